This is an optimization exercise on Yosys and OpenROAD, whose aim is small area, not a production implementation. RTL that was checked went through simulation tests only; none was proved equivalent to the original. Order is by start time. A run may have started before the one above it ended, and the first run may already hold edits. Not every run is shown, and edits may drop behaviour that the tests do not exercise. For runs 1, 3 to 6, 9 and 10, only the layout was checked, not whether the RTL still works.

==> config.mk <==
export PLATFORM = sky130hd
export DESIGN_NAME = test_lcd_ctrl
export DESIGN_NICKNAME = test_lcd_ctrl
export VERILOG_FILES = /design/flow/design.v
export SDC_FILE = /design/flow/constraint.sdc
export NUM_CORES = 4
export LEC_CHECK = 0
export CAP_MARGIN = 20
export CORE_MARGIN = 2
export CORE_UTILIZATION = 40
export SLEW_MARGIN = 20
==> constraint.sdc <==
create_clock -name core_clock -period 10.0 [get_ports {clk}]
set_input_delay 2.0000 -clock core_clock [delete_from_list [all_inputs] [get_ports {clk}]]
set_output_delay 2.0000 -clock core_clock [all_outputs]
set_load 0.01 [all_outputs]
==> design.v <==
module interrupt_controller #(parameter MFREQ_KHZ = 1, parameter REPEAT = 0) (input wire mclk, input wire rst, input wire raiseInterrupt, input wire[15:0] delay_ms, output reg interrupt);
    reg[63:0] clk_counter;
    reg[16:0] ms_counter;
    reg upCount;
    reg rIntLatched;
    always @ (posedge mclk) begin
        if(rst) begin
            clk_counter <= 0;
            ms_counter <= 0;
            upCount <= 0;
            interrupt <= 0;
            rIntLatched <= 0;
        end
        else if(raiseInterrupt && !rIntLatched) begin
            upCount <= 1;
            rIntLatched <= 1;
            ms_counter <= 0;
            clk_counter <= 0;
        end
        else if(clk_counter >= MFREQ_KHZ) begin
            clk_counter <= 0;
            ms_counter <= ms_counter + upCount;
            if(ms_counter >= delay_ms - 1) begin
                interrupt <= 1;
                ms_counter <= 0;
                if(REPEAT == 0) upCount <= 0;
            end
        end
        else clk_counter <= clk_counter + 1;
        if(!raiseInterrupt && rIntLatched) rIntLatched <= 0;
        if(interrupt && !rst) interrupt <= 0;
    end
endmodule
module lcd_controller #(parameter MFREQ_KHZ = 1, InsWaitTime = 16'd10, DataWaitTime = 10, RefreshTime = 320)(
    input wire mclk, input wire rst,
    input wire[127:0] LineA, input wire[127:0] LineB,
    output reg[7:0] DB, output reg RS, output reg E, output reg RW
);
    reg init_bar;
    parameter INIT_CMD_LST_SIZE = 21;
    wire[10*INIT_CMD_LST_SIZE-1: 0] init_cmd = {
        {1'b1, 1'b0, 8'b00011111},
        {1'b1, 1'b0, 8'b00011111},
        {1'b1, 1'b0, 8'b00011011},
        {1'b1, 1'b0, 8'b00011011},
        {1'b1, 1'b0, 8'b00011011},
        {1'b1, 1'b0, 8'b00010001},
        {1'b1, 1'b0, 8'b00011111},
        {1'b1, 1'b0, 8'b00011111},
        {1'b0, 1'b0, 8'b01001000},  
        {1'b1, 1'b0, 8'b00000000},
        {1'b1, 1'b0, 8'b00000100},
        {1'b1, 1'b0, 8'b00000000},
        {1'b1, 1'b0, 8'b00011111},
        {1'b1, 1'b0, 8'b00001110},
        {1'b1, 1'b0, 8'b00001110},
        {1'b1, 1'b0, 8'b00001110},
        {1'b1, 1'b0, 8'b00000100},
        {1'b0, 1'b0, 8'b01000000},  
        {1'b0, 1'b0, 8'b00000110}, 
        {1'b0, 1'b0, 8'b00001100},
        {1'b0, 1'b0, 8'b00111000}
    };
    reg[4:0] init_state;
    reg init_substate;
    parameter DATA_LST_SIZE = 34;
    wire[10*DATA_LST_SIZE-1: 0] data_lst = {
        {1'b1, 1'b0, LineB[15*8+:8]},
        {1'b1, 1'b0, LineB[14*8+:8]},
        {1'b1, 1'b0, LineB[13*8+:8]},
        {1'b1, 1'b0, LineB[12*8+:8]},
        {1'b1, 1'b0, LineB[11*8+:8]},
        {1'b1, 1'b0, LineB[10*8+:8]},
        {1'b1, 1'b0, LineB[ 9*8+:8]},
        {1'b1, 1'b0, LineB[ 8*8+:8]},
        {1'b1, 1'b0, LineB[ 7*8+:8]},
        {1'b1, 1'b0, LineB[ 6*8+:8]},
        {1'b1, 1'b0, LineB[ 5*8+:8]},
        {1'b1, 1'b0, LineB[ 4*8+:8]},
        {1'b1, 1'b0, LineB[ 3*8+:8]},
        {1'b1, 1'b0, LineB[ 2*8+:8]},
        {1'b1, 1'b0, LineB[ 1*8+:8]},
        {1'b1, 1'b0, LineB[ 0*8+:8]},
        {1'b0, 1'b0, 8'b11000000},  
        {1'b1, 1'b0, LineA[15*8+:8]},
        {1'b1, 1'b0, LineA[14*8+:8]},
        {1'b1, 1'b0, LineA[13*8+:8]},
        {1'b1, 1'b0, LineA[12*8+:8]},
        {1'b1, 1'b0, LineA[11*8+:8]},
        {1'b1, 1'b0, LineA[10*8+:8]},
        {1'b1, 1'b0, LineA[ 9*8+:8]},
        {1'b1, 1'b0, LineA[ 8*8+:8]},
        {1'b1, 1'b0, LineA[ 7*8+:8]},
        {1'b1, 1'b0, LineA[ 6*8+:8]},
        {1'b1, 1'b0, LineA[ 5*8+:8]},
        {1'b1, 1'b0, LineA[ 4*8+:8]},
        {1'b1, 1'b0, LineA[ 3*8+:8]},
        {1'b1, 1'b0, LineA[ 2*8+:8]},
        {1'b1, 1'b0, LineA[ 1*8+:8]},
        {1'b1, 1'b0, LineA[ 0*8+:8]},
        {1'b0, 1'b0, 8'b10000000}   
    };
    reg[6:0] data_state;
    reg data_substate;
    reg exec_next;
    wire init_ins_intr;
    interrupt_controller #(MFREQ_KHZ, 0) init_ctrl_ins(.mclk(mclk), .rst(rst), .raiseInterrupt(~exec_next), .delay_ms(InsWaitTime[15:0]), .interrupt(init_ins_intr));
    reg send_next;
    wire data_intr;
    interrupt_controller #(MFREQ_KHZ, 0) ctrl_data(.mclk(mclk), .rst(rst), .raiseInterrupt(send_next), .delay_ms(DataWaitTime[15:0]), .interrupt(data_intr));
    reg exec_data_next;
    wire exec_intr;
    interrupt_controller #(MFREQ_KHZ, 0) ctrl_ins(.mclk(mclk), .rst(rst), .raiseInterrupt(exec_data_next), .delay_ms(InsWaitTime[15:0]), .interrupt(exec_intr));
    reg start_refresh_intr;
    wire refresh_data_intr;
    interrupt_controller #(MFREQ_KHZ, 1) ctrl_refresh(.mclk(mclk), .rst(rst), .raiseInterrupt(start_refresh_intr), .delay_ms(RefreshTime[15:0]), .interrupt(refresh_data_intr));
    always @ (posedge mclk) begin
        if(rst) begin
            init_bar <= 0;
            init_state <= 0;
            init_substate <= 0;
            E <= 0;
            RS <= 0;
            DB <= 0;
            exec_next <= 1;
            RW <= 0;
            data_state <= 0;
            data_substate <= 0;
            send_next <= 0;
            exec_data_next <= 0;
            start_refresh_intr <= 0;
        end
        else if(~init_bar) begin
            if(init_ins_intr) begin
                if(init_substate) begin
                    if(init_state < INIT_CMD_LST_SIZE - 1) init_state <= init_state + 1;
                    else begin
                        init_bar <= 1;
                        start_refresh_intr <= 1;
                        send_next <= data_lst[9];
                        exec_data_next <= ~data_lst[9];
                    end
                    init_substate <= ~init_substate;
                end
                else begin
                    init_substate <= ~init_substate;
                end
                exec_next <= 1;
            end
            else begin
                exec_next <= 0;
            end
            if(init_substate) begin
                E <= 0;
            end
            else begin
                {RS, RW, DB} <= init_cmd[10*init_state+:10];
                E <= 1;
            end
        end
        else begin
            if(data_intr || exec_intr) begin
                if(data_substate) begin
                    if(data_state < DATA_LST_SIZE - 1) data_state <= data_state + 1;
                    else begin
                        data_state <= 0;
                    end
                    data_substate <= ~data_substate;
                end
                else begin
                    data_substate <= ~data_substate;
                end
                send_next <= data_lst[(10*data_state)+9+:1];
                exec_data_next <= ~data_lst[(10*data_state)+9+:1];
            end
            else begin
                send_next <= 0;
                exec_data_next <= 0;
            end
            if(data_substate) begin
                E <= 0;
            end
            else begin
                {RS, RW, DB} <= data_lst[10*data_state+:10];
                E <= 1;
            end
        end
    end
endmodule
module timer(input wire clk, input wire rst, input wire tick, input wire[1:0] timer_mode, input wire[23:0] time_in, output wire[23:0] time_out, output wire buzzer);
  wire [7:0] sec_in, min_in, hour_in;
  reg [7:0] sec_reg, min_reg, hour_reg;
  reg isbuzzer;
  assign {hour_in, min_in, sec_in} = time_in;
  assign time_out = {hour_reg, min_reg, sec_reg};
  assign buzzer = isbuzzer;  
    always@(posedge clk)
    if (rst)
        begin
          sec_reg <= 8'h00;
          min_reg <= 8'h00;
          hour_reg <= 8'h00;
          isbuzzer <= 0;
        end
    else if (tick)
    begin 
    if (timer_mode == 2'b01)
        begin
          sec_reg <= sec_in;
          min_reg <= min_in;
          hour_reg <= hour_in;
          isbuzzer <= 0;
        end
    else if (!isbuzzer)
        begin
          isbuzzer <= (time_out == 24'h0) ? 1 : 0;
          casex(sec_reg)
            8'h00:
              begin
                sec_reg <= 8'h59;
              end
            8'h?0:
              begin
                sec_reg <= {(sec_reg[7:4]-4'h1), 4'h9};
              end
            default:
              begin
                sec_reg <= sec_reg - 8'h01;
              end
          endcase
          if(sec_reg == 8'h00)
            begin
              casex(min_reg)
                8'h00:
                  begin
                    min_reg <= 8'h59;
                  end
                8'h?0:
                  begin
                    min_reg <= {(min_reg[7:4]-4'h1), 4'h9};
                  end
                default:
                  begin
                    min_reg <= min_reg - 8'h01;
                  end
              endcase
            end
            if((sec_reg == 8'h00) & (min_reg == 8'h00))
            begin
              casex(hour_reg)
                8'h00:
                  begin
                    hour_reg <= 8'h00;
                  end
                8'h10:
                  begin
                    hour_reg <= 8'h09;
                  end
                8'h20: 
                  begin
                    hour_reg <= 8'h19;
                  end
                default:
                  begin
                    hour_reg <= hour_reg - 8'h01;
                  end
              endcase
            end
        end
    end
endmodule
module datemodule(input clk, input rst, input [7:0] hour_in, input [23:0] date_in, input [2:0] weekday_in, input [1:0] date_mode, output [23:0] date_out, output [2:0] weekday_out);
  wire [7:0] day_in;
  wire [7:0] month_in;
  wire [7:0] year_in;
  reg [7:0] day_reg, day_reg_del;  
  reg [7:0] month_reg, month_reg_del;  
  reg [7:0] year_reg;
  reg [2:0] weekdayreg;
  reg [7:0] hour_reg;  
  reg new_day;  
  wire new_year, new_month;  
  assign {day_in, month_in, year_in} = date_in;
  assign date_out = {day_reg, month_reg, year_reg};
  assign weekday_out = weekdayreg;
  assign new_year = (month_reg == 8'h01) & (month_reg_del != 8'h01);
  assign new_month = (day_reg == 8'h01) & (day_reg_del != 8'h01);
  always@(posedge clk)  
  if (rst)
  begin
      new_day <= 0;
      hour_reg <= 8'h00;
      day_reg_del <= 8'h00;
      month_reg_del <= 8'h00;
      year_reg <= 8'h00;
      month_reg <= 8'h00;
      day_reg <= 8'h00;
      weekdayreg <= 3'b000;
  end
  else
  begin
      new_day <= (hour_in == 8'h0) & (hour_reg == 8'h23);
      hour_reg <= hour_in;
      day_reg_del <= day_reg;
      month_reg_del <= month_reg;
      if(date_mode == 2'b11)   
      begin
          year_reg <= year_in;
          month_reg <= month_in;
          day_reg <= day_in;
          weekdayreg <= weekday_in;
      end
      else begin
          if(new_year)
            begin
              casex(year_reg)
                8'h?9: year_reg <= {(year_reg[7:4]+4'h1),4'h0};  
                default: year_reg <= year_reg + 8'b01;  
              endcase 
            end
          if(new_month)
            begin
              case(month_reg)
                8'h12: month_reg <= 8'h01;  
                8'h09: month_reg <= 8'h10;  
                default: month_reg <= month_reg + 4'h1;
              endcase 
            end
          if(new_day)
            begin
              casex(month_reg)
                5'd2:  
                    casex(day_reg)
                      8'h29: day_reg <= 8'h01;  
                      8'h28: day_reg <= (year_reg[1:0] == 2'b00) ? 8'h29 : 8'h1;  
                      8'h?9: day_reg <= {(day_reg[5:4]+2'h1),4'h0};  
                      default: day_reg <= day_reg + 8'd1; 
                    endcase
                5'b00??0:  
                  casex(day_reg)
                    8'h30: day_reg <= 8'd01;
                    8'h?9: day_reg <= {(day_reg[5:4]+2'h1),4'h0};  
                    default: day_reg <= day_reg + 8'd01;
                  endcase
                5'b00??1:  
                  casex(day_reg)
                    8'h31: day_reg <= 8'd01;
                    8'h?9: day_reg <= {(day_reg[5:4]+2'h1),4'h0};  
                    default: day_reg <= day_reg + 8'd01;
                  endcase
                5'b????0:  
                  casex(day_reg)
                    8'h31: day_reg <= 8'd01;
                    8'h?9: day_reg <= {(day_reg[5:4]+2'h1),4'h0};  
                    default: day_reg <= day_reg + 8'd1;
                  endcase
                5'b????1:  
                  casex(day_reg)
                    8'h30: day_reg <= 8'd01;
                    8'h?9: day_reg <= {(day_reg[5:4]+2'h1),4'h0};  
                    default: day_reg <= day_reg + 8'd1;
                  endcase
              endcase
              weekdayreg <= (weekdayreg == 3'b110) ? 3'b000 : weekday_out + 3'b001;  
            end
        end
  end     
endmodule 
module setdate (
    input clk,
    input rst,
    input button1,
    input button2,
    input button3,
    input [1:0] set_mode,
    output reg [3:0] day1,
    output reg [3:0] day2,
    output reg [3:0] month1,
    output reg [3:0] month2,
    output reg [3:0] year1,
    output reg [3:0] year2, 
    output reg [2:0] day );
    parameter DAY = 2'b00, MONTH = 2'b01, YEAR = 2'b10, WEEKDAY = 2'b11;
    reg [1:0] state;
    reg issetpressednow;
    always @(posedge clk) begin
        if (rst) begin
            state <= DAY;
            day1 <= 0;
            day2 <= 0;
            month1 <= 0;
            month2 <= 0;
            year1 <= 0;
            year2 <= 0;
            day <= 0;
            issetpressednow <= 0;
        end
        else if (set_mode == 2'b11) begin
            if (issetpressednow) begin
                state <= 0;
                day1 <= 0;
                day2 <= 0;
                month1 <= 0;
                month2 <= 0;
                year1 <= 0;
                year2 <= 0;
                issetpressednow <= 0;
            end
            casex(state)
                DAY: begin
                    if (button1) begin
                        day1 <= (day1 == 4'h3) ? 4'b0 : day1 + 1;
                    end
                    if (button2) begin
                        day2 <= (day2 == 4'h9) ? 4'b0 : day2 + 1;
                    end
                    if (button3) begin
                        state <= MONTH;
                    end
                end
                MONTH: begin
                    if (button1) begin
                        month1 <= (month1 == 4'h3) ? 4'b0 : month1 + 1;
                    end
                    if (button2) begin
                        month2 <= (month2 == 4'h9) ? 4'b0 : month2 + 1;
                    end
                    if (button3) begin
                        state <= YEAR;
                    end
                end
                YEAR: begin
                    if (button1) begin
                        year1 <= (year1 == 4'h9) ? 4'b0 : year1 + 1;
                    end
                    if (button2) begin
                        year2 <= (year2 == 4'h9) ? 4'b0 : year2 + 1;
                    end
                    if (button3) begin
                        state <= WEEKDAY;
                    end
                end
                WEEKDAY: begin
                    if (button1) begin
                        day <= (day == 3'h6) ? 3'h0 : day + 1;
                    end
                    if (button3) begin
                        state <= DAY;
                    end
                end
                default: state <= DAY;
            endcase
        end
        else begin
           issetpressednow <= 1;
        end
    end
endmodule  
module settime (
    input wire clk,
    input wire rst,
    input wire button1,
    input wire button2,
    input wire button3,
    input wire [1:0] set_mode,
    output reg [3:0] hour1,
    output reg [3:0] hour2,
    output reg [3:0] min1,
    output reg [3:0] min2,
    output reg [3:0] sec1,
    output reg [3:0] sec2,
    output reg [4:0] dbg_led 
  );
    parameter HOUR = 2'b00, MIN = 2'b01, SEC = 2'b10, DONE = 2'b11;
    reg [1:0] state;
    reg issetpressednow;
    always @(posedge clk) begin
        if (rst) begin
            state <= HOUR;
            issetpressednow <= 0;
            hour1 <= 4'b0;
            hour2 <= 4'b0;
            min1 <= 4'b0;
            min2 <= 4'b0;
            sec1 <= 4'b0;
            sec2 <= 4'b0;
            dbg_led <= 0;
        end
        else if (set_mode == 2'b01) begin
            if (!issetpressednow) begin  
                state <= HOUR; 
                issetpressednow <= 1;  
                hour1 <= 4'b0;
                hour2 <= 4'b0;
                min1 <= 4'b0;
                min2 <= 4'b0;
                sec1 <= 4'b0;
                sec2 <= 4'b0;
            end
            else begin
                dbg_led[0] <= (state == 0);
                case(state)
                    HOUR: begin
                        dbg_led[1] <= 1;
                        if (button1) begin
                            hour1 <= (hour1 == 4'h2) ? 4'b0 : hour1 + 1;
                            dbg_led[2] <= ~dbg_led[2];
                        end
                        if (button2) begin
                            hour2 <= (hour2 == 4'h9) ? 4'b0 : hour2 + 1;
                        end
                        if (button3) begin
                            state <= MIN;
                        end
                    end
                    MIN: begin
                        if (button1) begin
                            min1 <= (min1 == 4'h5) ? 4'b0 : min1 + 1;
                        end
                        if (button2) begin
                            min2 <= (min2 == 4'h9) ? 4'b0 : min2 + 1;
                        end
                        if (button3) begin
                            state <= SEC;
                        end
                    end
                    SEC: begin
                        if (button1) begin
                            sec1 <= (sec1 == 4'h5) ? 4'b0 : sec1 + 1;
                        end
                        if (button2) begin
                            sec2 <= (sec2 == 4'h9) ? 4'b0 : sec2 + 1;
                        end
                        if (button3) begin
                            state <= HOUR;
                        end
                    end
                    default: state <= HOUR;
                endcase
            end
        end
        else if (set_mode == 2'b00) begin
            issetpressednow <= 0;  
            dbg_led <= 0;
            dbg_led[1] <= 0;
        end
    end
endmodule  
module clocktime(input wire clk, input wire tick, input wire rst, input wire[1:0] clk_mode, input wire [23:0] time_in, output wire[23:0] time_out);
  wire [7:0] sec_in, min_in, hour_in;
  reg [7:0] sec_reg, min_reg, hour_reg;
  assign {hour_in, min_in, sec_in} = time_in;
  assign time_out = {hour_reg, min_reg, sec_reg};
  always@(posedge clk)
    begin
      if (rst) begin
         hour_reg <= 8'h00;
         min_reg <= 8'h00;
         sec_reg <= 8'h00;
      end
      else if (!tick) begin
      end
      else if (clk_mode == 2'b01) begin
          sec_reg <= sec_in;
          min_reg <= min_in;
          hour_reg <= hour_in;
      end
      else if (clk_mode == 2'b00)
        begin
          casex(sec_reg)
            8'h59:
              begin
                sec_reg <= 8'h00;
              end
            8'h?9:
              begin
                sec_reg <= {(sec_reg[7:4]+4'h1), 4'h0};
              end
            default:
              begin
                sec_reg <= sec_reg + 8'h01;
              end
          endcase
          if(sec_reg == 8'h59)
            begin
              casex(min_reg)
                8'h59:
                  begin
                    min_reg <= 8'h0;
                  end
                8'h?9:
                  begin
                    min_reg <= {(min_reg[7:4]+4'h1), 4'h0};
                  end
                default:
                  begin
                    min_reg <= min_reg + 8'h01;
                  end
              endcase
            end
            if((sec_reg == 8'h59) && (min_reg == 8'h59))
            begin
              casex(hour_reg)
                8'h23:
                  begin
                    hour_reg <= 8'h00;
                  end
                8'b000?1001:  
                  begin
                    hour_reg <= {(hour_reg[5:4]+3'd1),4'd0};
                  end
                default:
                  begin
                    hour_reg <= hour_reg + 8'h01;
                  end
              endcase
            end
        end
        else begin
        end
    end
endmodule  
module formattime (
  input wire [1:0] clk_mode,      
  input wire [1:0] timer_mode,   
  input wire setampm,   
  input wire [23:0] clock_time,  
  input wire [23:0] alarm_time,  
  input wire [23:0] timer_time,  
  output [23:0] bcd_time,    
  output ampm);
  wire [5:0] hour24Sub;
  wire [23:0] hour24; 
  wire [5:0] hour12;
  wire issetampm = 0;
  assign hour24 = (timer_mode == 2'b10 || timer_mode == 2'b01) ? timer_time : ((clk_mode == 2'b10) ? alarm_time : clock_time);
  assign hour24Sub = hour24[21:16] - ((hour24[21:17] == 5'b10000) ? 6'h18 : 6'h12);  
  assign ampm = (hour24[23:16] > 8'h11 && timer_mode == 0 && clk_mode == 0);  
  assign hour12 = ((hour24[23:16] == 8'h00) || (hour24[23:16] == 8'h12)) ? 6'h12 : ((ampm) ? hour24Sub : hour24[21:16]);
  assign bcd_time = (setampm && timer_mode == 0 && clk_mode == 0) ? {2'b00, hour12, hour24[15:0]} : hour24;
endmodule  
module alarm(input clk, input rst, input [1:0] alarm_mode, input [15:0] in_time, output reg ring);
  reg [15:0] time_alarm;  
  always@(posedge clk)
    begin
      if(rst)
        begin
          time_alarm <= 16'd0; 
          ring <= 1'b0;
        end
      else
        begin
          time_alarm <= (alarm_mode == 2'b10) ? in_time : time_alarm;
          ring <= ((in_time >= time_alarm) && (in_time < time_alarm + 16'h0001)) ? 1 : 0; 
        end
    end
endmodule 
module clock_top #(parameter M_FREQ = 1) (
    input wire mclk, input wire rst,
    input wire[1:0] clk_mode, input wire[1:0] timer_mode, input wire [5:0] vButton,
    output wire[23:0] bcd_time,
    output wire ampm,  
    output wire[2:0] weekday,
    output wire[23:0] date,
    output wire buzzer,
    output wire timer_buzzer,
    output wire[4:0] dbg_led
);
reg clk1;
wire outtime;
wire [23:0] connectTime;
wire [23:0] alarm_time;
wire [23:0] clock_time;
wire [23:0] timer_time;
wire [23:0] timer_out;
wire [23:0] setDate;
wire [2:0] setWeekday;
reg [31:0] counter;  
wire tick1 = (counter >= M_FREQ) && !clk1;  
always @(posedge mclk) begin
    if (rst) begin
        counter <= 0;
        clk1 <= 0;
    end
    else if (counter >= M_FREQ) begin  
        counter <= 0;
        clk1 <= ~clk1; 
    end
    else begin
        counter <= counter + 1;
    end
end
formattime d7 (.clk_mode(clk_mode), .timer_mode(timer_mode), .setampm(vButton[3]), .clock_time(clock_time), .alarm_time(alarm_time), .timer_time(timer_out), .bcd_time(bcd_time), .ampm(ampm));
settime d1 (.clk(mclk), .rst(rst), .button1(vButton[0]), .button2(vButton[1]), .button3(vButton[2]), .set_mode(clk_mode), .hour1(connectTime[23:20]), .hour2(connectTime[19:16]), .min1(connectTime[15:12]), .min2(connectTime[11:8]), .sec1(connectTime[7:4]), .sec2(connectTime[3:0]), .dbg_led(dbg_led));
clocktime d2 (.clk(mclk), .tick(tick1), .rst(rst), .clk_mode(clk_mode), .time_in(connectTime), .time_out(clock_time));  
settime d4 (.clk(mclk), .rst(rst), .button1(vButton[0]), .button2(vButton[1]), .button3(vButton[2]), .set_mode({clk_mode[0], clk_mode[1]}), .hour1(alarm_time[23:20]), .hour2(alarm_time[19:16]), .min1(alarm_time[15:12]), .min2(alarm_time[11:8]), .sec1(alarm_time[7:4]), .sec2(alarm_time[3:0]));
alarm d3 (.clk(mclk), .rst(rst), .alarm_mode(clk_mode), .in_time(bcd_time[23:8]), .ring(buzzer));
setdate d6 (.clk(mclk), .rst(rst), .button1(vButton[0]), .button2(vButton[1]), .button3(vButton[2]), .set_mode(clk_mode), .day1(setDate[23:20]), .day2(setDate[19:16]), .month1(setDate[15:12]), .month2(setDate[11:8]), .year1(setDate[7:4]), .year2(setDate[3:0]), .day(setWeekday));
datemodule d5 (.clk(mclk), .rst(rst), .hour_in(clock_time[23:16]), .date_in(setDate), .weekday_in(setWeekday), .date_mode(clk_mode), .date_out(date), .weekday_out(weekday));
settime d8 (.clk(mclk), .rst(rst), .button1(vButton[0]), .button2(vButton[1]), .button3(vButton[2]), .set_mode(timer_mode), .hour1(timer_time[23:20]), .hour2(timer_time[19:16]), .min1(timer_time[15:12]), .min2(timer_time[11:8]), .sec1(timer_time[7:4]), .sec2(timer_time[3:0]));
timer d9 (.clk(mclk), .rst(rst), .tick(tick1), .timer_mode(timer_mode), .time_in(timer_time), .time_out(timer_out), .buzzer(timer_buzzer));
endmodule
module lcd_display_controller #(parameter M_FREQ = 1, InsWaitTime = 16'd10, DataWaitTime = 10, RefreshTime = 320, CLK_DIV = 6000000) (
    input wire mclk, input wire rst, 
    output wire[7:0] DB, output wire RS, output wire E, output wire RW,
    input wire[1:0] clk_mode, input wire[1:0] timer_mode, input wire[5:0] vButton,
    output wire buzzer,
    output wire[4:0] dbg_led
);
    wire[127:0] lineA;
    wire[127:0] lineB;
    wire alarm_buzzer;
    wire timer_buzzer;
    assign buzzer = (alarm_buzzer && vButton[4]) || (timer_buzzer && vButton[5]);
    wire[23:0] bcd_time;
    wire am_pm;
    wire[2:0] weekday;
    wire[23:0] date;
    lcd_controller #(M_FREQ, InsWaitTime, DataWaitTime, RefreshTime) lcd_ctrl(
        .mclk(mclk), .rst(rst), 
        .LineA(lineA), .LineB(lineB), 
        .E(E), .RS(RS), .RW(RW), .DB(DB)
    );
    clock_top #(CLK_DIV) clk_top(
        .mclk(mclk), .rst(rst), 
        .clk_mode(clk_mode), .timer_mode(timer_mode), .vButton(vButton), 
        .bcd_time(bcd_time), .ampm(am_pm), .weekday(weekday), .date(date), 
        .buzzer(alarm_buzzer), .timer_buzzer(timer_buzzer), 
        .dbg_led(dbg_led)
    );
    wire[63:0] weekdays0 = {8'h45, 8'h53, 8'h46, 8'h54, 8'h57, 8'h54, 8'h4d, 8'h53};
    wire[63:0] weekdays1 = {8'h45, 8'h61, 8'h72, 8'h68, 8'h65, 8'h75, 8'h6f, 8'h75};
    wire[63:0] weekdays2 = {8'h45, 8'h74, 8'h69, 8'h75, 8'h64, 8'h65, 8'h6e, 8'h6e};
    wire[23:0] week_disp = {weekdays2[8*weekday+:8], weekdays1[8*weekday+:8], weekdays0[8*weekday+:8]};
    wire[79:0] date_disp = { 
               {4'b0011, date[ 3: 0]}, {4'b0011, date[ 7: 4]}, 
                8'h30,                  8'h32,
        8'h2d, {4'b0011, date[11: 8]}, {4'b0011, date[15:12]},
        8'h2d, {4'b0011, date[19:16]}, {4'b0011, date[23:20]}
    };
    wire[71:0] time_disp = { 
        8'h20, {4'b0011, bcd_time[ 3: 0]}, {4'b0011, bcd_time[ 7: 4]}, 
        8'h3a, {4'b0011, bcd_time[11: 8]}, {4'b0011, bcd_time[15:12]}, 
        8'h3a, {4'b0011, bcd_time[19:16]}, {4'b0011, bcd_time[23:20]}  
    };
    wire[63:0] str_set_time = {
        8'h65,  
        8'h6d,  
        8'h69,  
        8'h54,  
        8'h20, 
        8'h74,  
        8'h65,  
        8'h53   
    };
    wire[71:0] str_set_timer = {
        8'h72,  
        8'h65,  
        8'h6d,  
        8'h69,  
        8'h54,  
        8'h20, 
        8'h74,  
        8'h65,  
        8'h53   
    };
    wire[39:0] str_view_timer = {
        8'h72,  
        8'h65,  
        8'h6d,  
        8'h69,  
        8'h54   
    };
    wire[63:0] str_set_date = {
        8'h65,  
        8'h74,  
        8'h61,  
        8'h44,  
        8'h20, 
        8'h74,  
        8'h65,  
        8'h53   
    };
    wire[71:0] str_set_alarm = {
        8'h6d,  
        8'h72,  
        8'h61,  
        8'h6c,  
        8'h41,  
        8'h20, 
        8'h74,  
        8'h65,  
        8'h53   
    };
    wire [7:0] timerChar = vButton[5] ? 8'h01 : 8'h20;
    wire [7:0] alarmChar = vButton[4] ? 8'h00 : 8'h20;
    reg[2:0] disp_screen;
    wire[127:0] scr0a = (disp_screen == 3'b000) ? { alarmChar, timerChar, week_disp[23:0], 8'h2c, date_disp[79:0] } : 128'b0;
    wire[127:0] scr1a = (disp_screen == 3'b001) ? { {8{8'h20}}, str_set_time[63:0] } : 128'b0;
    wire[127:0] scr2a = (disp_screen == 3'b010) ? { {8{8'h20}}, str_set_date[63:0] } : 128'b0;
    wire[127:0] scr3a = (disp_screen == 3'b011) ? { {7{8'h20}}, str_set_alarm[71:0] } : 128'b0;
    wire[127:0] scr4a = (disp_screen == 3'b100) ? { {7{8'h20}}, str_set_timer[71:0] } : 128'b0;
    wire[127:0] scr5a = (disp_screen == 3'b101) ? { {11{8'h20}}, str_view_timer[39:0] } : 128'b0;
    wire[127:0] show_time = (vButton[3] && disp_screen == 3'b000) ? { {2{8'h20}}, 8'h4d, (am_pm) ? 8'h50 : 8'h41, time_disp[71:0], {3{8'h20}} } : { {3{8'h20}}, time_disp[71:0], {4{8'h20}} };
    assign lineA = scr0a | scr1a | scr2a | scr3a | scr4a | scr5a;
    assign lineB = (disp_screen != 3'b010) ? show_time : { 8'h20, week_disp[23:0], 8'h20, date_disp[79:0], 8'h20 };
    always @ (posedge mclk) begin
        if(rst) begin
            disp_screen <= 0;
        end
        else begin
            if(timer_mode == 2'b00) begin    
                if(clk_mode == 2'b00) begin
                    disp_screen <= 3'b000;
                end
                else if(clk_mode == 2'b01) begin
                    disp_screen <= 3'b001;
                end
                else if(clk_mode == 2'b11) begin
                    disp_screen <= 3'b010;
                end
                else if(clk_mode == 2'b10) begin
                    disp_screen <= 3'b011;
                end
            end
            else if(timer_mode == 2'b01) begin
                disp_screen <= 3'b100;
            end
            else if(timer_mode == 2'b10) begin
                disp_screen <= 3'b101;
            end
        end
    end
endmodule
module button_sampler #(parameter SFREQ_KHZ = 1) (
    input wire mclk, input wire rst,
    input wire pSetButton, input wire pAlarmButton, input wire pTimerToggle0, input wire pTimerToggle1,
    input wire pButton0, input wire pButton1, input wire pButton2,
    output reg[6:0] sbutton
);
    reg[31:0] counter;
    always @ (posedge mclk) begin
        if(rst) begin
            counter <= 0;
            sbutton <= 0;
        end
        else if(counter >= SFREQ_KHZ) begin
            counter <= 0;
            sbutton <= { pButton0, pButton1, pButton2, pSetButton, pAlarmButton, pTimerToggle0, pTimerToggle1 };
        end
        else counter <= counter + 1;
    end
endmodule
module button_controller #(parameter MFREQ_KHZ = 1) (
    input wire mclk, input wire rst,
    input wire pSetButton, input wire pAlarmButton, input wire pTimerToggle0, input wire pTimerToggle1, 
    input wire pButton0, input wire pButton1, input wire pButton2,
    output reg[1:0] clk_mode, output reg[1:0] timer_mode, output reg[5:0] vButton
);
    wire sButton0;
    wire sButton1;
    wire sButton2;
    wire sSetButton;
    wire sAlarmButton;
    wire sTimerToggle0;
    wire sTimerToggle1;
    reg lsButton0;
    reg lsButton1;
    reg lsButton2;
    reg lsSetButton;
    reg lsAlarmButton;
    reg lsTimerToggle0;
    reg lsTimerToggle1;
    button_sampler #(MFREQ_KHZ*5) bsampler( 
        .mclk(mclk), .rst(rst), 
        .pSetButton(pSetButton), .pAlarmButton(pAlarmButton), 
        .pButton0(pButton0), .pButton1(pButton1), .pButton2(pButton2),
        .pTimerToggle0(pTimerToggle0), .pTimerToggle1(pTimerToggle1), 
        .sbutton({ sButton0, sButton1, sButton2, sSetButton, sAlarmButton, sTimerToggle0, sTimerToggle1 })
    );
    always @ (posedge mclk) begin
      if(rst) begin
        lsButton0 <= 0; lsButton1 <= 0; lsButton2 <= 0;
        lsSetButton <= 0; lsAlarmButton <= 0; lsTimerToggle0 <= 0; lsTimerToggle1 <= 0;
        vButton <= 0; clk_mode <= 0; timer_mode <= 0;
      end
      else begin
        if(sButton0 && !lsButton0) begin
            lsButton0 <= 1;
            if(clk_mode == 0 && timer_mode == 0) vButton[3] <= ~vButton[3];
            vButton[0] <= 1;
        end
        else if(!sButton0 && lsButton0) begin
            lsButton0 <= 0;
            vButton[0] <= 0;
        end
        else vButton[0] <= 0;
        if(sButton1 && !lsButton1) begin
            lsButton1 <= 1;
            if(clk_mode == 0 && timer_mode == 0) vButton[4] <= ~vButton[4];
            vButton[1] <= 1;
        end
        else if(!sButton1 && lsButton1) begin
            lsButton1 <= 0;
            vButton[1] <= 0;
        end
        else vButton[1] <= 0;
        if(sButton2 && !lsButton2) begin
            lsButton2 <= 1;
            if(clk_mode == 0 && timer_mode == 0) vButton[5] <= ~vButton[5];
            vButton[2] <= 1;
        end
        else if(!sButton2 && lsButton2) begin
            lsButton2 <= 0;
            vButton[2] <= 0;
        end
        else vButton[2] <= 0;
        if(sTimerToggle0 && !lsTimerToggle0) begin
            lsTimerToggle0 <= 1;
            if(timer_mode == 0 && clk_mode == 0) timer_mode <= 1;
            if(timer_mode == 1 && clk_mode == 0) timer_mode <= 0;
        end
        else if(!sTimerToggle0 && lsTimerToggle0) begin
            lsTimerToggle0 <= 0;
        end
        if(sTimerToggle1 && !lsTimerToggle1) begin
            lsTimerToggle1 <= 1;
            if(timer_mode == 0 && clk_mode == 0) timer_mode <= 2;
            if(timer_mode == 2 && clk_mode == 0) timer_mode <= 0;
        end
        else if(!sTimerToggle1 && lsTimerToggle1) begin
            lsTimerToggle1 <= 0;
        end
        if(sSetButton && !lsSetButton) begin
            lsSetButton <= 1;
            if(clk_mode == 0 && timer_mode == 0) clk_mode <= 1;
            else if(clk_mode == 1 && timer_mode == 0) clk_mode <= 3;
            else if(clk_mode == 3 && timer_mode == 0) clk_mode <= 0;
        end
        else if(!sSetButton && lsSetButton) begin
            lsSetButton <= 0;
        end
        if(sAlarmButton && !lsAlarmButton) begin
            lsAlarmButton <= 1;
            if(clk_mode == 0 && timer_mode == 0) clk_mode <= 2;
            if(clk_mode == 2 && timer_mode == 0) clk_mode <= 0;
        end
        else if(!sAlarmButton && lsAlarmButton) begin
            lsAlarmButton <= 0;
        end
      end
    end
endmodule
module test_lcd_ctrl(
    input wire clk, input wire rst, output wire redled, output wire dbg_l2, output wire dbg_l3, output wire dbg_l4,
    input wire pSetButton, input wire pAlarmButton, input wire pTimerToggle0, input wire pTimerToggle1, 
    input wire pButton0, input wire pButton1, input wire pButton2,
    output wire RS, output wire E, output wire RW,
    output wire LCD_DB0,
    output wire LCD_DB1,
    output wire LCD_DB2,
    output wire LCD_DB3,
    output wire LCD_DB4,
    output wire LCD_DB5,
    output wire LCD_DB6,
    output wire LCD_DB7,
    output wire buzzer
);
    wire[5:0] vButton;
    wire[1:0] mode;
    wire[1:0] timer_mode;
    wire[4:0] tmpLED;
    button_controller #(2) bctrl(
        .mclk(clk), .rst(rst), 
        .pSetButton(~pSetButton), .pAlarmButton(~pAlarmButton), .pTimerToggle0(~pTimerToggle0), .pTimerToggle1(~pTimerToggle1), 
        .pButton0(~pButton0), .pButton2(~pButton2), .pButton1(~pButton1), 
        .vButton(vButton), .clk_mode(mode), .timer_mode(timer_mode)
    );
    lcd_display_controller #(3, 5, 2, 2, 499) lcd_disp_ctrl(
        .mclk(clk), .rst(rst), 
        .E(E), .RS(RS), .RW(RW), 
        .DB({LCD_DB7, LCD_DB6, LCD_DB5, LCD_DB4, LCD_DB3, LCD_DB2, LCD_DB1, LCD_DB0}),
        .vButton(vButton), .clk_mode(mode), .timer_mode(timer_mode), 
        .dbg_led(tmpLED),
        .buzzer(buzzer)
    );
    assign redled = vButton[4];
    assign dbg_l2 = vButton[5];
    assign dbg_l3 = timer_mode[0];
    assign dbg_l4 = timer_mode[1];
endmodule
==> run.sh <==
#!/bin/bash
# synth_recipe.tcl (not shown) runs the flow's synth.tcl, then flattens the netlist and writes it again
# the make line also repeats each setting of config.mk as NAME=value (left out here)
make -C /OpenROAD-flow-scripts/flow DESIGN_CONFIG=/design/flow/config.mk WORK_HOME=/design/flow/orfs CLKGATE_MAP_FILE= SYNTH_SCRIPT=/design/flow/synth_recipe.tcl finish
==> results of run 1 <==
## logic make-up (layout without fill, tap and decap cells)
logic type,Yosys count,in the layout,share of synthesized area
mux,77,77,0.02764
other cells,1,239,0.0001296
compound gates,873,873,0.1937
simple gates,1339,1339,0.2267
buf+inv,326,304,0.04477
fa+ha+maj,157,157,0.06817
xor+xnor,76,76,0.02301
flops,601,601,0.4159
## Yosys cell counts (19+ instances only)
library cell / number / area share
sky130_fd_sc_hd__a211oi_1: 57 / 0.015
sky130_fd_sc_hd__a21oi_1: 279 / 0.048
sky130_fd_sc_hd__a221oi_1: 22 / 0.0067
sky130_fd_sc_hd__a22oi_1: 29 / 0.0075
sky130_fd_sc_hd__a31oi_1: 46 / 0.0099
sky130_fd_sc_hd__and3_1: 56 / 0.012
sky130_fd_sc_hd__buf_1: 22 / 0.0029
sky130_fd_sc_hd__buf_2: 20 / 0.0035
sky130_fd_sc_hd__clkbuf_1: 151 / 0.020
sky130_fd_sc_hd__dfxtp_1: 601 / 0.42
sky130_fd_sc_hd__ha_1: 156 / 0.067
sky130_fd_sc_hd__inv_1: 119 / 0.015
sky130_fd_sc_hd__mux2i_1: 63 / 0.022
sky130_fd_sc_hd__nand2_1: 272 / 0.035
sky130_fd_sc_hd__nand2b_1: 33 / 0.0071
sky130_fd_sc_hd__nand3_1: 86 / 0.015
sky130_fd_sc_hd__nand4_1: 53 / 0.011
sky130_fd_sc_hd__nor2_1: 457 / 0.059
sky130_fd_sc_hd__nor2b_1: 59 / 0.013
sky130_fd_sc_hd__nor3_1: 93 / 0.016
sky130_fd_sc_hd__nor4_1: 80 / 0.017
sky130_fd_sc_hd__o211ai_1: 28 / 0.0073
sky130_fd_sc_hd__o21ai_0: 197 / 0.034
sky130_fd_sc_hd__or3_1: 27 / 0.0058
sky130_fd_sc_hd__or3b_2: 19 / 0.0058
sky130_fd_sc_hd__xnor2_1: 54 / 0.016
sky130_fd_sc_hd__xor2_1: 22 / 0.0067
## per-layer routing
layer | vias up | wire length (µm) | track usage
met3 | 181 | 4864 | 0.03567
met4 | 0 | 2503 | 0.07562
met2 | 740 | 32470 | 0.3102
met5 | - | 0 | 0
met1 | 11494 | 35120 | 0.2766
li1 | 12481 | - | -
## area by class of cell
cell class                      count  area [µm²]  share of cell area
Tap cell                          950        1189             0.03592
Multi-Input combinational cell   2760       16520              0.4992
Sequential cell                   601       12030              0.3637
Inverter                          125       470.5             0.01422
Timing Repair Buffer               53       473.0             0.01429
Antenna cell                        1       2.502          0.00007563
Clock buffer                       89        1922             0.05808
Clock inverter                     37       480.5             0.01452
## stage by stage
stage               area (µm²)  std cells  hold slack, ns  setup WS, ns
floorplan                29820       3687          0.3733         5.963
global placement         30680       4489          0.3825         5.059
detailed placement       30680       4489          0.3830         5.036
CTS                      33090       4615          0.3915         4.995
global route             33090       4615          0.4127         4.574
finish                   33090       4616          0.3904         4.940
## how the worst max path moves through the flow
stage / from / to / slack [ns] / depth (start not counted)
after global placement: bctrl.timer_mode[0]$_SDFF_PP0_ / lcd_disp_ctrl.clk_top.d3.ring$_SDFF_PP0_ / 5.06 / 20
after detailed placement: bctrl.timer_mode[0]$_SDFF_PP0_ / lcd_disp_ctrl.clk_top.d3.ring$_SDFF_PP0_ / 5.04 / 20
final: bctrl.timer_mode[0]$_SDFF_PP0_ / lcd_disp_ctrl.clk_top.d3.ring$_SDFF_PP0_ / 4.94 / 20
after global routing: bctrl.timer_mode[0]$_SDFF_PP0_ / lcd_disp_ctrl.clk_top.d3.ring$_SDFF_PP0_ / 4.57 / 20
after CTS: bctrl.timer_mode[0]$_SDFF_PP0_ / lcd_disp_ctrl.clk_top.d3.ring$_SDFF_PP0_ / 5.00 / 20
after floorplan: bctrl.timer_mode[0]$_SDFF_PP0_ / lcd_disp_ctrl.clk_top.d3.ring$_SDFF_PP0_ / 5.96 / 18
## worst max-delay path: stages, from the launching register on
cell and delay [ns]:
sky130_fd_sc_hd__dfxtp_1 0.40, sky130_fd_sc_hd__inv_1 0.09, sky130_fd_sc_hd__ha_1 0.29, sky130_fd_sc_hd__buf_4 0.25, sky130_fd_sc_hd__inv_2 0.38, sky130_fd_sc_hd__mux2i_1 0.60
sky130_fd_sc_hd__nand2_1 0.15, sky130_fd_sc_hd__or3_1 0.37, sky130_fd_sc_hd__ha_1 0.22, sky130_fd_sc_hd__ha_1 0.25, sky130_fd_sc_hd__nand2b_1 0.10, sky130_fd_sc_hd__o22ai_1 0.06
sky130_fd_sc_hd__o21ai_0 0.21, sky130_fd_sc_hd__xnor2_1 0.25, sky130_fd_sc_hd__and3_1 0.32, sky130_fd_sc_hd__ha_1 0.28, sky130_fd_sc_hd__a21oi_1 0.16, sky130_fd_sc_hd__nor2b_1 0.06
sky130_fd_sc_hd__o21ai_0 0.18, sky130_fd_sc_hd__o2111ai_1 0.13, sky130_fd_sc_hd__nor3_1 0.20
==> summary.md, run 1 <==
| Metric | Value |
|---|---|
| Maximum number of pins on one net before global-route repair | `around 180` |
| Detailed-router iteration count before antenna repair | `6` |
| Yosys synthesis warning count | `13` |
| EDFF count, synth | `0` |
| Number of nets at the end of the flow | `~3800` |
| Post-synthesis area per instance | `8.385 µm²` |
| CTS resizes | `0` |
| Register clock-pin slew on the reported worst setup and hold paths | `0.06 ns` |
| Most frequent cells in the layout | `sky130_fd_sc_hd__dfxtp_1, sky130_fd_sc_hd__nor2_1, sky130_fd_sc_hd__a21oi_1` |
| Detailed Place HPWL | `between 50000 and 60000 µm` |
| Total via count in the routed design | `around 25000` |
| Worst-margin pin slew | `~1.1 ns` |
| Launch instance of the worst register-to-register path | `bctrl.timer_mode[0]$_SDFF_PP0_` |
| Main flop type after synthesis | `sky130_fd_sc_hd__dfxtp_1` |
| DRC violation count after routing | `0` |
| Routed length per instance | `roughly 16 µm` |
| Routability congestion estimate from global placement | `0.9516` |
| Clk sinks | `roughly 600` |
| Total overflow reported by the global router | `0` |
| Via count of the first global-routing pass | `23033` |
| Classification of the worst setup path | `register to register` |
| Count of routing violations after the opening detailed-route iteration | `2220` |
| Average vias per placed instance | `approximately 5.4` |
| Worst-path fanout max | `40` |
| Post-Synthesis Cells | `3450` |
| CTS Buf Count | `slightly below 70` |
| Final number of hold-violating endpoints | `0` |
| Area of the core | `71490 µm²` |
| CP Capture Type | `register` |
| Remaining antenna violation count after routing | `0` |
| Fmax | `197.6 MHz` |
| Initial core utilization | `0.4047` |
| Postcts setup bufs | `0` |
| Unrepaired setup endpoints after global routing | `no` |
| Arrival time reported for the critical path endpoint | `5.59 ns` |
| HP Start | `lcd_disp_ctrl.clk_top.d5.hour_reg[6]$_SDFF_PP0_` |
| Antenna violations before repair | `0` |
| Area overhead of the layout relative to synthesis | `14.38%` |
| GRT Overall Usage | `0.2001` |
| Setup TNS | `0 ns` |
| Final routed wirelength across all metal layers | `74950 µm` |
| Final number of max-transition violations | `0` |
| Core occupancy in the finished layout | `0.4629` |
| Sequential area share after synthesis | `0.4159` |
| # setup viols final | `0` |
| Result of the run | `complete, no violations` |
| CP required | `~11 ns` |
| Largest buffer count on any clock path | `3` |
| Die Span Y | `272.9 µm` |
| Leading cell type in the layout, fill and taps excluded | `sky130_fd_sc_hd__dfxtp_1` |
| End of the worst hold path | `lcd_disp_ctrl.clk_top.d5.new_day$_SDFF_PP0_` |
| Reg2Reg Depth | `20` |
| Cell area after synthesis | `~29000 µm²` |
| Setup slack of the most critical reg-to-reg path | `4.94 ns` |
| Fill cell instance count of the final layout | `about 7100` |
| Clock latency on the worst-skew pair | `around 0.62 ns` |
| Share of the clock period used by the worst path | `0.5060` |
| Placement Rows | `98` |
| Skew final | `0.01946 ns` |
| Worst setup SP type | `register` |
| Biggest regs | `lcd_disp_ctrl.lcd_ctrl.ctrl_data.clk_counter x64, lcd_disp_ctrl.lcd_ctrl.ctrl_ins.clk_counter x64, lcd_disp_ctrl.lcd_ctrl.init_ctrl_ins.clk_counter x64` |
| Flop and latch count out of synthesis | `601` |
| Total of buffers placed on input and output ports | `23` |
| Number of top-level design ports | `25` |
| Root Buffer | `sky130_fd_sc_hd__clkbuf_16` |
| Area of the die | `74490 µm²` |
| Clock tree from TritonCTS | `yes` |
| Global-route wire length before repair | `122700 µm` |
| Yosys cell types | `around 110` |
| Layout cells sized above 1 | `0.06548` |
| Number of instances on the worst hold path | `1` |
| Endpoint of the lowest-slack register-to-register path | `lcd_disp_ctrl.clk_top.d3.ring$_SDFF_PP0_` |
| Worst-case headroom to the max-slew limit | `0.2485` |
| Type of the most critical hold path | `register to register` |
| # Max-Cap Violations | `0` |
| Number of hold buffers added after CTS | `0` |
| Number of H-tree levels | `3` |
| Time the worst path needs with I/O delays and setup | `5.060 ns` |
| Die Wd | `272.9 µm` |
| Synth async-reset ratio | `0` |
Power of run 1 is not shown: the default activity estimate is doubtful for this run.
==> inputs of run 2 (changes only) <==
==> design.v (replaced) <==
module test_lcd_ctrl(
    input wire clk, input wire rst, output wire redled, output wire dbg_l2, output wire dbg_l3, output wire dbg_l4,
    input wire pSetButton, input wire pAlarmButton, input wire pTimerToggle0, input wire pTimerToggle1,
    input wire pButton0, input wire pButton1, input wire pButton2,
    output wire RS, output wire E, output wire RW,
    output wire LCD_DB0,
    output wire LCD_DB1,
    output wire LCD_DB2,
    output wire LCD_DB3,
    output wire LCD_DB4,
    output wire LCD_DB5,
    output wire LCD_DB6,
    output wire LCD_DB7,
    output wire buzzer
);
    wire [6:0] pin = ~{pButton0, pButton1, pButton2, pSetButton, pAlarmButton, pTimerToggle0, pTimerToggle1};
    reg [3:0] bcnt;
    reg [6:0] smp;
    reg [6:0] rise;
    always @(posedge clk) begin
        if (rst) begin
            bcnt <= 0; smp <= 0; rise <= 0;
        end else if (bcnt == 4'd10) begin
            bcnt <= 0; smp <= pin; rise <= pin & ~smp;
        end else bcnt <= bcnt + 1'b1;
    end
    wire act = (bcnt == 4'd0);
    wire pul = (bcnt == 4'd1);
    wire b1 = pul & rise[6];
    wire b2 = pul & rise[5];
    wire b3 = pul & rise[4];
    reg [1:0] cm, tm;
    reg t12, alm_en, tmr_en;
    wire idle = (cm == 2'd0) && (tm == 2'd0);
    always @(posedge clk) begin
        if (rst) begin
            cm <= 0; tm <= 0; t12 <= 0; alm_en <= 0; tmr_en <= 0;
        end else if (act) begin
            if (rise[6] && idle) t12 <= ~t12;
            if (rise[5] && idle) alm_en <= ~alm_en;
            if (rise[4] && idle) tmr_en <= ~tmr_en;
            if (rise[1]) begin
                if (tm == 2'd0 && cm == 2'd0) tm <= 2'd1;
                if (tm == 2'd1 && cm == 2'd0) tm <= 2'd0;
            end
            if (rise[0]) begin
                if (tm == 2'd0 && cm == 2'd0) tm <= 2'd2;
                if (tm == 2'd2 && cm == 2'd0) tm <= 2'd0;
            end
            if (rise[3]) begin
                if (cm == 2'd0 && tm == 2'd0) cm <= 2'd1;
                else if (cm == 2'd1 && tm == 2'd0) cm <= 2'd3;
                else if (cm == 2'd3 && tm == 2'd0) cm <= 2'd0;
            end
            if (rise[2]) begin
                if (cm == 2'd0 && tm == 2'd0) cm <= 2'd2;
                if (cm == 2'd2 && tm == 2'd0) cm <= 2'd0;
            end
        end
    end
    assign redled = alm_en;
    assign dbg_l2 = tmr_en;
    assign dbg_l3 = tm[0];
    assign dbg_l4 = tm[1];
    reg [2:0] scr;
    always @(posedge clk) begin
        if (rst) scr <= 0;
        else if (tm == 2'd0) scr <= (cm == 2'd0) ? 3'd0 : (cm == 2'd1) ? 3'd1 : (cm == 2'd3) ? 3'd2 : 3'd3;
        else if (tm == 2'd1) scr <= 3'd4;
        else if (tm == 2'd2) scr <= 3'd5;
    end
    wire was_set = (scr != 3'd0);
    reg [9:0] dcnt;
    always @(posedge clk) begin
        if (rst || dcnt == 10'd999) dcnt <= 0;
        else dcnt <= dcnt + 1'b1;
    end
    wire tick = (dcnt == 10'd499);
    wire [1:0] ts_h1; wire [3:0] ts_h2; wire [2:0] ts_m1; wire [3:0] ts_m2; wire [2:0] ts_s1; wire [3:0] ts_s2;
    wire [1:0] as_h1; wire [3:0] as_h2; wire [2:0] as_m1; wire [3:0] as_m2; wire [2:0] as_s1; wire [3:0] as_s2;
    wire [1:0] rs_h1; wire [3:0] rs_h2; wire [2:0] rs_m1; wire [3:0] rs_m2; wire [2:0] rs_s1; wire [3:0] rs_s2;
    settime u_tset(.clk(clk), .rst(rst), .b1(b1), .b2(b2), .b3(b3), .en(cm == 2'd1), .first(!was_set),
        .h1(ts_h1), .h2(ts_h2), .m1(ts_m1), .m2(ts_m2), .s1(ts_s1), .s2(ts_s2));
    settime u_aset(.clk(clk), .rst(rst), .b1(b1), .b2(b2), .b3(b3), .en(cm == 2'd2), .first(!was_set),
        .h1(as_h1), .h2(as_h2), .m1(as_m1), .m2(as_m2), .s1(as_s1), .s2(as_s2));
    settime u_rset(.clk(clk), .rst(rst), .b1(b1), .b2(b2), .b3(b3), .en(tm == 2'd1), .first(!was_set),
        .h1(rs_h1), .h2(rs_h2), .m1(rs_m1), .m2(rs_m2), .s1(rs_s1), .s2(rs_s2));
    reg [7:0] hr;
    reg [2:0] mi1; reg [3:0] mi2;
    reg [2:0] se1; reg [3:0] se2;
    wire se59 = (se1 == 3'd5) && (se2 == 4'd9);
    wire mi59 = (mi1 == 3'd5) && (mi2 == 4'd9);
    always @(posedge clk) begin
        if (rst) begin
            hr <= 0; mi1 <= 0; mi2 <= 0; se1 <= 0; se2 <= 0;
        end else if (tick) begin
            if (cm == 2'd1) begin
                hr <= {2'b00, ts_h1, ts_h2};
                mi1 <= ts_m1; mi2 <= ts_m2; se1 <= ts_s1; se2 <= ts_s2;
            end else if (cm == 2'd0) begin
                if (se2 == 4'd9) begin
                    se2 <= 0;
                    se1 <= (se1 == 3'd5) ? 3'd0 : se1 + 1'b1;
                end else se2 <= se2 + 1'b1;
                if (se59) begin
                    if (mi2 == 4'd9) begin
                        mi2 <= 0;
                        mi1 <= (mi1 == 3'd5) ? 3'd0 : mi1 + 1'b1;
                    end else mi2 <= mi2 + 1'b1;
                    if (mi59) begin
                        if (hr == 8'h23) hr <= 8'h00;
                        else if (hr == 8'h09 || hr == 8'h19) hr <= {2'b00, hr[5:4] + 2'd1, 4'd0};
                        else hr <= hr + 1'b1;
                    end
                end
            end
        end
    end
    reg [1:0] th1; reg [3:0] th2; reg [2:0] tm1; reg [3:0] tm2; reg [2:0] ts1; reg [3:0] ts2;
    reg tbuz;
    wire ts00 = (ts1 == 3'd0) && (ts2 == 4'd0);
    wire tm00 = (tm1 == 3'd0) && (tm2 == 4'd0);
    wire th00 = (th1 == 2'd0) && (th2 == 4'd0);
    always @(posedge clk) begin
        if (rst) begin
            th1 <= 0; th2 <= 0; tm1 <= 0; tm2 <= 0; ts1 <= 0; ts2 <= 0; tbuz <= 0;
        end else if (tick) begin
            if (tm == 2'd1) begin
                th1 <= rs_h1; th2 <= rs_h2; tm1 <= rs_m1; tm2 <= rs_m2; ts1 <= rs_s1; ts2 <= rs_s2;
                tbuz <= 0;
            end else if (!tbuz) begin
                tbuz <= ts00 && tm00 && th00;
                if (ts2 == 4'd0) begin
                    ts2 <= 4'd9;
                    ts1 <= (ts1 == 3'd0) ? 3'd5 : ts1 - 1'b1;
                end else ts2 <= ts2 - 1'b1;
                if (ts00) begin
                    if (tm2 == 4'd0) begin
                        tm2 <= 4'd9;
                        tm1 <= (tm1 == 3'd0) ? 3'd5 : tm1 - 1'b1;
                    end else tm2 <= tm2 - 1'b1;
                    if (tm00 && !th00) begin
                        if (th2 == 4'd0) begin
                            th2 <= 4'd9;
                            th1 <= th1 - 1'b1;
                        end else th2 <= th2 - 1'b1;
                    end
                end
            end
        end
    end
    wire norm = (cm == 2'd0) && (tm == 2'd0);
    wire use_tmr = (tm == 2'd1) || (tm == 2'd2);
    wire [7:0] h24 = use_tmr ? {2'b00, th1, th2} : (cm == 2'd2) ? {2'b00, as_h1, as_h2} : hr;
    wire [7:0] mm = use_tmr ? {1'b0, tm1, tm2} : (cm == 2'd2) ? {1'b0, as_m1, as_m2} : {1'b0, mi1, mi2};
    wire [7:0] ss = use_tmr ? {1'b0, ts1, ts2} : (cm == 2'd2) ? {1'b0, as_s1, as_s2} : {1'b0, se1, se2};
    wire am_pm = (hr > 8'h11) && norm;
    wire [5:0] hsub = hr[5:0] - ((hr[5:1] == 5'b10000) ? 6'h18 : 6'h12);
    wire [5:0] h12 = ((hr == 8'h00) || (hr == 8'h12)) ? 6'h12 : (am_pm ? hsub : hr[5:0]);
    wire [7:0] hh = (t12 && norm) ? {2'b00, h12} : h24;
    reg [1:0] al_h1; reg [3:0] al_h2; reg [2:0] al_m1; reg [3:0] al_m2;
    reg ring;
    always @(posedge clk) begin
        if (rst) begin
            al_h1 <= 0; al_h2 <= 0; al_m1 <= 0; al_m2 <= 0; ring <= 0;
        end else begin
            if (cm == 2'd2) begin
                al_h1 <= hh[5:4]; al_h2 <= hh[3:0]; al_m1 <= mm[6:4]; al_m2 <= mm[3:0];
            end
            ring <= ({hh, mm} == {2'b00, al_h1, al_h2, 1'b0, al_m1, al_m2});
        end
    end
    assign buzzer = (ring && alm_en) || (tbuz && tmr_en);
    reg [1:0] dst;
    reg [1:0] sd_d1; reg [3:0] sd_d2; reg [1:0] sd_m1; reg [3:0] sd_m2; reg [3:0] sd_y1; reg [3:0] sd_y2; reg [2:0] sd_wd;
    wire dset = (cm == 2'd3);
    wire dclr = (scr != 3'd2);
    always @(posedge clk) begin
        if (rst) begin
            dst <= 0; sd_d1 <= 0; sd_d2 <= 0; sd_m1 <= 0; sd_m2 <= 0; sd_y1 <= 0; sd_y2 <= 0; sd_wd <= 0;
        end else if (dset) begin
            if (dclr) begin
                dst <= 0; sd_d1 <= 0; sd_d2 <= 0; sd_m1 <= 0; sd_m2 <= 0; sd_y1 <= 0; sd_y2 <= 0;
            end
            case (dst)
                2'd0: begin
                    if (b1) sd_d1 <= (sd_d1 == 2'd3) ? 2'd0 : sd_d1 + 1'b1;
                    if (b2) sd_d2 <= (sd_d2 == 4'd9) ? 4'd0 : sd_d2 + 1'b1;
                    if (b3) dst <= 2'd1;
                end
                2'd1: begin
                    if (b1) sd_m1 <= (sd_m1 == 2'd3) ? 2'd0 : sd_m1 + 1'b1;
                    if (b2) sd_m2 <= (sd_m2 == 4'd9) ? 4'd0 : sd_m2 + 1'b1;
                    if (b3) dst <= 2'd2;
                end
                2'd2: begin
                    if (b1) sd_y1 <= (sd_y1 == 4'd9) ? 4'd0 : sd_y1 + 1'b1;
                    if (b2) sd_y2 <= (sd_y2 == 4'd9) ? 4'd0 : sd_y2 + 1'b1;
                    if (b3) dst <= 2'd3;
                end
                default: begin
                    if (b1) sd_wd <= (sd_wd == 3'd6) ? 3'd0 : sd_wd + 1'b1;
                    if (b3) dst <= 2'd0;
                end
            endcase
        end
    end
    reg [5:0] day; reg [7:0] mon; reg [7:0] yr; reg [2:0] wd;
    reg p23, pd1, pm1, nday;
    wire nmon = (day == 6'h01) && !pd1;
    wire nyr = (mon == 8'h01) && !pm1;
    wire feb = (mon == 8'h02);
    wire m30 = (mon[7:5] == 3'd0) && ((mon[4:3] == 2'b00) ^ mon[0]);
    wire m31 = (mon[7:5] == 3'd0) && !m30;
    always @(posedge clk) begin
        if (rst) begin
            nday <= 0; p23 <= 0; pd1 <= 0; pm1 <= 0;
            day <= 0; mon <= 0; yr <= 0; wd <= 0;
        end else begin
            nday <= (hr == 8'h00) && p23;
            p23 <= (hr == 8'h23);
            pd1 <= (day == 6'h01);
            pm1 <= (mon == 8'h01);
            if (dset) begin
                yr <= {sd_y1, sd_y2}; mon <= {2'b00, sd_m1, sd_m2}; day <= {sd_d1, sd_d2}; wd <= sd_wd;
            end else begin
                if (nyr) begin
                    if (yr[3:0] == 4'h9) yr <= {yr[7:4] + 4'h1, 4'h0};
                    else yr <= yr + 1'b1;
                end
                if (nmon) begin
                    if (mon == 8'h12) mon <= 8'h01;
                    else if (mon == 8'h09) mon <= 8'h10;
                    else mon <= mon + 1'b1;
                end
                if (nday) begin
                    if (feb) begin
                        if (day == 6'h29) day <= 6'h01;
                        else if (day == 6'h28) day <= (yr[1:0] == 2'b00) ? 6'h29 : 6'h01;
                        else if (day[3:0] == 4'h9) day <= {day[5:4] + 2'h1, 4'h0};
                        else day <= day + 1'b1;
                    end else if (m30 || m31) begin
                        if (day == (m30 ? 6'h30 : 6'h31)) day <= 6'h01;
                        else if (day[3:0] == 4'h9) day <= {day[5:4] + 2'h1, 4'h0};
                        else day <= day + 1'b1;
                    end
                    wd <= (wd == 3'd6) ? 3'd0 : wd + 1'b1;
                end
            end
        end
    end
    wire[63:0] weekdays0 = {8'h45, 8'h53, 8'h46, 8'h54, 8'h57, 8'h54, 8'h4d, 8'h53};
    wire[63:0] weekdays1 = {8'h45, 8'h61, 8'h72, 8'h68, 8'h65, 8'h75, 8'h6f, 8'h75};
    wire[63:0] weekdays2 = {8'h45, 8'h74, 8'h69, 8'h75, 8'h64, 8'h65, 8'h6e, 8'h6e};
    wire[23:0] week_disp = {weekdays2[8*wd+:8], weekdays1[8*wd+:8], weekdays0[8*wd+:8]};
    wire[79:0] date_disp = {
               {4'b0011, yr[3:0]}, {4'b0011, yr[7:4]},
                8'h30,                  8'h32,
        8'h2d, {4'b0011, mon[3:0]}, {4'b0011, mon[7:4]},
        8'h2d, {4'b0011, day[3:0]}, {2'b00, 2'b11, 2'b00, day[5:4]}
    };
    wire[71:0] time_disp = {
        8'h20, {4'b0011, ss[3:0]}, {4'b0011, ss[7:4]},
        8'h3a, {4'b0011, mm[3:0]}, {4'b0011, mm[7:4]},
        8'h3a, {4'b0011, hh[3:0]}, {4'b0011, hh[7:4]}
    };
    wire [7:0] timerChar = tmr_en ? 8'h01 : 8'h20;
    wire [7:0] alarmChar = alm_en ? 8'h00 : 8'h20;
    reg [127:0] lineA;
    always @(*) begin
        case (scr)
            3'd0: lineA = { alarmChar, timerChar, week_disp[23:0], 8'h2c, date_disp[79:0] };
            3'd1: lineA = { {8{8'h20}}, 64'h656d6954_20746553 };
            3'd2: lineA = { {8{8'h20}}, 64'h65746144_20746553 };
            3'd3: lineA = { {7{8'h20}}, 72'h6d72616c41_20746553 };
            3'd4: lineA = { {7{8'h20}}, 72'h72656d6954_20746553 };
            3'd5: lineA = { {11{8'h20}}, 40'h72656d6954 };
            default: lineA = 128'b0;
        endcase
    end
    wire [127:0] lineB = (scr == 3'd2) ? { 8'h20, week_disp[23:0], 8'h20, date_disp[79:0], 8'h20 } :
                         (t12 && scr == 3'd0) ? { {2{8'h20}}, 8'h4d, am_pm ? 8'h50 : 8'h41, time_disp[71:0], {3{8'h20}} } :
                         { {3{8'h20}}, time_disp[71:0], {4{8'h20}} };
    reg [4:0] wcnt;
    reg [5:0] idx;
    reg sub, ib;
    reg rE, rRS;
    reg [7:0] rDB;
    wire intr = (wcnt == 5'd0);
    reg [8:0] ient;
    always @(*) begin
        case (idx[4:0])
            5'd0: ient = 9'h038;
            5'd1: ient = 9'h00c;
            5'd2: ient = 9'h006;
            5'd3: ient = 9'h040;
            5'd4: ient = 9'h104;
            5'd5: ient = 9'h10e;
            5'd6: ient = 9'h10e;
            5'd7: ient = 9'h10e;
            5'd8: ient = 9'h11f;
            5'd9: ient = 9'h100;
            5'd10: ient = 9'h104;
            5'd11: ient = 9'h100;
            5'd12: ient = 9'h048;
            5'd13: ient = 9'h11f;
            5'd14: ient = 9'h11f;
            5'd15: ient = 9'h111;
            5'd16: ient = 9'h11b;
            5'd17: ient = 9'h11b;
            5'd18: ient = 9'h11b;
            5'd19: ient = 9'h11f;
            5'd20: ient = 9'h11f;
            default: ient = 9'h000;
        endcase
    end
    wire [4:0] posA = idx[4:0] - 5'd1;
    wire [5:0] posB = idx - 6'd18;
    wire [8:0] dent = (idx == 6'd0) ? 9'h080 : (idx == 6'd17) ? 9'h0c0 :
                      (idx < 6'd17) ? {1'b1, lineA[8*posA[3:0] +: 8]} : {1'b1, lineB[8*posB[3:0] +: 8]};
    always @(posedge clk) begin
        if (rst) begin
            wcnt <= 5'd22; idx <= 0; sub <= 0; ib <= 0;
            rE <= 0; rRS <= 0; rDB <= 0;
        end else begin
            if (intr) begin
                sub <= ~sub;
                if (!ib) begin
                    if (sub && idx == 6'd20) begin
                        ib <= 1; idx <= 0; wcnt <= 5'd21;
                    end else begin
                        if (sub) idx <= idx + 1'b1;
                        wcnt <= 5'd22;
                    end
                end else begin
                    if (sub) idx <= (idx == 6'd33) ? 6'd0 : idx + 1'b1;
                    wcnt <= rRS ? 5'd9 : 5'd21;
                end
            end else wcnt <= wcnt - 1'b1;
            if (sub) rE <= 0;
            else begin
                rE <= 1;
                {rRS, rDB} <= ib ? dent : ient;
            end
        end
    end
    assign E = rE;
    assign RS = rRS;
    assign RW = 1'b0;
    assign {LCD_DB7, LCD_DB6, LCD_DB5, LCD_DB4, LCD_DB3, LCD_DB2, LCD_DB1, LCD_DB0} = rDB;
endmodule
module settime (
    input wire clk, input wire rst,
    input wire b1, input wire b2, input wire b3,
    input wire en, input wire first,
    output reg [1:0] h1, output reg [3:0] h2,
    output reg [2:0] m1, output reg [3:0] m2,
    output reg [2:0] s1, output reg [3:0] s2
);
    reg [1:0] st;
    always @(posedge clk) begin
        if (rst) begin
            st <= 0; h1 <= 0; h2 <= 0; m1 <= 0; m2 <= 0; s1 <= 0; s2 <= 0;
        end else if (en) begin
            if (first) begin
                st <= 0; h1 <= 0; h2 <= 0; m1 <= 0; m2 <= 0; s1 <= 0; s2 <= 0;
            end else begin
                case (st)
                    2'd0: begin
                        if (b1) h1 <= (h1 == 2'd2) ? 2'd0 : h1 + 1'b1;
                        if (b2) h2 <= (h2 == 4'd9) ? 4'd0 : h2 + 1'b1;
                        if (b3) st <= 2'd1;
                    end
                    2'd1: begin
                        if (b1) m1 <= (m1 == 3'd5) ? 3'd0 : m1 + 1'b1;
                        if (b2) m2 <= (m2 == 4'd9) ? 4'd0 : m2 + 1'b1;
                        if (b3) st <= 2'd2;
                    end
                    default: begin
                        if (b1) s1 <= (s1 == 3'd5) ? 3'd0 : s1 + 1'b1;
                        if (b2) s2 <= (s2 == 4'd9) ? 4'd0 : s2 + 1'b1;
                        if (b3) st <= 2'd0;
                    end
                endcase
            end
        end
    end
endmodule
==> run 2 against run 1 <==
- setup slack worse by 0.24 ns
- final cell count down 43%
- core utilization down 1.9 points
- synthesized cell count down 38%
- first-iteration DRC count down 39%
- clock skew about the same
- critical endpoint is now ient[3]$_DFF_P_
- sequential cell count down 355
- still clean on timing, DRC and antenna
- maximum frequency down 4.5%
==> summary.md, run 2 <==
| Metric | Value |
|---|---|
| Flip-flop count of the largest register, all copies and words added | `10` |
| Area overhead of the layout relative to synthesis | `9.724% (was 14.38%)` |
| Final Instance Area | `17630 µm² (was 33090 µm²)` |
| Fill cell instance count of the final layout | `4017 (was 7081)` |
| Area of the die | `41800 µm² (was 74490 µm²)` |
| Total of buffers placed on input and output ports | `23 (unchanged)` |
| Average vias per placed instance | `6.046 (was 5.393)` |
| Worst-margin pin slew | `1.045 ns (was 1.119 ns)` |
| CP required | `10.46 ns (was 10.53 ns)` |
| Leading cell type in the layout, fill and taps excluded | `sky130_fd_sc_hd__nor2_1 (was sky130_fd_sc_hd__dfxtp_1)` |
| Layout cells sized above 1 | `0.06277 (was 0.06548)` |
| Die Wd | `204.4 µm (was 272.9 µm)` |
| HP Start | `smp[6]$_SDFFE_PP0P_ (was lcd_disp_ctrl.clk_top.d5.hour_reg[6]$_SDFF_PP0_)` |
| Most repeated cell in the gate-level netlist after synthesis | `sky130_fd_sc_hd__nor2_1 (was sky130_fd_sc_hd__dfxtp_1)` |
| Clk sinks | `246 (was 601)` |
| Via count of the first global-routing pass | `14398 (was 23033)` |
| Top post-synthesis cells by count | `sky130_fd_sc_hd__nor2_1, sky130_fd_sc_hd__dfxtp_1, sky130_fd_sc_hd__nand2_1 (was sky130_fd_sc_hd__dfxtp_1, sky130_fd_sc_hd__nor2_1, sky130_fd_sc_hd__a21oi_1)` |
| Post-Synthesis Cells | `2129 (was 3450)` |
| Main flop type after synthesis | `sky130_fd_sc_hd__dfxtp_1 (unchanged)` |
| Initial core utilization | `0.4045 (was 0.4047)` |
| Post-synthesis area per instance | `7.549 µm² (was 8.385 µm²)` |
| Main area contributors after synthesis | `sky130_fd_sc_hd__dfxtp_1, sky130_fd_sc_hd__nor2_1, sky130_fd_sc_hd__a21oi_1 (was sky130_fd_sc_hd__dfxtp_1, sky130_fd_sc_hd__ha_1, sky130_fd_sc_hd__nor2_1)` |
| Area fraction of the dominant cell type after synthesis | `0.3064 (was 0.4159)` |
| Slowest cell on the critical path | `sky130_fd_sc_hd__ha_1 (was sky130_fd_sc_hd__mux2i_1)` |
| Area of the core | `39730 µm² (was 71490 µm²)` |
| Worst-case headroom to the max-slew limit | `0.2983 (was 0.2485)` |
| Clock tree from TritonCTS | `yes (unchanged)` |
| Setup slack of the most critical reg-to-reg path | `4.70 ns (was 4.94 ns)` |
| Synth async-reset ratio | `0 (unchanged)` |
| Skew final | `0.01987 ns (was 0.01946 ns)` |
| Number of instances on the worst hold path | `1 (unchanged)` |
| CP Capture Type | `register (unchanged)` |
| Number of hold buffers added after CTS | `0 (unchanged)` |
| Sequential area share after synthesis | `0.3064 (was 0.4159)` |
| Postcts setup bufs | `0 (unchanged)` |
| Time the worst path needs with I/O delays and setup | `5.299 ns (was 5.060 ns)` |
| EDFF count, synth | `0 (unchanged)` |
| Arrival time reported for the critical path endpoint | `5.76 ns (was 5.59 ns)` |
| Setup TNS | `0 ns (unchanged)` |
| Biggest cell delay along the critical path | `1.22 ns (was 0.60 ns)` |
| End of the worst hold path | `rise[6]$_SDFFE_PP0P_ (was lcd_disp_ctrl.clk_top.d5.new_day$_SDFF_PP0_)` |
| Worst-path fanout max | `71 (was 40)` |
| Non-filler cells, final | `2612 (was 4616)` |
| Share of the clock period used by the worst path | `0.5299 (was 0.5060)` |
| GRT Overall Usage | `0.2343 (was 0.2001)` |
| Reg with most FFs | `dcnt` |
| Critical Path, Cell by Cell | `buf_4 -> clkinv_1 -> ha_1 -> inv_1 -> o31a_1 -> nor2_1 -> inv_1 -> ha_1 -> mux2_2 -> a22oi_1 -> a22oi_1 (was inv_1 -> ha_1 -> buf_4 -> inv_2 -> mux2i_1 -> nand2_1 -> or3_1 -> ha_1 -> ha_1 -> nand2b_1 -> o22ai_1 -> o21ai_0 -> xnor2_1 -> and3_1 -> ha_1 -> a21oi_1 -> nor2b_1 -> o21ai_0 -> o2111ai_1 -> nor3_1)` |
| Launch instance of the worst register-to-register path | `idx[0]$_SDFFE_PP0P_ (was bctrl.timer_mode[0]$_SDFF_PP0_)` |
| Result of the run | `complete, no violations (unchanged)` |
| Final number of max-transition violations | `0 (unchanged)` |
| Endpoint of the lowest-slack register-to-register path | `ient[3]$_DFF_P_ (was lcd_disp_ctrl.clk_top.d3.ring$_SDFF_PP0_)` |
| Most frequent cells in the layout | `sky130_fd_sc_hd__nor2_1, sky130_fd_sc_hd__dfxtp_1, sky130_fd_sc_hd__nand2_1 (was sky130_fd_sc_hd__dfxtp_1, sky130_fd_sc_hd__nor2_1, sky130_fd_sc_hd__a21oi_1)` |
| Core occupancy in the finished layout | `0.4438 (was 0.4629)` |
| Count of routing violations after the opening detailed-route iteration | `1354 (was 2220)` |
| Worst setup SP type | `register (unchanged)` |
| Number of top-level design ports | `25 (unchanged)` |
| Register clock-pin slew on the reported worst setup and hold paths | `0.06 ns (about the same)` |
| CTS Buf Count | `29 (was 69)` |
| Antenna violations before repair | `0 (unchanged)` |
| Fmax | `188.7 MHz (was 197.6 MHz)` |
| Root Buffer | `sky130_fd_sc_hd__clkbuf_16 (unchanged)` |
| CTS resizes | `0 (unchanged)` |
| Maximum number of pins on one net before global-route repair | `90 (was 181)` |
| Unrepaired setup endpoints after global routing | `no (unchanged)` |
| Routed length per instance | `19.10 µm (was 16.24 µm)` |
| Global-route wire length before repair | `79350 µm (was 122700 µm)` |
| # Max-Cap Violations | `0 (unchanged)` |
| Number of nets at the end of the flow | `2144 (was 3776)` |
| Number of cells after detailed placement | `2559 (was 4489)` |
| Detailed Place HPWL | `35110 µm (was 51440 µm)` |
| Total overflow reported by the global router | `0 (unchanged)` |
| Cell area after synthesis | `16070 µm² (was 28930 µm²)` |
| Largest buffer count on any clock path | `3 (unchanged)` |
| # setup viols final | `0 (unchanged)` |
| Area leader, netlist | `sky130_fd_sc_hd__dfxtp_1 (unchanged)` |
| Classification of the worst setup path | `register to register (unchanged)` |
| # diodes | `0 (was 1)` |
| Clock latency on the worst-skew pair | `0.59 ns (was 0.62 ns)` |
| Placement Rows | `73 (was 98)` |
| Final routed wirelength across all metal layers | `49880 µm (was 74950 µm)` |
| Flop and latch count out of synthesis | `246 (was 601)` |
| Die Span Y | `204.4 µm (was 272.9 µm)` |
| Final number of hold-violating endpoints | `0 (unchanged)` |
| Number of H-tree levels | `1 (was 3)` |
| Type of the most critical hold path | `register to register (unchanged)` |
| Cell Area, Placed | `16640 µm² (was 30680 µm²)` |
| DRC violation count after routing | `0 (unchanged)` |
| Detailed-router iteration count before antenna repair | `8 (was 6)` |
| Yosys synthesis warning count | `2 (was 13)` |
| Total via count in the routed design | `15793 (was 24896)` |
| Routability congestion estimate from global placement | `0.9554 (was 0.9516)` |
| Remaining antenna violation count after routing | `0 (unchanged)` |
| Yosys cell types | `84 (was 108)` |
| Reg2Reg Depth | `11 (was 20)` |
-- run 2: cell types whose count changed after synthesis, sizes merged, moves of 54 or more --
cell	delta
nand2	-65
ha	-86
o21ai	-54
a21oi	-105
nor2	-202
dfxtp	-355
nor4	-64
-- run 2: cells by family after synthesis --
logic type / synth area share
other cells: 0.0002333
simple gates: 0.2532
flops: 0.3064
mux: 0.04383
compound gates: 0.2564
xor+xnor: 0.03379
buf+inv: 0.05162
fa+ha+maj: 0.05450
-- run 2: through the flow --
stage                     setup WS [ns]  hold slack [ns]
after floorplan                   6.299           0.4210
final                             4.701           0.4377
after CTS                         4.864           0.4391
after detailed placement          4.847           0.4335
after global routing              4.322           0.4543
after global placement            4.939           0.4268
-- run 2: cell type report --
type / count / area, µm² / area share
multi-input combinational: 1664 / 10340 / 0.5864
sequential: 246 / 4926 / 0.2793
clock buffer: 41 / 860.8 / 0.04882
tap: 525 / 656.9 / 0.03725
timing repair buffer: 50 / 434.2 / 0.02462
inverter: 74 / 277.8 / 0.01575
clock inverter: 12 / 137.6 / 0.007805
-- run 2: worst max path at each step --
stage                           end  cells past startpoint  slack, ns                 from
CTS                 ient[3]$_DFF_P_                     11       4.86  idx[0]$_SDFFE_PP0P_
finish              ient[3]$_DFF_P_                     11       4.70  idx[0]$_SDFFE_PP0P_
detailed placement  ient[3]$_DFF_P_                     11       4.85  idx[0]$_SDFFE_PP0P_
global placement    ient[3]$_DFF_P_                     11       4.94  idx[0]$_SDFFE_PP0P_
global route        ient[1]$_DFF_P_                     11       4.32  idx[0]$_SDFFE_PP0P_
floorplan           ient[3]$_DFF_P_                      9       6.30                  rst
-- run 2: worst max-delay path, delay by kind of cell (launching register included) --
kind	cells	cell delay [ns]
compound gates	3	0.72
fa+ha+maj	2	1.54
buf+inv	4	2.03
flops	1	0.32
mux	1	0.33
simple gates	1	0.19
-- run 2: metal layers --
| layer | track usage | share of wire | vias up |
|---|---|---|---|
| li1 | - | - | 7644 |
| met1 | 0.3299 | 0.46 | 7466 |
| met2 | 0.3599 | 0.44 | 562 |
| met3 | 0.03571 | 0.066 | 121 |
| met4 | 0.08747 | 0.036 | 0 |
| met5 | 0 | 0 | - |
Power of run 2 is not shown: the default activity estimate is doubtful for this run.
==> inputs of run 3 (changes only) <==
--- a/design.v
+++ b/design.v
@@ -77,13 +77,15 @@
     end
     wire tick = (dcnt == 10'd499);
     wire [1:0] ts_h1; wire [3:0] ts_h2; wire [2:0] ts_m1; wire [3:0] ts_m2; wire [2:0] ts_s1; wire [3:0] ts_s2;
+    wire [1:0] as_st;
     wire [1:0] as_h1; wire [3:0] as_h2; wire [2:0] as_m1; wire [3:0] as_m2; wire [2:0] as_s1; wire [3:0] as_s2;
     wire [1:0] rs_h1; wire [3:0] rs_h2; wire [2:0] rs_m1; wire [3:0] rs_m2; wire [2:0] rs_s1; wire [3:0] rs_s2;
-    settime u_tset(.clk(clk), .rst(rst), .b1(b1), .b2(b2), .b3(b3), .en(cm == 2'd1), .first(!was_set),
+    settime u_tset(.clk(clk), .rst(rst), .b1(b1), .b2(b2), .b3(b3), .en(cm == 2'd1), .first(!was_set), .ld(1'b0), .ldv(13'd0), .st(),
         .h1(ts_h1), .h2(ts_h2), .m1(ts_m1), .m2(ts_m2), .s1(ts_s1), .s2(ts_s2));
     settime u_aset(.clk(clk), .rst(rst), .b1(b1), .b2(b2), .b3(b3), .en(cm == 2'd2), .first(!was_set),
+        .ld(cm == 2'd2 && tm != 2'd0), .ldv({hh[5:0], mm[6:0]}), .st(as_st),
         .h1(as_h1), .h2(as_h2), .m1(as_m1), .m2(as_m2), .s1(as_s1), .s2(as_s2));
-    settime u_rset(.clk(clk), .rst(rst), .b1(b1), .b2(b2), .b3(b3), .en(tm == 2'd1), .first(!was_set),
+    settime u_rset(.clk(clk), .rst(rst), .b1(b1), .b2(b2), .b3(b3), .en(tm == 2'd1), .first(!was_set), .ld(1'b0), .ldv(13'd0), .st(),
         .h1(rs_h1), .h2(rs_h2), .m1(rs_m1), .m2(rs_m2), .s1(rs_s1), .s2(rs_s2));
     reg [7:0] hr;
     reg [2:0] mi1; reg [3:0] mi2;
@@ -158,16 +160,15 @@
     wire [5:0] hsub = hr[5:0] - ((hr[5:1] == 5'b10000) ? 6'h18 : 6'h12);
     wire [5:0] h12 = ((hr == 8'h00) || (hr == 8'h12)) ? 6'h12 : (am_pm ? hsub : hr[5:0]);
     wire [7:0] hh = (t12 && norm) ? {2'b00, h12} : h24;
-    reg [1:0] al_h1; reg [3:0] al_h2; reg [2:0] al_m1; reg [3:0] al_m2;
+    wire [12:0] ahm = {as_h1, as_h2, as_m1, as_m2};
+    reg chg;
     reg ring;
     always @(posedge clk) begin
         if (rst) begin
-            al_h1 <= 0; al_h2 <= 0; al_m1 <= 0; al_m2 <= 0; ring <= 0;
+            chg <= 0; ring <= 0;
         end else begin
-            if (cm == 2'd2) begin
-                al_h1 <= hh[5:4]; al_h2 <= hh[3:0]; al_m1 <= mm[6:4]; al_m2 <= mm[3:0];
-            end
-            ring <= ({hh, mm} == {2'b00, al_h1, al_h2, 1'b0, al_m1, al_m2});
+            chg <= was_set ? ((b1 | b2) & !as_st[1]) : (ahm != 13'd0);
+            ring <= (cm == 2'd2 && tm == 2'd0 && was_set) ? !chg : ({hh, mm} == {2'b00, as_h1, as_h2, 1'b0, as_m1, as_m2});
         end
     end
     assign buzzer = (ring && alm_en) || (tbuz && tmr_en);
@@ -249,47 +250,18 @@
             end
         end
     end
-    wire[63:0] weekdays0 = {8'h45, 8'h53, 8'h46, 8'h54, 8'h57, 8'h54, 8'h4d, 8'h53};
-    wire[63:0] weekdays1 = {8'h45, 8'h61, 8'h72, 8'h68, 8'h65, 8'h75, 8'h6f, 8'h75};
-    wire[63:0] weekdays2 = {8'h45, 8'h74, 8'h69, 8'h75, 8'h64, 8'h65, 8'h6e, 8'h6e};
-    wire[23:0] week_disp = {weekdays2[8*wd+:8], weekdays1[8*wd+:8], weekdays0[8*wd+:8]};
-    wire[79:0] date_disp = {
-               {4'b0011, yr[3:0]}, {4'b0011, yr[7:4]},
-                8'h30,                  8'h32,
-        8'h2d, {4'b0011, mon[3:0]}, {4'b0011, mon[7:4]},
-        8'h2d, {4'b0011, day[3:0]}, {2'b00, 2'b11, 2'b00, day[5:4]}
-    };
-    wire[71:0] time_disp = {
-        8'h20, {4'b0011, ss[3:0]}, {4'b0011, ss[7:4]},
-        8'h3a, {4'b0011, mm[3:0]}, {4'b0011, mm[7:4]},
-        8'h3a, {4'b0011, hh[3:0]}, {4'b0011, hh[7:4]}
-    };
-    wire [7:0] timerChar = tmr_en ? 8'h01 : 8'h20;
-    wire [7:0] alarmChar = alm_en ? 8'h00 : 8'h20;
-    reg [127:0] lineA;
-    always @(*) begin
-        case (scr)
-            3'd0: lineA = { alarmChar, timerChar, week_disp[23:0], 8'h2c, date_disp[79:0] };
-            3'd1: lineA = { {8{8'h20}}, 64'h656d6954_20746553 };
-            3'd2: lineA = { {8{8'h20}}, 64'h65746144_20746553 };
-            3'd3: lineA = { {7{8'h20}}, 72'h6d72616c41_20746553 };
-            3'd4: lineA = { {7{8'h20}}, 72'h72656d6954_20746553 };
-            3'd5: lineA = { {11{8'h20}}, 40'h72656d6954 };
-            default: lineA = 128'b0;
-        endcase
-    end
-    wire [127:0] lineB = (scr == 3'd2) ? { 8'h20, week_disp[23:0], 8'h20, date_disp[79:0], 8'h20 } :
-                         (t12 && scr == 3'd0) ? { {2{8'h20}}, 8'h4d, am_pm ? 8'h50 : 8'h41, time_disp[71:0], {3{8'h20}} } :
-                         { {3{8'h20}}, time_disp[71:0], {4{8'h20}} };
     reg [4:0] wcnt;
-    reg [5:0] idx;
+    reg ln;
+    reg [3:0] pos;
+    reg cmdf;
     reg sub, ib;
     reg rE, rRS;
     reg [7:0] rDB;
     wire intr = (wcnt == 5'd0);
+    wire [4:0] lp = {ln, pos};
     reg [8:0] ient;
     always @(*) begin
-        case (idx[4:0])
+        case (lp)
             5'd0: ient = 9'h038;
             5'd1: ient = 9'h00c;
             5'd2: ient = 9'h006;
@@ -314,33 +286,109 @@
             default: ient = 9'h000;
         endcase
     end
-    wire [4:0] posA = idx[4:0] - 5'd1;
-    wire [5:0] posB = idx - 6'd18;
-    wire [8:0] dent = (idx == 6'd0) ? 9'h080 : (idx == 6'd17) ? 9'h0c0 :
-                      (idx < 6'd17) ? {1'b1, lineA[8*posA[3:0] +: 8]} : {1'b1, lineB[8*posB[3:0] +: 8]};
+    wire dlay = ln ? (scr == 3'd2) : (scr == 3'd0);
+    wire t12l = t12 && (scr == 3'd0);
+    wire [3:0] qd = pos - {3'd0, ln};
+    wire [3:0] qt = pos + {3'd0, t12l};
+    reg [7:0] wk0, wk1, wk2;
+    always @(*) begin
+        case (wd)
+            3'd0: begin wk0 = 8'h53; wk1 = 8'h75; wk2 = 8'h6e; end
+            3'd1: begin wk0 = 8'h4d; wk1 = 8'h6f; wk2 = 8'h6e; end
+            3'd2: begin wk0 = 8'h54; wk1 = 8'h75; wk2 = 8'h65; end
+            3'd3: begin wk0 = 8'h57; wk1 = 8'h65; wk2 = 8'h64; end
+            3'd4: begin wk0 = 8'h54; wk1 = 8'h68; wk2 = 8'h75; end
+            3'd5: begin wk0 = 8'h46; wk1 = 8'h72; wk2 = 8'h69; end
+            3'd6: begin wk0 = 8'h53; wk1 = 8'h61; wk2 = 8'h74; end
+            default: begin wk0 = 8'h45; wk1 = 8'h45; wk2 = 8'h45; end
+        endcase
+    end
+    reg [7:0] chr;
+    always @(*) begin
+        chr = 8'h20;
+        if (dlay) begin
+            case (qd)
+                4'd0: chr = {6'b001100, day[5:4]};
+                4'd1: chr = {4'h3, day[3:0]};
+                4'd2, 4'd5: chr = 8'h2d;
+                4'd3: chr = {4'h3, mon[7:4]};
+                4'd4: chr = {4'h3, mon[3:0]};
+                4'd6: chr = 8'h32;
+                4'd7: chr = 8'h30;
+                4'd8: chr = {4'h3, yr[7:4]};
+                4'd9: chr = {4'h3, yr[3:0]};
+                4'd10: chr = ln ? 8'h20 : 8'h2c;
+                4'd11: chr = wk0;
+                4'd12: chr = wk1;
+                4'd13: chr = wk2;
+                4'd14: chr = ln ? 8'h20 : (tmr_en ? 8'h01 : 8'h20);
+                default: chr = ln ? 8'h20 : (alm_en ? 8'h00 : 8'h20);
+            endcase
+        end else if (ln) begin
+            case (qt)
+                4'd4: chr = {4'h3, hh[7:4]};
+                4'd5: chr = {4'h3, hh[3:0]};
+                4'd6, 4'd9: chr = 8'h3a;
+                4'd7: chr = {4'h3, mm[7:4]};
+                4'd8: chr = {4'h3, mm[3:0]};
+                4'd10: chr = {4'h3, ss[7:4]};
+                4'd11: chr = {4'h3, ss[3:0]};
+                4'd13: chr = t12l ? (am_pm ? 8'h50 : 8'h41) : 8'h20;
+                4'd14: chr = t12l ? 8'h4d : 8'h20;
+                default: chr = 8'h20;
+            endcase
+        end else if (scr == 3'd5) begin
+            case (pos)
+                4'd0: chr = 8'h54;
+                4'd1: chr = 8'h69;
+                4'd2: chr = 8'h6d;
+                4'd3: chr = 8'h65;
+                4'd4: chr = 8'h72;
+                default: chr = 8'h20;
+            endcase
+        end else begin
+            case (pos)
+                4'd0: chr = 8'h53;
+                4'd1: chr = 8'h65;
+                4'd2: chr = 8'h74;
+                4'd4: chr = (scr == 3'd1) ? 8'h54 : (scr == 3'd2) ? 8'h44 : (scr == 3'd3) ? 8'h41 : 8'h54;
+                4'd5: chr = (scr == 3'd1) ? 8'h69 : (scr == 3'd2) ? 8'h61 : (scr == 3'd3) ? 8'h6c : 8'h69;
+                4'd6: chr = (scr == 3'd1) ? 8'h6d : (scr == 3'd2) ? 8'h74 : (scr == 3'd3) ? 8'h61 : 8'h6d;
+                4'd7: chr = (scr == 3'd1) ? 8'h65 : (scr == 3'd2) ? 8'h65 : (scr == 3'd3) ? 8'h72 : 8'h65;
+                4'd8: chr = (scr == 3'd3) ? 8'h6d : (scr == 3'd4) ? 8'h72 : 8'h20;
+                default: chr = 8'h20;
+            endcase
+        end
+    end
     always @(posedge clk) begin
         if (rst) begin
-            wcnt <= 5'd22; idx <= 0; sub <= 0; ib <= 0;
+            wcnt <= 5'd22; ln <= 0; pos <= 0; cmdf <= 0; sub <= 0; ib <= 0;
             rE <= 0; rRS <= 0; rDB <= 0;
         end else begin
             if (intr) begin
                 sub <= ~sub;
                 if (!ib) begin
-                    if (sub && idx == 6'd20) begin
-                        ib <= 1; idx <= 0; wcnt <= 5'd21;
+                    if (sub && lp == 5'd20) begin
+                        ib <= 1; ln <= 0; pos <= 0; cmdf <= 1; wcnt <= 5'd21;
                     end else begin
-                        if (sub) idx <= idx + 1'b1;
+                        if (sub) {ln, pos} <= lp + 1'b1;
                         wcnt <= 5'd22;
                     end
                 end else begin
-                    if (sub) idx <= (idx == 6'd33) ? 6'd0 : idx + 1'b1;
+                    if (sub) begin
+                        if (cmdf) cmdf <= 0;
+                        else begin
+                            {ln, pos} <= lp + 1'b1;
+                            if (pos == 4'd15) cmdf <= 1;
+                        end
+                    end
                     wcnt <= rRS ? 5'd9 : 5'd21;
                 end
             end else wcnt <= wcnt - 1'b1;
             if (sub) rE <= 0;
             else begin
                 rE <= 1;
-                {rRS, rDB} <= ib ? dent : ient;
+                {rRS, rDB} <= !ib ? ient : cmdf ? {2'b01, ln, 6'd0} : {1'b1, chr};
             end
         end
     end
@@ -353,14 +401,17 @@
     input wire clk, input wire rst,
     input wire b1, input wire b2, input wire b3,
     input wire en, input wire first,
+    input wire ld, input wire [12:0] ldv,
+    output reg [1:0] st,
     output reg [1:0] h1, output reg [3:0] h2,
     output reg [2:0] m1, output reg [3:0] m2,
     output reg [2:0] s1, output reg [3:0] s2
 );
-    reg [1:0] st;
     always @(posedge clk) begin
         if (rst) begin
             st <= 0; h1 <= 0; h2 <= 0; m1 <= 0; m2 <= 0; s1 <= 0; s2 <= 0;
+        end else if (ld) begin
+            {h1, h2, m1, m2} <= ldv;
         end else if (en) begin
             if (first) begin
                 st <= 0; h1 <= 0; h2 <= 0; m1 <= 0; m2 <= 0; s1 <= 0; s2 <= 0;
--- a/config.mk
+++ b/config.mk
@@ -5,7 +5,9 @@
 export SDC_FILE = /design/flow/constraint.sdc
 export NUM_CORES = 4
 export LEC_CHECK = 0
+export ABC_AREA = 1
 export CAP_MARGIN = 20
 export CORE_MARGIN = 2
 export CORE_UTILIZATION = 40
+export CTS_BUF_LIST = sky130_fd_sc_hd__clkbuf_4
 export SLEW_MARGIN = 20
==> run 3 against run 2 <==
- register-to-register slack improved by 2.0 ns
- still clean
- first-iteration DRC count decreased by 18%
- final cell count increased by 8.5%
- critical path depth decreased by 8
==> summary.md, run 3 <==
| Metric | Value |
|---|---|
| Clock tree from TritonCTS | `yes (unchanged)` |
| Detailed-router iteration count before antenna repair | `5 (was 8)` |
| Number of instances on the worst hold path | `2 (was 1)` |
| CP Capture Type | `primary output (was register)` |
| Reg with most FFs | `dcnt (unchanged)` |
| Sequential area share after synthesis | `0.3153 (was 0.3064)` |
| Category of cells accounting for the largest share of critical-path delay | `buffers and inverters (unchanged)` |
| Number of hold buffers added after CTS | `0 (unchanged)` |
| Unrepaired setup endpoints after global routing | `no (unchanged)` |
| Number of top-level design ports | `25 (unchanged)` |
| Routed length per instance | `14.94 µm (was 19.10 µm)` |
| Largest buffer count on any clock path | `3 (unchanged)` |
| Launch instance of the worst register-to-register path | `tm[1]$_SDFFE_PP0P_ (was idx[0]$_SDFFE_PP0P_)` |
| Synth async-reset ratio | `0 (unchanged)` |
| Yosys cell types | `62 (was 84)` |
| GRT Overall Usage | `0.2204 (was 0.2343)` |
| Critical Path, Cell by Cell | `inv_1 -> o21ai_0 -> clkdlybuf4s50_1 (was buf_4 -> clkinv_1 -> ha_1 -> inv_1 -> o31a_1 -> nor2_1 -> inv_1 -> ha_1 -> mux2_2 -> a22oi_1 -> a22oi_1)` |
| Global-route wire length before repair | `69870 µm (was 79350 µm)` |
| Biggest cell delay along the critical path | `0.60 ns (was 1.22 ns)` |
| Setup TNS | `0 ns (unchanged)` |
| Die Span Y | `196.7 µm (was 204.4 µm)` |
| Register clock-pin slew on the reported worst setup and hold paths | `0.06 ns (about the same)` |
| Main flop type after synthesis | `sky130_fd_sc_hd__dfxtp_1 (unchanged)` |
| Maximum number of pins on one net before global-route repair | `82 (was 90)` |
| Yosys synthesis warning count | `2 (unchanged)` |
| Cell area after synthesis | `14860 µm² (was 16070 µm²)` |
| # Max-Cap Violations | `0 (unchanged)` |
| Time the worst path needs with I/O delays and setup | `4.062 ns (was 5.299 ns)` |
| Final number of hold-violating endpoints | `0 (unchanged)` |
| Area fraction of the dominant cell type after synthesis | `0.3153 (was 0.3064)` |
| Result of the run | `complete, no violations (unchanged)` |
| Count of routing violations after the opening detailed-route iteration | `1114 (was 1354)` |
| Top post-synthesis cells by count | `sky130_fd_sc_hd__nand2_1, sky130_fd_sc_hd__inv_1, sky130_fd_sc_hd__nor2_1 (was sky130_fd_sc_hd__nor2_1, sky130_fd_sc_hd__dfxtp_1, sky130_fd_sc_hd__nand2_1)` |
| Final number of max-transition violations | `0 (unchanged)` |
| Via count of the first global-routing pass | `14227 (was 14398)` |
| Main area contributors after synthesis | `sky130_fd_sc_hd__dfxtp_1, sky130_fd_sc_hd__nand2_1, sky130_fd_sc_hd__inv_1 (was sky130_fd_sc_hd__dfxtp_1, sky130_fd_sc_hd__nor2_1, sky130_fd_sc_hd__a21oi_1)` |
| Total via count in the routed design | `15035 (was 15793)` |
| Detailed Place HPWL | `30670 µm (was 35110 µm)` |
| Most frequent cells in the layout | `sky130_fd_sc_hd__nand2_1, sky130_fd_sc_hd__inv_1, sky130_fd_sc_hd__nor2_1 (was sky130_fd_sc_hd__nor2_1, sky130_fd_sc_hd__dfxtp_1, sky130_fd_sc_hd__nand2_1)` |
| Type of the most critical hold path | `register to register (unchanged)` |
| Worst-case headroom to the max-slew limit | `0.3279 (was 0.2983)` |
| Skew final | `0.02637 ns (was 0.01987 ns)` |
| CP Depth | `3 (was 11)` |
| Post-synthesis area per instance | `6.539 µm² (was 7.549 µm²)` |
| Number of buffers and inverters on the critical path | `2 (was 4)` |
| Flip-flop count of the largest register, all copies and words added | `10 (unchanged)` |
| Total overflow reported by the global router | `0 (unchanged)` |
| Postcts setup bufs | `0 (unchanged)` |
| Clk sinks | `234 (was 246)` |
| Layout cells sized above 1 | `0.08799 (was 0.06277)` |
| Root Buffer | `sky130_fd_sc_hd__clkbuf_4 (was sky130_fd_sc_hd__clkbuf_16)` |
| CP required | `8.00 ns (was 10.46 ns)` |
| CTS resizes | `0 (unchanged)` |
| Clock latency on the worst-skew pair | `0.70 ns (was 0.59 ns)` |
| Number of H-tree levels | `3 (was 1)` |
| # setup viols final | `0 (unchanged)` |
| Total of buffers placed on input and output ports | `23 (unchanged)` |
| Remaining antenna violation count after routing | `0 (unchanged)` |
| Antenna violations before repair | `1 (was 0)` |
| Final routed wirelength across all metal layers | `42320 µm (was 49880 µm)` |
| Classification of the worst setup path | `register to primary output (was register to register)` |
| Area overhead of the layout relative to synthesis | `10.19% (was 9.724%)` |
| DRC violation count after routing | `0 (unchanged)` |
| Worst-margin pin slew | `1.008 ns (was 1.045 ns)` |
| Critical Path Source | `tmr_en$_SDFFE_PP0P_ (was idx[0]$_SDFFE_PP0P_)` |
| Area leader, netlist | `sky130_fd_sc_hd__dfxtp_1 (unchanged)` |
| EDFF count, synth | `0 (unchanged)` |
| Placement Rows | `70 (was 73)` |
| HP Start | `p23$_SDFF_PP0_ (was smp[6]$_SDFFE_PP0P_)` |
| Flop and latch count out of synthesis | `234 (was 246)` |
| Arrival time reported for the critical path endpoint | `2.06 ns (was 5.76 ns)` |
| Initial core utilization | `0.4058 (was 0.4045)` |
| Worst-path fanout max | `4 (was 71)` |
| Routability congestion estimate from global placement | `0.9295 (was 0.9554)` |
| Share of the clock period used by the worst path | `0.4062 (was 0.5299)` |
| Average vias per placed instance | `5.307 (was 6.046)` |
| Area of the die | `38700 µm² (was 41800 µm²)` |
| Number of nets at the end of the flow | `2392 (was 2144)` |
| Die Wd | `196.7 µm (was 204.4 µm)` |
| Post-Synthesis Cells | `2272 (was 2129)` |
| Fill cell instance count of the final layout | `3909 (was 4017)` |
| Most repeated cell in the gate-level netlist after synthesis | `sky130_fd_sc_hd__nand2_1 (was sky130_fd_sc_hd__nor2_1)` |
| CTS Buf Count | `70 (was 29)` |
| Area of the core | `36610 µm² (was 39730 µm²)` |
| Reg2Reg Depth | `14 (was 11)` |
| Slowest cell on the critical path | `sky130_fd_sc_hd__clkdlybuf4s50_1 (was sky130_fd_sc_hd__ha_1)` |
| Fmax | `246.2 MHz (was 188.7 MHz)` |
| Worst setup SP type | `register (unchanged)` |
| Leading cell type in the layout, fill and taps excluded | `sky130_fd_sc_hd__nand2_1 (was sky130_fd_sc_hd__nor2_1)` |
run 3: worst register-to-register path, stage by stage (launching register included):
cell,delay [ns]
sky130_fd_sc_hd__dfxtp_1,0.45
sky130_fd_sc_hd__inv_1,0.09
sky130_fd_sc_hd__ha_1,0.73
sky130_fd_sc_hd__inv_1,0.56
sky130_fd_sc_hd__or2_2,0.45
sky130_fd_sc_hd__nand2_1,0.15
sky130_fd_sc_hd__nor2_1,0.07
sky130_fd_sc_hd__nor2_1,0.11
sky130_fd_sc_hd__nand2_1,0.09
sky130_fd_sc_hd__nor2_1,0.10
sky130_fd_sc_hd__nand2_1,0.06
sky130_fd_sc_hd__nand2_1,0.07
sky130_fd_sc_hd__nand2_1,0.12
sky130_fd_sc_hd__nand2_1,0.10
sky130_fd_sc_hd__a21oi_1,0.06
run 3: stage by stage:
step	instances	worst slack, ns	hold WS [ns]	instance area, µm²	util
after floorplan	2272	6.760	0.4101	14860	-
after global placement	2711	5.913	0.4138	15470	0.4225
after detailed placement	2711	5.843	0.4251	15470	0.4225
after CTS	2832	5.829	0.4262	16360	0.4469
after global routing	2833	5.783	0.4588	16370	0.4472
final	2833	5.938	0.4217	16370	0.4472
run 3: cell type report:
class / instances / area [µm²] / share of cell area
sequential: 234 / 4684 / 0.2862
clock buffer: 102 / 765.7 / 0.04677
multi-input combinational: 1674 / 8772 / 0.5358
antenna: 1 / 2.502 / 0.0001529
inverter: 305 / 1151 / 0.07031
timing repair buffer: 30 / 280.3 / 0.01712
clock inverter: 19 / 128.9 / 0.007872
tap: 468 / 585.6 / 0.03577
run 3: worst paths after layout:
path,to,slack [ns]
worst max-delay path,buzzer,5.94
worst max register to register,rDB[0]$_SDFFE_PP0N_,6.69
worst min-delay path,nday$_SDFF_PP0_,0.42
worst min register to register,nday$_SDFF_PP0_,0.42
run 3: logic make-up after synthesis:
group                      after synthesis  synth area share
buffers and inverters                  364           0.09466
and+or+nand+nor                       1075            0.3176
DFF                                    234            0.3153
adders and majority gates               68           0.05727
xor gates and xnor gates                22           0.01550
AOI/OAI and AO/OA                      508            0.1994
other                                    1         0.0002524
run 3: layer usage:
metal / routed length [µm] / global-route usage / up-vias
li1: - / - / 7689
met1: 19190 / 0.2805 / 6857
met2: 19480 / 0.3689 / 386
met3: 2192 / 0.03833 / 103
met4: 1461 / 0.09134 / 0
met5: 0 / 0 / -
Power of run 3 is not shown: the default activity estimate is doubtful for this run.
==> inputs of run 4 (changes only) <==
--- a/config.mk
+++ b/config.mk
@@ -8,6 +8,7 @@
 export ABC_AREA = 1
 export CAP_MARGIN = 20
 export CORE_MARGIN = 2
-export CORE_UTILIZATION = 40
-export CTS_BUF_LIST = sky130_fd_sc_hd__clkbuf_4
+export CORE_UTILIZATION = 60
+export CTS_BUF_LIST = sky130_fd_sc_hd__clkbuf_2
+export CTS_CLUSTER_SIZE = 20
 export SLEW_MARGIN = 20
==> run 4 against run 3 <==
- still clean
- register-to-register slack better by 0.02 ns
- non-clock buffer count is 1 higher
- sequential share of layout area is 0.87 points higher
- die area shrank 33%
- setup slack got worse by 0.22 ns
- maximum frequency decreased by 5.2%
- critical endpoint unchanged
==> summary.md, run 4 <==
| Metric | Value |
|---|---|
| Result of the run | `complete, no violations (unchanged)` |
| Main flop type after synthesis | `sky130_fd_sc_hd__dfxtp_1 (unchanged)` |
| Routed length on met1 | `17960 µm (was 19190 µm)` |
| Flop and latch count out of synthesis | `234 (unchanged)` |
| CP required | `8.00 ns (about the same)` |
| # setup viols final | `0 (unchanged)` |
| Sequential area share after synthesis | `0.3153 (unchanged)` |
| Layout cells sized above 1 | `0.08624 (was 0.08799)` |
| Reg with most FFs | `dcnt (unchanged)` |
| Routability congestion estimate from global placement | `0.9496 (was 0.9295)` |
| Setup slack of the most critical reg-to-reg path | `6.71 ns (was 6.69 ns)` |
| Classification of the worst setup path | `register to primary output (unchanged)` |
| Worst setup SP type | `register (unchanged)` |
| Main area contributors after synthesis | `sky130_fd_sc_hd__dfxtp_1, sky130_fd_sc_hd__nand2_1, sky130_fd_sc_hd__inv_1 (unchanged)` |
| Global-route wire length before repair | `67280 µm (was 69870 µm)` |
| Fmax | `233.4 MHz (was 246.2 MHz)` |
| Clk sinks | `234 (unchanged)` |
| Area fraction of the dominant cell type after synthesis | `0.3153 (unchanged)` |
| Total of buffers placed on input and output ports | `23 (unchanged)` |
| Routed length per instance | `15.12 µm (was 14.94 µm)` |
| Root Buffer | `sky130_fd_sc_hd__clkbuf_2 (was sky130_fd_sc_hd__clkbuf_4)` |
| Type of the most critical hold path | `register to register (unchanged)` |
| Count of routing violations after the opening detailed-route iteration | `1121 (was 1114)` |
| Critical Path Source | `tmr_en$_SDFFE_PP0P_ (unchanged)` |
| Post-Synthesis Cells | `2272 (unchanged)` |
| CP Capture Type | `primary output (unchanged)` |
| Post-synthesis area per instance | `6.539 µm² (unchanged)` |
| EDFF count, synth | `0 (unchanged)` |
| Most repeated cell in the gate-level netlist after synthesis | `sky130_fd_sc_hd__nand2_1 (unchanged)` |
| Remaining antenna violation count after routing | `0 (unchanged)` |
| CTS Buf Count | `67 (was 70)` |
| Maximum number of pins on one net before global-route repair | `89 (was 82)` |
| Yosys synthesis warning count | `2 (unchanged)` |
| Reg2Reg Depth | `13 (was 14)` |
| Placement Rows | `57 (was 70)` |
| Postcts setup bufs | `0 (unchanged)` |
| Routed length on met3 | `2333 µm (was 2192 µm)` |
| Average vias per placed instance | `5.640 (was 5.307)` |
| Number of instances on the worst hold path | `1 (was 2)` |
| Unrepaired setup endpoints after global routing | `no (unchanged)` |
| Time the worst path needs with I/O delays and setup | `4.285 ns (was 4.062 ns)` |
| Initial core utilization | `0.6109 (was 0.4058)` |
| DRC violation count after routing | `0 (unchanged)` |
| Worst-path fanout max | `4 (unchanged)` |
| Detailed-router iteration count before antenna repair | `6 (was 5)` |
| Area leader, netlist | `sky130_fd_sc_hd__dfxtp_1 (unchanged)` |
| Die Span Y | `161.4 µm (was 196.7 µm)` |
| Endpoint of the lowest-slack register-to-register path | `ring$_SDFF_PP0_ (was rDB[0]$_SDFFE_PP0N_)` |
| Number of H-tree levels | `3 (unchanged)` |
| Flip-flop count of the largest register, all copies and words added | `10 (unchanged)` |
| Worst-margin pin slew | `1.106 ns (was 1.008 ns)` |
| Detailed Place HPWL | `29030 µm (was 30670 µm)` |
| Final routed wirelength across all metal layers | `40510 µm (was 42320 µm)` |
| Skew final | `0.07568 ns (was 0.02637 ns)` |
| Clock tree from TritonCTS | `yes (unchanged)` |
| Detail Route met2 WL | `18850 µm (was 19480 µm)` |
| Clock latency on the worst-skew pair | `0.85 ns (was 0.70 ns)` |
| Category of cells accounting for the largest share of critical-path delay | `buffers and inverters (unchanged)` |
| Most frequent cells in the layout | `sky130_fd_sc_hd__nand2_1, sky130_fd_sc_hd__inv_1, sky130_fd_sc_hd__nor2_1 (unchanged)` |
| Cell area after synthesis | `14860 µm² (unchanged)` |
| Slowest cell on the critical path | `sky130_fd_sc_hd__clkdlybuf4s50_1 (unchanged)` |
| Biggest cell delay along the critical path | `0.61 ns (was 0.60 ns)` |
| Number of hold buffers added after CTS | `0 (unchanged)` |
| Die Wd | `161.4 µm (was 196.7 µm)` |
| Synth async-reset ratio | `0 (unchanged)` |
| Arrival time reported for the critical path endpoint | `2.28 ns (was 2.06 ns)` |
| Via count of the first global-routing pass | `14186 (was 14227)` |
| Final number of max-transition violations | `0 (unchanged)` |
| Area overhead of the layout relative to synthesis | `6.939% (was 10.19%)` |
| Area of the die | `26040 µm² (was 38700 µm²)` |
| Area of the core | `24320 µm² (was 36610 µm²)` |
| Final number of hold-violating endpoints | `0 (unchanged)` |
| Register clock-pin slew on the reported worst setup and hold paths | `0.09 ns (was 0.06 ns)` |
| GRT Overall Usage | `0.3113 (was 0.2204)` |
| Fill cell instance count of the final layout | `2364 (was 3909)` |
| Area of all sequential standard cells | `4684 µm² (unchanged)` |
| Antenna violations before repair | `2 (was 1)` |
| CP Depth | `3 (unchanged)` |
| Setup TNS | `0 ns (unchanged)` |
| Worst-case headroom to the max-slew limit | `0.2629 (was 0.3279)` |
| Combined area of the multi-input logic cells | `8766 µm² (was 8772 µm²)` |
| Top metal layer carrying routed signals | `met4 (unchanged)` |
| Yosys cell types | `62 (unchanged)` |
| Worst setup path endpoint | `buzzer (unchanged)` |
| Share of the clock period used by the worst path | `0.4285 (was 0.4062)` |
| Launch instance of the worst register-to-register path | `tm[1]$_SDFFE_PP0P_ (unchanged)` |
| Number of buffers and inverters on the critical path | `2 (unchanged)` |
| Number of top-level design ports | `25 (unchanged)` |
| Total overflow reported by the global router | `0 (unchanged)` |
| Largest buffer count on any clock path | `3 (unchanged)` |
| Critical Path, Cell by Cell | `inv_1 -> o21ai_0 -> clkdlybuf4s50_1 (unchanged)` |
| Number of nets at the end of the flow | `2390 (was 2392)` |
| Top post-synthesis cells by count | `sky130_fd_sc_hd__nand2_1, sky130_fd_sc_hd__inv_1, sky130_fd_sc_hd__nor2_1 (unchanged)` |
| Leading cell type in the layout, fill and taps excluded | `sky130_fd_sc_hd__nand2_1 (unchanged)` |
| # Max-Cap Violations | `0 (unchanged)` |
| CTS resizes | `0 (unchanged)` |
| Total via count in the routed design | `15114 (was 15035)` |
==> run 4: cell counts after synthesis <==
Identical to the previous run, type by type.
==> run 4: layout make-up <==
type                       count  area share
tap                          324     0.02552
timing repair buffer          31     0.01811
clock buffer                  98     0.03087
sequential                   234      0.2949
clock inverter                12    0.006143
inverter                     305     0.07245
antenna                        2   0.0003150
multi-input combinational   1674      0.5517
==> run 4: logic make-up (layout without fill, tap and decap cells) <==
group / count (synthesis) / after routing / share of synthesized area
buf+inv: 364 / 446 / 0.09466
xor+xnor: 22 / 22 / 0.01550
other cells: 1 / 3 / 0.0002524
flops: 234 / 234 / 0.3153
simple gates: 1075 / 1075 / 0.3176
compound gates: 508 / 508 / 0.1994
fa+ha+maj: 68 / 68 / 0.05727
==> run 4: worst min-delay path by stage <==
stage / from / end / slack, ns
4_1_cts: smp[2]$_SDFFE_PP0P_ / rise[2]$_SDFFE_PP0P_ / 0.45
6_report: smp[2]$_SDFFE_PP0P_ / rise[2]$_SDFFE_PP0P_ / 0.45
3_5_place_dp: p23$_SDFF_PP0_ / nday$_SDFF_PP0_ / 0.44
3_3_place_gp: dcnt[0]$_SDFF_PP0_ / dcnt[0]$_SDFF_PP0_ / 0.43
2_1_floorplan: p23$_SDFF_PP0_ / nday$_SDFF_PP0_ / 0.41
5_1_grt: smp[2]$_SDFFE_PP0P_ / rise[2]$_SDFFE_PP0P_ / 0.47
==> run 4: metrics by stage <==
step	cells	worst slack, ns	utilization	hold slack [ns]	area [µm²]
finish	2680	5.715	0.6533	0.4466	15890
global placement	2568	6.093	0.6289	0.4256	15290
CTS	2678	5.711	0.6531	0.4497	15880
floorplan	2272	6.760	-	0.4101	14860
global route	2679	5.638	0.6532	0.4675	15890
detailed placement	2568	6.086	0.6289	0.4386	15290
==> run 4: per-layer routing <==
metal / vias up / track usage
met5: - / 0
met4: 0 / 0.1343
met3: 82 / 0.05342
met2: 437 / 0.5249
met1: 6923 / 0.3925
li1: 7672 / -
Power of run 4 is not shown: the default activity estimate is doubtful for this run.
==> inputs of run 5 (changes only) <==
--- a/design.v
+++ b/design.v
@@ -19,13 +19,13 @@
     reg [6:0] rise;
     always @(posedge clk) begin
         if (rst) begin
-            bcnt <= 0; smp <= 0; rise <= 0;
-        end else if (bcnt == 4'd10) begin
-            bcnt <= 0; smp <= pin; rise <= pin & ~smp;
-        end else bcnt <= bcnt + 1'b1;
+            bcnt <= 4'd1; smp <= 0; rise <= 0;
+        end else if (bcnt == 4'd7) begin
+            bcnt <= 4'd1; smp <= pin; rise <= pin & ~smp;
+        end else bcnt <= {bcnt[2:0], bcnt[3] ^ bcnt[2]};
     end
-    wire act = (bcnt == 4'd0);
-    wire pul = (bcnt == 4'd1);
+    wire act = (bcnt == 4'd1);
+    wire pul = (bcnt == 4'd2);
     wire b1 = pul & rise[6];
     wire b2 = pul & rise[5];
     wire b3 = pul & rise[4];
@@ -72,10 +72,10 @@
     wire was_set = (scr != 3'd0);
     reg [9:0] dcnt;
     always @(posedge clk) begin
-        if (rst || dcnt == 10'd999) dcnt <= 0;
-        else dcnt <= dcnt + 1'b1;
+        if (rst || dcnt == 10'd982) dcnt <= 10'd1;
+        else dcnt <= {dcnt[8:0], dcnt[9] ^ dcnt[6]};
     end
-    wire tick = (dcnt == 10'd499);
+    wire tick = (dcnt == 10'd502);
     wire [1:0] ts_h1; wire [3:0] ts_h2; wire [2:0] ts_m1; wire [3:0] ts_m2; wire [2:0] ts_s1; wire [3:0] ts_s2;
     wire [1:0] as_st;
     wire [1:0] as_h1; wire [3:0] as_h2; wire [2:0] as_m1; wire [3:0] as_m2; wire [2:0] as_s1; wire [3:0] as_s2;
==> flow/run.sh (new file) <==
#!/bin/bash
# Layout flow: the standard synthesis, then the combinational logic between
# the flip-flops re-mapped by ABC for area (flip-flops, their names and cells
# untouched; the result is proved equivalent before it is used), then the
# standard floorplan, placement, CTS (without dummy loads), routing and finish.
# Each tool's output goes to a log file of its own in this folder.
set -euo pipefail
W=$(pwd)
F=$W/flow
R=$W/orfs/results/${FLOW_PLATFORM}/test_lcd_ctrl/base
LIB=$FLOW_HOME/platforms/${FLOW_PLATFORM}/lib/sky130_fd_sc_hd__tt_025C_1v80.lib
YOSYS=$FLOW_HOME/../tools/install/yosys/bin/yosys
[[ -x $YOSYS ]] || YOSYS=$(command -v yosys)

bash standard.sh synth > $W/log_1_standard_synth.txt 2>&1

cp $R/1_2_yosys.v $W/synth_std.v
DU=""
for c in $(grep -oE "sky130_fd_sc_hd__(probe|lpflow)[a-z0-9_]*" $FLOW_HOME/platforms/${FLOW_PLATFORM}/config.mk | sort -u); do
  DU="$DU -dont_use $c"
done
echo "module sky130_fd_sc_hd__dfxtp_1(input CLK, input D, output Q); endmodule" > $W/ff_stub.v
cat > $W/resyn1.ys <<EOS
read_liberty -ignore_miss_func $LIB
read_verilog $W/synth_std.v
delete sky130_fd_sc_hd__dfxtp_1
read_verilog -lib $W/ff_stub.v
hierarchy -top $FLOW_TOP
flatten
opt -purge
abc -liberty $LIB $DU -script +strash;&get,-n;&deepsyn,-T,${DEEPSYN_T:-60};&put;dch,-f;map,-a;
opt_clean -purge
write_verilog -noattr -nohex -nodec $W/resyn_mid.v
EOS
cat > $W/resyn2.ys <<EOS
read_liberty -lib $LIB
read_verilog $W/resyn_mid.v
hierarchy -top $FLOW_TOP
splitnets
opt_clean -purge
hilomap -singleton -hicell sky130_fd_sc_hd__conb_1 HI -locell sky130_fd_sc_hd__conb_1 LO
insbuf -buf sky130_fd_sc_hd__buf_2 A X
check -assert -mapped
tee -o $W/resyn_stat.txt stat -liberty $LIB
write_verilog -noattr -nohex -nodec $W/synth_resyn.v
EOS
cat > $W/equiv.ys <<EOS
read_liberty -ignore_miss_func $LIB
read_verilog $W/std_cut.v
rename $FLOW_TOP gold
read_verilog $W/resyn_cut.v
rename $FLOW_TOP gate
hierarchy -check
flatten gold gate
opt_clean gold gate
miter -equiv -flatten -make_assert gold gate miter
hierarchy -top miter
sat -verify -prove-asserts miter
EOS
use=0
if $YOSYS -q $W/resyn1.ys > $W/log_2_resyn1.txt 2>&1 \
   && $YOSYS -q $W/resyn2.ys > $W/log_3_resyn2.txt 2>&1 \
   && python3 $F/cutff.py $W/synth_std.v $W/std_cut.v $W/ff_std.txt > $W/log_4_cut.txt 2>&1 \
   && python3 $F/cutff.py $W/synth_resyn.v $W/resyn_cut.v $W/ff_resyn.txt >> $W/log_4_cut.txt 2>&1 \
   && cmp -s $W/ff_std.txt $W/ff_resyn.txt \
   && [[ $(grep -c "sky130_fd_sc_hd__df" $W/synth_std.v) == $(grep -c "sky130_fd_sc_hd__df" $W/synth_resyn.v) ]] \
   && $YOSYS -q $W/equiv.ys > $W/log_5_equiv.txt 2>&1; then
  use=1
fi
echo "resynthesised netlist used: $use" | tee $W/log_6_choice.txt
if [[ $use == 1 ]]; then
  cp $W/synth_resyn.v $R/1_2_yosys.v
  rm -f $R/1_synth.odb $R/1_synth.sdc
fi

# CTS without dummy loads; the clustering settings are in cts_args.txt
export CTS_ARGS="$(cat $F/cts_args.txt)"
bash standard.sh finish > $W/log_7_standard_finish.txt 2>&1
==> flow/cts_args.txt (new file) <==
-sink_clustering_enable -repair_clock_nets -dont_use_dummy_load -sink_clustering_size 20 -sink_clustering_max_diameter 60 -buf_list {sky130_fd_sc_hd__clkbuf_8}
==> flow/cutff.py (new file) <==
import re, sys
# cut dfxtp flops of a flat netlist into ports, keyed by instance name
src = open(sys.argv[1]).read()
pat = re.compile(r'sky130_fd_sc_hd__dfxtp_\d+\s+(\\\S+|\S+)\s*\(\s*\.CLK\(([^()]*)\),\s*\.D\(([^()]*)\),\s*\.Q\(([^()]*)\)\s*\);', re.S)
flops = {}
def rep(m):
    name, clk, d, q = m.group(1), m.group(2), m.group(3).strip(), m.group(4).strip()
    flops[name] = (d, q)
    return ''
body = pat.sub(rep, src)
names = sorted(flops)
idx = {n: i for i, n in enumerate(names)}
key = open(sys.argv[3], 'w') if len(sys.argv) > 3 else None
ports = []
decl = []
for n in names:
    i = idx[n]; d, q = flops[n]
    ports += ['ffq_%d' % i, 'ffd_%d' % i]
    decl.append('  input ffq_%d;\n  output ffd_%d;\n  assign %s = ffq_%d;\n  assign ffd_%d = %s ;\n' % (i, i, q, i, i, d))
    if key: key.write('%d %s\n' % (i, n))
m = re.search(r'module\s+test_lcd_ctrl\s*\(', body)
body = body[:m.end()] + ' ' + ', '.join(ports) + ', ' + body[m.end():]
e = body.index(');', m.end()) + 2
body = body[:e] + '\n' + ''.join(decl) + body[e:]
open(sys.argv[2], 'w').write(body)
print(len(names), 'flops cut')
==> standard.sh (new file) <==
#!/bin/bash
# synth_recipe.tcl (not shown) runs the flow's synth.tcl, then flattens the netlist and writes it again
# the make line also repeats each setting of config.mk as NAME=value (left out here)
make -C /OpenROAD-flow-scripts/flow DESIGN_CONFIG=/design/flow/config.mk WORK_HOME=/design/flow/orfs CLKGATE_MAP_FILE= SYNTH_SCRIPT=/design/flow/synth_recipe.tcl "${@:-finish}"
--- a/config.mk
+++ b/config.mk
@@ -8,7 +8,5 @@
 export ABC_AREA = 1
 export CAP_MARGIN = 20
 export CORE_MARGIN = 2
-export CORE_UTILIZATION = 60
-export CTS_BUF_LIST = sky130_fd_sc_hd__clkbuf_2
-export CTS_CLUSTER_SIZE = 20
+export CORE_UTILIZATION = 65
 export SLEW_MARGIN = 20
removed: run.sh
==> run 5 against run 4 <==
- still clean
- clock skew rose by 0.0097 ns
- final cell count fell by 27%
- synthesized cell count fell by 26%
- wire length fell by 18%
- first-iteration DRC count rose by 11%
- global-route usage rose by 4.7 points
- area after synthesis fell by 23%
- critical path depth rose by 21
- non-clock buffer count fell by 1
- core utilization rose by 5.8 points
- highest routed layer unchanged
==> summary.md, run 5 <==
| Metric | Value |
|---|---|
| Result of the run | `complete, no violations (unchanged)` |
| Placement Rows | `48 (was 57)` |
| Number of nets at the end of the flow | `1740 (was 2390)` |
| Layout cells sized above 1 | `0.02024 (was 0.08624)` |
| Type of the most critical hold path | `register to register (unchanged)` |
| Clk sinks | `234 (unchanged)` |
| Time the worst path needs with I/O delays and setup | `4.777 ns (was 4.285 ns)` |
| Yosys synthesis warning count | `2 (unchanged)` |
| Routed length per instance | `16.98 µm (was 15.12 µm)` |
| Via count of the first global-routing pass | `10642 (was 14186)` |
| HP Start | `dcnt[7]$_SDFF_PP0_ (was smp[2]$_SDFFE_PP0P_)` |
| Die Wd | `136.9 µm (was 161.4 µm)` |
| Area of the core | `17300 µm² (was 24320 µm²)` |
| Final number of hold-violating endpoints | `0 (unchanged)` |
| Count of routing violations after the opening detailed-route iteration | `1245 (was 1121)` |
| Flip-flop count of the largest register, all copies and words added | `10 (unchanged)` |
| Root Buffer | `sky130_fd_sc_hd__clkbuf_8 (was sky130_fd_sc_hd__clkbuf_2)` |
| Reg with most FFs | `dcnt (unchanged)` |
| DRC violation count after routing | `0 (unchanged)` |
| Most frequent cells in the layout | `sky130_fd_sc_hd__clkinv_1, sky130_fd_sc_hd__nor2_1, sky130_fd_sc_hd__dfxtp_1 (was sky130_fd_sc_hd__nand2_1, sky130_fd_sc_hd__inv_1, sky130_fd_sc_hd__nor2_1)` |
| Number of top-level design ports | `25 (unchanged)` |
| Worst-margin pin slew | `0.9343 ns (was 1.106 ns)` |
| Combined area of the multi-input logic cells | `5628 µm² (was 8766 µm²)` |
| Routability congestion estimate from global placement | `1.006 (was 0.9496)` |
| Area of all sequential standard cells | `4684 µm² (unchanged)` |
| Final number of max-transition violations | `0 (unchanged)` |
| CTS Buf Count | `19 (was 67)` |
| # Max-Cap Violations | `0 (unchanged)` |
| CP required | `10.41 ns (was 8.00 ns)` |
| Post-Synthesis Cells | `1681 (was 2272)` |
| Average vias per placed instance | `6.068 (was 5.640)` |
| Worst setup SP type | `register (unchanged)` |
| CTS resizes | `0 (unchanged)` |
| GRT Overall Usage | `0.3581 (was 0.3113)` |
| # diodes | `0 (was 2)` |
| Cell area after synthesis | `11480 µm² (was 14860 µm²)` |
| Maximum number of pins on one net before global-route repair | `42 (was 89)` |
| Critical Path, Cell by Cell | `clkinv_1 -> nor4_1 -> nand2_1 -> nor3_1 -> clkinv_1 -> nor2_1 -> clkinv_1 -> nor2_1 -> clkinv_1 -> nor3_1 -> nand4_1 -> nor2_1 -> nor2_1 -> nor3_1 -> clkinv_1 -> nor2_1 -> o2111ai_1 -> nand2_1 -> clkinv_1 -> nor2_1 -> clkinv_1 -> nor3_1 -> o21ai_0 -> a21oi_1 (was inv_1 -> o21ai_0 -> clkdlybuf4s50_1)` |
| Total overflow reported by the global router | `0 (unchanged)` |
| Total via count in the routed design | `11857 (was 15114)` |
| Reg2Reg Depth | `24 (was 13)` |
| Total of buffers placed on input and output ports | `23 (unchanged)` |
| Critical Path Most Common Cell | `sky130_fd_sc_hd__clkinv_1` |
| Arrival time reported for the critical path endpoint | `5.19 ns (was 2.28 ns)` |
| Initial core utilization | `0.6638 (was 0.6109)` |
| Detailed Place HPWL | `25730 µm (was 29030 µm)` |
| Setup TNS | `0 ns (unchanged)` |
| Postcts setup bufs | `0 (unchanged)` |
| Unrepaired setup endpoints after global routing | `no (unchanged)` |
| Register clock-pin slew on the reported worst setup and hold paths | `0.12 ns (was 0.09 ns)` |
| Detailed-router iteration count before antenna repair | `5 (was 6)` |
| Area of the die | `18740 µm² (was 26040 µm²)` |
| Classification of the worst setup path | `register to register (was register to primary output)` |
| Largest buffer count on any clock path | `3 (unchanged)` |
| Global-route wire length before repair | `53320 µm (was 67280 µm)` |
| Setup slack of the most critical reg-to-reg path | `5.22 ns (was 6.71 ns)` |
| Number of H-tree levels | `1 (was 3)` |
| Remaining antenna violation count after routing | `0 (unchanged)` |
| Endpoint of the lowest-slack register-to-register path | `hr[7]$_SDFFE_PP0P_ (was ring$_SDFF_PP0_)` |
| Clock tree from TritonCTS | `yes (unchanged)` |
| Skew final | `0.08535 ns (was 0.07568 ns)` |
| CP Capture Type | `register (was primary output)` |
| Share of the clock period used by the worst path | `0.4777 (was 0.4285)` |
| Biggest cell delay along the critical path | `0.36 ns (was 0.61 ns)` |
| Worst-case headroom to the max-slew limit | `0.3748 (was 0.2629)` |
| Number of hold buffers added after CTS | `0 (unchanged)` |
| Number of instances on the worst hold path | `2 (was 1)` |
| Antenna violations before repair | `0 (was 2)` |
| Area overhead of the layout relative to synthesis | `7.106% (was 6.939%)` |
| End of the worst hold path | `dcnt[8]$_SDFF_PP0_ (was rise[2]$_SDFFE_PP0P_)` |
| Final routed wirelength across all metal layers | `33180 µm (was 40510 µm)` |
| Launch instance of the worst register-to-register path | `dcnt[6]$_SDFF_PP0_ (was tm[1]$_SDFFE_PP0P_)` |
| Fill cell instance count of the final layout | `1531 (was 2364)` |
| Die Span Y | `136.9 µm (was 161.4 µm)` |
| # setup viols final | `0 (unchanged)` |
| Slowest cell on the critical path | `sky130_fd_sc_hd__dfxtp_1 (was sky130_fd_sc_hd__clkdlybuf4s50_1)` |
| Leading cell type in the layout, fill and taps excluded | `sky130_fd_sc_hd__clkinv_1 (was sky130_fd_sc_hd__nand2_1)` |
| Worst-path fanout max | `6 (was 4)` |
| Post-synthesis area per instance | `6.830 µm² (was 6.539 µm²)` |
| Fmax | `209.3 MHz (was 233.4 MHz)` |
| Clock latency on the worst-skew pair | `0.56 ns (was 0.85 ns)` |
run 5: worst max-delay path, delay by kind of cell, from the launching register on:
family / cells / cell delay [ns]
DFF: 1 / 0.36
and+or+nand+nor: 14 / 2.89
AOI/OAI and AO/OA: 3 / 0.39
buffers and inverters: 7 / 0.98
run 5: area by class of cell:
cell class,count,area share
sequential,234,0.3810
inverter,310,0.09463
multi-input combinational,1136,0.4577
timing repair buffer,30,0.02259
clock buffer,19,0.02127
tap,225,0.02289
run 5: metal layers:
| metal | GRT usage | part of all wire | vias up |
|---|---|---|---|
| li1 | - | - | 5814 |
| met1 | 0.5292 | 0.45 | 5424 |
| met2 | 0.5369 | 0.42 | 543 |
| met3 | 0.06333 | 0.099 | 76 |
| met4 | 0.09737 | 0.029 | 0 |
| met5 | 0 | 0 | - |
run 5: how the worst max path moves through the flow:
stage	from	end	slack [ns]	depth (start not counted)
6_report	dcnt[6]$_SDFF_PP0_	hr[7]$_SDFFE_PP0P_	5.22	24
5_1_grt	dcnt[6]$_SDFF_PP0_	hr[7]$_SDFFE_PP0P_	4.58	24
4_1_cts	dcnt[6]$_SDFF_PP0_	hr[7]$_SDFFE_PP0P_	5.29	24
2_1_floorplan	rst	sd_y2[3]$_SDFFE_PP0P_	5.73	11
3_5_place_dp	rst	sd_y2[3]$_SDFFE_PP0P_	4.81	12
3_3_place_gp	rst	sd_y2[3]$_SDFFE_PP0P_	4.95	12
run 5: through the flow:
stage                     setup slack [ns]  hold WS (ns)  utilization  cell area (µm²)  std cells
final                                5.223        0.4268       0.7109            12300       1954
after global placement               4.951        0.4068       0.6958            12040       1935
after CTS                            5.294        0.4282       0.7109            12300       1954
after global routing                 4.581        0.4576       0.7109            12300       1954
after detailed placement             4.814        0.4116       0.6958            12040       1935
after floorplan                      5.729        0.4024            -            11480       1681
Power of run 5 is not shown: the default activity estimate is doubtful for this run.
==> inputs of run 6 (changes only) <==
==> flow/cts_args.txt (replaced) <==
-sink_clustering_enable -repair_clock_nets -dont_use_dummy_load -sink_clustering_size 30 -sink_clustering_max_diameter 80 -buf_list {sky130_fd_sc_hd__clkbuf_16}
==> run 6 against run 5 <==
- via count rose by 0.42%
- sequential share of layout area fell by 0.12 points
- core utilization grew 0.22 points
- die area is the same
- count of clock-buffer cells in the layout decreased by 7
- register-to-register slack gained 0.03 ns
- clock skew shrank 0.039 ns
- sequential cell count stayed put
- largest cell class unchanged
==> summary.md, run 6 <==
| Metric | Value |
|---|---|
| Type of the most critical hold path | `register to register (unchanged)` |
| Leading cell type in the layout, fill and taps excluded | `sky130_fd_sc_hd__clkinv_1 (unchanged)` |
| Global-route wire length before repair | `53530 µm (was 53320 µm)` |
| Via count of the first global-routing pass | `10653 (was 10642)` |
| Total overflow reported by the global router | `0 (unchanged)` |
| Result of the run | `complete, no violations (unchanged)` |
| Routability congestion estimate from global placement | `1.006 (unchanged)` |
| Most frequent cells in the layout | `sky130_fd_sc_hd__clkinv_1, sky130_fd_sc_hd__nor2_1, sky130_fd_sc_hd__dfxtp_1 (unchanged)` |
| Final number of hold-violating endpoints | `0 (unchanged)` |
| Antenna violations before repair | `0 (unchanged)` |
| Critical Path, Cell by Cell | `buf_2 -> nor2_1 -> clkinv_1 -> nor2_1 -> clkinv_1 -> nor2_1 -> nand2_1 -> nor2_1 -> clkinv_1 -> o21ai_0 -> nand2_1 -> a32o_1 (was clkinv_1 -> nor4_1 -> nand2_1 -> nor3_1 -> clkinv_1 -> nor2_1 -> clkinv_1 -> nor2_1 -> clkinv_1 -> nor3_1 -> nand4_1 -> nor2_1 -> nor2_1 -> nor3_1 -> clkinv_1 -> nor2_1 -> o2111ai_1 -> nand2_1 -> clkinv_1 -> nor2_1 -> clkinv_1 -> nor3_1 -> o21ai_0 -> a21oi_1)` |
| Worst-path fanout max | `21 (was 6)` |
| Fmax | `210.1 MHz (was 209.3 MHz)` |
| Postcts setup bufs | `0 (unchanged)` |
| Area overhead of the layout relative to synthesis | `7.443% (was 7.106%)` |
| Number of H-tree levels | `1 (unchanged)` |
| Yosys synthesis warning count | `2 (unchanged)` |
| Arrival time reported for the critical path endpoint | `5.13 ns (was 5.19 ns)` |
| Count of routing violations after the opening detailed-route iteration | `1244 (was 1245)` |
| # setup viols final | `0 (unchanged)` |
| CTS Buf Count | `12 (was 19)` |
| Maximum number of pins on one net before global-route repair | `42 (unchanged)` |
| DRC violation count after routing | `0 (unchanged)` |
| Area of the die | `18740 µm² (unchanged)` |
| Number of hold buffers added after CTS | `0 (unchanged)` |
| Total via count in the routed design | `11907 (was 11857)` |
| Number of nets at the end of the flow | `1733 (was 1740)` |
| Biggest cell delay along the critical path | `0.61 ns (was 0.36 ns)` |
| Total of buffers placed on input and output ports | `23 (unchanged)` |
| Clock tree from TritonCTS | `yes (unchanged)` |
| Flip-flop count of the largest register, all copies and words added | `10 (unchanged)` |
| Final number of max-transition violations | `0 (unchanged)` |
| Skew final | `0.04587 ns (was 0.08535 ns)` |
| Root Buffer | `sky130_fd_sc_hd__clkbuf_16 (was sky130_fd_sc_hd__clkbuf_8)` |
| CP required | `10.37 ns (was 10.41 ns)` |
| Share of the clock period used by the worst path | `0.4759 (was 0.4777)` |
| Average vias per placed instance | `6.116 (was 6.068)` |
| Detailed Place HPWL | `25730 µm (unchanged)` |
| Unrepaired setup endpoints after global routing | `no (unchanged)` |
| CTS resizes | `0 (unchanged)` |
| Cell area after synthesis | `11480 µm² (unchanged)` |
| Worst-case headroom to the max-slew limit | `0.3815 (was 0.3748)` |
| Non-filler cells, final | `1947 (was 1954)` |
| Post-Synthesis Cells | `1681 (unchanged)` |
| Clk sinks | `234 (unchanged)` |
| Reg with most FFs | `dcnt (unchanged)` |
| Setup TNS | `0 ns (unchanged)` |
| Critical Path Most Common Cell | `sky130_fd_sc_hd__nor2_1 (was sky130_fd_sc_hd__clkinv_1)` |
| Placement Rows | `48 (unchanged)` |
| Detailed-router iteration count before antenna repair | `6 (was 5)` |
| Clock latency on the worst-skew pair | `0.49 ns (was 0.56 ns)` |
| Die Wd | `136.9 µm (unchanged)` |
| Remaining antenna violation count after routing | `0 (unchanged)` |
| Post-synthesis area per instance | `6.830 µm² (unchanged)` |
| Register clock-pin slew on the reported worst setup and hold paths | `0.10 ns (was 0.12 ns)` |
| Worst-margin pin slew | `0.9244 ns (was 0.9343 ns)` |
| Number of top-level design ports | `25 (unchanged)` |
| Slowest cell on the critical path | `sky130_fd_sc_hd__clkinv_1 (was sky130_fd_sc_hd__dfxtp_1)` |
| Layout cells sized above 1 | `0.01626 (was 0.02024)` |
| Number of cells after detailed placement | `1935 (unchanged)` |
| Largest buffer count on any clock path | `3 (unchanged)` |
| GRT Overall Usage | `0.3582 (was 0.3581)` |
| Time the worst path needs with I/O delays and setup | `4.759 ns (was 4.777 ns)` |
| Area of the core | `17300 µm² (unchanged)` |
| CP Capture Type | `register (unchanged)` |
| Die Span Y | `136.9 µm (unchanged)` |
| Final routed wirelength across all metal layers | `33130 µm (was 33180 µm)` |
| Classification of the worst setup path | `input pin to register (was register to register)` |
| Worst setup SP type | `input pin (was register)` |
| # Max-Cap Violations | `0 (unchanged)` |
| # diodes | `0 (unchanged)` |
| Initial core utilization | `0.6638 (unchanged)` |
| Routed length per instance | `17.02 µm (was 16.98 µm)` |
run 6: path summary, 6_finish.rpt:
path / from / cells after the start / to / slack [ns]
max: rst / 12 / sd_y2[3]$_SDFFE_PP0P_ / 5.24
min: dcnt[8]$_SDFF_PP0_ / 2 / dcnt[9]$_SDFF_PP0_ / 0.42
max reg2reg: dcnt[6]$_SDFF_PP0_ / 24 / hr[7]$_SDFFE_PP0P_ / 5.25
min reg2reg: dcnt[8]$_SDFF_PP0_ / 2 / dcnt[9]$_SDFF_PP0_ / 0.42
run 6: stage by stage:
stage / util / cell area [µm²] / hold slack [ns] / setup slack, ns
floorplan: - / 11480 / 0.4024 / 5.729
global placement: 0.6958 / 12040 / 0.4068 / 4.951
detailed placement: 0.6958 / 12040 / 0.4116 / 4.814
CTS: 0.7132 / 12340 / 0.4257 / 5.315
global route: 0.7132 / 12340 / 0.4543 / 4.612
finish: 0.7132 / 12340 / 0.4250 / 5.241
run 6: metal layers:
layer / share of wire / vias to the layer above / GRT usage
met2: 0.42 / 548 / 0.5342
met1: 0.46 / 5453 / 0.5331
met4: 0.029 / 0 / 0.1019
met3: 0.095 / 84 / 0.05852
li1: - / 5822 / -
met5: 0 / - / 0
run 6: critical path: cells and delay by family:
family,cells,cell delay [ns]
AOI/OAI and AO/OA,2,0.45
and+or+nand+nor,6,1.55
buffers and inverters,4,1.11
run 6: final cells by class:
class,instances,area (µm²)
well taps,225,281.5
multi-input cells,1136,5628
clock buffers,12,300.3
inverters,310,1164
flip-flops and latches,234,4684
fillers,1528,4961
repair buffers,30,277.8
Power of run 6 is not shown: the default activity estimate is doubtful for this run.
==> inputs of run 7 (changes only) <==
--- a/design.v
+++ b/design.v
@@ -80,12 +80,12 @@
     wire [1:0] as_st;
     wire [1:0] as_h1; wire [3:0] as_h2; wire [2:0] as_m1; wire [3:0] as_m2; wire [2:0] as_s1; wire [3:0] as_s2;
     wire [1:0] rs_h1; wire [3:0] rs_h2; wire [2:0] rs_m1; wire [3:0] rs_m2; wire [2:0] rs_s1; wire [3:0] rs_s2;
-    settime u_tset(.clk(clk), .rst(rst), .b1(b1), .b2(b2), .b3(b3), .en(cm == 2'd1), .first(!was_set), .ld(1'b0), .ldv(13'd0), .st(),
+    settime u_tset(.clk(clk), .rst(rst), .upd(pul && cm == 2'd1), .i1(rise[6]), .i2(rise[5]), .i3(rise[4]), .first(!was_set), .ld(1'b0), .ldv(13'd0), .st(),
         .h1(ts_h1), .h2(ts_h2), .m1(ts_m1), .m2(ts_m2), .s1(ts_s1), .s2(ts_s2));
-    settime u_aset(.clk(clk), .rst(rst), .b1(b1), .b2(b2), .b3(b3), .en(cm == 2'd2), .first(!was_set),
+    settime u_aset(.clk(clk), .rst(rst), .upd(pul && cm == 2'd2), .i1(rise[6]), .i2(rise[5]), .i3(rise[4]), .first(!was_set),
         .ld(cm == 2'd2 && tm != 2'd0), .ldv({hh[5:0], mm[6:0]}), .st(as_st),
         .h1(as_h1), .h2(as_h2), .m1(as_m1), .m2(as_m2), .s1(as_s1), .s2(as_s2));
-    settime u_rset(.clk(clk), .rst(rst), .b1(b1), .b2(b2), .b3(b3), .en(tm == 2'd1), .first(!was_set), .ld(1'b0), .ldv(13'd0), .st(),
+    settime u_rset(.clk(clk), .rst(rst), .upd(pul && tm == 2'd1), .i1(rise[6]), .i2(rise[5]), .i3(rise[4]), .first(!was_set), .ld(1'b0), .ldv(13'd0), .st(),
         .h1(rs_h1), .h2(rs_h2), .m1(rs_m1), .m2(rs_m2), .s1(rs_s1), .s2(rs_s2));
     reg [7:0] hr;
     reg [2:0] mi1; reg [3:0] mi2;
@@ -399,8 +399,8 @@
 endmodule
 module settime (
     input wire clk, input wire rst,
-    input wire b1, input wire b2, input wire b3,
-    input wire en, input wire first,
+    input wire upd, input wire i1, input wire i2, input wire i3,
+    input wire first,
     input wire ld, input wire [12:0] ldv,
     output reg [1:0] st,
     output reg [1:0] h1, output reg [3:0] h2,
@@ -408,32 +408,28 @@
     output reg [2:0] s1, output reg [3:0] s2
 );
     always @(posedge clk) begin
-        if (rst) begin
+        if (rst || (upd && first && !ld)) begin
             st <= 0; h1 <= 0; h2 <= 0; m1 <= 0; m2 <= 0; s1 <= 0; s2 <= 0;
         end else if (ld) begin
             {h1, h2, m1, m2} <= ldv;
-        end else if (en) begin
-            if (first) begin
-                st <= 0; h1 <= 0; h2 <= 0; m1 <= 0; m2 <= 0; s1 <= 0; s2 <= 0;
-            end else begin
-                case (st)
-                    2'd0: begin
-                        if (b1) h1 <= (h1 == 2'd2) ? 2'd0 : h1 + 1'b1;
-                        if (b2) h2 <= (h2 == 4'd9) ? 4'd0 : h2 + 1'b1;
-                        if (b3) st <= 2'd1;
-                    end
-                    2'd1: begin
-                        if (b1) m1 <= (m1 == 3'd5) ? 3'd0 : m1 + 1'b1;
-                        if (b2) m2 <= (m2 == 4'd9) ? 4'd0 : m2 + 1'b1;
-                        if (b3) st <= 2'd2;
-                    end
-                    default: begin
-                        if (b1) s1 <= (s1 == 3'd5) ? 3'd0 : s1 + 1'b1;
-                        if (b2) s2 <= (s2 == 4'd9) ? 4'd0 : s2 + 1'b1;
-                        if (b3) st <= 2'd0;
-                    end
-                endcase
-            end
+        end else if (upd) begin
+            case (st)
+                2'd0: begin
+                    if (i1) h1 <= (h1 == 2'd2) ? 2'd0 : h1 + 1'b1;
+                    if (i2) h2 <= (h2 == 4'd9) ? 4'd0 : h2 + 1'b1;
+                    if (i3) st <= 2'd1;
+                end
+                2'd1: begin
+                    if (i1) m1 <= (m1 == 3'd5) ? 3'd0 : m1 + 1'b1;
+                    if (i2) m2 <= (m2 == 4'd9) ? 4'd0 : m2 + 1'b1;
+                    if (i3) st <= 2'd2;
+                end
+                default: begin
+                    if (i1) s1 <= (s1 == 3'd5) ? 3'd0 : s1 + 1'b1;
+                    if (i2) s2 <= (s2 == 4'd9) ? 4'd0 : s2 + 1'b1;
+                    if (i3) st <= 2'd0;
+                end
+            endcase
         end
     end
 endmodule
==> flow/cts_args.txt (replaced) <==
-sink_clustering_enable -repair_clock_nets -dont_use_dummy_load -sink_clustering_size 16 -sink_clustering_max_diameter 50 -buf_list {sky130_fd_sc_hd__clkbuf_8}
==> run 7 against run 6 <==
- first-iteration DRC count decreased by 0.56%
- clock skew increased by 0.053 ns
- register-to-register slack got worse by 0.51 ns
- global-route usage increased by 1.5 points
- maximum frequency decreased by 10%
- synthesized cell count increased by 0.36%
- setup slack got worse by 0.54 ns
- non-clock buffer count decreased by 1
==> summary.md, run 7 <==
| Metric | Value |
|---|---|
| Number of hold buffers added after CTS | `0 (unchanged)` |
| Routability congestion estimate from global placement | `1.079 (was 1.006)` |
| # diodes | `0 (unchanged)` |
| Area overhead of the layout relative to synthesis | `7.717% (was 7.443%)` |
| Time the worst path needs with I/O delays and setup | `5.303 ns (was 4.759 ns)` |
| Post-synthesis area per instance | `6.776 µm² (was 6.830 µm²)` |
| Yosys synthesis warning count | `2 (unchanged)` |
| Initial core utilization | `0.6632 (was 0.6638)` |
| Worst-path fanout max | `32 (was 21)` |
| Maximum number of pins on one net before global-route repair | `33 (was 42)` |
| Clock tree from TritonCTS | `yes (unchanged)` |
| Remaining antenna violation count after routing | `0 (unchanged)` |
| Via count of the first global-routing pass | `10904 (was 10653)` |
| Setup TNS | `0 ns (unchanged)` |
| # Max-Cap Violations | `0 (unchanged)` |
| Result of the run | `complete, no violations (unchanged)` |
| Critical Path Most Common Cell | `sky130_fd_sc_hd__clkinv_1 (was sky130_fd_sc_hd__nor2_1)` |
| Final number of max-transition violations | `0 (unchanged)` |
| Core occupancy in the finished layout | `0.7144 (was 0.7132)` |
| Post-Synthesis Cells | `1687 (was 1681)` |
| Total overflow reported by the global router | `0 (unchanged)` |
| Arrival time reported for the critical path endpoint | `5.73 ns (was 5.13 ns)` |
| Final number of hold-violating endpoints | `0 (unchanged)` |
| Register clock-pin slew on the reported worst setup and hold paths | `0.10 ns (about the same)` |
| Routed length per instance | `17.52 µm (was 17.02 µm)` |
| HP Start | `dcnt[1]$_SDFF_PP0_ (was dcnt[8]$_SDFF_PP0_)` |
| Tightest hold margin | `0.4216 ns (was 0.4250 ns)` |
| Fill cell instance count of the final layout | `1425 (was 1528)` |
| CP Capture Type | `register (unchanged)` |
| Area of the die | `18660 µm² (was 18740 µm²)` |
| Detailed-router iteration count before antenna repair | `6 (unchanged)` |
| # setup viols final | `0 (unchanged)` |
| Clk sinks | `234 (unchanged)` |
| DRC violation count after routing | `0 (unchanged)` |
| Total of buffers placed on input and output ports | `23 (unchanged)` |
| Root Buffer | `sky130_fd_sc_hd__clkbuf_8 (was sky130_fd_sc_hd__clkbuf_16)` |
| Setup slack of the most critical reg-to-reg path | `4.74 ns (was 5.25 ns)` |
| Worst-margin pin slew | `1.024 ns (was 0.9244 ns)` |
| Count of routing violations after the opening detailed-route iteration | `1237 (was 1244)` |
| Flip-flop count of the largest register, all copies and words added | `10 (unchanged)` |
| Critical Path, Cell by Cell | `clkdlybuf4s50_1 -> buf_4 -> clkinv_1 -> nand3_1 -> clkinv_1 -> nor2_1 -> clkinv_1 -> o41ai_1 (was buf_2 -> nor2_1 -> clkinv_1 -> nor2_1 -> clkinv_1 -> nor2_1 -> nand2_1 -> nor2_1 -> clkinv_1 -> o21ai_0 -> nand2_1 -> a32o_1)` |
| Global-route wire length before repair | `55240 µm (was 53530 µm)` |
| Number of nets at the end of the flow | `1750 (was 1733)` |
| Largest buffer count on any clock path | `3 (unchanged)` |
| Cell area after synthesis | `11430 µm² (was 11480 µm²)` |
| Die Span Y | `136.6 µm (was 136.9 µm)` |
| Worst setup SP type | `input pin (unchanged)` |
| Clock latency on the worst-skew pair | `0.58 ns (was 0.49 ns)` |
| Fmax | `188.6 MHz (was 210.1 MHz)` |
| Layout cells sized above 1 | `0.02243 (was 0.01626)` |
| Average vias per placed instance | `6.060 (was 6.116)` |
| Worst slack at placement | `4.272 ns (was 4.814 ns)` |
| Reg2Reg Depth | `22 (was 24)` |
| Number of H-tree levels | `1 (unchanged)` |
| Endpoint of the lowest-slack register-to-register path | `hr[7]$_SDFFE_PP0P_ (unchanged)` |
| Skew final | `0.09843 ns (was 0.04587 ns)` |
| Share of the clock period used by the worst path | `0.5303 (was 0.4759)` |
| Number of instances on the worst hold path | `2 (unchanged)` |
| Postcts setup bufs | `0 (unchanged)` |
| Number of top-level design ports | `25 (unchanged)` |
| Worst-case headroom to the max-slew limit | `0.3000 (was 0.3815)` |
| Detailed Place HPWL | `26600 µm (was 25730 µm)` |
| Total via count in the routed design | `11902 (was 11907)` |
| CTS resizes | `0 (unchanged)` |
| End of the worst hold path | `dcnt[2]$_SDFF_PP0_ (was dcnt[9]$_SDFF_PP0_)` |
| Leading cell type in the layout, fill and taps excluded | `sky130_fd_sc_hd__nor2_1 (was sky130_fd_sc_hd__clkinv_1)` |
| Area of all sequential standard cells | `4684 µm² (unchanged)` |
| Slowest cell on the critical path | `sky130_fd_sc_hd__clkinv_1 (unchanged)` |
| Launch instance of the worst register-to-register path | `dcnt[6]$_SDFF_PP0_ (unchanged)` |
| Unrepaired setup endpoints after global routing | `no (unchanged)` |
| Biggest cell delay along the critical path | `0.68 ns (was 0.61 ns)` |
| Antenna violations before repair | `0 (unchanged)` |
| Final routed wirelength across all metal layers | `34410 µm (was 33130 µm)` |
| CTS Buf Count | `24 (was 12)` |
| Most frequent cells in the layout | `sky130_fd_sc_hd__nor2_1, sky130_fd_sc_hd__clkinv_1, sky130_fd_sc_hd__dfxtp_1 (was sky130_fd_sc_hd__clkinv_1, sky130_fd_sc_hd__nor2_1, sky130_fd_sc_hd__dfxtp_1)` |
| Worst Slack Setup Final | `4.697 ns (was 5.241 ns)` |
| GRT Overall Usage | `0.3728 (was 0.3582)` |
| Area of the core | `17240 µm² (was 17300 µm²)` |
| CP required | `10.42 ns (was 10.37 ns)` |
| Type of the most critical hold path | `register to register (unchanged)` |
| Die Wd | `136.6 µm (was 136.9 µm)` |
| Placement Rows | `48 (unchanged)` |
| Combined area of the multi-input logic cells | `5597 µm² (was 5628 µm²)` |
| Reg with most FFs | `dcnt (unchanged)` |
| Classification of the worst setup path | `input pin to register (unchanged)` |
-- run 7: final cells by class --
type,count,share of cell area
Inverter,305,0.09298
Tap cell,225,0.02286
Multi-Input combinational cell,1147,0.4545
Clock buffer,24,0.02683
Sequential cell,234,0.3804
Timing Repair Buffer,29,0.02236
-- run 7: through the flow --
stage / cells / instance area [µm²]
final: 1964 / 12310
after global routing: 1964 / 12310
after CTS: 1964 / 12310
after detailed placement: 1940 / 11980
after global placement: 1940 / 11980
after floorplan: 1687 / 11430
-- run 7: how the worst max path moves through the flow --
stage                               endpoint  slack (ns)  depth (start not counted)          startpoint
after global placement    tm[0]$_SDFFE_PP0P_        4.51                          8                 rst
after detailed placement  tm[0]$_SDFFE_PP0P_        4.27                          8                 rst
final                     tm[0]$_SDFFE_PP0P_        4.70                          8                 rst
after global routing      hr[7]$_SDFFE_PP0P_        4.40                         22  dcnt[6]$_SDFF_PP0_
after floorplan           ient[6]$_SDFF_PP0_        6.18                         13                 rst
after CTS                 tm[0]$_SDFFE_PP0P_        4.84                          8                 rst
-- run 7: critical path, delay by kind of cell --
| kind | cells | cell delay, ns |
|---|---|---|
| buf+inv | 5 | 2.08 |
| simple gates | 2 | 1.25 |
| compound gates | 1 | 0.38 |
-- run 7: routing by layer --
| layer | global-route usage | routed length, µm | up-vias |
|---|---|---|---|
| li1 | - | - | 5778 |
| met1 | 0.5250 | 15040 | 5473 |
| met2 | 0.5811 | 15030 | 552 |
| met3 | 0.05852 | 3127 | 99 |
| met4 | 0.1291 | 1219 | 0 |
| met5 | 0 | 0 | - |
Power of run 7 is not shown: the default activity estimate is doubtful for this run.
==> inputs of run 8 (changes only) <==
--- a/flow/run.sh
+++ b/flow/run.sh
@@ -28,7 +28,7 @@
 hierarchy -top $FLOW_TOP
 flatten
 opt -purge
-abc -liberty $LIB $DU -script +strash;&get,-n;&deepsyn,-T,${DEEPSYN_T:-60};&put;dch,-f;map,-a;
+abc -liberty $LIB $DU -script +strash;dc2;&get,-n;&deepsyn,-T,60;&put;dch,-f;&get,-n;&nf,-R,1000;&put;
 opt_clean -purge
 write_verilog -noattr -nohex -nodec $W/resyn_mid.v
 EOS
@@ -75,4 +75,6 @@
 
 # CTS without dummy loads; the clustering settings are in cts_args.txt
 export CTS_ARGS="$(cat $F/cts_args.txt)"
+# every port still gets its own buffer, the smallest one
+export BUFFER_PORTS_ARGS="-buffer_cell sky130_fd_sc_hd__buf_1"
 bash standard.sh finish > $W/log_7_standard_finish.txt 2>&1
==> run 8 against run 7 <==
- clock skew rose by 0.0032 ns
- non-clock buffer count rose by 9
- die area fell by 2.2%
- register-to-register slack improved by 0.55 ns
- hold slack improved by 0.019 ns
- first-iteration DRC count fell by 26%
- core utilization rose by 0.34 points
- sequential share of layout area rose by 1.0 points
- synthesized cell count fell by 18%
- critical path depth rose by 3
- maximum frequency rose by 4.5%
- area after synthesis fell by 2.3%
==> summary.md, run 8 <==
| Metric | Value |
|---|---|
| Detailed-router iteration count before antenna repair | `7 (was 6)` |
| Area of the core | `16700 µm² (was 17240 µm²)` |
| Area of all sequential standard cells | `4684 µm² (unchanged)` |
| Die Span Y | `135.1 µm (was 136.6 µm)` |
| CTS resizes | `0 (unchanged)` |
| Clock tree from TritonCTS | `yes (unchanged)` |
| Combined area of the multi-input logic cells | `6394 µm² (was 5597 µm²)` |
| Total via count in the routed design | `10909 (was 11902)` |
| Clock latency on the worst-skew pair | `0.58 ns (about the same)` |
| Result of the run | `complete, no violations (unchanged)` |
| Number of top-level design ports | `25 (unchanged)` |
| Classification of the worst setup path | `input pin to register (unchanged)` |
| Placement Rows | `47 (was 48)` |
| Total of buffers placed on input and output ports | `23 (unchanged)` |
| Root Buffer | `sky130_fd_sc_hd__clkbuf_8 (unchanged)` |
| CP Capture Type | `register (unchanged)` |
| Time the worst path needs with I/O delays and setup | `5.077 ns (was 5.303 ns)` |
| GRT Overall Usage | `0.3378 (was 0.3728)` |
| Routability congestion estimate from global placement | `1.046 (was 1.079)` |
| Setup TNS | `0 ns (unchanged)` |
| DRC violation count after routing | `0 (unchanged)` |
| Most frequent cells in the layout | `sky130_fd_sc_hd__dfxtp_1, sky130_fd_sc_hd__nand2_1, sky130_fd_sc_hd__nor2_1 (was sky130_fd_sc_hd__nor2_1, sky130_fd_sc_hd__clkinv_1, sky130_fd_sc_hd__dfxtp_1)` |
| Share of the clock period used by the worst path | `0.5077 (was 0.5303)` |
| Biggest cell delay along the critical path | `0.77 ns (was 0.68 ns)` |
| Final number of max-transition violations | `0 (unchanged)` |
| Total overflow reported by the global router | `0 (unchanged)` |
| Flip-flop count of the largest register, all copies and words added | `10 (unchanged)` |
| Final number of hold-violating endpoints | `0 (unchanged)` |
| Clk sinks | `234 (unchanged)` |
| Layout cells sized above 1 | `0.02978 (was 0.02243)` |
| Leading cell type in the layout, fill and taps excluded | `sky130_fd_sc_hd__dfxtp_1 (was sky130_fd_sc_hd__nor2_1)` |
| Post-synthesis area per instance | `8.080 µm² (was 6.776 µm²)` |
| Antenna violations before repair | `0 (unchanged)` |
| Detailed Place HPWL | `22840 µm (was 26600 µm)` |
| Initial core utilization | `0.6686 (was 0.6632)` |
| Worst-margin pin slew | `0.9190 ns (was 1.024 ns)` |
| Global-route wire length before repair | `49750 µm (was 55240 µm)` |
| Average vias per placed instance | `6.556 (was 6.060)` |
| Worst-path fanout max | `56 (was 32)` |
| Area overhead of the layout relative to synthesis | `7.350% (was 7.717%)` |
| Area of the die | `18240 µm² (was 18660 µm²)` |
| Cell area after synthesis | `11170 µm² (was 11430 µm²)` |
| Launch instance of the worst register-to-register path | `dcnt[3]$_SDFF_PP0_ (was dcnt[6]$_SDFF_PP0_)` |
| Fmax | `197.0 MHz (was 188.6 MHz)` |
| Remaining antenna violation count after routing | `0 (unchanged)` |
| Worst-case headroom to the max-slew limit | `0.3787 (was 0.3000)` |
| Number of H-tree levels | `1 (unchanged)` |
| Via count of the first global-routing pass | `9976 (was 10904)` |
| Postcts setup bufs | `0 (unchanged)` |
| # Max-Cap Violations | `0 (unchanged)` |
| # diodes | `0 (unchanged)` |
| Post-Synthesis Cells | `1382 (was 1687)` |
| Number of hold buffers added after CTS | `0 (unchanged)` |
| Critical Path Source | `rst (unchanged)` |
| Yosys synthesis warning count | `2 (unchanged)` |
| Maximum number of pins on one net before global-route repair | `57 (was 33)` |
| Skew final | `0.1016 ns (was 0.09843 ns)` |
| Setup slack of the most critical reg-to-reg path | `5.29 ns (was 4.74 ns)` |
| Number of buffers and inverters on the critical path | `3 (was 5)` |
| Routed length per instance | `18.76 µm (was 17.52 µm)` |
| Critical Path, Cell by Cell | `clkbuf_2 -> buf_4 -> clkinv_1 -> nand3_1 -> nor2b_1 -> nand3_1 -> nor2_1 -> a21oi_1 -> or2_0 -> a21o_1 -> a221o_1 (was clkdlybuf4s50_1 -> buf_4 -> clkinv_1 -> nand3_1 -> clkinv_1 -> nor2_1 -> clkinv_1 -> o41ai_1)` |
| Fill cell instance count of the final layout | `1370 (was 1425)` |
| Arrival time reported for the critical path endpoint | `5.53 ns (was 5.73 ns)` |
| Type of the most critical hold path | `register to register (unchanged)` |
| Core occupancy in the finished layout | `0.7178 (was 0.7144)` |
| Final routed wirelength across all metal layers | `31210 µm (was 34410 µm)` |
| Reg with most FFs | `dcnt (unchanged)` |
| Critical Path Most Common Cell | `sky130_fd_sc_hd__nand3_1 (was sky130_fd_sc_hd__clkinv_1)` |
| Worst setup SP type | `input pin (unchanged)` |
| CP required | `10.46 ns (was 10.42 ns)` |
| Die Wd | `135.1 µm (was 136.6 µm)` |
| Slowest cell on the critical path | `sky130_fd_sc_hd__clkinv_1 (unchanged)` |
| Unrepaired setup endpoints after global routing | `no (unchanged)` |
| Count of routing violations after the opening detailed-route iteration | `919 (was 1237)` |
| HP Start | `u_rset.s1[2]$_SDFFE_PP0P_ (was dcnt[1]$_SDFF_PP0_)` |
| Number of nets at the end of the flow | `1455 (was 1750)` |
| Largest buffer count on any clock path | `3 (unchanged)` |
| # setup viols final | `0 (unchanged)` |
| CTS Buf Count | `25 (was 24)` |
| Register clock-pin slew on the reported worst setup and hold paths | `0.08 ns (was 0.10 ns)` |
| Category of cells accounting for the largest share of critical-path delay | `simple AND/OR/NAND/NOR gates (was buffers and inverters)` |
## run 8: final cells by class
class	count	share of cell area
clock buffer	25	0.02870
inverter	24	0.007515
multi-input combinational	1123	0.5333
sequential	234	0.3908
tap	220	0.02296
timing repair buffer	38	0.01670
## run 8: worst paths after layout
kind | end | cells after the start
setup / recovery | u_aset.m2[2]$_SDFFE_PP0P_ | 11
hold / removal | u_rset.s1[1]$_SDFFE_PP0P_ | 1
setup reg to reg | th1[0]$_SDFFE_PP0P_ | 15
hold reg to reg | u_rset.s1[1]$_SDFFE_PP0P_ | 1
## run 8: layer usage
metal  global-route usage  part of all wire
met1               0.4720              0.43
met2               0.5214              0.43
met3              0.05518             0.093
met4               0.1406             0.041
met5                    0                 0
## run 8: stage by stage
| step | worst slack, ns | hold WS, ns | cells | cell area [µm²] |
|---|---|---|---|---|
| global route | 4.634 | 0.4492 | 1664 | 11990 |
| detailed placement | 4.468 | 0.4334 | 1639 | 11640 |
| finish | 4.923 | 0.4405 | 1664 | 11990 |
| global placement | 4.571 | 0.4226 | 1639 | 11640 |
| floorplan | 6.039 | 0.3997 | 1382 | 11170 |
| CTS | 5.054 | 0.4365 | 1664 | 11980 |
Power of run 8 is not shown: the default activity estimate is doubtful for this run.
==> inputs of run 9 (changes only) <==
--- a/design.v
+++ b/design.v
@@ -64,10 +64,8 @@
     assign dbg_l4 = tm[1];
     reg [2:0] scr;
     always @(posedge clk) begin
-        if (rst) scr <= 0;
-        else if (tm == 2'd0) scr <= (cm == 2'd0) ? 3'd0 : (cm == 2'd1) ? 3'd1 : (cm == 2'd3) ? 3'd2 : 3'd3;
-        else if (tm == 2'd1) scr <= 3'd4;
-        else if (tm == 2'd2) scr <= 3'd5;
+        if (tm == 2'd0) scr <= (cm == 2'd0) ? 3'd0 : (cm == 2'd1) ? 3'd1 : (cm == 2'd3) ? 3'd2 : 3'd3;
+        else scr <= tm[1] ? 3'd5 : 3'd4;
     end
     wire was_set = (scr != 3'd0);
     reg [9:0] dcnt;
@@ -164,12 +162,8 @@
     reg chg;
     reg ring;
     always @(posedge clk) begin
-        if (rst) begin
-            chg <= 0; ring <= 0;
-        end else begin
-            chg <= was_set ? ((b1 | b2) & !as_st[1]) : (ahm != 13'd0);
-            ring <= (cm == 2'd2 && tm == 2'd0 && was_set) ? !chg : ({hh, mm} == {2'b00, as_h1, as_h2, 1'b0, as_m1, as_m2});
-        end
+        chg <= was_set ? ((b1 | b2) & !as_st[1]) : (ahm != 13'd0);
+        ring <= (cm == 2'd2 && tm == 2'd0 && was_set) ? !chg : ({hh, mm} == {2'b00, as_h1, as_h2, 1'b0, as_m1, as_m2});
     end
     assign buzzer = (ring && alm_en) || (tbuz && tmr_en);
     reg [1:0] dst;
@@ -208,6 +202,10 @@
     end
     reg [5:0] day; reg [7:0] mon; reg [7:0] yr; reg [2:0] wd;
     reg p23, pd1, pm1, nday;
+    always @(posedge clk) begin
+        pd1 <= (day == 6'h01);
+        pm1 <= (mon == 8'h01);
+    end
     wire nmon = (day == 6'h01) && !pd1;
     wire nyr = (mon == 8'h01) && !pm1;
     wire feb = (mon == 8'h02);
@@ -215,13 +213,11 @@
     wire m31 = (mon[7:5] == 3'd0) && !m30;
     always @(posedge clk) begin
         if (rst) begin
-            nday <= 0; p23 <= 0; pd1 <= 0; pm1 <= 0;
+            nday <= 0; p23 <= 0;
             day <= 0; mon <= 0; yr <= 0; wd <= 0;
         end else begin
             nday <= (hr == 8'h00) && p23;
             p23 <= (hr == 8'h23);
-            pd1 <= (day == 6'h01);
-            pm1 <= (mon == 8'h01);
             if (dset) begin
                 yr <= {sd_y1, sd_y2}; mon <= {2'b00, sd_m1, sd_m2}; day <= {sd_d1, sd_d2}; wd <= sd_wd;
             end else begin
@@ -408,8 +404,18 @@
     output reg [2:0] s1, output reg [3:0] s2
 );
     always @(posedge clk) begin
+        if (upd && first && !ld) st <= 0;
+        else if (upd && !ld) begin
+            case (st)
+                2'd0: if (i3) st <= 2'd1;
+                2'd1: if (i3) st <= 2'd2;
+                default: if (i3) st <= 2'd0;
+            endcase
+        end
+    end
+    always @(posedge clk) begin
         if (rst || (upd && first && !ld)) begin
-            st <= 0; h1 <= 0; h2 <= 0; m1 <= 0; m2 <= 0; s1 <= 0; s2 <= 0;
+            h1 <= 0; h2 <= 0; m1 <= 0; m2 <= 0; s1 <= 0; s2 <= 0;
         end else if (ld) begin
             {h1, h2, m1, m2} <= ldv;
         end else if (upd) begin
@@ -417,17 +423,14 @@
                 2'd0: begin
                     if (i1) h1 <= (h1 == 2'd2) ? 2'd0 : h1 + 1'b1;
                     if (i2) h2 <= (h2 == 4'd9) ? 4'd0 : h2 + 1'b1;
-                    if (i3) st <= 2'd1;
                 end
                 2'd1: begin
                     if (i1) m1 <= (m1 == 3'd5) ? 3'd0 : m1 + 1'b1;
                     if (i2) m2 <= (m2 == 4'd9) ? 4'd0 : m2 + 1'b1;
-                    if (i3) st <= 2'd2;
                 end
                 default: begin
                     if (i1) s1 <= (s1 == 3'd5) ? 3'd0 : s1 + 1'b1;
                     if (i2) s2 <= (s2 == 4'd9) ? 4'd0 : s2 + 1'b1;
-                    if (i3) st <= 2'd0;
                 end
             endcase
         end
--- a/flow/run.sh
+++ b/flow/run.sh
@@ -28,7 +28,7 @@
 hierarchy -top $FLOW_TOP
 flatten
 opt -purge
-abc -liberty $LIB $DU -script +strash;dc2;&get,-n;&deepsyn,-T,60;&put;dch,-f;&get,-n;&nf,-R,1000;&put;
+abc -liberty $LIB $DU -script +strash;dc2;&get,-n;&deepsyn,-T,180;&put;dch,-f;&get,-n;&nf,-R,1000;&put;
 opt_clean -purge
 write_verilog -noattr -nohex -nodec $W/resyn_mid.v
 EOS
==> flow/cts_args.txt (replaced) <==
-sink_clustering_enable -repair_clock_nets -dont_use_dummy_load -sink_clustering_size 20 -sink_clustering_max_diameter 60 -buf_list {sky130_fd_sc_hd__clkbuf_8}
--- a/config.mk
+++ b/config.mk
@@ -6,7 +6,7 @@
 export NUM_CORES = 4
 export LEC_CHECK = 0
 export ABC_AREA = 1
-export CAP_MARGIN = 20
+export CAP_MARGIN = 10
 export CORE_MARGIN = 2
 export CORE_UTILIZATION = 65
-export SLEW_MARGIN = 20
+export SLEW_MARGIN = 10
==> run 9 against run 8 <==
- maximum frequency shrank 7.6%
- global-route usage shrank 0.89 points
- count of clock-buffer cells in the layout shrank 8
- core utilization shrank 0.96 points
- non-clock buffer count shrank 4
- sequential share of layout area grew 0.53 points
- critical path type is now register to register
==> summary.md, run 9 <==
| Metric | Value |
|---|---|
| Postcts setup bufs | `0 (unchanged)` |
| Area overhead of the layout relative to synthesis | `6.130% (was 7.350%)` |
| Share of the clock period used by the worst path | `0.5494 (was 0.5077)` |
| Average vias per placed instance | `6.596 (was 6.556)` |
| Die Span Y | `134.9 µm (was 135.1 µm)` |
| Routed length on met1 | `13780 µm (was 13480 µm)` |
| Detail Route met2 WL | `13110 µm (was 13550 µm)` |
| Count of routing violations after the opening detailed-route iteration | `1229 (was 919)` |
| Layout cells sized above 1 | `0.02099 (was 0.02978)` |
| Worst setup SP type | `register (was input pin)` |
| Unrepaired setup endpoints after global routing | `no (unchanged)` |
| Die Wd | `134.9 µm (was 135.1 µm)` |
| Worst-path fanout max | `6 (was 56)` |
| Clock tree from TritonCTS | `yes (unchanged)` |
| Detailed-router iteration count before antenna repair | `8 (was 7)` |
| Clock latency on the worst-skew pair | `0.53 ns (was 0.58 ns)` |
| Final number of hold-violating endpoints | `0 (unchanged)` |
| Root Buffer | `sky130_fd_sc_hd__clkbuf_8 (unchanged)` |
| Number of top-level design ports | `25 (unchanged)` |
| # Max-Cap Violations | `0 (unchanged)` |
| Area of the die | `18210 µm² (was 18240 µm²)` |
| Critical Path Most Common Cell | `sky130_fd_sc_hd__or2_0 (was sky130_fd_sc_hd__nand3_1)` |
| Reg2Reg Depth | `18 (was 15)` |
| CTS Buf Count | `17 (was 25)` |
| HP Start | `sd_y1[0]$_SDFFE_PP0P_ (was u_rset.s1[2]$_SDFFE_PP0P_)` |
| Register clock-pin slew on the reported worst setup and hold paths | `0.11 ns (was 0.08 ns)` |
| CP Capture Type | `register (unchanged)` |
| Top metal layer carrying routed signals | `met5 (was met4)` |
| Worst setup path endpoint | `th2[0]$_SDFFE_PP0P_ (was u_aset.m2[2]$_SDFFE_PP0P_)` |
| Area of the core | `16700 µm² (unchanged)` |
| # setup viols final | `0 (unchanged)` |
| Number of nets at the end of the flow | `1440 (was 1455)` |
| Routed length per instance | `18.54 µm (was 18.76 µm)` |
| Tightest hold margin | `0.4221 ns (was 0.4405 ns)` |
| Skew final | `0.06214 ns (was 0.1016 ns)` |
| Remaining antenna violation count after routing | `0 (unchanged)` |
| Final Instance Area | `11830 µm² (was 11990 µm²)` |
| Antenna violations before repair | `1 (was 0)` |
| DRC violation count after routing | `0 (unchanged)` |
| Critical Path, Cell by Cell | `nand4b_1 -> or4_1 -> or3_1 -> or2_0 -> or4_1 -> or4_1 -> or2_0 -> or3_1 -> or2_0 -> nor2_1 -> clkinv_1 -> or3_1 -> or2_0 -> nand2b_1 -> or2_0 -> nor2_1 -> o21a_1 -> o21ai_0 (was clkbuf_2 -> buf_4 -> clkinv_1 -> nand3_1 -> nor2b_1 -> nand3_1 -> nor2_1 -> a21oi_1 -> or2_0 -> a21o_1 -> a221o_1)` |
| Global-route wire length before repair | `48530 µm (was 49750 µm)` |
| Final routed wirelength across all metal layers | `30590 µm (was 31210 µm)` |
| Worst-case headroom to the max-slew limit | `0.2681 (was 0.3787)` |
| Worst Slack Setup Final | `4.506 ns (was 4.923 ns)` |
| Time the worst path needs with I/O delays and setup | `5.494 ns (was 5.077 ns)` |
| Maximum number of pins on one net before global-route repair | `54 (was 57)` |
| Endpoint of the lowest-slack register-to-register path | `th2[0]$_SDFFE_PP0P_ (was th1[0]$_SDFFE_PP0P_)` |
| Routability congestion estimate from global placement | `1.021 (was 1.046)` |
| Type of the most critical hold path | `register to register (unchanged)` |
| Reg with most FFs | `dcnt (unchanged)` |
| Most frequent cells in the layout | `sky130_fd_sc_hd__dfxtp_1, sky130_fd_sc_hd__nand2_1, sky130_fd_sc_hd__nor2_1 (unchanged)` |
| Yosys synthesis warning count | `2 (unchanged)` |
| CTS resizes | `0 (unchanged)` |
| CP Depth | `18 (was 11)` |
| CP required | `10.42 ns (was 10.46 ns)` |
| Worst slack at placement | `4.576 ns (was 4.468 ns)` |
| Total via count in the routed design | `10884 (was 10909)` |
| GRT Overall Usage | `0.3289 (was 0.3378)` |
| Category of cells accounting for the largest share of critical-path delay | `simple AND/OR/NAND/NOR gates (unchanged)` |
| Largest buffer count on any clock path | `3 (unchanged)` |
| Total overflow reported by the global router | `0 (unchanged)` |
| Result of the run | `complete, no violations (unchanged)` |
| Number of hold buffers added after CTS | `0 (unchanged)` |
| Post-Synthesis Cells | `1379 (was 1382)` |
| Flip-flop count of the largest register, all copies and words added | `10 (unchanged)` |
| Post-synthesis area per instance | `8.082 µm² (was 8.080 µm²)` |
| Initial core utilization | `0.6673 (was 0.6686)` |
| Via count of the first global-routing pass | `9563 (was 9976)` |
| Launch instance of the worst register-to-register path | `dcnt[0]$_SDFF_PP1_ (was dcnt[3]$_SDFF_PP0_)` |
| Detailed Place HPWL | `22630 µm (was 22840 µm)` |
| Final number of max-transition violations | `0 (unchanged)` |
| Cell Area, Placed | `11590 µm² (was 11640 µm²)` |
| Critical Path Source | `dcnt[0]$_SDFF_PP1_ (was rst)` |
| Routed length on met3 | `2871 µm (was 2898 µm)` |
| Worst-margin pin slew | `1.098 ns (was 0.9190 ns)` |
| Cell area after synthesis | `11140 µm² (was 11170 µm²)` |
| Number of buffers and inverters on the critical path | `1 (was 3)` |
| Slowest cell on the critical path | `sky130_fd_sc_hd__or4_1 (was sky130_fd_sc_hd__clkinv_1)` |
| Number of H-tree levels | `1 (unchanged)` |
| Setup TNS | `0 ns (unchanged)` |
| Leading cell type in the layout, fill and taps excluded | `sky130_fd_sc_hd__dfxtp_1 (unchanged)` |
| Fmax | `182.0 MHz (was 197.0 MHz)` |
| Clk sinks | `234 (unchanged)` |
| Biggest cell delay along the critical path | `0.57 ns (was 0.77 ns)` |
| Arrival time reported for the critical path endpoint | `5.91 ns (was 5.53 ns)` |
| Placement Rows | `47 (unchanged)` |
| Classification of the worst setup path | `register to register (was input pin to register)` |
| Total of buffers placed on input and output ports | `23 (unchanged)` |
| Setup slack of the most critical reg-to-reg path | `4.51 ns (was 5.29 ns)` |
## run 9: cell types whose count changed in the layout (fill, tap and decap cells not counted), moves of 7 or more
cell / before / now
sky130_fd_sc_hd__nand2_1: 181 / 165
sky130_fd_sc_hd__o21ai_0: 98 / 109
sky130_fd_sc_hd__a21oi_1: 109 / 126
sky130_fd_sc_hd__and4_1: 11 / 4
sky130_fd_sc_hd__nor3_1: 69 / 53
sky130_fd_sc_hd__and3_1: 21 / 33
sky130_fd_sc_hd__clkbuf_8: 25 / 17
sky130_fd_sc_hd__o31ai_1: 20 / 28
## run 9: stage by stage
step                  util  cells
floorplan                -   1379
global placement    0.6940   1632
detailed placement  0.6940   1632
CTS                 0.7080   1649
global route        0.7080   1649
finish              0.7082   1650
## run 9: area by class of cell
cell class / instances / area, µm²
Inverter: 25 / 93.84
Timing Repair Buffer: 34 / 170.2
Clock buffer: 17 / 234.0
Multi-Input combinational cell: 1119 / 6367
Antenna cell: 1 / 2.502
Sequential cell: 234 / 4684
Fill cell: 1380 / 4873
Tap cell: 220 / 275.3
## run 9: worst min-delay path by stage
stage / endpoint / slack (ns) / cells past startpoint
after floorplan: dcnt[6]$_SDFF_PP0_ / 0.41 / 2
after global placement: dcnt[6]$_SDFF_PP0_ / 0.43 / 2
after detailed placement: dcnt[6]$_SDFF_PP0_ / 0.43 / 2
after CTS: yr[4]$_SDFFE_PP0P_ / 0.43 / 2
after global routing: yr[4]$_SDFFE_PP0P_ / 0.43 / 2
final: yr[4]$_SDFFE_PP0P_ / 0.42 / 2
## run 9: worst min-delay path, delay by kind of cell, from the launching register on
kind	cells	cell delay, ns
simple gates	2	0.10
flops	1	0.32
## run 9: metal layers
metal	GRT usage	vias up
met2	0.5099	474
met4	0.07581	2
li1	-	5220
met3	0.06081	74
met1	0.4785	5114
met5	0	-
Power of run 9 is not shown: the default activity estimate is doubtful for this run.
==> inputs of run 10 (changes only) <==
==> flow/cts_args.txt (replaced) <==
-sink_clustering_enable -repair_clock_nets -dont_use_dummy_load -sink_clustering_size 24 -sink_clustering_max_diameter 70 -buf_list {sky130_fd_sc_hd__clkbuf_8 sky130_fd_sc_hd__clkbuf_16}
--- a/config.mk
+++ b/config.mk
@@ -6,7 +6,7 @@
 export NUM_CORES = 4
 export LEC_CHECK = 0
 export ABC_AREA = 1
-export CAP_MARGIN = 10
+export CAP_MARGIN = 20
 export CORE_MARGIN = 2
 export CORE_UTILIZATION = 65
-export SLEW_MARGIN = 10
+export SLEW_MARGIN = 20
==> run 10 against run 9 <==
- wire length is 1.2% higher
- count of clock-buffer cells in the layout is 2 lower
- global-route usage is 0.61 points higher
- via count is 0.40% higher
- setup slack worse by 0.0013 ns
- maximum frequency hardly changed
- still clean
- critical path depth stayed put
==> summary.md, run 10 <==
| Metric | Value |
|---|---|
| Layout cells sized above 1 | `0.01962 (was 0.02099)` |
| Number of nets at the end of the flow | `1438 (was 1440)` |
| Number of hold buffers added after CTS | `0 (unchanged)` |
| Largest buffer count on any clock path | `3 (unchanged)` |
| Reg2Reg Depth | `18 (unchanged)` |
| Placement Rows | `47 (unchanged)` |
| Endpoint of the lowest-slack register-to-register path | `th2[3]$_SDFFE_PP0P_ (was th2[0]$_SDFFE_PP0P_)` |
| Via count of the first global-routing pass | `9718 (was 9563)` |
| CTS resizes | `0 (unchanged)` |
| Average vias per placed instance | `6.635 (was 6.596)` |
| Global-route wire length before repair | `49300 µm (was 48530 µm)` |
| Fill cell instance count of the final layout | `1362 (was 1380)` |
| Flip-flop count of the largest register, all copies and words added | `10 (unchanged)` |
| Worst setup path endpoint | `th2[3]$_SDFFE_PP0P_ (was th2[0]$_SDFFE_PP0P_)` |
| Tightest hold margin | `0.4462 ns (was 0.4221 ns)` |
| Yosys synthesis warning count | `2 (unchanged)` |
| Worst-margin pin slew | `1.083 ns (was 1.098 ns)` |
| Core occupancy in the finished layout | `0.7165 (was 0.7082)` |
| Count of routing violations after the opening detailed-route iteration | `1377 (was 1229)` |
| Unrepaired setup endpoints after global routing | `no (unchanged)` |
| Detailed Place HPWL | `22630 µm (unchanged)` |
| Skew final | `0.05903 ns (was 0.06214 ns)` |
| CP Capture Type | `register (unchanged)` |
| Antenna violations before repair | `1 (unchanged)` |
| Most frequent cells in the layout | `sky130_fd_sc_hd__dfxtp_1, sky130_fd_sc_hd__nand2_1, sky130_fd_sc_hd__nor2_1 (unchanged)` |
| Worst slack at placement | `4.576 ns (unchanged)` |
| # diodes | `0 (was 1)` |
| Area of the core | `16700 µm² (unchanged)` |
| Critical Path Source | `dcnt[0]$_SDFF_PP1_ (unchanged)` |
| Post-Synthesis Cells | `1379 (unchanged)` |
| GRT Overall Usage | `0.3350 (was 0.3289)` |
| Reg with most FFs | `dcnt (unchanged)` |
| Post-synthesis area per instance | `8.082 µm² (unchanged)` |
| Result of the run | `complete, no violations (unchanged)` |
| Number of H-tree levels | `1 (unchanged)` |
| Area overhead of the layout relative to synthesis | `7.376% (was 6.130%)` |
| Worst setup SP type | `register (unchanged)` |
| CP required | `10.38 ns (was 10.42 ns)` |
| Remaining antenna violation count after routing | `0 (unchanged)` |
| Final number of hold-violating endpoints | `0 (unchanged)` |
| Final routed wirelength across all metal layers | `30960 µm (was 30590 µm)` |
| Classification of the worst setup path | `register to register (unchanged)` |
| Clock latency on the worst-skew pair | `0.50 ns (was 0.53 ns)` |
| Share of the clock period used by the worst path | `0.5495 (was 0.5494)` |
| Worst Slack Setup Final | `4.505 ns (was 4.506 ns)` |
| Register clock-pin slew on the reported worst setup and hold paths | `0.09 ns (was 0.11 ns)` |
| # setup viols final | `0 (unchanged)` |
| # Max-Cap Violations | `0 (unchanged)` |
| Routability congestion estimate from global placement | `1.021 (unchanged)` |
| CTS Buf Count | `15 (was 17)` |
| Area of all sequential standard cells | `4684 µm² (unchanged)` |
| Total via count in the routed design | `10928 (was 10884)` |
| Final number of max-transition violations | `0 (unchanged)` |
| Area of the die | `18210 µm² (unchanged)` |
| Clock tree from TritonCTS | `yes (unchanged)` |
| Root Buffer | `sky130_fd_sc_hd__clkbuf_16 (was sky130_fd_sc_hd__clkbuf_8)` |
| Routed length per instance | `18.79 µm (was 18.54 µm)` |
| Time the worst path needs with I/O delays and setup | `5.495 ns (was 5.494 ns)` |
| Maximum number of pins on one net before global-route repair | `54 (unchanged)` |
| Initial core utilization | `0.6673 (unchanged)` |
| Setup TNS | `0 ns (unchanged)` |
| Setup slack of the most critical reg-to-reg path | `4.50 ns (was 4.51 ns)` |
| Total of buffers placed on input and output ports | `23 (unchanged)` |
| Worst-path fanout max | `6 (unchanged)` |
| DRC violation count after routing | `0 (unchanged)` |
| Type of the most critical hold path | `register to register (unchanged)` |
| Launch instance of the worst register-to-register path | `dcnt[0]$_SDFF_PP1_ (unchanged)` |
| Number of top-level design ports | `25 (unchanged)` |
| Fmax | `182.0 MHz (about the same)` |
| Worst-case headroom to the max-slew limit | `0.2779 (was 0.2681)` |
| Postcts setup bufs | `0 (unchanged)` |
| Clk sinks | `234 (unchanged)` |
| Detailed-router iteration count before antenna repair | `8 (unchanged)` |
| Total overflow reported by the global router | `0 (unchanged)` |
| Combined area of the multi-input logic cells | `6367 µm² (unchanged)` |
| Arrival time reported for the critical path endpoint | `5.87 ns (was 5.91 ns)` |
| Cell area after synthesis | `11140 µm² (unchanged)` |
| Die Wd | `134.9 µm (unchanged)` |
| Die Span Y | `134.9 µm (unchanged)` |
| Leading cell type in the layout, fill and taps excluded | `sky130_fd_sc_hd__dfxtp_1 (unchanged)` |
run 10: cell types whose count changed in the layout (fill, tap and decap cells not counted), sizes merged:
cell	before	now
diode	1	0
clkbuf	18	16
run 10: final cells by class:
type | instances | share of cell area
timing repair buffer | 34 | 0.01422
inverter | 25 | 0.007842
clock buffer | 15 | 0.03137
sequential | 234 | 0.3915
tap | 220 | 0.02300
multi-input combinational | 1119 | 0.5321
run 10: per-layer routing:
layer  wire length, µm  vias up  track usage
li1                  -     5198            -
met1             13550     5141       0.4788
met2             13370      512       0.5189
met3              3159       77      0.06494
met4               881        0      0.09433
met5                 0        -            0
run 10: worst min path at each step:
stage                        startpoint                    to  slack (ns)  cells after the start
floorplan            dcnt[5]$_SDFF_PP0_    dcnt[6]$_SDFF_PP0_        0.41                      2
global placement     dcnt[5]$_SDFF_PP0_    dcnt[6]$_SDFF_PP0_        0.43                      2
detailed placement   dcnt[5]$_SDFF_PP0_    dcnt[6]$_SDFF_PP0_        0.43                      2
CTS                  dcnt[5]$_SDFF_PP0_    dcnt[6]$_SDFF_PP0_        0.45                      2
global route        smp[4]$_SDFFE_PP0P_  rise[4]$_SDFFE_PP0P_        0.47                      1
finish              smp[0]$_SDFFE_PP0P_  rise[0]$_SDFFE_PP0P_        0.45                      1
run 10: worst max-delay path, stage by stage, from the launching register on:
cell and delay [ns]:
sky130_fd_sc_hd__dfxtp_1 0.31, sky130_fd_sc_hd__nand4b_1 0.19, sky130_fd_sc_hd__or4_1 0.57, sky130_fd_sc_hd__or3_1 0.39, sky130_fd_sc_hd__or2_0 0.31, sky130_fd_sc_hd__or4_1 0.50, sky130_fd_sc_hd__or4_1 0.46, sky130_fd_sc_hd__or2_0 0.27
sky130_fd_sc_hd__or3_1 0.38, sky130_fd_sc_hd__or2_0 0.24, sky130_fd_sc_hd__nor2_1 0.18, sky130_fd_sc_hd__clkinv_1 0.09, sky130_fd_sc_hd__or3_1 0.34, sky130_fd_sc_hd__or2_0 0.30, sky130_fd_sc_hd__nand2b_1 0.21, sky130_fd_sc_hd__or2_0 0.25
sky130_fd_sc_hd__nor2_1 0.16, sky130_fd_sc_hd__o21a_1 0.15, sky130_fd_sc_hd__o31ai_1 0.07
run 10: through the flow:
step           std cells  cell area (µm²)
3_5_place_dp        1632            11590
5_1_grt             1647            11970
6_report            1647            11970
4_1_cts             1647            11970
3_3_place_gp        1632            11590
2_1_floorplan       1379            11140
Power of run 10 is not shown: the default activity estimate is doubtful for this run.
==> inputs of run 11 (changes only) <==
--- a/design.v
+++ b/design.v
@@ -279,7 +279,7 @@
             5'd18: ient = 9'h11b;
             5'd19: ient = 9'h11f;
             5'd20: ient = 9'h11f;
-            default: ient = 9'h000;
+            default: ient = 9'hxxx;
         endcase
     end
     wire dlay = ln ? (scr == 3'd2) : (scr == 3'd0);
@@ -296,7 +296,7 @@
             3'd4: begin wk0 = 8'h54; wk1 = 8'h68; wk2 = 8'h75; end
             3'd5: begin wk0 = 8'h46; wk1 = 8'h72; wk2 = 8'h69; end
             3'd6: begin wk0 = 8'h53; wk1 = 8'h61; wk2 = 8'h74; end
-            default: begin wk0 = 8'h45; wk1 = 8'h45; wk2 = 8'h45; end
+            default: begin wk0 = 8'hxx; wk1 = 8'hxx; wk2 = 8'hxx; end
         endcase
     end
     reg [7:0] chr;
==> flow/cts_args.txt (replaced) <==
-sink_clustering_enable -repair_clock_nets -dont_use_dummy_load -sink_clustering_size 18 -sink_clustering_max_diameter 55 -buf_list {sky130_fd_sc_hd__clkbuf_8}
--- a/config.mk
+++ b/config.mk
@@ -6,7 +6,7 @@
 export NUM_CORES = 4
 export LEC_CHECK = 0
 export ABC_AREA = 1
-export CAP_MARGIN = 20
+export CAP_MARGIN = 10
 export CORE_MARGIN = 2
 export CORE_UTILIZATION = 65
-export SLEW_MARGIN = 20
+export SLEW_MARGIN = 10
==> run 11 against run 10 <==
- synthesized cell count is 0.94% lower
- sequential share of layout area is 0.79 points higher
- maximum frequency is 13% higher
- critical path depth is 3 lower
- count of clock-buffer cells in the layout is 5 higher
- first-iteration DRC count is 19% lower
- highest routed layer unchanged
- setup slack better by 0.64 ns
- critical path type unchanged
- wire length is 1.7% lower
- still clean
- largest cell class unchanged
- clock skew is 0.0093 ns lower
==> summary.md, run 11 <==
| Metric | Value |
|---|---|
| Result of the run | `complete, no violations (unchanged)` |
| Register clock-pin slew on the reported worst setup and hold paths | `0.10 ns (was 0.09 ns)` |
| Worst-margin pin slew | `1.206 ns (was 1.083 ns)` |
| Number of hold buffers added after CTS | `0 (unchanged)` |
| Die Wd | `134.2 µm (was 134.9 µm)` |
| Remaining antenna violation count after routing | `0 (unchanged)` |
| Number of H-tree levels | `1 (unchanged)` |
| Average vias per placed instance | `6.574 (was 6.635)` |
| Time the worst path needs with I/O delays and setup | `4.851 ns (was 5.495 ns)` |
| DRC violation count after routing | `0 (unchanged)` |
| Worst slack at placement | `4.862 ns (was 4.576 ns)` |
| Number of top-level design ports | `25 (unchanged)` |
| Total overflow reported by the global router | `0 (unchanged)` |
| Skew final | `0.04969 ns (was 0.05903 ns)` |
| Placement Rows | `47 (unchanged)` |
| Clock tree from TritonCTS | `yes (unchanged)` |
| Type of the most critical hold path | `register to register (unchanged)` |
| Area of the core | `16580 µm² (was 16700 µm²)` |
| Most frequent cells in the layout | `sky130_fd_sc_hd__dfxtp_1, sky130_fd_sc_hd__nor2_1, sky130_fd_sc_hd__nand2_1 (was sky130_fd_sc_hd__dfxtp_1, sky130_fd_sc_hd__nand2_1, sky130_fd_sc_hd__nor2_1)` |
| Area of all sequential standard cells | `4684 µm² (unchanged)` |
| Global-route wire length before repair | `49270 µm (was 49300 µm)` |
| GRT Overall Usage | `0.3355 (was 0.3350)` |
| CP required | `10.44 ns (was 10.38 ns)` |
| # diodes | `0 (unchanged)` |
| Share of the clock period used by the worst path | `0.4851 (was 0.5495)` |
| Flip-flop count of the largest register, all copies and words added | `10 (unchanged)` |
| Worst-case headroom to the max-slew limit | `0.1872 (was 0.2779)` |
| # Max-Cap Violations | `0 (unchanged)` |
| Count of routing violations after the opening detailed-route iteration | `1119 (was 1377)` |
| Maximum number of pins on one net before global-route repair | `43 (was 54)` |
| Post-Synthesis Cells | `1366 (was 1379)` |
| # setup viols final | `0 (unchanged)` |
| Die Span Y | `134.2 µm (was 134.9 µm)` |
| Fill cell instance count of the final layout | `1389 (was 1362)` |
| Combined area of the multi-input logic cells | `6235 µm² (was 6367 µm²)` |
| Detailed-router iteration count before antenna repair | `6 (was 8)` |
| Classification of the worst setup path | `register to register (unchanged)` |
| Area overhead of the layout relative to synthesis | `6.449% (was 7.376%)` |
| Worst-path fanout max | `7 (was 6)` |
| Clock latency on the worst-skew pair | `0.55 ns (was 0.50 ns)` |
| Initial core utilization | `0.6645 (was 0.6673)` |
| Total of buffers placed on input and output ports | `23 (unchanged)` |
| Fmax | `206.1 MHz (was 182.0 MHz)` |
| CP Capture Type | `register (unchanged)` |
| Final number of hold-violating endpoints | `0 (unchanged)` |
| Clk sinks | `234 (unchanged)` |
| Total via count in the routed design | `10769 (was 10928)` |
| Setup TNS | `0 ns (unchanged)` |
| Arrival time reported for the critical path endpoint | `5.29 ns (was 5.87 ns)` |
| Largest buffer count on any clock path | `3 (unchanged)` |
| Reg with most FFs | `dcnt (unchanged)` |
| Unrepaired setup endpoints after global routing | `no (unchanged)` |
| Number of instances on the worst hold path | `2 (was 1)` |
| Yosys synthesis warning count | `2 (unchanged)` |
| CTS resizes | `0 (unchanged)` |
| Cell area after synthesis | `11020 µm² (was 11140 µm²)` |
| Reg2Reg Depth | `15 (was 18)` |
| Via count of the first global-routing pass | `9574 (was 9718)` |
| Routed length per instance | `18.57 µm (was 18.79 µm)` |
| Final number of max-transition violations | `0 (unchanged)` |
| Leading cell type in the layout, fill and taps excluded | `sky130_fd_sc_hd__dfxtp_1 (unchanged)` |
| Final routed wirelength across all metal layers | `30410 µm (was 30960 µm)` |
| Root Buffer | `sky130_fd_sc_hd__clkbuf_8 (was sky130_fd_sc_hd__clkbuf_16)` |
| Routability congestion estimate from global placement | `0.9830 (was 1.021)` |
| Post-synthesis area per instance | `8.067 µm² (was 8.082 µm²)` |
| Detailed Place HPWL | `22750 µm (was 22630 µm)` |
| Antenna violations before repair | `0 (was 1)` |
| Number of nets at the end of the flow | `1429 (was 1438)` |
| Worst setup SP type | `register (unchanged)` |
| Postcts setup bufs | `0 (unchanged)` |
| Area of the die | `18010 µm² (was 18210 µm²)` |
| Layout cells sized above 1 | `0.02257 (was 0.01962)` |
| CTS Buf Count | `20 (was 15)` |
| Worst Slack Setup Final | `5.149 ns (was 4.505 ns)` |
[run 11: cell type report]
cell class / instances / share of cell area
timing repair buffer: 33 / 0.01387
tap: 220 / 0.02347
clock buffer: 20 / 0.02347
sequential: 234 / 0.3994
inverter: 26 / 0.008320
multi-input combinational: 1105 / 0.5315
[run 11: final timing paths]
| kind | endpoint | from | slack (ns) |
|---|---|---|---|
| worst max-delay path | th1[1]$_SDFFE_PP0P_ | dcnt[0]$_SDFF_PP1_ | 5.15 |
| worst min-delay path | dcnt[6]$_SDFF_PP0_ | dcnt[5]$_SDFF_PP0_ | 0.44 |
| worst min register to register | dcnt[6]$_SDFF_PP0_ | dcnt[5]$_SDFF_PP0_ | 0.44 |
| worst max register to register | th1[1]$_SDFFE_PP0P_ | dcnt[0]$_SDFF_PP1_ | 5.15 |
[run 11: critical path, cell delays in order, from the launching register on]
cell                       delay (ns)
sky130_fd_sc_hd__dfxtp_1         0.32
sky130_fd_sc_hd__nand4b_1        0.17
sky130_fd_sc_hd__or4_1           0.63
sky130_fd_sc_hd__nor4_1          0.49
sky130_fd_sc_hd__nand2_1         0.17
sky130_fd_sc_hd__or2_0           0.31
sky130_fd_sc_hd__nor3_1          0.42
sky130_fd_sc_hd__nand2b_1        0.18
sky130_fd_sc_hd__nor2_1          0.25
sky130_fd_sc_hd__nand2_1         0.12
sky130_fd_sc_hd__or2_0           0.31
sky130_fd_sc_hd__nor4_1          0.52
sky130_fd_sc_hd__nor2b_1         0.25
sky130_fd_sc_hd__nand2_1         0.09
sky130_fd_sc_hd__or2_0           0.26
sky130_fd_sc_hd__a32o_1          0.27
[run 11: through the flow]
step	cell area, µm²	hold WS [ns]	utilization	instances
after floorplan	11020	0.4019	-	1366
after global placement	11450	0.4162	0.6906	1618
after detailed placement	11450	0.4243	0.6906	1618
after CTS	11730	0.4391	0.7072	1638
after global routing	11730	0.4557	0.7073	1638
final	11730	0.4377	0.7073	1638
[run 11: per-layer routing]
| layer | vias to the layer above | wire, µm | GRT usage |
|---|---|---|---|
| li1 | 5202 | - | - |
| met1 | 5002 | 13240 | 0.4585 |
| met2 | 480 | 13990 | 0.5581 |
| met3 | 85 | 2113 | 0.03477 |
| met4 | 0 | 1067 | 0.1111 |
| met5 | - | 0 | 0 |
Power of run 11 is not shown: the default activity estimate is doubtful for this run.
==> inputs of run 12 (changes only) <==
--- a/config.mk
+++ b/config.mk
@@ -8,5 +8,5 @@
 export ABC_AREA = 1
 export CAP_MARGIN = 10
 export CORE_MARGIN = 2
-export CORE_UTILIZATION = 65
+export CORE_UTILIZATION = 75
 export SLEW_MARGIN = 10
==> run 12 against run 11 <==
- die area shrank 13%
- clock skew down 0.0027 ns
- sequential cell count unchanged
- hold slack improved by 0.0080 ns
- maximum frequency increased by 0.41%
- area after synthesis did not move
- synthesized cell count did not move
- register-to-register slack better by 0.02 ns
- wire length is 1.6% higher
- critical path depth stayed put
- setup slack improved by 0.020 ns
==> summary.md, run 12 <==
| Metric | Value |
|---|---|
| Result of the run | `complete, no violations (unchanged)` |
| Final number of max-transition violations | `0 (unchanged)` |
| Number of hold buffers added after CTS | `0 (unchanged)` |
| Arrival time reported for the critical path endpoint | `5.27 ns (was 5.29 ns)` |
| Register clock-pin slew on the reported worst setup and hold paths | `0.11 ns (was 0.10 ns)` |
| # diodes | `0 (unchanged)` |
| Antenna violations before repair | `0 (unchanged)` |
| Biggest cell delay along the critical path | `0.66 ns (was 0.63 ns)` |
| Via count of the first global-routing pass | `10134 (was 9574)` |
| Number of H-tree levels | `1 (unchanged)` |
| Routability congestion estimate from global placement | `1.060 (was 0.9830)` |
| Average vias per placed instance | `6.951 (was 6.574)` |
| Number of nets at the end of the flow | `1425 (was 1429)` |
| Total of buffers placed on input and output ports | `23 (unchanged)` |
| Number of buffers and inverters on the critical path | `0 (unchanged)` |
| Layout cells sized above 1 | `0.01980 (was 0.02257)` |
| Total via count in the routed design | `11107 (was 10769)` |
| Initial core utilization | `0.7640 (was 0.6645)` |
| Clk sinks | `234 (unchanged)` |
| Remaining antenna violation count after routing | `0 (unchanged)` |
| Worst-case headroom to the max-slew limit | `0.1091 (was 0.1872)` |
| Leading cell type in the layout, fill and taps excluded | `sky130_fd_sc_hd__dfxtp_1 (unchanged)` |
| Slowest cell on the critical path | `sky130_fd_sc_hd__or4_1 (unchanged)` |
| Time the worst path needs with I/O delays and setup | `4.832 ns (was 4.851 ns)` |
| Worst slack at placement | `4.903 ns (was 4.862 ns)` |
| Clock latency on the worst-skew pair | `0.54 ns (was 0.55 ns)` |
| Root Buffer | `sky130_fd_sc_hd__clkbuf_8 (unchanged)` |
| Placement Rows | `44 (was 47)` |
| Skew final | `0.04702 ns (was 0.04969 ns)` |
| Worst-margin pin slew | `1.324 ns (was 1.206 ns)` |
| Area of the die | `15680 µm² (was 18010 µm²)` |
| Maximum number of pins on one net before global-route repair | `43 (unchanged)` |
| Number of top-level design ports | `25 (unchanged)` |
| GRT Overall Usage | `0.3799 (was 0.3355)` |
| CTS Buf Count | `18 (was 20)` |
| Worst-path fanout max | `7 (unchanged)` |
| Detailed-router iteration count before antenna repair | `6 (unchanged)` |
| Postcts setup bufs | `0 (unchanged)` |
| # setup viols final | `0 (unchanged)` |
| Area of the core | `14420 µm² (was 16580 µm²)` |
| Final routed wirelength across all metal layers | `30900 µm (was 30410 µm)` |
| Worst Slack Setup Final | `5.168 ns (was 5.149 ns)` |
| Area overhead of the layout relative to synthesis | `5.632% (was 6.449%)` |
| Clock tree from TritonCTS | `yes (unchanged)` |
| Critical Path, Cell by Cell | `nand4b_1 -> or4_1 -> nor4_1 -> nand2_1 -> or2_0 -> nor3_1 -> nand2b_1 -> nor2_1 -> nand2_1 -> or2_0 -> nor4_1 -> nor2b_1 -> nand2_1 -> or2_0 -> a32o_1 (unchanged)` |
| Total overflow reported by the global router | `0 (unchanged)` |
| Cell area after synthesis | `11020 µm² (unchanged)` |
| Final number of hold-violating endpoints | `0 (unchanged)` |
| Worst setup SP type | `register (unchanged)` |
| Fmax | `207.0 MHz (was 206.1 MHz)` |
| Setup TNS | `0 ns (unchanged)` |
| Post-Synthesis Cells | `1366 (unchanged)` |
| DRC violation count after routing | `0 (unchanged)` |
| Type of the most critical hold path | `register to register (unchanged)` |
| Global-route wire length before repair | `49580 µm (was 49270 µm)` |
| Final Instance Area | `11640 µm² (was 11730 µm²)` |
| CTS resizes | `0 (unchanged)` |
| Category of cells accounting for the largest share of critical-path delay | `simple AND/OR/NAND/NOR gates (unchanged)` |
| # Max-Cap Violations | `0 (unchanged)` |
| Unrepaired setup endpoints after global routing | `no (unchanged)` |
| Die Wd | `125.2 µm (was 134.2 µm)` |
| Detailed Place HPWL | `22610 µm (was 22750 µm)` |
| Die Span Y | `125.2 µm (was 134.2 µm)` |
| Flip-flop count of the largest register, all copies and words added | `10 (unchanged)` |
| CP required | `10.44 ns (about the same)` |
| Share of the clock period used by the worst path | `0.4832 (was 0.4851)` |
| Reg with most FFs | `dcnt (unchanged)` |
| Routed length per instance | `19.34 µm (was 18.57 µm)` |
| CP Capture Type | `register (unchanged)` |
| Classification of the worst setup path | `register to register (unchanged)` |
| Most frequent cells in the layout | `sky130_fd_sc_hd__dfxtp_1, sky130_fd_sc_hd__nor2_1, sky130_fd_sc_hd__nand2_1 (unchanged)` |
| Largest buffer count on any clock path | `3 (unchanged)` |
| Cell Area, Placed | `11380 µm² (was 11450 µm²)` |
| Post-synthesis area per instance | `8.067 µm² (unchanged)` |
| Count of routing violations after the opening detailed-route iteration | `1486 (was 1119)` |
| Yosys synthesis warning count | `2 (unchanged)` |
-- run 12: final timing paths --
kind	startpoint	to	slack [ns]	cells after the start
worst max-delay path	dcnt[6]$_SDFF_PP0_	th1[1]$_SDFFE_PP0P_	5.17	15
worst min register to register	smp[0]$_SDFFE_PP0P_	rise[0]$_SDFFE_PP0P_	0.45	1
worst max register to register	dcnt[6]$_SDFF_PP0_	th1[1]$_SDFFE_PP0P_	5.17	15
worst min-delay path	smp[0]$_SDFFE_PP0P_	rise[0]$_SDFFE_PP0P_	0.45	1
-- run 12: final cells by class --
type                            instances  area (µm²)
Clock buffer                           18       247.7
Fill cell                             989        2784
Inverter                               26       97.59
Multi-Input combinational cell       1105        6235
Sequential cell                       234        4684
Tap cell                              184       230.2
Timing Repair Buffer                   31       145.1
-- run 12: through the flow --
stage          utilization  std cells  hold slack [ns]
6_report            0.8070       1598           0.4457
5_1_grt             0.8070       1598           0.4614
4_1_cts             0.8065       1597           0.4476
3_5_place_dp        0.7893       1579           0.4241
3_3_place_gp        0.7893       1579           0.4240
2_1_floorplan            -       1366           0.4019
-- run 12: per-layer routing --
metal	part of all wire	GRT usage	routed length (µm)	vias to the layer above
li1	-	-	-	5190
met1	0.40	0.4924	12470	5166
met2	0.46	0.6231	14150	617
met3	0.087	0.05734	2682	134
met4	0.052	0.1882	1603	0
met5	0	0	0	-
-- run 12: worst register-to-register path: cells and delay by family (launching register included) --
family,cells,cell delay [ns]
and+or+nand+nor,14,4.10
DFF,1,0.39
AOI/OAI and AO/OA,1,0.27
Power of run 12 is not shown: the default activity estimate is doubtful for this run.
==> inputs of run 13 (changes only) <==
--- a/design.v
+++ b/design.v
@@ -150,7 +150,7 @@
         end
     end
     wire norm = (cm == 2'd0) && (tm == 2'd0);
-    wire use_tmr = (tm == 2'd1) || (tm == 2'd2);
+    wire use_tmr = |tm;
     wire [7:0] h24 = use_tmr ? {2'b00, th1, th2} : (cm == 2'd2) ? {2'b00, as_h1, as_h2} : hr;
     wire [7:0] mm = use_tmr ? {1'b0, tm1, tm2} : (cm == 2'd2) ? {1'b0, as_m1, as_m2} : {1'b0, mi1, mi2};
     wire [7:0] ss = use_tmr ? {1'b0, ts1, ts2} : (cm == 2'd2) ? {1'b0, as_s1, as_s2} : {1'b0, se1, se2};
@@ -253,7 +253,7 @@
     reg sub, ib;
     reg rE, rRS;
     reg [7:0] rDB;
-    wire intr = (wcnt == 5'd0);
+    wire intr = (wcnt == 5'd1);
     wire [4:0] lp = {ln, pos};
     reg [8:0] ient;
     always @(*) begin
@@ -358,17 +358,17 @@
     end
     always @(posedge clk) begin
         if (rst) begin
-            wcnt <= 5'd22; ln <= 0; pos <= 0; cmdf <= 0; sub <= 0; ib <= 0;
+            wcnt <= 5'd25; ln <= 0; pos <= 0; cmdf <= 0; sub <= 0; ib <= 0;
             rE <= 0; rRS <= 0; rDB <= 0;
         end else begin
             if (intr) begin
                 sub <= ~sub;
                 if (!ib) begin
                     if (sub && lp == 5'd20) begin
-                        ib <= 1; ln <= 0; pos <= 0; cmdf <= 1; wcnt <= 5'd21;
+                        ib <= 1; ln <= 0; pos <= 0; cmdf <= 1; wcnt <= 5'd19;
                     end else begin
                         if (sub) {ln, pos} <= lp + 1'b1;
-                        wcnt <= 5'd22;
+                        wcnt <= 5'd25;
                     end
                 end else begin
                     if (sub) begin
@@ -378,9 +378,9 @@
                             if (pos == 4'd15) cmdf <= 1;
                         end
                     end
-                    wcnt <= rRS ? 5'd9 : 5'd21;
+                    wcnt <= rRS ? 5'd23 : 5'd19;
                 end
-            end else wcnt <= wcnt - 1'b1;
+            end else wcnt <= {wcnt[3:0], wcnt[4] ^ wcnt[2]};
             if (sub) rE <= 0;
             else begin
                 rE <= 1;
--- a/config.mk
+++ b/config.mk
@@ -8,5 +8,5 @@
 export ABC_AREA = 1
 export CAP_MARGIN = 10
 export CORE_MARGIN = 2
-export CORE_UTILIZATION = 75
+export CORE_UTILIZATION = 85
 export SLEW_MARGIN = 10
==> run 13 against run 12 <==
- the flow now stops in global placement without I/O
- synthesized cell count fell by 1.2%
- area after synthesis fell by 0.28%
==> summary.md, run 13 <==
| Metric | Value |
|---|---|
| Post-synthesis area per instance | `8.139 µm² (was 8.067 µm²)` |
| Cell area after synthesis | `10990 µm² (was 11020 µm²)` |
| Die Span Y | `117.7 µm (was 125.2 µm)` |
| Die Wd | `117.7 µm (was 125.2 µm)` |
| Post-Synthesis Cells | `1350 (was 1366)` |
| Yosys synthesis warning count | `2 (unchanged)` |
| Stop Error | `[ERROR GPL-0301] Utilization 101.360 % exceeds 100%.` |
| Initial core utilization | `0.8707 (was 0.7640)` |
| Result of the run | `did not finish (was complete, no violations)` |
| Placement Rows | `41 (was 44)` |
| Failing step | `global placement without I/O` |
==> inputs of run 14 (changes only) <==
--- a/config.mk
+++ b/config.mk
@@ -8,5 +8,5 @@
 export ABC_AREA = 1
 export CAP_MARGIN = 10
 export CORE_MARGIN = 2
-export CORE_UTILIZATION = 85
+export CORE_UTILIZATION = 75
 export SLEW_MARGIN = 10
==> run 14 against run 13 <==
- now clean on timing, DRC and antenna
- synthesized cell count fell by 0.96%
- area after synthesis shrank 0.26%
==> summary.md, run 14 <==
| Metric | Value |
|---|---|
| Result of the run | `complete, no violations (was did not finish)` |
| Global-route wire length before repair | `49720 µm` |
| Setup TNS | `0 ns` |
| Routability congestion estimate from global placement | `1.012` |
| Fill cell instance count of the final layout | `1012` |
| Arrival time reported for the critical path endpoint | `5.33 ns` |
| DRC violation count after routing | `0` |
| # Max-Cap Violations | `0` |
| Antenna violations before repair | `1` |
| Final number of hold-violating endpoints | `0` |
| Flip-flop count of the largest register, all copies and words added | `10` |
| Core occupancy in the finished layout | `0.8049` |
| Clk sinks | `234` |
| Initial core utilization | `0.7598 (was 0.8707)` |
| Post-synthesis area per instance | `8.197 µm² (was 8.139 µm²)` |
| Number of cells after detailed placement | `between 1500 and 2000` |
| Met3 usage | `0.07775` |
| Root Buffer | `sky130_fd_sc_hd__clkbuf_8` |
| Met2 track utilization from global routing | `0.6323` |
| Share of the clock period used by the worst path | `0.4948` |
| Number of hold buffers added after CTS | `0` |
| Remaining antenna violation count after routing | `0` |
| Post-Synthesis Cells | `1337 (was 1350)` |
| Postcts setup bufs | `0` |
| Total overflow reported by the global router | `0` |
| Count of routing violations after the opening detailed-route iteration | `1418` |
| Final number of max-transition violations | `0` |
| Most heavily used metal layer in global routing | `met2` |
| Worst setup SP type | `register` |
| Largest buffer count on any clock path | `3` |
| Area of the core | `14420 µm²` |
| GRT Overall Usage | `0.3836` |
| Detailed Place HPWL | `22340 µm` |
| Average vias per placed instance | `6.887` |
| Clock tree from TritonCTS | `yes` |
| # setup viols final | `0` |
| Grt met1 use | `0.4823` |
| Non-filler cells, final | `1573` |
| Area of the die | `15600 µm²` |
| CTS Buf Count | `18` |
| Detailed-router iteration count before antenna repair | `6` |
| Worst-margin pin slew | `roughly 1.1 ns` |
| Die Span Y | `124.9 µm (was 117.7 µm)` |
| Die Wd | `124.9 µm (was 117.7 µm)` |
| Number of top-level design ports | `25` |
| Unrepaired setup endpoints after global routing | `no` |
| Worst-path fanout max | `7` |
| Clock latency on the worst-skew pair | `between 0.5 and 0.6 ns` |
| Register clock-pin slew on the reported worst setup and hold paths | `around 0.11 ns` |
| Leading cell type in the layout, fill and taps excluded | `sky130_fd_sc_hd__dfxtp_1` |
| Layout cells sized above 1 | `0.02232` |
| Fmax | `between 200 and 250 MHz` |
| Classification of the worst setup path | `register to register` |
| Worst-case headroom to the max-slew limit | `0.2511` |
| Total via count in the routed design | `10833` |
| Skew final | `0.04851 ns` |
| Reg with most FFs | `dcnt` |
| Number of H-tree levels | `1` |
| Area overhead of the layout relative to synthesis | `5.937%` |
| Most frequent cells in the layout | `sky130_fd_sc_hd__dfxtp_1, sky130_fd_sc_hd__nand2_1, sky130_fd_sc_hd__nor2_1` |
| CTS resizes | `0` |
| CP required | `10.39 ns` |
| Final routed wirelength across all metal layers | `30790 µm` |
| Placement Rows | `44 (was 41)` |
| Cell area after synthesis | `10960 µm² (was 10990 µm²)` |
| # diodes | `0` |
| Routed length per instance | `19.58 µm` |
| Number of nets at the end of the flow | `1400` |
| Via count of the first global-routing pass | `between 10000 and 15000` |
| Time the worst path needs with I/O delays and setup | `between 4 and 5 ns` |
| Type of the most critical hold path | `register to register` |
| Total of buffers placed on input and output ports | `23` |
| Yosys synthesis warning count | `2 (unchanged)` |
| CP Capture Type | `register` |
| Maximum number of pins on one net before global-route repair | `36` |
[run 14: worst max-delay path, cell delays in order, from the launching register on]
cell,delay (ns)
sky130_fd_sc_hd__dfxtp_1,0.32
sky130_fd_sc_hd__nand4b_1,0.20
sky130_fd_sc_hd__or4_1,0.65
sky130_fd_sc_hd__nor3_1,0.32
sky130_fd_sc_hd__nand2_1,0.14
sky130_fd_sc_hd__xor2_1,0.19
sky130_fd_sc_hd__nand2_1,0.12
sky130_fd_sc_hd__nor3_1,0.28
sky130_fd_sc_hd__nand2_1,0.14
sky130_fd_sc_hd__nor2_1,0.13
sky130_fd_sc_hd__and3_1,0.26
sky130_fd_sc_hd__and3_1,0.24
sky130_fd_sc_hd__nand2_1,0.07
sky130_fd_sc_hd__nor3_1,0.22
sky130_fd_sc_hd__and2_0,0.32
sky130_fd_sc_hd__and3_1,0.23
sky130_fd_sc_hd__and2_0,0.20
sky130_fd_sc_hd__a41o_1,0.15
sky130_fd_sc_hd__a21oi_1,0.10
sky130_fd_sc_hd__o21ai_0,0.16
sky130_fd_sc_hd__mux2_1,0.35
[run 14: per-layer routing]
metal / up-vias / wire length [µm]
li1: 5093 / -
met1: 5018 / 12410
met2: 595 / 14110
met3: 127 / 2761
met4: 0 / 1510
met5: - / 0
[run 14: worst paths after layout]
check	start	end	slack [ns]	depth (start not counted)
setup / recovery	dcnt[3]$_SDFF_PP0_	hr[5]$_SDFFE_PP0P_	5.05	20
hold / removal	dcnt[5]$_SDFF_PP0_	dcnt[6]$_SDFF_PP0_	0.44	2
setup reg to reg	dcnt[3]$_SDFF_PP0_	hr[5]$_SDFFE_PP0P_	5.05	20
hold reg to reg	dcnt[5]$_SDFF_PP0_	dcnt[6]$_SDFF_PP0_	0.44	2
[run 14: area by class of cell]
type / count / area (µm²) / share of cell area
Timing Repair Buffer: 35 / 177.7 / 0.01530
Clock buffer: 18 / 247.7 / 0.02134
Multi-Input combinational cell: 1078 / 6180 / 0.5323
Inverter: 24 / 90.09 / 0.007759
Sequential cell: 234 / 4684 / 0.4035
Tap cell: 184 / 230.2 / 0.01983
[run 14: through the flow]
stage               hold WS, ns  area (µm²)  setup slack (ns)
finish                   0.4382       11610             5.052
global route             0.4545       11610             4.573
CTS                      0.4417       11610             5.160
detailed placement       0.4294       11360             5.088
global placement         0.4142       11360             5.324
floorplan                0.4050       10960             5.901
Power of run 14 is not shown: the default activity estimate is doubtful for this run.
==> inputs of run 15 (changes only) <==
--- a/config.mk
+++ b/config.mk
@@ -6,7 +6,8 @@
 export NUM_CORES = 4
 export LEC_CHECK = 0
 export ABC_AREA = 1
-export CAP_MARGIN = 10
+export CAP_MARGIN = 0
 export CORE_MARGIN = 2
 export CORE_UTILIZATION = 75
-export SLEW_MARGIN = 10
+export GPL_TIMING_DRIVEN = 0
+export SLEW_MARGIN = 0
==> run 15 against run 14 <==
- still clean on timing, DRC and antenna
- setup slack worse by 0.15 ns
- non-clock buffer count down 7
- count of clock-buffer cells in the layout up 2
- critical endpoint is now hr[2]$_SDFFE_PP0P_
- hold slack about the same
- synthesized cell count up 0.97%
- area after synthesis up 0.26%
- final area up 0.45%
- largest cell class unchanged
==> summary.md, run 15 <==
| Metric | Value |
|---|---|
| Most frequent cells in the layout | `sky130_fd_sc_hd__dfxtp_1, sky130_fd_sc_hd__nand2_1, sky130_fd_sc_hd__nor2_1 (unchanged)` |
| Critical Path Most Common Cell | `sky130_fd_sc_hd__nand2_1 (unchanged)` |
| Number of H-tree levels | `1 (unchanged)` |
| Area of the die | `15640 µm² (was 15600 µm²)` |
| Postcts setup bufs | `0 (unchanged)` |
| Routability congestion estimate from global placement | `0.9712 (was 1.012)` |
| Post-Synthesis Cells | `1350 (was 1337)` |
| Time the worst path needs with I/O delays and setup | `5.099 ns (was 4.948 ns)` |
| Routed length per instance | `19.70 µm (was 19.58 µm)` |
| Skew final | `0.1043 ns (was 0.04851 ns)` |
| Unrepaired setup endpoints after global routing | `no (unchanged)` |
| Number of instances on the worst hold path | `1 (was 2)` |
| Fill cell instance count of the final layout | `949 (was 1012)` |
| Area overhead of the layout relative to synthesis | `6.137% (was 5.937%)` |
| Yosys synthesis warning count | `2 (unchanged)` |
| Placement Rows | `44 (unchanged)` |
| Remaining antenna violation count after routing | `0 (unchanged)` |
| Final routed wirelength across all metal layers | `31150 µm (was 30790 µm)` |
| # diodes | `0 (unchanged)` |
| Clock latency on the worst-skew pair | `0.58 ns (was 0.54 ns)` |
| Final number of max-transition violations | `0 (unchanged)` |
| Global-route wire length before repair | `50310 µm (was 49720 µm)` |
| DRC violation count after routing | `0 (unchanged)` |
| Total via count in the routed design | `11015 (was 10833)` |
| Worst-path fanout max | `7 (unchanged)` |
| Biggest cell delay along the critical path | `0.68 ns (was 0.65 ns)` |
| Setup TNS | `0 ns (unchanged)` |
| # Max-Cap Violations | `0 (unchanged)` |
| CP required | `10.45 ns (was 10.39 ns)` |
| Type of the most critical hold path | `register to register (unchanged)` |
| Reg with most FFs | `dcnt (unchanged)` |
| Clock tree from TritonCTS | `yes (unchanged)` |
| Slowest cell on the critical path | `sky130_fd_sc_hd__or4_1 (unchanged)` |
| Core occupancy in the finished layout | `0.8086 (was 0.8049)` |
| Fmax | `196.1 MHz (was 202.1 MHz)` |
| Share of the clock period used by the worst path | `0.5099 (was 0.4948)` |
| Worst setup SP type | `register (unchanged)` |
| Total of buffers placed on input and output ports | `23 (unchanged)` |
| Clk sinks | `234 (unchanged)` |
| Setup slack of the most critical reg-to-reg path | `4.90 ns (was 5.05 ns)` |
| HP Start | `smp[2]$_SDFFE_PP0P_ (was dcnt[5]$_SDFF_PP0_)` |
| Detailed Place HPWL | `21840 µm (was 22340 µm)` |
| # setup viols final | `0 (unchanged)` |
| CTS resizes | `0 (unchanged)` |
| Detailed-router iteration count before antenna repair | `8 (was 6)` |
| Via count of the first global-routing pass | `10079 (was 10132)` |
| Flip-flop count of the largest register, all copies and words added | `10 (unchanged)` |
| Post-synthesis area per instance | `8.139 µm² (was 8.197 µm²)` |
| Result of the run | `complete, no violations (unchanged)` |
| End of the worst hold path | `rise[2]$_SDFFE_PP0P_ (was dcnt[6]$_SDFF_PP0_)` |
| Worst-margin pin slew | `1.403 ns (was 1.123 ns)` |
| Count of routing violations after the opening detailed-route iteration | `1455 (was 1418)` |
| Total overflow reported by the global router | `0 (unchanged)` |
| Area of the core | `14420 µm² (unchanged)` |
| Register clock-pin slew on the reported worst setup and hold paths | `0.11 ns (about the same)` |
| CP Capture Type | `register (unchanged)` |
| Number of nets at the end of the flow | `1408 (was 1400)` |
| Leading cell type in the layout, fill and taps excluded | `sky130_fd_sc_hd__dfxtp_1 (unchanged)` |
| Reg2Reg Depth | `18 (was 20)` |
| Worst-case headroom to the max-slew limit | `0.05628 (was 0.2511)` |
| Number of top-level design ports | `25 (unchanged)` |
| Initial core utilization | `0.7618 (was 0.7598)` |
| Root Buffer | `sky130_fd_sc_hd__clkbuf_8 (unchanged)` |
| Final number of hold-violating endpoints | `0 (unchanged)` |
| CTS Buf Count | `20 (was 18)` |
| Endpoint of the lowest-slack register-to-register path | `hr[2]$_SDFFE_PP0P_ (was hr[5]$_SDFFE_PP0P_)` |
| Antenna violations before repair | `0 (was 1)` |
| Largest buffer count on any clock path | `3 (unchanged)` |
| Number of buffers and inverters on the critical path | `0 (unchanged)` |
| Cell area after synthesis | `10990 µm² (was 10960 µm²)` |
| Critical Path, Cell by Cell | `nand4b_1 -> or4_1 -> nor3_1 -> nand2_1 -> nor3_1 -> nand2_1 -> nor2_1 -> nand3_1 -> nor4_1 -> nand2_1 -> nor3b_1 -> nand2_1 -> nor2_1 -> nand3_1 -> o21ai_0 -> a21oi_1 -> o31ai_1 -> o21ai_0 (was nand4b_1 -> or4_1 -> nor3_1 -> nand2_1 -> xor2_1 -> nand2_1 -> nor3_1 -> nand2_1 -> nor2_1 -> and3_1 -> and3_1 -> nand2_1 -> nor3_1 -> and2_0 -> and3_1 -> and2_0 -> a41o_1 -> a21oi_1 -> o21ai_0 -> mux2_1)` |
| Number of hold buffers added after CTS | `0 (unchanged)` |
| Arrival time reported for the critical path endpoint | `5.55 ns (was 5.33 ns)` |
| Launch instance of the worst register-to-register path | `dcnt[3]$_SDFF_PP0_ (unchanged)` |
| Classification of the worst setup path | `register to register (unchanged)` |
| Die Wd | `125.0 µm (was 124.9 µm)` |
| Die Span Y | `125.0 µm (was 124.9 µm)` |
| GRT Overall Usage | `0.3858 (was 0.3836)` |
| Maximum number of pins on one net before global-route repair | `41 (was 36)` |
| Category of cells accounting for the largest share of critical-path delay | `simple AND/OR/NAND/NOR gates (unchanged)` |
| Layout cells sized above 1 | `0.02147 (was 0.02232)` |
| Average vias per placed instance | `6.967 (was 6.887)` |
==> run 15: how the worst max path moves through the flow <==
stage	startpoint	depth (start not counted)	to
6_report	dcnt[3]$_SDFF_PP0_	18	hr[2]$_SDFFE_PP0P_
5_1_grt	dcnt[6]$_SDFF_PP0_	19	hr[5]$_SDFFE_PP0P_
4_1_cts	dcnt[3]$_SDFF_PP0_	18	hr[2]$_SDFFE_PP0P_
3_5_place_dp	dcnt[3]$_SDFF_PP0_	18	hr[2]$_SDFFE_PP0P_
3_3_place_gp	rst	6	mi1[2]$_SDFFE_PP0P_
2_1_floorplan	dcnt[3]$_SDFF_PP0_	12	th2[3]$_SDFFE_PP0P_
==> run 15: area by class of cell <==
type,instances,area [µm²],area share
repair buffers,27,152.6,0.01309
inverters,36,135.1,0.01159
multi-input cells,1079,6180,0.5299
well taps,184,230.2,0.01974
plain buffers,1,5.005,0.0004291
flip-flops and latches,234,4684,0.4017
clock buffers,20,275.3,0.02360
==> run 15: layer usage <==
layer	wire length, µm	vias to the layer above	global-route usage	part of all wire
met4	1396	0	0.1706	0.045
met5	0	-	0	0
li1	-	5125	-	-
met1	12720	5082	0.5324	0.41
met2	13730	666	0.5981	0.44
met3	3295	142	0.06846	0.11
==> run 15: stage by stage <==
stage	area, µm²	instances	worst slack [ns]	hold WS (ns)
finish	11660	1581	4.901	0.4380
global route	11660	1581	4.430	0.4486
CTS	11640	1580	5.038	0.4393
detailed placement	11370	1560	5.164	0.4295
global placement	11300	1557	3.627	0.4112
floorplan	10990	1350	5.985	0.4050
Power of run 15 is not shown: the default activity estimate is doubtful for this run.
==> inputs of run 16 (changes only) <==
--- a/flow/run.sh
+++ b/flow/run.sh
@@ -28,7 +28,7 @@
 hierarchy -top $FLOW_TOP
 flatten
 opt -purge
-abc -liberty $LIB $DU -script +strash;dc2;&get,-n;&deepsyn,-T,180;&put;dch,-f;&get,-n;&nf,-R,1000;&put;
+abc -liberty $LIB $DU -script +strash;dc2;&get,-n;&deepsyn,-T,180;&put;dch,-f;&get,-n;&nf,-R,1000;&put;strash;dch,-f;&get,-n;&nf,-R,1000;&put;strash;dch,-f;&get,-n;&nf,-R,1000;&put;
 opt_clean -purge
 write_verilog -noattr -nohex -nodec $W/resyn_mid.v
 EOS
--- a/config.mk
+++ b/config.mk
@@ -6,8 +6,7 @@
 export NUM_CORES = 4
 export LEC_CHECK = 0
 export ABC_AREA = 1
-export CAP_MARGIN = 0
+export CAP_MARGIN = 10
 export CORE_MARGIN = 2
 export CORE_UTILIZATION = 75
-export GPL_TIMING_DRIVEN = 0
-export SLEW_MARGIN = 0
+export SLEW_MARGIN = 10
==> run 16 against run 15 <==
- global-route usage down 0.98 points
- hold slack worse by 0.019 ns
- final area shrank 0.50%
- first-iteration DRC count down 7.7%
- register-to-register slack better by 0.48 ns
- highest routed layer is now met5
- wire length down 3.2%
==> summary.md, run 16 <==
| Metric | Value |
|---|---|
| DRC violation count after routing | `0 (unchanged)` |
| Root Buffer | `sky130_fd_sc_hd__clkbuf_8 (unchanged)` |
| # Max-Cap Violations | `0 (unchanged)` |
| # setup viols final | `0 (unchanged)` |
| Post-synthesis area per instance | `8.179 µm² (was 8.139 µm²)` |
| HP Start | `smp[3]$_SDFFE_PP0P_ (was smp[2]$_SDFFE_PP0P_)` |
| Die Wd | `124.9 µm (was 125.0 µm)` |
| Antenna violations before repair | `1 (was 0)` |
| Clock latency on the worst-skew pair | `0.54 ns (was 0.58 ns)` |
| Unrepaired setup endpoints after global routing | `no (unchanged)` |
| Number of top-level design ports | `25 (unchanged)` |
| Clock tree from TritonCTS | `yes (unchanged)` |
| Clk sinks | `234 (unchanged)` |
| Share of the clock period used by the worst path | `0.4614 (was 0.5099)` |
| Number of H-tree levels | `1 (unchanged)` |
| Reg with most FFs | `dcnt (unchanged)` |
| CTS Buf Count | `18 (was 20)` |
| Total via count in the routed design | `10831 (was 11015)` |
| Final number of hold-violating endpoints | `0 (unchanged)` |
| Remaining antenna violation count after routing | `0 (unchanged)` |
| Worst Slack Setup Final | `5.386 ns (was 4.901 ns)` |
| CP Capture Type | `register (unchanged)` |
| Die Span Y | `124.9 µm (was 125.0 µm)` |
| Register clock-pin slew on the reported worst setup and hold paths | `0.11 ns (about the same)` |
| Largest buffer count on any clock path | `3 (unchanged)` |
| Layout cells sized above 1 | `0.02157 (was 0.02147)` |
| Routed length per instance | `19.14 µm (was 19.70 µm)` |
| Type of the most critical hold path | `register to register (unchanged)` |
| Worst-path fanout max | `6 (was 7)` |
| Initial core utilization | `0.7599 (was 0.7618)` |
| Worst-case headroom to the max-slew limit | `0.2956 (was 0.05628)` |
| Detailed Place HPWL | `22000 µm (was 21840 µm)` |
| Area overhead of the layout relative to synthesis | `5.867% (was 6.137%)` |
| Leading cell type in the layout, fill and taps excluded | `sky130_fd_sc_hd__dfxtp_1 (unchanged)` |
| Post-Synthesis Cells | `1340 (was 1350)` |
| Total overflow reported by the global router | `0 (unchanged)` |
| Final routed wirelength across all metal layers | `30150 µm (was 31150 µm)` |
| Critical Path Source | `dcnt[3]$_SDFF_PP0_ (unchanged)` |
| Number of hold buffers added after CTS | `0 (unchanged)` |
| Arrival time reported for the critical path endpoint | `5.01 ns (was 5.55 ns)` |
| Number of nets at the end of the flow | `1402 (was 1408)` |
| Area of the die | `15600 µm² (was 15640 µm²)` |
| Count of routing violations after the opening detailed-route iteration | `1343 (was 1455)` |
| Total of buffers placed on input and output ports | `23 (unchanged)` |
| Skew final | `0.04898 ns (was 0.1043 ns)` |
| Flip-flop count of the largest register, all copies and words added | `10 (unchanged)` |
| Via count of the first global-routing pass | `9788 (was 10079)` |
| Worst slack at placement | `5.411 ns (was 5.164 ns)` |
| Routability congestion estimate from global placement | `1.007 (was 0.9712)` |
| Postcts setup bufs | `0 (unchanged)` |
| GRT Overall Usage | `0.3760 (was 0.3858)` |
| Most frequent cells in the layout | `sky130_fd_sc_hd__dfxtp_1, sky130_fd_sc_hd__nor2_1, sky130_fd_sc_hd__nand2_1 (was sky130_fd_sc_hd__dfxtp_1, sky130_fd_sc_hd__nand2_1, sky130_fd_sc_hd__nor2_1)` |
| Area of the core | `14420 µm² (unchanged)` |
| Launch instance of the worst register-to-register path | `dcnt[3]$_SDFF_PP0_ (unchanged)` |
| Worst-margin pin slew | `1.053 ns (was 1.403 ns)` |
| Yosys synthesis warning count | `2 (unchanged)` |
| CP required | `10.40 ns (was 10.45 ns)` |
| Setup TNS | `0 ns (unchanged)` |
| Result of the run | `complete, no violations (unchanged)` |
| Final number of max-transition violations | `0 (unchanged)` |
| Classification of the worst setup path | `register to register (unchanged)` |
| Time the worst path needs with I/O delays and setup | `4.614 ns (was 5.099 ns)` |
| Worst setup SP type | `register (unchanged)` |
| Detailed-router iteration count before antenna repair | `6 (was 8)` |
| Average vias per placed instance | `6.877 (was 6.967)` |
| Placement Rows | `44 (unchanged)` |
| CTS resizes | `0 (unchanged)` |
| Cell area after synthesis | `10960 µm² (was 10990 µm²)` |
| Fmax | `216.7 MHz (was 196.1 MHz)` |
| Global-route wire length before repair | `48690 µm (was 50310 µm)` |
| # diodes | `0 (unchanged)` |
| Maximum number of pins on one net before global-route repair | `58 (was 41)` |
[run 16: layout make-up]
class	count	area (µm²)
clock buffers	18	247.7
fillers	1004	2820
inverters	27	101.3
multi-input cells	1078	6170
flip-flops and latches	234	4684
well taps	184	230.2
repair buffers	34	170.2
[run 16: worst max-delay path: stages (launching register included)]
cell and delay (ns):
sky130_fd_sc_hd__dfxtp_1 0.34, sky130_fd_sc_hd__nand4b_1 0.19, sky130_fd_sc_hd__or4_1 0.58, sky130_fd_sc_hd__nor2_1 0.42, sky130_fd_sc_hd__nand3_1 0.18, sky130_fd_sc_hd__nor3_1 0.35
sky130_fd_sc_hd__nand2_1 0.09, sky130_fd_sc_hd__nor2_1 0.18, sky130_fd_sc_hd__and3_1 0.30, sky130_fd_sc_hd__and3_1 0.21, sky130_fd_sc_hd__nand2_1 0.07, sky130_fd_sc_hd__nor3b_1 0.34
sky130_fd_sc_hd__nand2_1 0.17, sky130_fd_sc_hd__clkinv_1 0.10, sky130_fd_sc_hd__nand2_1 0.13, sky130_fd_sc_hd__o22ai_1 0.28, sky130_fd_sc_hd__a21oi_1 0.16, sky130_fd_sc_hd__o21ai_0 0.20
sky130_fd_sc_hd__o21ai_0 0.17
[run 16: final timing paths]
kind                          endpoint  slack, ns  cells after the start
setup reg to reg    hr[2]$_SDFFE_PP0P_       5.39                     18
hold reg to reg   rise[3]$_SDFFE_PP0P_       0.42                      1
setup / recovery    hr[2]$_SDFFE_PP0P_       5.39                     18
hold / removal    rise[3]$_SDFFE_PP0P_       0.42                      1
[run 16: layer usage]
metal,track usage,up-vias,routed length [µm]
met5,0,-,13
met1,0.5285,5025,12920
li1,-,5062,-
met4,0.1320,2,984
met2,0.5789,643,13080
met3,0.07818,99,3159
[run 16: stage by stage]
step           cells  utilization  hold slack (ns)  area [µm²]
3_3_place_gp    1557       0.7873           0.4213       11360
2_1_floorplan   1340            -           0.4067       10960
3_5_place_dp    1557       0.7873           0.4254       11360
4_1_cts         1575       0.8045           0.4167       11600
5_1_grt         1575       0.8045           0.4318       11600
6_report        1575       0.8045           0.4194       11600
Power of run 16 is not shown: the default activity estimate is doubtful for this run.
==> inputs of run 17 (changes only) <==
--- a/flow/run.sh
+++ b/flow/run.sh
@@ -28,7 +28,7 @@
 hierarchy -top $FLOW_TOP
 flatten
 opt -purge
-abc -liberty $LIB $DU -script +strash;dc2;&get,-n;&deepsyn,-T,180;&put;dch,-f;&get,-n;&nf,-R,1000;&put;strash;dch,-f;&get,-n;&nf,-R,1000;&put;strash;dch,-f;&get,-n;&nf,-R,1000;&put;
+abc -liberty $LIB $DU -script +strash;dc2;&get,-n;&deepsyn,-T,180;&put;dch,-f;&get,-n;&nf,-R,1000;&put;
 opt_clean -purge
 write_verilog -noattr -nohex -nodec $W/resyn_mid.v
 EOS
==> flow/cts_args.txt (replaced) <==
-sink_clustering_enable -repair_clock_nets -dont_use_dummy_load -sink_clustering_size 12 -sink_clustering_max_diameter 45 -buf_list {sky130_fd_sc_hd__clkbuf_4 sky130_fd_sc_hd__clkbuf_8}
==> run 17 against run 16 <==
- critical path depth fell by 6
- die area rose by 0.24%
- maximum frequency fell by 5.5%
- setup slack got worse by 0.27 ns
- via count rose by 1.9%
- clock skew rose by 0.0097 ns
- still clean
- sequential share of layout area fell by 0.63 points
- register-to-register slack got worse by 0.27 ns
- first-iteration DRC count rose by 11%
==> summary.md, run 17 <==
| Metric | Value |
|---|---|
| Final number of max-transition violations | `0 (unchanged)` |
| Skew final | `0.05868 ns (was 0.04898 ns)` |
| Setup slack of the most critical reg-to-reg path | `5.12 ns (was 5.39 ns)` |
| Number of hold buffers added after CTS | `0 (unchanged)` |
| Worst slack at placement | `5.231 ns (was 5.411 ns)` |
| Layout cells sized above 1 | `0.03112 (was 0.02157)` |
| Detailed Place HPWL | `21680 µm (was 22000 µm)` |
| Postcts setup bufs | `0 (unchanged)` |
| Fill cell instance count of the final layout | `1001 (was 1004)` |
| Clk sinks | `234 (unchanged)` |
| GRT Overall Usage | `0.3854 (was 0.3760)` |
| # setup viols final | `0 (unchanged)` |
| Fmax | `204.9 MHz (was 216.7 MHz)` |
| Result of the run | `complete, no violations (unchanged)` |
| Largest buffer count on any clock path | `3 (unchanged)` |
| Worst setup SP type | `register (unchanged)` |
| CTS Buf Count | `27 (was 18)` |
| Area of the core | `14420 µm² (unchanged)` |
| Arrival time reported for the critical path endpoint | `5.36 ns (was 5.01 ns)` |
| Endpoint of the lowest-slack register-to-register path | `th2[3]$_SDFFE_PP0P_ (was hr[2]$_SDFFE_PP0P_)` |
| Worst-margin pin slew | `1.173 ns (was 1.053 ns)` |
| Detailed-router iteration count before antenna repair | `6 (unchanged)` |
| Worst setup path endpoint | `th2[3]$_SDFFE_PP0P_ (was hr[2]$_SDFFE_PP0P_)` |
| Leading cell type in the layout, fill and taps excluded | `sky130_fd_sc_hd__dfxtp_1 (unchanged)` |
| Final routed wirelength across all metal layers | `30840 µm (was 30150 µm)` |
| Global-route wire length before repair | `50260 µm (was 48690 µm)` |
| Critical Path Source | `dcnt[0]$_SDFF_PP1_ (was dcnt[3]$_SDFF_PP0_)` |
| Total of buffers placed on input and output ports | `23 (unchanged)` |
| Setup TNS | `0 ns (unchanged)` |
| Root Buffer | `sky130_fd_sc_hd__clkbuf_8 (unchanged)` |
| Cell area after synthesis | `10990 µm² (was 10960 µm²)` |
| Routability congestion estimate from global placement | `1.053 (was 1.007)` |
| Type of the most critical hold path | `register to register (unchanged)` |
| Unrepaired setup endpoints after global routing | `no (unchanged)` |
| Yosys synthesis warning count | `2 (unchanged)` |
| CTS resizes | `0 (unchanged)` |
| Most frequent cells in the layout | `sky130_fd_sc_hd__dfxtp_1, sky130_fd_sc_hd__nor2_1, sky130_fd_sc_hd__nand2_1 (unchanged)` |
| Initial core utilization | `0.7618 (was 0.7599)` |
| Reg2Reg Depth | `12 (was 18)` |
| DRC violation count after routing | `0 (unchanged)` |
| Share of the clock period used by the worst path | `0.4880 (was 0.4614)` |
| Clock latency on the worst-skew pair | `0.59 ns (was 0.54 ns)` |
| Number of top-level design ports | `25 (unchanged)` |
| Flip-flop count of the largest register, all copies and words added | `10 (unchanged)` |
| Total via count in the routed design | `11033 (was 10831)` |
| Post-synthesis area per instance | `8.139 µm² (was 8.179 µm²)` |
| Routed length per instance | `19.30 µm (was 19.14 µm)` |
| Number of H-tree levels | `1 (unchanged)` |
| Placement Rows | `44 (unchanged)` |
| Core occupancy in the finished layout | `0.8172 (was 0.8045)` |
| Tightest hold margin | `0.4346 ns (was 0.4194 ns)` |
| Register clock-pin slew on the reported worst setup and hold paths | `0.08 ns (was 0.11 ns)` |
| # Max-Cap Violations | `0 (unchanged)` |
| HP Start | `ient[5]$_SDFF_PP0_ (was smp[3]$_SDFFE_PP0P_)` |
| Die Span Y | `125.0 µm (was 124.9 µm)` |
| Total overflow reported by the global router | `0 (unchanged)` |
| Number of nets at the end of the flow | `1425 (was 1402)` |
| Area of the die | `15640 µm² (was 15600 µm²)` |
| Time the worst path needs with I/O delays and setup | `4.880 ns (was 4.614 ns)` |
| Worst-case headroom to the max-slew limit | `0.2149 (was 0.2956)` |
| Reg with most FFs | `dcnt (unchanged)` |
| CP required | `10.48 ns (was 10.40 ns)` |
| Maximum number of pins on one net before global-route repair | `58 (unchanged)` |
| Classification of the worst setup path | `register to register (unchanged)` |
| Clock tree from TritonCTS | `yes (unchanged)` |
| Worst-path fanout max | `7 (was 6)` |
| Average vias per placed instance | `6.904 (was 6.877)` |
| Post-Synthesis Cells | `1350 (was 1340)` |
| Final number of hold-violating endpoints | `0 (unchanged)` |
| Launch instance of the worst register-to-register path | `dcnt[0]$_SDFF_PP1_ (was dcnt[3]$_SDFF_PP0_)` |
| Worst Slack Setup Final | `5.120 ns (was 5.386 ns)` |
| Via count of the first global-routing pass | `10197 (was 9788)` |
| CP Capture Type | `register (unchanged)` |
| Die Wd | `125.0 µm (was 124.9 µm)` |
| Antenna violations before repair | `1 (unchanged)` |
| Remaining antenna violation count after routing | `0 (unchanged)` |
| Count of routing violations after the opening detailed-route iteration | `1486 (was 1343)` |
| Area overhead of the layout relative to synthesis | `7.277% (was 5.867%)` |
| # diodes | `0 (unchanged)` |
## run 17: stage by stage
stage / std cells / area [µm²]
2_1_floorplan: 1350 / 10990
3_3_place_gp: 1571 / 11420
3_5_place_dp: 1571 / 11420
4_1_cts: 1598 / 11790
5_1_grt: 1598 / 11790
6_report: 1598 / 11790
## run 17: worst min-delay path by stage
| stage | to | slack (ns) | cells after the start |
|---|---|---|---|
| 3_3_place_gp | rDB[5]$_SDFFE_PP0N_ | 0.41 | 2 |
| 2_1_floorplan | wcnt[4]$_SDFF_PP1_ | 0.40 | 1 |
| 6_report | rDB[5]$_SDFFE_PP0N_ | 0.43 | 2 |
| 4_1_cts | rDB[5]$_SDFFE_PP0N_ | 0.44 | 2 |
| 3_5_place_dp | rDB[5]$_SDFFE_PP0N_ | 0.42 | 2 |
| 5_1_grt | wcnt[4]$_SDFF_PP1_ | 0.46 | 1 |
## run 17: critical path, cell delays in order, from the launching register on
cell	delay, ns
sky130_fd_sc_hd__dfxtp_1	0.40
sky130_fd_sc_hd__nand4b_1	0.23
sky130_fd_sc_hd__or4_1	0.59
sky130_fd_sc_hd__or4_1	0.51
sky130_fd_sc_hd__or3_1	0.43
sky130_fd_sc_hd__nor4_1	0.54
sky130_fd_sc_hd__nand3_1	0.25
sky130_fd_sc_hd__or2_0	0.31
sky130_fd_sc_hd__nor3_1	0.36
sky130_fd_sc_hd__a21boi_0	0.36
sky130_fd_sc_hd__nor2_1	0.18
sky130_fd_sc_hd__or4_1	0.52
sky130_fd_sc_hd__nand3_1	0.09
## run 17: metal layers
| metal | up-vias | routed length, µm | GRT usage |
|---|---|---|---|
| li1 | 5151 | - | - |
| met1 | 5057 | 12810 | 0.5339 |
| met2 | 706 | 13460 | 0.5934 |
| met3 | 119 | 3229 | 0.07360 |
| met4 | 0 | 1336 | 0.1660 |
| met5 | - | 0 | 0 |
## run 17: area by class of cell
type / instances / area [µm²] / area share
clock buffer: 27 / 371.6 / 0.03153
sequential: 234 / 4684 / 0.3974
inverter: 36 / 135.1 / 0.01146
multi-input combinational: 1079 / 6166 / 0.5231
timing repair buffer: 38 / 200.2 / 0.01698
tap: 184 / 230.2 / 0.01953
Power of run 17 is not shown: the default activity estimate is doubtful for this run.
==> inputs of run 18 (changes only) <==
--- a/flow/run.sh
+++ b/flow/run.sh
@@ -28,7 +28,7 @@
 hierarchy -top $FLOW_TOP
 flatten
 opt -purge
-abc -liberty $LIB $DU -script +strash;dc2;&get,-n;&deepsyn,-T,180;&put;dch,-f;&get,-n;&nf,-R,1000;&put;
+abc -liberty $LIB $DU -script +strash;dc2;&get,-n;&deepsyn,-T,600;&put;dch,-f;&get,-n;&nf,-R,1000;&put;
 opt_clean -purge
 write_verilog -noattr -nohex -nodec $W/resyn_mid.v
 EOS
==> flow/cts_args.txt (replaced) <==
-sink_clustering_enable -repair_clock_nets -dont_use_dummy_load -sink_clustering_size 18 -sink_clustering_max_diameter 55 -buf_list {sky130_fd_sc_hd__clkbuf_8}
==> run 18 against run 17 <==
- maximum frequency grew 1.9%
- still clean on timing, DRC and antenna
- non-clock buffer count unchanged
- count of clock-buffer cells in the layout decreased by 9
- via count is 1.7% lower
- critical path depth is the same
- hold slack better by 0.0038 ns
- die area unchanged
- core utilization down 0.86 points
==> summary.md, run 18 <==
| Metric | Value |
|---|---|
| CP Capture Type | `register (unchanged)` |
| Critical Path, Cell by Cell | `nand4b_1 -> or4_1 -> or4_1 -> or3_1 -> nor4_1 -> nand3_1 -> or2_0 -> nor3_1 -> a21boi_0 -> nor2_1 -> or4_1 -> nand3_1 (unchanged)` |
| CP required | `10.46 ns (was 10.48 ns)` |
| Maximum number of pins on one net before global-route repair | `58 (unchanged)` |
| Number of buffers and inverters on the critical path | `0 (unchanged)` |
| # setup viols final | `0 (unchanged)` |
| Antenna violations before repair | `0 (was 1)` |
| Worst setup SP type | `register (unchanged)` |
| Flip-flop count of the largest register, all copies and words added | `10 (unchanged)` |
| Yosys synthesis warning count | `2 (unchanged)` |
| Post-synthesis area per instance | `8.139 µm² (unchanged)` |
| Area of the die | `15640 µm² (unchanged)` |
| Number of nets at the end of the flow | `1416 (was 1425)` |
| Area overhead of the layout relative to synthesis | `6.149% (was 7.277%)` |
| Detailed Place HPWL | `21680 µm (unchanged)` |
| Placement Rows | `44 (unchanged)` |
| Critical Path Most Common Cell | `sky130_fd_sc_hd__or4_1 (unchanged)` |
| Worst-path fanout max | `7 (unchanged)` |
| Setup TNS | `0 ns (unchanged)` |
| Via count of the first global-routing pass | `9920 (was 10197)` |
| Unrepaired setup endpoints after global routing | `no (unchanged)` |
| DRC violation count after routing | `0 (unchanged)` |
| Total via count in the routed design | `10847 (was 11033)` |
| Detailed-router iteration count before antenna repair | `7 (was 6)` |
| Routed length per instance | `18.77 µm (was 19.30 µm)` |
| Fmax | `208.7 MHz (was 204.9 MHz)` |
| Remaining antenna violation count after routing | `0 (unchanged)` |
| Category of cells accounting for the largest share of critical-path delay | `simple AND/OR/NAND/NOR gates (unchanged)` |
| Most frequent cells in the layout | `sky130_fd_sc_hd__dfxtp_1, sky130_fd_sc_hd__nor2_1, sky130_fd_sc_hd__nand2_1 (unchanged)` |
| Share of the clock period used by the worst path | `0.4791 (was 0.4880)` |
| Worst-case headroom to the max-slew limit | `0.2132 (was 0.2149)` |
| Initial core utilization | `0.7618 (unchanged)` |
| Number of hold buffers added after CTS | `0 (unchanged)` |
| Die Wd | `125.0 µm (unchanged)` |
| Worst-margin pin slew | `1.176 ns (was 1.173 ns)` |
| Final routed wirelength across all metal layers | `29830 µm (was 30840 µm)` |
| # diodes | `0 (unchanged)` |
| Number of H-tree levels | `1 (unchanged)` |
| Die Span Y | `125.0 µm (unchanged)` |
| Area of the core | `14420 µm² (unchanged)` |
| Type of the most critical hold path | `register to register (unchanged)` |
| Layout cells sized above 1 | `0.02491 (was 0.03112)` |
| Clock tree from TritonCTS | `yes (unchanged)` |
| Post-Synthesis Cells | `1350 (unchanged)` |
| Clock latency on the worst-skew pair | `0.55 ns (was 0.59 ns)` |
| Result of the run | `complete, no violations (unchanged)` |
| GRT Overall Usage | `0.3730 (was 0.3854)` |
| Count of routing violations after the opening detailed-route iteration | `1458 (was 1486)` |
| Average vias per placed instance | `6.826 (was 6.904)` |
| CTS Buf Count | `18 (was 27)` |
| Postcts setup bufs | `0 (unchanged)` |
| Register clock-pin slew on the reported worst setup and hold paths | `0.11 ns (was 0.08 ns)` |
| Arrival time reported for the critical path endpoint | `5.25 ns (was 5.36 ns)` |
| Largest buffer count on any clock path | `3 (unchanged)` |
| Classification of the worst setup path | `register to register (unchanged)` |
| Total overflow reported by the global router | `0 (unchanged)` |
| Biggest cell delay along the critical path | `0.66 ns (was 0.59 ns)` |
| Slowest cell on the critical path | `sky130_fd_sc_hd__or4_1 (unchanged)` |
| Total of buffers placed on input and output ports | `23 (unchanged)` |
| Global-route wire length before repair | `48870 µm (was 50260 µm)` |
| Leading cell type in the layout, fill and taps excluded | `sky130_fd_sc_hd__dfxtp_1 (unchanged)` |
| Final number of max-transition violations | `0 (unchanged)` |
| Time the worst path needs with I/O delays and setup | `4.791 ns (was 4.880 ns)` |
| Skew final | `0.08477 ns (was 0.05868 ns)` |
| Number of top-level design ports | `25 (unchanged)` |
| Final number of hold-violating endpoints | `0 (unchanged)` |
| Routability congestion estimate from global placement | `1.053 (unchanged)` |
| Root Buffer | `sky130_fd_sc_hd__clkbuf_8 (unchanged)` |
| CTS resizes | `0 (unchanged)` |
| Reg with most FFs | `dcnt (unchanged)` |
| Fill cell instance count of the final layout | `1027 (was 1001)` |
| Cell area after synthesis | `10990 µm² (unchanged)` |
| Clk sinks | `234 (unchanged)` |
| # Max-Cap Violations | `0 (unchanged)` |
[run 18: final timing paths]
path | startpoint | to | slack (ns) | cells past startpoint
max | dcnt[3]$_SDFF_PP0_ | th2[3]$_SDFFE_PP0P_ | 5.21 | 12
min | ient[5]$_SDFF_PP0_ | rDB[5]$_SDFFE_PP0N_ | 0.44 | 2
max reg2reg | dcnt[3]$_SDFF_PP0_ | th2[3]$_SDFFE_PP0P_ | 5.21 | 12
min reg2reg | ient[5]$_SDFF_PP0_ | rDB[5]$_SDFFE_PP0N_ | 0.44 | 2
[run 18: per-layer routing]
metal | vias up | global-route usage | share of wire
met5 | - | 0 | 0
met4 | 0 | 0.1490 | 0.039
met3 | 112 | 0.07403 | 0.10
met2 | 637 | 0.5659 | 0.43
met1 | 4981 | 0.5272 | 0.42
li1 | 5117 | - | -
[run 18: layout make-up]
class,instances,area [µm²],share of cell area
Clock buffer,18,247.7,0.02124
Inverter,36,135.1,0.01159
Multi-Input combinational cell,1079,6166,0.5286
Sequential cell,234,4684,0.4016
Tap cell,184,230.2,0.01974
Timing Repair Buffer,38,200.2,0.01716
[run 18: tightest hold or removal path: cells and delay by family (launching register included)]
| family | cells | cell delay (ns) |
|---|---|---|
| AO/OA/AOI/OAI | 1 | 0.06 |
| flip-flops | 1 | 0.31 |
| buffers and inverters | 1 | 0.04 |
[run 18: through the flow]
| step | std cells | util | setup WS, ns | hold slack [ns] | instance area [µm²] |
|---|---|---|---|---|---|
| 2_1_floorplan | 1350 | - | 5.985 | 0.4050 | 10990 |
| 3_3_place_gp | 1571 | 0.7915 | 5.442 | 0.4110 | 11420 |
| 3_5_place_dp | 1571 | 0.7915 | 5.231 | 0.4170 | 11420 |
| 4_1_cts | 1589 | 0.8086 | 5.300 | 0.4387 | 11660 |
| 5_1_grt | 1589 | 0.8086 | 4.711 | 0.4677 | 11660 |
| 6_report | 1589 | 0.8086 | 5.209 | 0.4385 | 11660 |
Power of run 18 is not shown: the default activity estimate is doubtful for this run.

what the ideal ports hide:
No port has a modelled driver above. Below, the same layouts with a new extraction and two added sets of constraints. Step 1: set_driving_cell puts a clkbuf_16 on clk and a buf_2 on each other input, an assumption about the parent block. Step 2, shift: input delay + t, output delay - t, t = (earliest + latest rising clock arrival at the registers) / 2. This alone moves slack from input paths to output paths. Slacks: ideal ports / drivers / drivers and shift; pairs: ideal ports / drivers.
run	t, ns	setup WS [ns]	worst data-port slew with drivers (ns)
run 1	0.669	4.940 / 4.940 / 4.940	0.05
run 2	0.632	4.701 / 4.701 / 4.701	0.04
run 3	0.739	5.938 / 5.888 / 5.841	0.05
run 4	0.854	5.715 / 5.674 / 6.064	0.03
run 5	0.561	5.223 / 5.223 / 4.749	0.06
run 6	0.517	5.241 / 5.249 / 4.743	0.06
run 7	0.578	4.697 / 4.717 / 4.139	0.07
run 8	0.572	4.923 / 4.945 / 4.373	0.03
run 9	0.543	4.506 / 4.506 / 4.506	0.04
run 10	0.516	4.505 / 4.505 / 4.505	0.04
run 11	0.564	5.149 / 5.149 / 4.777	0.03
run 12	0.556	5.168 / 5.168 / 4.813	0.03
run 14	0.562	5.052 / 5.052 / 5.007	0.03
run 15	0.563	4.901 / 4.901 / 4.901	0.03
run 16	0.561	5.386 / 5.386 / 5.198	0.04
run 17	0.596	5.120 / 5.120 / 5.120	0.03
run 18	0.549	5.209 / 5.209 / 5.209	0.03
After both steps every run listed still meets setup and hold. The setup slack of run 7, which loses most, moves by +0.020 ns with the drivers and by -0.558 ns with both steps.
